This is an optimization exercise on Yosys and OpenROAD, whose aim is small area, not a production implementation.
Where RTL was checked, it was by simulation tests only, not by an equivalence proof against the original.
Runs are listed by start time; runs that overlapped did not see each other's results, and the first one shown may already differ from the original design.
The series may have gaps, and a smaller design here may also do less where the tests do not look.
Only the layout flow was run in runs 8, 9, 12 and 13; the RTL was not checked for function there.
In runs 7 to 13 and 15 to 20 the design's own scripts or RTL, not TritonCTS, make the clock network.
The clock input has no modelled driver; a real chip could not lean on it and would need a root buffer or a full tree.
No activity file was given, so power comes from the tool's default toggle rates.

File: flow/run.sh
#!/bin/bash
# synth_recipe.tcl (not shown) runs the flow's synth.tcl, then flattens the netlist and writes it again
# the make line also repeats each setting of config.mk as NAME=value (left out here)
make -C /OpenROAD-flow-scripts/flow DESIGN_CONFIG=/design/flow/config.mk WORK_HOME=/design/flow/orfs CLKGATE_MAP_FILE= SYNTH_SCRIPT=/design/flow/synth_recipe.tcl finish
File: flow/config.mk
export PLATFORM = sky130hd
export DESIGN_NAME = Tetris
export DESIGN_NICKNAME = Tetris
export VERILOG_FILES = /design/flow/design.v
export SDC_FILE = /design/flow/constraint.sdc
export NUM_CORES = 4
export LEC_CHECK = 0
export CAP_MARGIN = 20
export CORE_MARGIN = 2
export CORE_UTILIZATION = 40
export SLEW_MARGIN = 20
File: flow/constraint.sdc
create_clock -name core_clock -period 40.0 [get_ports {I_CLK}]
set_input_delay 8.0000 -clock core_clock [delete_from_list [all_inputs] [get_ports {I_CLK}]]
set_output_delay 8.0000 -clock core_clock [all_outputs]
set_load 0.01 [all_outputs]
File: flow/design.v
`timescale 1ns / 1ps
module d_ff(
    clk,
    rst,
    d,
    q
);
input wire clk;
input wire rst;
input wire d;
output reg q;
always@(posedge clk) begin
    if (rst)
        q <= 1'b0;
    else
        q <= d;
end
endmodule
`timescale 1ns / 1ps
module KEY_PRESS(
    clk,
    rst,
    key_sw,
    result
);
parameter
    hold_delay = 800 * 525;  
input clk;
input rst;
input key_sw;
output result;
reg [31:0] push_down_cnt;
reg pressed;
wire d_ff_val1;
wire d_ff_val2;
wire d_ff_val3;
always@(posedge clk) begin
    if (rst) begin
        pressed <= 0;
        push_down_cnt <= 0;
    end
    else if (!key_sw) begin
        pressed <= 0;
        push_down_cnt <= 0;
    end
    else if (push_down_cnt >= hold_delay) begin
        pressed <= 1;
        push_down_cnt <= 0;
    end
    else begin
        push_down_cnt <= push_down_cnt + 1;
    end
end
assign d_ff_val1 = pressed;
d_ff d_ff_module1
(
    .clk(clk),
    .rst(rst),
    .d(d_ff_val1),
    .q(d_ff_val2)
);
d_ff d_ff_module2
(
    .clk(clk),
    .rst(rst),
    .d(d_ff_val2),
    .q(d_ff_val3)
);
assign result = d_ff_val2 && ~d_ff_val3;
endmodule
`timescale 1ns / 1ps
module VGA(
    vga_clk,
    rst,
    coord_value,
    redOut, 
    greenOut,
    blueOut, 
    hsync,
    vsync,
    draw_finish,
    x_coord,
    y_coord,
    display_data
);
input vga_clk;
input rst;
input coord_value;   
output redOut, greenOut, blueOut;   
output hsync;     
output vsync;
output draw_finish;
output [7:0] x_coord;
output [7:0] y_coord;    
output display_data;
reg [9:0] hcount;    
reg [9:0] vcount;
reg [9:0] vpixel_cnt;
reg [9:0] hpixel_cnt;
reg [7:0] x_coord_cnt;
reg [7:0] y_coord_cnt;
reg [2:0] data; 
reg finish_bit;
parameter 
    hsync_end        = 10'd95,
    vsync_end        = 10'd1,
    hdata_begin      = 10'd143,
    hdata_end        = 10'd783,
    vdata_begin      = 10'd34,
    vdata_end        = 10'd514,
    hpixel_end       = 10'd799,
    vline_end        = 10'd524,
    h_start_offset   = 224,
    v_start_offset   = 24,
    h_end_offset     = 220,
    v_end_offset     = 14,
    h_border         = 8,
    v_border         = 8,
    clr_bg           = 3'b001,
    clr_border       = 3'b100,
    clr_pixel_filled = 3'b111,
    clr_pixel_empty  = 3'b000,
    pixel_div        = 24;
always @(posedge vga_clk) begin
        if (rst)
            hcount <= 10'd0;
        else if (hcount == hpixel_end)
            hcount <= 10'd0;
        else
            hcount <= hcount + 10'd1;
end
always @(posedge vga_clk) begin
    if (rst)
        vcount <= 10'd0;
    else if (hcount == hpixel_end) begin
        if (vcount == vline_end)
            vcount <= 10'd0;
        else
            vcount <= vcount + 10'd1;
    end
end
always @(posedge vga_clk) begin
    if (rst)
        finish_bit <= 0;
    else if (vcount == vline_end && hcount == 0)
        finish_bit <= 1;
    else
        finish_bit <= 0;
end
always @(posedge vga_clk)
if (rst) begin
    vpixel_cnt <= 0;
    hpixel_cnt <= 0;
    x_coord_cnt <= 0;
    y_coord_cnt <= 0;
    data <= 0;
end
else begin
    if (hcount == hpixel_end) begin
        if (vcount - vdata_begin > v_start_offset
            && vcount < vdata_end - v_end_offset)
        begin
            if (vpixel_cnt < pixel_div) begin
                vpixel_cnt <= vpixel_cnt + 1;
            end
            else begin
                vpixel_cnt <= 0;
                y_coord_cnt <= y_coord_cnt + 1;
            end
        end
        else begin
            vpixel_cnt <= 0;
            y_coord_cnt <= 0;
        end
    end
    if (hcount - hdata_begin > h_start_offset
        && hcount < hdata_end - h_end_offset)
    begin
        if (hpixel_cnt < pixel_div) begin
            hpixel_cnt <= hpixel_cnt + 1;
        end
        else begin
            hpixel_cnt <= 0;
            x_coord_cnt <= x_coord_cnt + 1;
        end
    end
    else begin
        hpixel_cnt <= 0;
        x_coord_cnt <= 0;
    end
    if (hcount - hdata_begin > h_start_offset
        && hcount < hdata_end - h_end_offset
        && vcount - vdata_begin > v_start_offset
        && vcount < vdata_end - v_end_offset) 
    begin
        if (coord_value)
            data <= clr_pixel_filled;
        else
            data <= clr_pixel_empty;
    end
    else 
    begin  
        if (hcount - hdata_begin + h_border > h_start_offset
            && hcount - h_border < hdata_end - h_end_offset
            && vcount - vdata_begin + v_border > v_start_offset
            && vcount - v_border < vdata_end - v_end_offset)
            data <= clr_border;
        else
            data <= clr_bg;
    end
end
assign display_data = 
        (hcount >= hdata_begin) 
    && (hcount <  hdata_end)
    && (vcount >= vdata_begin) 
    && (vcount <  vdata_end); 
assign hsync = (hcount > hsync_end);
assign vsync = (vcount > vsync_end);
assign { redOut, greenOut, blueOut } = (display_data) ?  data : 3'b000;
assign x_coord = x_coord_cnt;
assign y_coord = y_coord_cnt;
assign draw_finish = finish_bit;
endmodule
`timescale 1ns / 1ps
module STORAGE_CTRL(
    clk,
    rst,
    read_x,
    read_y,
    data_swap,
    draw_finish,
    coord_value
);
input clk;
input rst;
input [7:0] read_x;
input [7:0] read_y;
input [143:0] data_swap;
input draw_finish;
output reg coord_value;
reg [143:0] data;
integer read_idx;  
always@(posedge clk) begin
    if (rst) begin
        coord_value <= 0;
        data <= 0;
    end
    else if (draw_finish) begin
        coord_value <= 0;
        data <= data_swap;
    end
    else begin
        read_idx = read_x + (8 * read_y);
        coord_value <= (read_idx < 144) ? data[read_idx] : 1'b0;  
    end
end
endmodule
`timescale 1ns / 1ps
module GAME_CTRL(
    clk,
    rst,
    op_keys,
    draw_finish,
    data_updated
);
parameter
    move_delay = 30,  
    x_min = 0,
    x_max = 7,
    x_size = 8,
    y_min = 0,
    y_max = 17,
    y_size = 18;
input clk;
input rst;
input [3:0] op_keys;  
input draw_finish;  
output reg [143:0] data_updated;
reg [3:0] op_keys_lt;
reg [7:0] head_x;
reg [7:0] head_y;
reg [143:0] data_next;  
integer head_idx;       
always@(posedge clk) begin
    if (rst) begin
        op_keys_lt <= 0;
        head_x = 0;
        head_y = 0;
        data_updated <= 0;
    end
    else if (draw_finish) begin
        if(op_keys_lt[0]) begin
            op_keys_lt[0] <= 0;
            if ((head_y - 1) > 0)  
                head_y = head_y - 1;
            else
                head_y = 0;
        end
        if(op_keys_lt[1]) begin
            op_keys_lt[1] <= 0;
            if ((head_y + 1) < 17) 
                head_y = head_y + 1;
            else
                head_y = 17;
        end
        if(op_keys_lt[2]) begin
            op_keys_lt[2] <= 0;
            if ((head_x - 1) > 0)  
                head_x = head_x - 1;
            else
                head_x = 0;
        end
        if(op_keys_lt[3]) begin
            op_keys_lt[3] <= 0;
            if ((head_x + 1) < 7)  
                head_x = head_x + 1;
            else
                head_x = 7;
        end
        data_next = 0;
        head_idx = head_x + (8 * head_y);
        if (head_idx < 144)  
            data_next[head_idx] = 1;
        data_updated <= data_next;
    end
    else begin
        op_keys_lt[0] <= op_keys[0] ? 1 : op_keys_lt[0];
        op_keys_lt[1] <= op_keys[1] ? 1 : op_keys_lt[1];
        op_keys_lt[2] <= op_keys[2] ? 1 : op_keys_lt[2];
        op_keys_lt[3] <= op_keys[3] ? 1 : op_keys_lt[3];
    end
end
endmodule
`timescale 1ns / 1ps
module GRID_CTRL(
    vga_clk,
    rst,
    op_keys,
    draw_finish,
    x_coord,
    y_coord,
    coord_value
);
parameter
    move_delay = 30;
input vga_clk;
input rst;
input [3:0] op_keys;
input draw_finish;
input [7:0] x_coord;
input [7:0] y_coord;
output coord_value;
wire [143:0] data_swap;
GAME_CTRL #(move_delay) game_module
(
    .clk(vga_clk),
    .rst(rst),
    .op_keys(op_keys),
    .draw_finish(draw_finish),
    .data_updated(data_swap)
);
STORAGE_CTRL storage_module
(
    .clk(vga_clk),
    .rst(rst),
    .read_x(x_coord),
    .read_y(y_coord),
    .data_swap(data_swap),
    .draw_finish(draw_finish),
    .coord_value(coord_value)
);
endmodule
`timescale 1ns / 1ps
module Tetris(
    I_CLK,
    I_KEY_UP,
    I_KEY_DOWN,
    I_KEY_LEFT,
    I_KEY_RIGHT,
    I_RESET,
    O_RED,
    O_GREEN,
    O_BLUE,
    O_HSYNC,
    O_VSYNC,
    O_LED_KUP,
    O_LED_KDOWN,
    O_LED_KLEFT,
    O_LED_KRIGHT,
    display_data,
    draw_finish
);
parameter
    move_delay = 30;
input I_CLK;
input I_KEY_UP;
input I_KEY_DOWN;
input I_KEY_LEFT;
input I_KEY_RIGHT;
input I_RESET;
output O_RED;
output O_GREEN;
output O_BLUE;
output O_HSYNC;
output O_VSYNC;
output O_LED_KUP;
output O_LED_KDOWN;
output O_LED_KLEFT;
output O_LED_KRIGHT;
output draw_finish;
output display_data;
wire coord_value;
wire [7:0] x_coord;
wire [7:0] y_coord;
wire [3:0] op_keys;
assign O_LED_KUP = I_KEY_UP;
assign O_LED_KDOWN = I_KEY_DOWN;
assign O_LED_KLEFT = I_KEY_LEFT;
assign O_LED_KRIGHT = I_KEY_RIGHT;
KEY_PRESS up_key_event
(
    .clk(I_CLK),
    .rst(I_RESET),
    .key_sw(I_KEY_UP),
    .result(op_keys[0])
);
KEY_PRESS down_key_event
(
    .clk(I_CLK),
    .rst(I_RESET),
    .key_sw(I_KEY_DOWN),
    .result(op_keys[1])
);
KEY_PRESS left_key_event
(
    .clk(I_CLK),
    .rst(I_RESET),
    .key_sw(I_KEY_LEFT),
    .result(op_keys[2])
);
KEY_PRESS right_key_event
(
    .clk(I_CLK),
    .rst(I_RESET),
    .key_sw(I_KEY_RIGHT),
    .result(op_keys[3])
);
VGA vga_controller
(
    .vga_clk(I_CLK),
    .rst(I_RESET),
    .coord_value(coord_value),
    .redOut(O_RED),
    .greenOut(O_GREEN),
    .blueOut(O_BLUE),
    .hsync(O_HSYNC),
    .vsync(O_VSYNC),
    .draw_finish(draw_finish),
    .x_coord(x_coord),
    .y_coord(y_coord),
    .display_data(display_data)
);
GRID_CTRL #(move_delay) grid_controller
(
    .vga_clk(I_CLK),
    .rst(I_RESET),
    .op_keys(op_keys),
    .draw_finish(draw_finish),
    .x_coord(x_coord),
    .y_coord(y_coord),
    .coord_value(coord_value)
);
endmodule
==> flow_summary.yaml, run 1 <==
grt:
  grt_pass1_wl_mm: 80.74
  grt_antenna_before_repair: 0
  grt_pass1_vias: 15705
  grt.overflow.total: 0
  grt_max_degree: 97
  grt_use_total_pct: 17.07
critical_path:
  cp_common_cell: "clkdlybuf4s50_1"
  worstPathCellList: "clkdlybuf4s50_1, clkdlybuf4s50_1"
  path_class: "input port to output pin"
  critPathBufInv: 2
  cp.required_ns: 32.00
  max_stage_delay_ns: 0.55
  cp_top_family: "buffers and inverters"
  r2r_cells: 27
  timing.rr.end: "grid_controller.game_module.data_updated[104]$_SDFFE_PP0P_"
  critPathSlowestCell: "clkdlybuf4s50_1"
  start_kind: "input port"
  path_max_fanout: 3
  arrival_ns: 9.05
  ff2ff_setup_slack_ns: 32.43
  cp-end-kind: "output pin"
  timing.rr.start: "grid_controller.game_module.head_y[0]$_SDFFE_PP0P_"
timing:
  rsz0062_at_grt: "false"
  finClkSkew_ns: 0.03037
  setup_viol: 0
  finalMaxSlewViolations: 0
  finalHoldViolCount: 0
  finalCriticalPeriod_ns: 17.05
  slew-limit-headroom_pct: 25.58
  worst_pin_slew_ns: 1.116
  period_share_pct: 42.62
  timing.hold.ws_ns: 0.4449
  max_freq_mhz: 58.66
  timing.setup.tns_ns: 0
yosys:
  synth_ff_type: "dfxtp_1"
  synth_edf_count: 0
  synth_area_leader_cell: "dfxtp_1"
  ys_seq_area_share_pct: 45.69
  synth_async_sr_flop_share_pct: 0
  ys_seq_elements: 509
  synth_top_area_share_pct: 45.69
  yosysWarnings: 5
  synthTopCellsByArea: "dfxtp_1, mux2i_1, nor2_1"
  synth_area_um2: 22300
  yosysUniqueCellTypes: 93
  synthCells: 2284
  syn_area_per_cell_um2: 9.765
detailed_routing:
  vias_per_cell: 5.272
  vias: 16300
  wl_met1_mm: 23.54
  drc_errors: 0
  drt-total-wl_mm: 48.93
  routedWlPerCell_um: 15.82
  route.met3.wl_mm: 1.737
  drt_iter0_markers: 1101
  top_layer_used: "met4"
  ant_nets: 0
  dr.pass1.iters: 5
  wl_met2_mm: 22.55
clocking:
  clkTransAtPathRegs_ns: 0.06
  cts_made_buffers: 54
  cts_hold_buf: 0
  postCtsSetupBuffers: 0
  cts_tree: "done"
  cts_max_level: 2
  cts.path.max_buffers: 3
  clock_latency_ns: 0.61
  clockRootBuffer: "clkbuf_16"
  clkSinkCount: 509
  cts_resized: 0
power_and_ir_drop:
  combPwrFrac_pct: 6.6
  seqPwrFrac_pct: 47.4
  switching_share_pct: 23.65
  power_w: 0.001087
  worst_ir_drop_vdd_v: 0.00003824
  clkPwrFrac_pct: 46.0
  powerDensity_nw_per_um2: 43.34
  switchingPower_w: 0.0002572
  power.internal_w: 0.0008302
  leakagePower_nw: 9.025
min_path:
  hp-start: "vga_controller.hpixel_cnt[0]$_SDFF_PP0_"
  hold_end: "vga_controller.hpixel_cnt[0]$_SDFF_PP0_"
  hold_path_class: "register to register"
  whs_path_depth: 1
floorplan:
  initial_core_util_pct: 40.48
  die_y_um: 240.1
  die_area_um2: 57660
  die_w_um: 240.1
  ioPinCount: 17
  coreArea_um2: 55090
  rows: 86
placed_design:
  dpl-instance-area_um2: 23280
  io_buffers: 16
  hpwl_mm: 31.44
  finalWeightedCongestion: 0.8435
cells_and_area:
  drive_gt1_share_pct: 7.850
  final_area_um2: 25090
  area_growth_pct: 12.49
  fillCellCount: 5273
  finalNetCount: 2370
  multi_input_area_um2: 11630
  seq_area_um2: 10200
  diodes: 0
  final_common_cell: "dfxtp_1"
  final_cell_mix: "dfxtp_1, nor2_1, mux2i_1, a22o_1, nand2_1"
run:
  cap_violations: 0
status:
  status: "complete, no violations"
power groups by stage:
stage / Combinational (W) / Clock (W) / Sequential (W)
2_1_floorplan: 0.0000580 / 0 / 0.000524
3_3_place_gp: 0.0000710 / 0 / 0.000526
3_5_place_dp: 0.0000720 / 0 / 0.000527
4_1_cts: 0.0000722 / 0.000513 / 0.000516
5_1_grt: 0.0000781 / 0.000534 / 0.000516
6_report: 0.0000722 / 0.000500 / 0.000516
logic make-up (layout without fill, tap and decap cells):
family                     after synthesis  count (layout)  share of synthesized area (%)
muxes                                  214             214                          10.86
AOI/OAI and AO/OA                      373             373                          13.04
xor gates and xnor gates               142             142                          5.638
DFF                                    509             509                          45.69
buffers and inverters                  185             189                          3.338
and+or+nand+nor                        797             797                          17.82
other                                    1              57                        0.01681
adders and majority gates               63              63                          3.601
per-layer routing:
metal  up-vias  global-route usage [%]
met5         -                       0
met1      7885                   23.39
met3        72                   2.262
met4         0                   5.063
li1       8097                       -
met2       246                   28.03
cell type report:
class	instances	area share (%)
multi-input cells	1646	46.34
clock buffers	82	6.403
well taps	748	3.730
repair buffers	37	1.272
clock inverters	17	0.8228
inverters	53	0.7929
flip-flops and latches	509	40.64
worst max path at each step:
| stage | startpoint | end | cells past startpoint |
|---|---|---|---|
| CTS | I_KEY_LEFT | O_LED_KLEFT | 2 |
| global route | I_KEY_UP | O_LED_KUP | 2 |
| floorplan | I_KEY_DOWN | O_LED_KDOWN | 1 |
| global placement | I_KEY_LEFT | O_LED_KLEFT | 2 |
| finish | I_KEY_LEFT | O_LED_KLEFT | 2 |
| detailed placement | I_KEY_LEFT | O_LED_KLEFT | 2 |
stage by stage:
stage / utilization [%] / instances / worst slack, ns
after floorplan: - / 2340 / 23.88
after global placement: 42.25 / 2993 / 22.95
after detailed placement: 42.25 / 2993 / 22.95
after CTS: 45.54 / 3092 / 22.95
after global routing: 45.54 / 3092 / 22.91
final: 45.54 / 3092 / 22.95
registers in the layout, summed over array words and instances (netlist names), 3 cells and up:
name / cells
vga_controller.y_coord_cnt: 8
vga_controller.x_coord_cnt: 8
grid_controller.storage_module.data: 144
vga_controller.hcount: 10
right_key_event.push_down_cnt: 32
up_key_event.push_down_cnt: 32
vga_controller.data: 3
grid_controller.game_module.data_updated: 144
grid_controller.game_module.head_y: 8
grid_controller.game_module.op_keys_lt: 4
down_key_event.push_down_cnt: 32
vga_controller.hpixel_cnt: 10
vga_controller.vpixel_cnt: 10
left_key_event.push_down_cnt: 32
vga_controller.vcount: 10
grid_controller.game_module.head_x: 8
synthesized netlist by cell type (6+ instances only):
cell type	instances
and2_1	10
buf_2	15
mux4_2	22
nor4_4	7
nor2_1	379
nor3_1	38
o22ai_1	12
or3_1	9
or2_2	14
xor2_1	66
buf_1	15
clkbuf_1	95
a2111oi_0	6
ha_1	61
and3_1	31
a21o_1	12
inv_1	52
a211oi_1	8
o21ai_0	32
o221ai_1	8
nand3b_1	7
mux2i_1	188
nand2b_1	13
nand4_1	28
a21oi_1	54
nand2_1	120
a22oi_1	7
xnor2_1	75
a22o_1	144
a31oi_1	13
nor4_1	16
nor4b_4	8
dfxtp_1	509
a221oi_1	9
nand3_1	63
nor2b_1	14
==> run 2, diff against run 1 <==
==> flow/design.v (replaced) <==
`timescale 1ns / 1ps
module d_ff(
    clk,
    rst,
    d,
    q
);
input wire clk;
input wire rst;
input wire d;
output reg q;
always@(posedge clk) begin
    if (rst)
        q <= 1'b0;
    else
        q <= d;
end
endmodule
`timescale 1ns / 1ps
module KEY_PRESS(
    clk,
    rst,
    key_sw,
    rise
);
input clk;
input rst;
input key_sw;
output rise;
localparam [18:0] C0   = 19'h66E32;
localparam [18:0] R    = 19'h3FFFF;
localparam [18:0] MASK = 19'b0101010101010101010;
reg  [18:0] q;
wire [18:0] s = q ^ MASK;
wire        en = key_sw & ~rst;
wire        fb = ~(s[18] ^ s[5]) | rise;
assign rise = (s == R);
always @(posedge clk)
    q <= (en ? {s[17:0], fb} : C0) ^ MASK;
endmodule
`timescale 1ns / 1ps
module VGA(
    vga_clk,
    rst,
    disp_row,
    disp_col,
    redOut,
    greenOut,
    blueOut,
    hsync,
    vsync,
    draw_finish,
    pre_finish,
    display_data
);
input vga_clk;
input rst;
input [4:0] disp_row;
input [2:0] disp_col;
output redOut, greenOut, blueOut;
output hsync;
output vsync;
output draw_finish;
output pre_finish;
output display_data;
reg [9:0] h;
reg [9:0] v;
wire h_end = (h == 10'd799);
wire v_end = (v == 10'd524);
always @(posedge vga_clk) begin
    if (rst) begin
        h <= 0;
        v <= 0;
    end
    else begin
        h <= h_end ? 10'd0 : h + 10'd1;
        if (h_end)
            v <= v_end ? 10'd0 : v + 10'd1;
    end
end
assign draw_finish = v_end && (h == 10'd1);
assign pre_finish  = v_end && (h == 10'd0);
assign display_data = (h >= 10'd143) && (h < 10'd783) && (v >= 10'd34) && (v < 10'd514);
assign hsync = (h > 10'd95);
assign vsync = (v > 10'd1);
wire grid_v = (v >= 10'd59) && (v <= 10'd499);
wire grid_h = (h == 10'd143) || ((h >= 10'd369) && (h <= 10'd563));
wire bord_v = (v >= 10'd51) && (v <= 10'd507);
wire bord_h = (h >= 10'd361) && (h <= 10'd571);
reg [9:0] col_lo, col_hi;
always @(*) begin
    col_lo = 10'd370 + 10'd25 * disp_col;
    col_hi = 10'd394 + 10'd25 * disp_col;
    if (disp_col == 3'd0) col_lo = 10'd369;
end
wire [9:0] row_lo = 10'd59 + 10'd25 * disp_row;
wire [9:0] row_hi = 10'd83 + 10'd25 * disp_row;
wire col_hit = ((h >= col_lo) && (h <= col_hi)) || ((h == 10'd143) && (disp_col == 3'd5));
wire row_hit = (disp_row < 5'd18) && (v >= row_lo) && (v <= row_hi);
wire lit = col_hit && row_hit;
reg [2:0] rgb;
always @(*) begin
    if (!display_data)
        rgb = 3'b000;
    else if (grid_h && grid_v)
        rgb = lit ? 3'b111 : 3'b000;
    else if (bord_h && bord_v)
        rgb = 3'b100;
    else
        rgb = 3'b001;
end
assign {redOut, greenOut, blueOut} = rgb;
endmodule
`timescale 1ns / 1ps
module STORAGE_CTRL;
endmodule
`timescale 1ns / 1ps
module GAME_CTRL(
    clk,
    rst,
    rise,
    draw_finish,
    pre_finish,
    disp_row,
    disp_col
);
input clk;
input rst;
input [3:0] rise;         
input draw_finish;
input pre_finish;         
output reg [4:0] disp_row;
output reg [2:0] disp_col;
reg [3:0] op_keys_lt;     
reg [7:0] head_x;
reg [7:0] head_y;
reg pub_valid;
reg [7:0] y1, y2, x1, x2;
wire [8:0] row = head_y + head_x[7:3];
always @(*) begin
    y1 = op_keys_lt[0] ? head_y - 8'd1 : head_y;
    y2 = op_keys_lt[1] ? ((y1 <= 8'd15) ? y1 + 8'd1 : 8'd17) : y1;
    x1 = op_keys_lt[2] ? head_x - 8'd1 : head_x;
    x2 = op_keys_lt[3] ? ((x1 <= 8'd5) ? x1 + 8'd1 : 8'd7) : x1;
end
always @(posedge clk) begin
    if (rst) begin
        op_keys_lt <= 0;
        head_x <= 0;
        head_y <= 0;
        pub_valid <= 0;
        disp_row <= 5'd31;
        disp_col <= 0;
    end
    else if (draw_finish) begin
        op_keys_lt <= rise;
        head_x <= x2;
        head_y <= y2;
        pub_valid <= 1;
        disp_row <= (pub_valid && row < 9'd18) ? row[4:0] : 5'd31;
        disp_col <= head_x[2:0];
    end
    else begin
        op_keys_lt <= op_keys_lt | (pre_finish ? 4'b0 : rise);
    end
end
endmodule
`timescale 1ns / 1ps
module GRID_CTRL;
endmodule
`timescale 1ns / 1ps
module Tetris(
    I_CLK,
    I_KEY_UP,
    I_KEY_DOWN,
    I_KEY_LEFT,
    I_KEY_RIGHT,
    I_RESET,
    O_RED,
    O_GREEN,
    O_BLUE,
    O_HSYNC,
    O_VSYNC,
    O_LED_KUP,
    O_LED_KDOWN,
    O_LED_KLEFT,
    O_LED_KRIGHT,
    display_data,
    draw_finish
);
input I_CLK;
input I_KEY_UP;
input I_KEY_DOWN;
input I_KEY_LEFT;
input I_KEY_RIGHT;
input I_RESET;
output O_RED;
output O_GREEN;
output O_BLUE;
output O_HSYNC;
output O_VSYNC;
output O_LED_KUP;
output O_LED_KDOWN;
output O_LED_KLEFT;
output O_LED_KRIGHT;
output draw_finish;
output display_data;
wire [3:0] rise;
wire [4:0] disp_row;
wire [2:0] disp_col;
wire pre_finish;
assign O_LED_KUP = I_KEY_UP;
assign O_LED_KDOWN = I_KEY_DOWN;
assign O_LED_KLEFT = I_KEY_LEFT;
assign O_LED_KRIGHT = I_KEY_RIGHT;
KEY_PRESS up_key_event    (.clk(I_CLK), .rst(I_RESET), .key_sw(I_KEY_UP),    .rise(rise[0]));
KEY_PRESS down_key_event  (.clk(I_CLK), .rst(I_RESET), .key_sw(I_KEY_DOWN),  .rise(rise[1]));
KEY_PRESS left_key_event  (.clk(I_CLK), .rst(I_RESET), .key_sw(I_KEY_LEFT),  .rise(rise[2]));
KEY_PRESS right_key_event (.clk(I_CLK), .rst(I_RESET), .key_sw(I_KEY_RIGHT), .rise(rise[3]));
VGA vga_controller
(
    .vga_clk(I_CLK),
    .rst(I_RESET),
    .disp_row(disp_row),
    .disp_col(disp_col),
    .redOut(O_RED),
    .greenOut(O_GREEN),
    .blueOut(O_BLUE),
    .hsync(O_HSYNC),
    .vsync(O_VSYNC),
    .draw_finish(draw_finish),
    .pre_finish(pre_finish),
    .display_data(display_data)
);
GAME_CTRL game_module
(
    .clk(I_CLK),
    .rst(I_RESET),
    .rise(rise),
    .draw_finish(draw_finish),
    .pre_finish(pre_finish),
    .disp_row(disp_row),
    .disp_col(disp_col)
);
endmodule
==> flow_summary.yaml, run 2 <==
status:
  status: "complete, no violations"
yosys:
  synthMostInstantiatedCell: "dfxtp_1"
  yosysUniqueCellTypes: 73
  synth_ff_type: "dfxtp_1"
  synthCells: 871
  synth_async_sr_flop_share_pct: 0
  synth_area_leader_cell: "dfxtp_1"
  synth_top_area_share_pct: 34.53
  yosys-top-cells-count: "dfxtp_1, nor2_1, nand2_1"
  synth_area_um2: 7247
  ys_seq_elements: 125
  syn_area_per_cell_um2: 8.320
  synthTopCellsByArea: "dfxtp_1, ha_1, nor2_1"
  yosysWarnings: 3
  synth_edf_count: 0
  ys_seq_area_share_pct: 34.53
floorplan:
  die_w_um: 138.6
  coreArea_um2: 17840
  initial_core_util_pct: 40.62
  ioPinCount: 17
  die_area_um2: 19210
  rows: 49
  die_y_um: 138.6
clocking:
  cts_hold_buf: 0
  clock_latency_ns: 0.41
  cts_made_buffers: 17
  cts_max_level: 4
  clockRootBuffer: "clkbuf_16"
  clkTransAtPathRegs_ns: 0.06
  cts_resized: 0
  cts.path.max_buffers: 2
  postCtsSetupBuffers: 0
  cts_tree: "done"
  clkSinkCount: 125
detailed_routing:
  routedWlPerCell_um: 13.51
  vias: 5829
  drt-total-wl_mm: 15.01
  drt_iter0_markers: 323
  ant_nets: 0
  vias_per_cell: 5.247
  dr.pass1.iters: 4
  drc_errors: 0
min_path:
  hold_path_class: "register to register"
critical_path:
  arrival_ns: 9.04
  ff2ff_setup_slack_ns: 36.90
  start_kind: "input port"
  path_max_fanout: 3
  cp_top_family: "buffers and inverters"
  critPathSlowestCell: "clkdlybuf4s50_1"
  cp.required_ns: 32.00
  worstPathCellList: "clkdlybuf4s50_1, clkdlybuf4s50_1"
  path_class: "input port to output pin"
  max_stage_delay_ns: 0.54
  cp_common_cell: "clkdlybuf4s50_1"
  cp-end-kind: "output pin"
  critPathBufInv: 2
grt:
  grt_max_degree: 33
  grt_use_total_pct: 16.02
  grt.overflow.total: 0
  grt_pass1_vias: 5364
  grt_antenna_before_repair: 0
  grt_pass1_wl_mm: 25.74
timing:
  setup_viol: 0
  max_freq_mhz: 58.67
  finalMaxSlewViolations: 0
  worst_pin_slew_ns: 0.8504
  finalCriticalPeriod_ns: 17.04
  slew-limit-headroom_pct: 43.15
  period_share_pct: 42.61
  timing.hold.ws_ns: 0.3738
  finalHoldViolCount: 0
  rsz0062_at_grt: "false"
  timing.setup.tns_ns: 0
  finClkSkew_ns: 0.008840
power_and_ir_drop:
  switching_share_pct: 24.18
  worst_ir_drop_vdd_v: 0.00002847
  seqPwrFrac_pct: 45.1
  powerDensity_nw_per_um2: 35.61
  combPwrFrac_pct: 2.8
  power.internal_w: 0.0002190
  leakagePower_nw: 3.310
  switchingPower_w: 0.00006985
  clkPwrFrac_pct: 52.1
run:
  cap_violations: 0
cells_and_area:
  area_growth_pct: 11.95
  fillCellCount: 1767
  finalNetCount: 959
  post-route-util_pct: 45.47
  multi_input_area_um2: 4425
  drive_gt1_share_pct: 4.762
  diodes: 0
  seq_area_um2: 2502
  final_common_cell: "dfxtp_1"
  final_cell_mix: "dfxtp_1, nor2_1, nand2_1, ha_1, a21oi_1"
placed_design:
  hpwl_mm: 10.93
  io_buffers: 16
  finalWeightedCongestion: 0.8198
[run 2: changes by cell type in the layout (fill, tap and decap cells not counted), moves of 36 or more]
cell / change
a22o_1: -142
clkbuf_16: -37
conb_1: -57
dfxtp_1: -382
mux2i_1: -181
nand3_1: -47
nor2_1: -254
xnor2_1: -51
xor2_1: -36
[run 2: final timing paths]
path,start,to,depth (start not counted)
worst max-delay path,I_KEY_LEFT,O_LED_KLEFT,2
worst min-delay path,down_key_event.q[17]$_DFF_P_,down_key_event.q[18]$_SDFF_PN1_,1
worst min register to register,down_key_event.q[17]$_DFF_P_,down_key_event.q[18]$_SDFF_PN1_,1
worst max register to register,vga_controller.v[6]$_SDFFE_PP0P_,game_module.head_x[4]$_SDFFE_PP0P_,5
[run 2: cells by family after synthesis]
group | share of synthesized area, %
AND/OR/NAND/NOR | 25.36
AO/OA/AOI/OAI | 13.35
flip-flops | 34.53
adder cells (fa/ha/maj) | 14.71
buffers and inverters | 4.403
XOR/XNOR | 6.526
multiplexers | 1.122
[run 2: power groups by stage]
stage / Sequential, W / Clock (W) / Combinational (W)
after floorplan: 0.000132 / 0 / 0.00000621
after global placement: 0.000133 / 0 / 0.00000815
after detailed placement: 0.000133 / 0 / 0.00000827
after CTS: 0.000130 / 0.000154 / 0.00000832
after global routing: 0.000131 / 0.000160 / 0.00000936
final: 0.000130 / 0.000150 / 0.00000816
[run 2: per-layer routing]
metal  global-route usage (%)  vias up  share of wire [%]
met1                    22.06     2666                 50
li1                         -     3072                  -
met5                        0        -                  0
met2                    25.17       74                 45
met3                    3.419       17                3.1
met4                    5.156        0                1.4
[run 2: final cells by class]
type / count / share of cell area, %
Clock inverter: 15 / 1.912
Inverter: 40 / 1.851
Multi-Input combinational cell: 668 / 54.55
Timing Repair Buffer: 17 / 2.067
Clock buffer: 17 / 5.244
Sequential cell: 125 / 30.85
Tap cell: 229 / 3.532
[run 2: stage by stage]
step | total power (W) | cells | area, um2 | setup slack [ns]
2_1_floorplan | 0.0001384 | 871 | 7247 | 23.88
5_1_grt | 0.0002998 | 1111 | 8113 | 22.91
4_1_cts | 0.0002928 | 1111 | 8113 | 22.95
6_report | 0.0002889 | 1111 | 8113 | 22.96
3_5_place_dp | 0.0001412 | 1079 | 7532 | 22.95
3_3_place_gp | 0.0001412 | 1079 | 7532 | 22.97
==> run 3, diff against run 2 <==
--- a/flow/design.v
+++ b/flow/design.v
@@ -63,41 +63,79 @@
 output draw_finish;
 output pre_finish;
 output display_data;
-reg [9:0] h;
-reg [9:0] v;
-wire h_end = (h == 10'd799);
-wire v_end = (v == 10'd524);
+reg [4:0] ha, hb, va, vb;
+function ge5;
+    input [4:0] x;
+    input [4:0] k;
+    integer i;
+    begin
+        ge5 = 1'b1;
+        for (i = 0; i < 5; i = i + 1)
+            ge5 = k[i] ? (x[i] & ge5) : (x[i] | ge5);
+    end
+endfunction
+function hge;
+    input [4:0] a;
+    input [4:0] b;
+    input integer t;
+    begin
+        hge = (t / 25 == 31) ? ((a == 5'd31) & ge5(b, t % 25))
+            : (ge5(a, t / 25 + 1) | ((a == t / 25) & ge5(b, t % 25)));
+    end
+endfunction
+function hin;     
+    input [4:0] a;
+    input [4:0] b;
+    input integer lo;
+    input integer hi;
+    begin
+        hin = hge(a, b, lo) & ~hge(a, b, hi + 1);
+    end
+endfunction
+wire hb_end = hb[4] & hb[3];                     
+wire vb_end = vb[4] & vb[3];                     
+wire h_end  = (ha == 5'd1) & (hb == 5'd4);       
+wire v_end  = (va == 5'd20) & vb_end;            
 always @(posedge vga_clk) begin
     if (rst) begin
-        h <= 0;
-        v <= 0;
+        ha <= 5'd1;
+        hb <= 5'd5;
+        va <= 5'd18;
+        vb <= 5'd16;
     end
     else begin
-        h <= h_end ? 10'd0 : h + 10'd1;
-        if (h_end)
-            v <= v_end ? 10'd0 : v + 10'd1;
-    end
-end
-assign draw_finish = v_end && (h == 10'd1);
-assign pre_finish  = v_end && (h == 10'd0);
-assign display_data = (h >= 10'd143) && (h < 10'd783) && (v >= 10'd34) && (v < 10'd514);
-assign hsync = (h > 10'd95);
-assign vsync = (v > 10'd1);
-wire grid_v = (v >= 10'd59) && (v <= 10'd499);
-wire grid_h = (h == 10'd143) || ((h >= 10'd369) && (h <= 10'd563));
-wire bord_v = (v >= 10'd51) && (v <= 10'd507);
-wire bord_h = (h >= 10'd361) && (h <= 10'd571);
-reg [9:0] col_lo, col_hi;
-always @(*) begin
-    col_lo = 10'd370 + 10'd25 * disp_col;
-    col_hi = 10'd394 + 10'd25 * disp_col;
-    if (disp_col == 3'd0) col_lo = 10'd369;
-end
-wire [9:0] row_lo = 10'd59 + 10'd25 * disp_row;
-wire [9:0] row_hi = 10'd83 + 10'd25 * disp_row;
-wire col_hit = ((h >= col_lo) && (h <= col_hi)) || ((h == 10'd143) && (disp_col == 3'd5));
-wire row_hit = (disp_row < 5'd18) && (v >= row_lo) && (v <= row_hi);
-wire lit = col_hit && row_hit;
+        hb <= hb_end ? 5'd0 : hb + 5'd1;
+        if (hb_end)
+            ha <= ha + 5'd1;
+        if (h_end) begin
+            vb <= vb_end ? 5'd0 : vb + 5'd1;
+            if (vb_end)
+                va <= (va == 5'd20) ? 5'd0 : va + 5'd1;
+        end
+    end
+end
+wire last_line = (va == 5'd18) & (vb == 5'd15);   
+wire h_30 = (ha == 5'd1) & (hb == 5'd5);          
+wire h_31 = (ha == 5'd1) & (hb == 5'd6);          
+assign pre_finish  = last_line & h_30;
+assign draw_finish = last_line & h_31;
+wire hsync_n = hin(ha, hb, 30, 125);              
+wire disp_h  = hge(ha, hb, 173) | ~hge(ha, hb, 13);    
+wire h143    = (ha == 5'd6) & (hb == 5'd23);
+wire grid_h  = h143 | hin(ha, hb, 399, 593);      
+wire bord_h  = hin(ha, hb, 391, 601);             
+wire vsync_n = (va == 5'd18) & (vb[4:1] == 4'd8);  
+wire disp_v  = hge(va, vb, 500) | ~hge(va, vb, 455);   
+wire grid_v  = ~hge(va, vb, 441);                 
+wire bord_v  = hge(va, vb, 517) | ~hge(va, vb, 449);   
+assign hsync = ~hsync_n;
+assign vsync = ~vsync_n;
+assign display_data = disp_h & disp_v;
+wire col_hit = h143 ? (disp_col == 3'd5)
+             : (ha == 5'd15) ? (disp_col == 3'd0)
+             : (ha[2:0] == disp_col);
+wire row_hit = (va == disp_row);
+wire lit = col_hit & row_hit;
 reg [2:0] rgb;
 always @(*) begin
     if (!display_data)
@@ -139,9 +177,9 @@
 wire [8:0] row = head_y + head_x[7:3];
 always @(*) begin
     y1 = op_keys_lt[0] ? head_y - 8'd1 : head_y;
-    y2 = op_keys_lt[1] ? ((y1 <= 8'd15) ? y1 + 8'd1 : 8'd17) : y1;
+    y2 = op_keys_lt[1] ? ((~|y1[7:4]) ? y1 + 8'd1 : 8'd17) : y1;
     x1 = op_keys_lt[2] ? head_x - 8'd1 : head_x;
-    x2 = op_keys_lt[3] ? ((x1 <= 8'd5) ? x1 + 8'd1 : 8'd7) : x1;
+    x2 = op_keys_lt[3] ? ((~|x1[7:3] & ~(x1[2] & x1[1])) ? x1 + 8'd1 : 8'd7) : x1;
 end
 always @(posedge clk) begin
     if (rst) begin
@@ -157,7 +195,7 @@
         head_x <= x2;
         head_y <= y2;
         pub_valid <= 1;
-        disp_row <= (pub_valid && row < 9'd18) ? row[4:0] : 5'd31;
+        disp_row <= (pub_valid && ~|row[8:5] && ~(row[4] & (row[3] | row[2] | row[1]))) ? row[4:0] : 5'd31;
         disp_col <= head_x[2:0];
     end
     else begin
==> flow_summary.yaml, run 3 <==
floorplan:
  rows: 44
  ioPinCount: 17
  die_area_um2: 15710
  die_w_um: 125.3
  initial_core_util_pct: 40.67
  die_y_um: 125.3
  coreArea_um2: 14480
timing:
  slew-limit-headroom_pct: 41.41
  setup_viol: 0
  period_share_pct: 42.58
  worst_pin_slew_ns: 0.8763
  finalHoldViolCount: 0
  rsz0062_at_grt: "false"
  finalCriticalPeriod_ns: 17.03
  finClkSkew_ns: 0.006871
  timing.setup.tns_ns: 0
  finalMaxSlewViolations: 0
  layout_setup_ws_ns: 22.97
  max_freq_mhz: 58.72
grt:
  grt_max_degree: 47
  grt_antenna_before_repair: 0
  grt_pass1_vias: 4636
  grt.overflow.total: 0
  grt_pass1_wl_mm: 21.75
  grt_use_total_pct: 16.83
critical_path:
  critPathBufInv: 2
  r2r_cells: 5
  cp_common_cell: "clkdlybuf4s50_1"
  start_kind: "input port"
  path_class: "input port to output pin"
  arrival_ns: 9.03
  startpoint: "I_KEY_DOWN"
  endpoint: "O_LED_KDOWN"
  worstPathCellList: "clkdlybuf4s50_1, clkdlybuf4s50_1"
  cp-end-kind: "output pin"
  critPathSlowestCell: "clkdlybuf4s50_1"
  cp.required_ns: 32.00
  cp_top_family: "buffers and inverters"
  cp_num_cells: 2
  ff2ff_setup_slack_ns: 36.84
  timing.rr.start: "vga_controller.hb[3]$_SDFF_PP0_"
  timing.rr.end: "game_module.disp_row[3]$_SDFFE_PP1P_"
  max_stage_delay_ns: 0.54
  path_max_fanout: 3
yosys:
  synth_adder_area_share_pct: 6.502
  synthMostInstantiatedCell: "dfxtp_1"
  synth_area_um2: 5888
  synthTopCellsByArea: "dfxtp_1, ha_1, nor2_1"
  syn_area_per_cell_um2: 8.608
  synth_compound_gate_area_share_pct: 13.32
  synth_area_leader_cell: "dfxtp_1"
  yosysUniqueCellTypes: 72
  synth_mux_area_share_pct: 0.8500
  synth-xor-area-share_pct: 4.462
  synthCells: 684
  synth_edf_count: 0
  yosys-top-cells-count: "dfxtp_1, nor2_1, nand2_1"
  synth_top_area_share_pct: 42.50
  ys_seq_elements: 125
  ys_seq_area_share_pct: 42.50
  synth_ff_type: "dfxtp_1"
  synth_top_family_by_area: "simple AND/OR/NAND/NOR gates"
  yosys.area_share.simple_pct: 27.20
  yosysWarnings: 3
  synth_async_sr_flop_share_pct: 0
min_path:
  hold_path_class: "register to register"
placed_design:
  hpwl_mm: 8.603
  io_buffers: 16
  pre_cts_ws_ns: 22.96
  finalWeightedCongestion: 0.8157
power_and_ir_drop:
  power_w: 0.0002969
  leakagePower_nw: 2.608
  worst_ir_drop_vdd_v: 0.00003687
  powerDensity_nw_per_um2: 44.33
detailed_routing:
  ant_nets: 0
  drc_errors: 0
  drt-total-wl_mm: 12.61
  vias: 4785
  drt_iter0_markers: 283
  dr.pass1.iters: 5
  vias_per_cell: 5.431
  routedWlPerCell_um: 14.32
clocking:
  cts_tree: "done"
  cts_max_level: 4
  postCtsSetupBuffers: 0
  cts.path.max_buffers: 2
  clock_latency_ns: 0.42
  cts_made_buffers: 17
  cts_resized: 0
  clkTransAtPathRegs_ns: 0.06
  cts_hold_buf: 0
  clkSinkCount: 125
  clockRootBuffer: "clkbuf_16"
cells_and_area:
  diodes: 0
  drive_gt1_share_pct: 6.743
  multi_input_area_um2: 3082
  post-route-util_pct: 46.26
  seq_area_um2: 2502
  area_growth_pct: 13.75
  fillCellCount: 1377
  finalNetCount: 720
  final_cell_mix: "dfxtp_1, nor2_1, nand2_1, a21oi_1, inv_1"
  final_common_cell: "dfxtp_1"
status:
  status: "complete, no violations"
run:
  cap_violations: 0
## run 3: cell types whose count changed in the layout (fill, tap and decap cells not counted), moves of 5 or more
| cell | previous run | this run |
|---|---|---|
| a21oi_1 | 50 | 41 |
| o21ai_0 | 27 | 17 |
| xnor2_1 | 24 | 19 |
| nand2_1 | 102 | 76 |
| nand3_1 | 16 | 11 |
| nor2_1 | 122 | 88 |
| nand4_1 | 21 | 16 |
| xor2_1 | 30 | 11 |
| a21o_1 | 9 | 4 |
| ha_1 | 82 | 29 |
## run 3: stage by stage
| step | hold slack (ns) | std cells | cell area [um2] |
|---|---|---|---|
| 6_report | 0.3758 | 881 | 6698 |
| 5_1_grt | 0.3876 | 881 | 6698 |
| 4_1_cts | 0.3784 | 881 | 6698 |
| 3_5_place_dp | 0.3646 | 849 | 6116 |
| 3_3_place_gp | 0.3575 | 849 | 6116 |
| 2_1_floorplan | 0.3527 | 684 | 5888 |
## run 3: cells by family after synthesis
group	count (synthesis)
fa+ha+maj	30
compound gates	117
simple gates	304
buf+inv	73
flops	125
mux	5
xor+xnor	30
## run 3: worst min path at each step
stage | startpoint | endpoint | cells after the start
CTS | up_key_event.q[2]$_SDFF_PN0_ | up_key_event.q[3]$_DFF_P_ | 1
global placement | up_key_event.q[17]$_DFF_P_ | up_key_event.q[18]$_SDFF_PN1_ | 1
floorplan | down_key_event.q[17]$_DFF_P_ | down_key_event.q[18]$_SDFF_PN1_ | 1
detailed placement | left_key_event.q[2]$_SDFF_PN0_ | left_key_event.q[3]$_DFF_P_ | 1
finish | up_key_event.q[2]$_SDFF_PN0_ | up_key_event.q[3]$_DFF_P_ | 1
global route | down_key_event.q[17]$_DFF_P_ | down_key_event.q[18]$_SDFF_PN1_ | 1
## run 3: final cells by class
class / instances / area share, %
Clock buffer: 19 / 6.763
Clock inverter: 13 / 1.924
Inverter: 37 / 2.074
Multi-Input combinational cell: 486 / 46.01
Sequential cell: 125 / 37.36
Tap cell: 184 / 3.437
Timing Repair Buffer: 17 / 2.429
## run 3: where the power goes
part | leakage [nW] | switching, W | internal [W]
Sequential | 1.02 | 0.00000397 | 0.000129
Combinational | 1.30 | 0.00000875 | 0.00000637
Clock | 0.281 | 0.0000590 | 0.0000899
## run 3: metal layers
layer / GRT usage (%) / routed length [um] / vias up
met4: 7.059 / 177 / 0
met2: 27.69 / 5976 / 83
li1: - / - / 2406
met1: 21.12 / 6066 / 2282
met5: 0 / 0 / -
met3: 4.151 / 392 / 14
==> run 4, diff against run 3 <==
==> flow/config.mk (replaced) <==
export PLATFORM = sky130hd
export DESIGN_NAME = Tetris
export DESIGN_NICKNAME = Tetris
export VERILOG_FILES = /design/flow/design.v
export SDC_FILE = /design/flow/constraint.sdc
export NUM_CORES = 4
export LEC_CHECK = 0
export ABC_AREA = 1
export CAP_MARGIN = 0
export CORE_MARGIN = 2
export CORE_UTILIZATION = 70
export CTS_BUF_LIST = sky130_fd_sc_hd__clkbuf_8
export CTS_CLUSTER_DIAMETER = 500
export CTS_CLUSTER_SIZE = 100
export SLEW_MARGIN = 0
==> flow_summary.yaml, run 4 <==
cells_and_area:
  diodes: 0
  final_cell_mix: "nand2_1, dfxtp_1, nor2_1, inv_1"
  final_common_cell: "nand2_1"
  finalNetCount: 791
  drive_gt1_share_pct: 7.422
  fillCellCount: 539
  area_growth_pct: 10.02
grt:
  grt_pass1_vias: 4404
  grt_use_met2_pct: 46.67
  grt_antenna_before_repair: 0
  grt_pass1_wl_mm: 19.57
  grt_max_degree: 27
  grt.overflow.total: 0
  grtUsageMet1_pct: 35.57
  globalRoute.busiestLayer: "met2"
  grt_use_total_pct: 27.97
  met3_usage_pct: 6.742
critical_path:
  start_kind: "input port"
  cp.required_ns: 32.00
  worstPathCellList: "clkdlybuf4s50_1, clkdlybuf4s50_1"
  cp_num_cells: 2
  ff2ff_setup_slack_ns: 37.80
  cp-end-kind: "output pin"
  startpoint: "I_KEY_DOWN"
  path_class: "input port to output pin"
  timing.rr.end: "game_module.head_y[4]$_SDFFE_PP0P_"
  timing.rr.start: "vga_controller.ha[1]$_SDFFE_PP0P_"
  critPathSlowestCell: "clkdlybuf4s50_1"
  arrival_ns: 9.02
  r2r_cells: 11
  max_stage_delay_ns: 0.54
  critPathBufInv: 2
  path_max_fanout: 2
  cp_common_cell: "clkdlybuf4s50_1"
  cp_top_family: "buffers and inverters"
detailed_routing:
  drt-total-wl_mm: 11.41
  ant_nets: 0
  routedWlPerCell_um: 13.12
  drc_errors: 0
  vias_per_cell: 5.459
  vias: 4749
  dr.pass1.iters: 4
  drt_iter0_markers: 261
power_and_ir_drop:
  worst_ir_drop_vdd_v: 0.00003741
  powerDensity_nw_per_um2: 40.98
  leakagePower_nw: 2.730
status:
  status: "complete, no violations"
timing:
  finalHoldViolCount: 0
  finalMaxSlewViolations: 0
  timing.setup.tns_ns: 0
  slew-limit-headroom_pct: 46.13
  max_freq_mhz: 58.75
  worst_pin_slew_ns: 0.8054
  period_share_pct: 42.55
  finClkSkew_ns: 0.01514
  setup_viol: 0
  layout_setup_ws_ns: 22.98
  rsz0062_at_grt: "false"
  finalCriticalPeriod_ns: 17.02
yosys:
  synth_edf_count: 0
  yosys-top-cells-count: "nand2_1, dfxtp_1, nor2_1"
  synthTopCellsByArea: "dfxtp_1, nand2_1, nor2_1"
  synth_area_um2: 5657
  ys_seq_elements: 125
  synthMostInstantiatedCell: "nand2_1"
  synthCells: 738
  syn_area_per_cell_um2: 7.665
  synth_top_area_share_pct: 44.24
  synth_ff_type: "dfxtp_1"
  synth_area_leader_cell: "dfxtp_1"
  ys_seq_area_share_pct: 44.24
  synth_async_sr_flop_share_pct: 0
  yosysUniqueCellTypes: 40
  yosysWarnings: 3
placed_design:
  hpwl_mm: 7.729
  pre_cts_ws_ns: 22.98
  io_buffers: 16
  finalWeightedCongestion: 0.8803
clocking:
  cts_resized: 0
  clockRootBuffer: "clkbuf_8"
  cts_max_level: 4
  clkTransAtPathRegs_ns: 0.08
  clock_latency_ns: 0.44
  clkSinkCount: 125
  cts_tree: "done"
  cts_made_buffers: 17
  cts.path.max_buffers: 2
  postCtsSetupBuffers: 0
  cts_hold_buf: 0
floorplan:
  die_y_um: 93.90
  initial_core_util_pct: 72.83
  die_w_um: 93.90
  die_area_um2: 8816
  ioPinCount: 17
  rows: 32
  coreArea_um2: 7767
min_path:
  hold_end: "right_key_event.q[18]$_SDFF_PN1_"
  hp-start: "right_key_event.q[17]$_DFF_P_"
  hold_path_class: "register to register"
  whs_path_depth: 1
run:
  cap_violations: 0
==> run 4: power by group <==
part / internal (W) / switching, W
Clock: 0.0000531 / 0.0000570
Sequential: 0.000128 / 0.00000325
Combinational: 0.00000529 / 0.00000795
==> run 4: area by class of cell <==
class / instances / area (um2) / area share, %
clock buffer: 18 / 247.7 / 3.981
clock inverter: 14 / 146.4 / 2.352
inverter: 98 / 367.9 / 5.911
multi-input combinational: 496 / 2664 / 42.80
sequential: 125 / 2502 / 40.21
tap: 102 / 127.6 / 2.051
timing repair buffer: 17 / 167.7 / 2.694
==> run 4: stage by stage <==
stage | instance area (um2) | hold WS (ns) | utilization, % | total power, W | instances
after floorplan | 5657 | 0.3660 | - | 0.0001435 | 738
after global placement | 5829 | 0.3703 | 75.05 | 0.0001469 | 838
after detailed placement | 5829 | 0.3768 | 75.05 | 0.0001475 | 838
after CTS | 6223 | 0.3948 | 80.12 | 0.0002563 | 870
after global routing | 6223 | 0.3947 | 80.12 | 0.0002640 | 870
final | 6223 | 0.3952 | 80.12 | 0.0002550 | 870
==> run 4: worst max-delay path by stage <==
stage,endpoint,slack (ns)
2_1_floorplan,O_LED_KDOWN,23.88
3_3_place_gp,O_LED_KRIGHT,22.99
3_5_place_dp,O_LED_KLEFT,22.98
4_1_cts,O_LED_KUP,22.97
5_1_grt,O_LED_KUP,22.94
6_report,O_LED_KDOWN,22.98
==> run 4: cell families (layout without fill, tap and decap cells) <==
group           after synthesis  count (layout)  synth area share (%)
xor+xnor                     24              24                 3.716
compound gates               92              92                 8.737
fa+ha+maj                    30              30                 6.768
buf+inv                     117             147                 8.671
flops                       125             125                 44.24
simple gates                350             350                 27.87
==> run 4: per-layer routing <==
metal  vias to the layer above  share of wire [%]
met4                         0               0.98
met1                      2216                 47
met2                        98                 48
met3                        14                3.9
li1                       2421                  -
met5                         -                  0
==> run 4: worst register-to-register path, cell delays in order, from the launching register on <==
cell and delay, ns:
dfxtp_1 0.37, inv_1 0.15, ha_1 0.22, nand3_2 0.15, inv_2 0.11, nand3_1 0.09
nor2_1 0.13, nand2_2 0.31, inv_2 0.32, nand2_1 0.09, o21ai_1 0.12, inv_1 0.04
==> run 5, diff against run 4 <==
--- a/flow/design.v
+++ b/flow/design.v
@@ -92,28 +92,33 @@
         hin = hge(a, b, lo) & ~hge(a, b, hi + 1);
     end
 endfunction
+localparam [4:0] HA0 = 5'd1, HB0 = 5'd5, VA0 = 5'd18, VB0 = 5'd16;
 wire hb_end = hb[4] & hb[3];                     
 wire vb_end = vb[4] & vb[3];                     
+wire va_end = va[4] & va[2];                     
 wire h_end  = (ha == 5'd1) & (hb == 5'd4);       
-wire v_end  = (va == 5'd20) & vb_end;            
-always @(posedge vga_clk) begin
-    if (rst) begin
-        ha <= 5'd1;
-        hb <= 5'd5;
-        va <= 5'd18;
-        vb <= 5'd16;
-    end
-    else begin
-        hb <= hb_end ? 5'd0 : hb + 5'd1;
-        if (hb_end)
-            ha <= ha + 5'd1;
-        if (h_end) begin
-            vb <= vb_end ? 5'd0 : vb + 5'd1;
-            if (vb_end)
-                va <= (va == 5'd20) ? 5'd0 : va + 5'd1;
+wire vb_clr = h_end & vb_end;
+wire va_clr = vb_clr & va_end;
+wire [5:0] tha, thb, tva, tvb;
+assign thb[0] = 1'b1;
+assign tha[0] = hb_end;
+assign tvb[0] = h_end;
+assign tva[0] = vb_clr;
+genvar i;
+generate
+    for (i = 0; i < 5; i = i + 1) begin : cnt
+        assign tha[i+1] = tha[i] & ha[i];
+        assign thb[i+1] = thb[i] & hb[i];
+        assign tva[i+1] = tva[i] & va[i];
+        assign tvb[i+1] = tvb[i] & vb[i];
+        always @(posedge vga_clk) begin
+            ha[i] <= rst ? HA0[i] : (ha[i] ^ tha[i]);
+            hb[i] <= rst ? HB0[i] : ~hb_end & (hb[i] ^ thb[i]);
+            va[i] <= rst ? VA0[i] : ~va_clr & (va[i] ^ tva[i]);
+            vb[i] <= rst ? VB0[i] : ~vb_clr & (vb[i] ^ tvb[i]);
         end
     end
-end
+endgenerate
 wire last_line = (va == 5'd18) & (vb == 5'd15);   
 wire h_30 = (ha == 5'd1) & (hb == 5'd5);          
 wire h_31 = (ha == 5'd1) & (hb == 5'd6);          
@@ -173,29 +178,54 @@
 reg [7:0] head_x;
 reg [7:0] head_y;
 reg pub_valid;
-reg [7:0] y1, y2, x1, x2;
+wire [7:0] y_dec = head_y - 8'd1;
+wire [4:0] y_inc = head_y[3:0] + 4'd1;
+wire       y_le15 = ~|head_y[7:4];
+wire       y_mid  = (y_le15 & |head_y[3:0]) | (head_y == 8'd16);   
+wire [7:0] x_dec = head_x - 8'd1;
+wire [2:0] x_inc = head_x[2:0] + 3'd1;
+wire       x_le5  = ~|head_x[7:3] & ~(head_x[2] & head_x[1]);
+wire       x_mid  = ~|head_x[7:3] & |head_x[2:0] & ~&head_x[2:0];    
+wire [1:0] y_op = draw_finish ? op_keys_lt[1:0] : 2'b00;
+wire [1:0] x_op = draw_finish ? op_keys_lt[3:2] : 2'b00;
+reg [7:0] y_new, x_new;
+always @(*) begin
+    case (y_op)
+        2'b00: y_new = head_y;
+        2'b01: y_new = y_dec;
+        2'b10: y_new = y_le15 ? {3'b000, y_inc} : 8'd17;
+        default: y_new = y_mid ? head_y : 8'd17;
+    endcase
+    case (x_op)
+        2'b00: x_new = head_x;
+        2'b01: x_new = x_dec;
+        2'b10: x_new = x_le5 ? {5'b00000, x_inc} : 8'd7;
+        default: x_new = x_mid ? head_x : 8'd7;
+    endcase
+end
 wire [8:0] row = head_y + head_x[7:3];
-always @(*) begin
-    y1 = op_keys_lt[0] ? head_y - 8'd1 : head_y;
-    y2 = op_keys_lt[1] ? ((~|y1[7:4]) ? y1 + 8'd1 : 8'd17) : y1;
-    x1 = op_keys_lt[2] ? head_x - 8'd1 : head_x;
-    x2 = op_keys_lt[3] ? ((~|x1[7:3] & ~(x1[2] & x1[1])) ? x1 + 8'd1 : 8'd7) : x1;
+wire row_ok = ~|row[8:5] & ~(row[4] & |row[3:1]);
+always @(posedge clk) begin
+    if (rst) begin
+        head_x <= 0;
+        head_y <= 0;
+    end
+    else begin
+        head_x <= x_new;
+        head_y <= y_new;
+    end
 end
 always @(posedge clk) begin
     if (rst) begin
         op_keys_lt <= 0;
-        head_x <= 0;
-        head_y <= 0;
         pub_valid <= 0;
         disp_row <= 5'd31;
         disp_col <= 0;
     end
     else if (draw_finish) begin
         op_keys_lt <= rise;
-        head_x <= x2;
-        head_y <= y2;
         pub_valid <= 1;
-        disp_row <= (pub_valid && ~|row[8:5] && ~(row[4] & (row[3] | row[2] | row[1]))) ? row[4:0] : 5'd31;
+        disp_row <= (pub_valid & row_ok) ? row[4:0] : 5'd31;
         disp_col <= head_x[2:0];
     end
     else begin
==> flow/flow/run.sh (new file) <==
#!/bin/bash
# Own layout flow: the standard synthesis, then the combinational logic between the
# flip-flops re-mapped for area with ABC (the flip-flops are kept as they are), checked
# for equivalence, then the standard layout steps.
set -euo pipefail
WORK=$(pwd -P)
R=$WORK/orfs/results/sky130hd/Tetris/base
LIB=$FLOW_HOME/platforms/sky130hd/lib/sky130_fd_sc_hd__tt_025C_1v80.lib
YOSYS=$FLOW_HOME/../tools/install/yosys/bin/yosys
[[ -x $YOSYS ]] || YOSYS=yosys
DONTUSE="-dont_use *probe* -dont_use *lpflow*"

bash standard.sh $R/1_2_yosys.v > $WORK/log_synth.txt 2>&1
cp $R/1_2_yosys.v $WORK/netlist_std.v

sed -e "s#{LIB}#$LIB#g; s#{IN}#$WORK/netlist_std.v#; s#{OUT}#$WORK/netlist_reopt.v#; s#{SCRIPT}#$WORK/flow/abc.script#; s#{DONTUSE}#$DONTUSE#" \
  flow/reopt.ys > $WORK/reopt_run.ys
if $YOSYS -s $WORK/reopt_run.ys > $WORK/log_reopt.txt 2>&1; then
  sed 's/^module Tetris(/module gold(/' $WORK/netlist_std.v > $WORK/eq_gold.v
  sed 's/^module Tetris(/module gate(/' $WORK/netlist_reopt.v > $WORK/eq_gate.v
  sed -e "s#{LIB}#$LIB#g; s#{GOLD}#$WORK/eq_gold.v#; s#{GATE}#$WORK/eq_gate.v#" flow/equiv.ys > $WORK/equiv_run.ys
  if $YOSYS -s $WORK/equiv_run.ys > $WORK/log_equiv.txt 2>&1; then
    cp $WORK/netlist_reopt.v $R/1_2_yosys.v
    echo "re-mapped netlist used" > $WORK/reopt_status.txt
  else
    echo "re-mapped netlist not equivalent; standard netlist kept" > $WORK/reopt_status.txt
  fi
else
  echo "re-mapping failed; standard netlist kept" > $WORK/reopt_status.txt
fi
touch $R/1_2_yosys.v

bash standard.sh finish > $WORK/log_layout.txt 2>&1
==> flow/flow/abc.script (new file) <==
strash
&get -n
&deepsyn -T 30
&put
map -a
topo
==> flow/flow/equiv.ys (new file) <==
read_liberty -ignore_miss_func {LIB}
read_verilog {GOLD} {GATE}
flatten gold gate
opt_clean
equiv_make gold gate eq
hierarchy -top eq
equiv_simple -undef
equiv_induct -undef
equiv_status -assert
==> flow/flow/reopt.ys (new file) <==
# Re-map the combinational logic of the standard synthesis netlist for area.
# Every flip-flop instance keeps its name, cell type and connections.
read_liberty -ignore_miss_func {LIB}
read_verilog {IN}
hierarchy -top Tetris
setattr -mod -set keep_hierarchy 1 sky130_fd_sc_hd__*df* sky130_fd_sc_hd__dl*
flatten
opt_clean -purge
techmap
opt -fast
abc -script {SCRIPT} -liberty {LIB} {DONTUSE}
opt_clean -purge
hilomap -singleton -hicell sky130_fd_sc_hd__conb_1 HI -locell sky130_fd_sc_hd__conb_1 LO
insbuf -buf sky130_fd_sc_hd__buf_4 A X Tetris
splitnets
opt_clean -purge
rename -enumerate -pattern _ro%_ Tetris
select -assert-none Tetris/t:$*
stat -liberty {LIB} Tetris
select Tetris
write_verilog -noattr -nohex -nodec -selected {OUT}
==> flow/standard.sh (new file) <==
#!/bin/bash
# synth_recipe.tcl (not shown) runs the flow's synth.tcl, then flattens the netlist and writes it again
# the make line also repeats each setting of config.mk as NAME=value (left out here)
make -C /OpenROAD-flow-scripts/flow DESIGN_CONFIG=/design/flow/config.mk WORK_HOME=/design/flow/orfs CLKGATE_MAP_FILE= SYNTH_SCRIPT=/design/flow/synth_recipe.tcl "${@:-finish}"
--- a/flow/config.mk
+++ b/flow/config.mk
@@ -5,7 +5,6 @@
 export SDC_FILE = /design/flow/constraint.sdc
 export NUM_CORES = 4
 export LEC_CHECK = 0
-export ABC_AREA = 1
 export CAP_MARGIN = 0
 export CORE_MARGIN = 2
 export CORE_UTILIZATION = 70
removed: flow/run.sh
==> flow_summary.yaml, run 5 <==
status:
  status: "complete, no violations"
cells_and_area:
  final_area_um2: 5300
  drive_gt1_share_pct: 6.547
  diodes: 0
  multi_input_area_um2: 1764
  final_common_cell: "dfxtp_1"
  final_cell_mix: "dfxtp_1, nor2_1, clkinv_1, nand2_1, a21oi_1"
  seq_area_um2: 2502
  finalNetCount: 604
  fillCellCount: 383
  area_growth_pct: 15.39
critical_path:
  arrival_ns: 9.04
  ff2ff_setup_slack_ns: 36.72
  cp-end-kind: "output pin"
  worstPathCellList: "clkdlybuf4s50_1, clkdlybuf4s50_1"
  startpoint: "I_KEY_DOWN"
  r2r_cells: 13
  path_class: "input port to output pin"
  cp_top_family: "buffers and inverters"
  max_stage_delay_ns: 0.55
  path_max_fanout: 2
  cp_common_cell: "clkdlybuf4s50_1"
  critPathBufInv: 2
  timing.rr.start: "vga_controller.va[1]$_SDFF_PP1_"
  critPathSlowestCell: "clkdlybuf4s50_1"
  timing.rr.end: "game_module.head_y[7]$_SDFFE_PP0P_"
  start_kind: "input port"
  cp.required_ns: 32.00
power_and_ir_drop:
  leakagePower_nw: 1.982
  power.internal_w: 0.0002118
  clkPwrFrac_pct: 48.0
  switchingPower_w: 0.00005852
  worst_ir_drop_vdd_v: 0.00004325
  combPwrFrac_pct: 3.6
  power_w: 0.0002704
  powerDensity_nw_per_um2: 51.01
  seqPwrFrac_pct: 48.3
  switching_share_pct: 21.65
timing:
  layout_setup_ws_ns: 22.96
  setup_viol: 0
  timing.setup.tns_ns: 0
  finalMaxSlewViolations: 0
  period_share_pct: 42.61
  finalHoldViolCount: 0
  worst_pin_slew_ns: 0.7213
  max_freq_mhz: 58.67
  rsz0062_at_grt: "false"
  slew-limit-headroom_pct: 51.76
  finClkSkew_ns: 0.01339
  finalCriticalPeriod_ns: 17.04
  timing.hold.ws_ns: 0.3770
detailed_routing:
  vias: 3978
  drt_iter0_markers: 255
  vias_per_cell: 5.782
  dr.pass1.iters: 5
  drt-total-wl_mm: 9.447
  routedWlPerCell_um: 13.73
  ant_nets: 0
  drc_errors: 0
yosys:
  synthCells: 567
  yosysWarnings: 3
  syn_area_per_cell_um2: 8.101
  synth_area_um2: 4593
clocking:
  clockRootBuffer: "clkbuf_8"
  clock_latency_ns: 0.42
  cts_made_buffers: 17
  clkSinkCount: 125
  cts_max_level: 4
  cts_hold_buf: 0
  cts_tree: "done"
  postCtsSetupBuffers: 0
  cts_resized: 0
  cts.path.max_buffers: 2
  clkTransAtPathRegs_ns: 0.08
min_path:
  hold_end: "left_key_event.q[10]$_SDFF_PN1_"
  whs_path_depth: 1
  hp-start: "left_key_event.q[9]$_DFF_P_"
  hold_path_class: "register to register"
floorplan:
  ioPinCount: 17
  coreArea_um2: 6350
  rows: 29
  die_w_um: 85.01
  die_area_um2: 7226
  initial_core_util_pct: 72.33
  die_y_um: 85.01
grt:
  grt_pass1_wl_mm: 16.68
  grt_use_total_pct: 28.45
  grt_pass1_vias: 3837
  grt_antenna_before_repair: 0
  grt.overflow.total: 0
  grt_max_degree: 18
run:
  cap_violations: 0
placed_design:
  pre_cts_ws_ns: 22.96
  finalWeightedCongestion: 0.9182
  io_buffers: 16
  dpl-instance-area_um2: 4820
  hpwl_mm: 6.486
run 5: power by group through the flow:
| stage | Combinational [W] | Sequential (W) | Clock [W] |
|---|---|---|---|
| floorplan | 0.00000650 | 0.000133 | 0 |
| global placement | 0.00000924 | 0.000133 | 0 |
| detailed placement | 0.00000955 | 0.000133 | 0 |
| CTS | 0.00000969 | 0.000131 | 0.000131 |
| global route | 0.0000111 | 0.000131 | 0.000136 |
| finish | 0.00000974 | 0.000131 | 0.000130 |
run 5: worst max-delay path by stage:
stage	slack (ns)	depth (start not counted)	end
2_1_floorplan	23.88	1	O_LED_KDOWN
3_5_place_dp	22.96	2	O_LED_KDOWN
4_1_cts	22.95	2	O_LED_KDOWN
3_3_place_gp	22.99	2	O_LED_KDOWN
6_report	22.96	2	O_LED_KDOWN
5_1_grt	22.94	2	O_LED_KDOWN
run 5: per-stage QoR:
stage	instances	util (%)
detailed placement	656	75.90
global placement	656	75.90
finish	688	83.47
floorplan	567	-
global route	688	83.47
CTS	688	83.47
run 5: area by class of cell:
class	count	share of cell area, %
clock buffer	20	5.194
clock inverter	12	3.872
timing repair buffer	16	3.022
inverter	79	5.595
multi-input combinational	359	33.29
sequential	125	47.21
tap	77	1.818
run 5: metal layers:
layer	part of all wire (%)	wire (um)	GRT usage, %	vias up
met5	0	0	0	-
met3	4.9	467	7.393	30
met4	2.5	232	11.26	0
met2	50	4708	48.93	117
li1	-	-	-	1968
met1	43	4039	34.01	1863
==> run 6, diff against run 5 <==
--- a/flow/flow/run.sh
+++ b/flow/flow/run.sh
@@ -30,4 +30,7 @@
 fi
 touch $R/1_2_yosys.v
 
+# Port buffers of the smallest buffer; a clock tree without dummy loads.
+export BUFFER_PORTS_ARGS="-inputs -outputs -buffer_cell sky130_fd_sc_hd__buf_1"
+export CTS_ARGS="-sink_clustering_enable -repair_clock_nets -sink_clustering_size 100 -sink_clustering_max_diameter 500 -buf_list sky130_fd_sc_hd__clkbuf_8 -dont_use_dummy_load"
 bash standard.sh finish > $WORK/log_layout.txt 2>&1
==> flow_summary.yaml, run 6 <==
cells_and_area:
  final_common_cell: "dfxtp_1"
  post-route-util_pct: 78.13
  finalNetCount: 605
  fillCellCount: 471
  final_cell_mix: "dfxtp_1, nor2_1, clkinv_1, nand2_1, a21oi_1"
  multi_input_area_um2: 1764
  final_area_um2: 4961
  area_growth_pct: 8.009
  seq_area_um2: 2502
  instances_no_fill: 674
  drive_gt1_share_pct: 4.355
  diodes: 0
critical_path:
  arrival_ns: 8.24
  timing.rr.start: "vga_controller.va[1]$_SDFF_PP1_"
  max_stage_delay_ns: 0.15
  worstPathCellList: "buf_1, buf_1"
  ff2ff_setup_slack_ns: 36.68
  critPathBufInv: 2
  path_max_fanout: 2
  path_class: "input port to output pin"
  timing.rr.end: "game_module.head_y[7]$_SDFFE_PP0P_"
  cp-end-kind: "output pin"
  cp.required_ns: 32.00
  cp_top_family: "buffers and inverters"
  start_kind: "input port"
  cp_common_cell: "buf_1"
  critPathSlowestCell: "buf_1"
  r2r_cells: 13
clocking:
  cts_tree: "done"
  cts_made_buffers: 17
  cts_max_level: 4
  cts_resized: 0
  clock_latency_ns: 0.41
  clkSinkCount: 125
  clockRootBuffer: "clkbuf_8"
  cts_hold_buf: 0
  clkTransAtPathRegs_ns: 0.06
  postCtsSetupBuffers: 0
  cts.path.max_buffers: 2
detailed_routing:
  vias: 3830
  wl_met2_mm: 4.474
  vias_per_cell: 5.682
  dr.pass1.iters: 6
  ant_nets: 0
  drt_iter0_markers: 178
  routedWlPerCell_um: 13.61
  drt-total-wl_mm: 9.174
  drc_errors: 0
  wl_met1_mm: 4.077
  route.met3.wl_um: 459
  top_layer_used: "met4"
floorplan:
  die_y_um: 85.01
  rows: 29
  die_area_um2: 7226
  ioPinCount: 17
  die_w_um: 85.01
  coreArea_um2: 6350
  initial_core_util_pct: 72.33
timing:
  setup_viol: 0
  timing.setup.tns_ns: 0
  finalCriticalPeriod_ns: 16.24
  slew-limit-headroom_pct: 59.76
  worst_pin_slew_ns: 0.5999
  max_freq_mhz: 61.58
  rsz0062_at_grt: "false"
  finalHoldViolCount: 0
  finClkSkew_ns: 0.02513
  finalMaxSlewViolations: 0
  period_share_pct: 40.60
grt:
  grt_max_degree: 18
  grt_pass1_vias: 3681
  grt.overflow.total: 0
  grt_antenna_before_repair: 0
  grt_pass1_wl_mm: 15.75
  grt_use_total_pct: 27.02
yosys:
  synthCells: 567
  synth_area_um2: 4593
  syn_area_per_cell_um2: 8.101
  yosysWarnings: 3
power_and_ir_drop:
  worst_ir_drop_vdd_v: 0.00004587
  powerDensity_nw_per_um2: 43.53
  leakagePower_nw: 1.833
run:
  cap_violations: 0
placed_design:
  dpl-instance-area_um2: 4727
  io_buffers: 16
  finalWeightedCongestion: 0.9328
  dp.cells: 657
  hpwl_mm: 6.528
min_path:
  hold_end: "right_key_event.q[18]$_SDFF_PN1_"
  whs_path_depth: 1
  hp-start: "right_key_event.q[17]$_DFF_P_"
  hold_path_class: "register to register"
status:
  status: "complete, no violations"
[run 6: changes by cell type in the layout (fill, tap and decap cells not counted), sizes merged]
cell,before,now
buf,0,17
bufinv,5,0
clkbuf,20,17
clkdlybuf4s50,16,0
clkinv,81,79
clkinvlp,2,0
inv,3,0
[run 6: power breakdown]
part | leakage [nW] | internal [W] | switching (W)
logic | 0.689 | 0.00000287 | 0.00000598
clock network | 0.122 | 0.0000372 | 0.0000390
registers | 1.02 | 0.000128 | 0.00000243
[run 6: cell type report]
class,count,share of cell area (%)
Clock buffer,17,4.716
Timing Repair Buffer,17,1.362
Multi-Input combinational cell,359,35.56
Sequential cell,125,50.44
Inverter,79,5.977
Tap cell,77,1.942
[run 6: worst max-delay path by stage]
stage          startpoint     endpoint  slack [ns]  depth (start not counted)
2_1_floorplan  I_KEY_DOWN  O_LED_KDOWN       23.88                          1
3_3_place_gp     I_KEY_UP    O_LED_KUP       23.76                          2
3_5_place_dp   I_KEY_DOWN  O_LED_KDOWN       23.76                          2
4_1_cts        I_KEY_DOWN  O_LED_KDOWN       23.76                          2
5_1_grt        I_KEY_LEFT  O_LED_KLEFT       23.70                          2
6_report       I_KEY_DOWN  O_LED_KDOWN       23.76                          2
[run 6: metrics by stage]
stage	worst slack [ns]	hold WS, ns	power, W
floorplan	23.88	0.3611	0.0001393
global placement	23.76	0.3702	0.0001419
detailed placement	23.76	0.3733	0.0001422
CTS	23.76	0.3879	0.0002165
global route	23.70	0.4073	0.0002231
finish	23.76	0.3859	0.0002159
[run 6: metal layers]
layer  vias up  track usage [%]
li1       1959                -
met1      1771            33.08
met2        79            44.82
met3        21            7.977
met4         0            10.82
met5         -                0
==> run 7, diff against run 6 <==
--- a/flow/flow/run.sh
+++ b/flow/flow/run.sh
@@ -30,7 +30,10 @@
 fi
 touch $R/1_2_yosys.v
 
-# Port buffers of the smallest buffer; a clock tree without dummy loads.
+# Port buffers of the smallest buffer; a two-level clock tree of a few large buffers.
 export BUFFER_PORTS_ARGS="-inputs -outputs -buffer_cell sky130_fd_sc_hd__buf_1"
-export CTS_ARGS="-sink_clustering_enable -repair_clock_nets -sink_clustering_size 100 -sink_clustering_max_diameter 500 -buf_list sky130_fd_sc_hd__clkbuf_8 -dont_use_dummy_load"
+export PRE_CTS_TCL=$WORK/flow/cts_tree.tcl
+export CTS_TREE_LEAVES=4
+export CTS_TREE_ROOT=sky130_fd_sc_hd__clkbuf_4
+export CTS_TREE_LEAF=sky130_fd_sc_hd__clkbuf_16
 bash standard.sh finish > $WORK/log_layout.txt 2>&1
==> flow/flow/cts_tree.tcl (new file) <==
# Simple two-level clock tree: one root buffer fed by the clock port, K leaf buffers,
# each driving one k-means cluster of the flip-flops. Sources setRC etc. from caller.
proc build_clock_tree { clk_port_name K root_cell leaf_cell } {
  set db [ord::get_db]
  set block [ord::get_db_block]
  set clknet [[$block findBTerm $clk_port_name] getNet]
  set sinks {}
  foreach it [$clknet getITerms] {
    set inst [$it getInst]
    set bb [$inst getBBox]
    lappend sinks [list $it [expr {([$bb xMin] + [$bb xMax]) / 2.0}] [expr {([$bb yMin] + [$bb yMax]) / 2.0}]]
  }
  set n [llength $sinks]
  # k-means, seeded along x
  set sorted [lsort -real -index 1 $sinks]
  set cx {}; set cy {}
  for {set k 0} {$k < $K} {incr k} {
    set s [lindex $sorted [expr {int(($k + 0.5) * $n / $K)}]]
    lappend cx [lindex $s 1]; lappend cy [lindex $s 2]
  }
  for {set iter 0} {$iter < 30} {incr iter} {
    set cap [expr {($n + $K - 1) / $K}]
    set sx [lrepeat $K 0.0]; set sy [lrepeat $K 0.0]; set cnt [lrepeat $K 0]
    set assign [lrepeat $n -1]
    # balanced assignment: sinks nearest to some centre first, each to the nearest centre with room
    set order {}
    set i 0
    foreach s $sinks {
      set bd 1e30
      for {set k 0} {$k < $K} {incr k} {
        set d [expr {abs([lindex $s 1] - [lindex $cx $k]) + abs([lindex $s 2] - [lindex $cy $k])}]
        if {$d < $bd} { set bd $d }
      }
      lappend order [list $i $bd]
      incr i
    }
    foreach o [lsort -real -index 1 $order] {
      set i [lindex $o 0]
      set s [lindex $sinks $i]
      set best -1; set bd 1e30
      for {set k 0} {$k < $K} {incr k} {
        if {[lindex $cnt $k] >= $cap} continue
        set d [expr {abs([lindex $s 1] - [lindex $cx $k]) + abs([lindex $s 2] - [lindex $cy $k])}]
        if {$d < $bd} { set bd $d; set best $k }
      }
      lset assign $i $best
      lset sx $best [expr {[lindex $sx $best] + [lindex $s 1]}]
      lset sy $best [expr {[lindex $sy $best] + [lindex $s 2]}]
      lset cnt $best [expr {[lindex $cnt $best] + 1}]
    }
    for {set k 0} {$k < $K} {incr k} {
      if {[lindex $cnt $k] > 0} {
        lset cx $k [expr {[lindex $sx $k] / [lindex $cnt $k]}]
        lset cy $k [expr {[lindex $sy $k] / [lindex $cnt $k]}]
      }
    }
  }
  puts "clock tree: $n sinks, clusters: $cnt"
  set rootm [$db findMaster $root_cell]
  set leafm [$db findMaster $leaf_cell]
  # root buffer at the centroid of the leaf buffers
  set rx 0.0; set ry 0.0
  for {set k 0} {$k < $K} {incr k} { set rx [expr {$rx + [lindex $cx $k] / $K}]; set ry [expr {$ry + [lindex $cy $k] / $K}] }
  set root [odb::dbInst_create $block $rootm "clkbuf_root_I_CLK"]
  set rootnet [odb::dbNet_create $block "clknet_root_I_CLK"]
  $rootnet setSigType CLOCK
  [$root findITerm A] connect $clknet
  [$root findITerm X] connect $rootnet
  $root setLocation [expr {int($rx)}] [expr {int($ry)}]
  $root setPlacementStatus PLACED
  set leafnets {}
  for {set k 0} {$k < $K} {incr k} {
    set b [odb::dbInst_create $block $leafm "clkbuf_leaf_${k}_I_CLK"]
    set net [odb::dbNet_create $block "clknet_leaf_${k}_I_CLK"]
    $net setSigType CLOCK
    [$b findITerm A] connect $rootnet
    [$b findITerm X] connect $net
    $b setLocation [expr {int([lindex $cx $k])}] [expr {int([lindex $cy $k])}]
    $b setPlacementStatus PLACED
    lappend leafnets $net
  }
  set i 0
  foreach s $sinks {
    set it [lindex $s 0]
    $it disconnect
    $it connect [lindex $leafnets [lindex $assign $i]]
    incr i
  }
}

# Sourced by ORFS's cts.tcl as PRE_CTS_TCL: its clock_tree_synthesis call builds this tree
# instead (CTS_TREE_LEAVES leaf buffers of CTS_TREE_LEAF under one CTS_TREE_ROOT buffer).
# The rest of cts.tcl (placement legalisation, timing repair) runs as usual.
proc clock_tree_synthesis { args } {
  build_clock_tree I_CLK $::env(CTS_TREE_LEAVES) $::env(CTS_TREE_ROOT) $::env(CTS_TREE_LEAF)
  set_propagated_clock [all_clocks]
}
==> flow_summary.yaml, run 7 <==
status:
  status: "complete, no violations"
grt:
  grt.overflow.total: 0
  grt_pass1_wl_mm: 15.22
  grt_pass1_vias: 3571
  grt_antenna_before_repair: 0
  grt_max_degree: 33
  grt_use_total_pct: 24.38
min_path:
  hold_path_class: "register to register"
  hp-start: "right_key_event.q[17]$_DFF_P_"
clocking:
  cts_hold_buf: 0
  clkTransAtPathRegs_ns: 0.11
  cts_resized: 0
  postCtsSetupBuffers: 0
  clock_latency_ns: 0.43
yosys:
  syn_area_per_cell_um2: 8.101
  yosysWarnings: 3
  synthCells: 567
  synth_area_um2: 4593
timing:
  worst_pin_slew_ns: 0.6135
  finClkSkew_ns: 0.01111
  rsz0062_at_grt: "false"
  finalCriticalPeriod_ns: 16.24
  timing.hold.ws_ns: 0.3964
  period_share_pct: 40.60
  finalMaxSlewViolations: 0
  slew-limit-headroom_pct: 58.72
  setup_viol: 0
  finalHoldViolCount: 0
  max_freq_mhz: 61.58
  timing.setup.tns_ns: 0
detailed_routing:
  dr.pass1.iters: 5
  routedWlPerCell_um: 13.07
  drc_errors: 0
  drt-total-wl_mm: 8.654
  vias: 3758
  drt_iter0_markers: 153
  ant_nets: 0
  vias_per_cell: 5.677
run:
  cap_violations: 0
floorplan:
  coreArea_um2: 6350
  ioPinCount: 17
  initial_core_util_pct: 72.33
  die_area_um2: 7226
  die_w_um: 85.01
  rows: 29
  die_y_um: 85.01
critical_path:
  worstPathCellList: "buf_1, buf_1"
  startpoint: "I_KEY_DOWN"
  path_max_fanout: 2
  max_stage_delay_ns: 0.15
  cp.required_ns: 32.00
  cp_common_cell: "buf_1"
  timing.rr.start: "vga_controller.va[1]$_SDFF_PP1_"
  critPathSlowestCell: "buf_1"
  critPathBufInv: 2
  ff2ff_setup_slack_ns: 36.67
  cp_top_family: "buffers and inverters"
  path_class: "input port to output pin"
  start_kind: "input port"
  cp-end-kind: "output pin"
  arrival_ns: 8.24
cells_and_area:
  diodes: 0
  final_common_cell: "dfxtp_1"
  drive_gt1_share_pct: 2.393
  finalNetCount: 593
  final_cell_mix: "dfxtp_1, nor2_1, clkinv_1, nand2_1, a21oi_1"
  area_growth_pct: 5.257
placed_design:
  io_buffers: 16
  hpwl_mm: 6.528
  finalWeightedCongestion: 0.9328
power_and_ir_drop:
  powerDensity_nw_per_um2: 39.80
  power_w: 0.0001924
  worst_ir_drop_vdd_v: 0.00004465
  leakagePower_nw: 1.764
==> run 7: area by class of cell <==
| type | instances | area [um2] |
|---|---|---|
| sequential | 125 | 2502 |
| timing repair buffer | 17 | 67.56 |
| multi-input combinational | 359 | 1764 |
| fill | 487 | 1515 |
| buffer | 5 | 107.6 |
| tap | 77 | 96.34 |
| inverter | 79 | 296.5 |
==> run 7: worst paths after layout <==
kind | cells past startpoint | to
worst min register to register | 1 | right_key_event.q[18]$_SDFF_PN1_
worst max-delay path | 2 | O_LED_KDOWN
worst min-delay path | 1 | right_key_event.q[18]$_SDFF_PN1_
worst max register to register | 13 | game_module.head_y[7]$_SDFFE_PP0P_
==> run 7: per-layer routing <==
layer | global-route usage, % | wire length (um) | vias to the layer above | part of all wire, %
met1 | 32.49 | 3842 | 1712 | 44
met2 | 43.47 | 4288 | 94 | 50
met3 | 1.459 | 354 | 15 | 4.1
li1 | - | - | 1937 | -
met4 | 6.061 | 168 | 0 | 1.9
met5 | 0 | 0 | - | 0
==> run 7: where the power goes <==
part	switching (W)	internal [W]	total, W
Clock	0.0000336	0.0000193	0.0000529
Combinational	0.00000596	0.00000287	0.00000883
Sequential	0.00000240	0.000128	0.000131
Total	0.0000420	0.000150	0.000192
==> run 7: stage by stage <==
step	std cells	instance area, um2	utilization, %	setup WS [ns]
detailed placement	657	4727	74.44	23.76
CTS	662	4835	76.14	23.76
finish	662	4835	76.14	23.76
global placement	657	4727	74.44	23.76
floorplan	567	4593	-	23.88
global route	662	4835	76.14	23.70
==> run 8, diff against run 7 <==
--- a/flow/design.v
+++ b/flow/design.v
@@ -177,32 +177,6 @@
 reg [3:0] op_keys_lt;     
 reg [7:0] head_x;
 reg [7:0] head_y;
-reg pub_valid;
-wire [7:0] y_dec = head_y - 8'd1;
-wire [4:0] y_inc = head_y[3:0] + 4'd1;
-wire       y_le15 = ~|head_y[7:4];
-wire       y_mid  = (y_le15 & |head_y[3:0]) | (head_y == 8'd16);   
-wire [7:0] x_dec = head_x - 8'd1;
-wire [2:0] x_inc = head_x[2:0] + 3'd1;
-wire       x_le5  = ~|head_x[7:3] & ~(head_x[2] & head_x[1]);
-wire       x_mid  = ~|head_x[7:3] & |head_x[2:0] & ~&head_x[2:0];    
-wire [1:0] y_op = draw_finish ? op_keys_lt[1:0] : 2'b00;
-wire [1:0] x_op = draw_finish ? op_keys_lt[3:2] : 2'b00;
-reg [7:0] y_new, x_new;
-always @(*) begin
-    case (y_op)
-        2'b00: y_new = head_y;
-        2'b01: y_new = y_dec;
-        2'b10: y_new = y_le15 ? {3'b000, y_inc} : 8'd17;
-        default: y_new = y_mid ? head_y : 8'd17;
-    endcase
-    case (x_op)
-        2'b00: x_new = head_x;
-        2'b01: x_new = x_dec;
-        2'b10: x_new = x_le5 ? {5'b00000, x_inc} : 8'd7;
-        default: x_new = x_mid ? head_x : 8'd7;
-    endcase
-end
 wire [8:0] row = head_y + head_x[7:3];
 wire row_ok = ~|row[8:5] & ~(row[4] & |row[3:1]);
 always @(posedge clk) begin
@@ -210,27 +184,36 @@
         head_x <= 0;
         head_y <= 0;
     end
-    else begin
-        head_x <= x_new;
-        head_y <= y_new;
+    else if (pre_finish) begin
+        if (op_keys_lt[0])
+            head_y <= head_y - 8'd1;
+        if (op_keys_lt[2])
+            head_x <= head_x - 8'd1;
+    end
+    else if (draw_finish) begin
+        if (op_keys_lt[1])
+            head_y <= (~|head_y[7:4]) ? {3'b000, head_y[3:0] + 5'd1} : 8'd17;
+        if (op_keys_lt[3])
+            head_x <= (~|head_x[7:3] & ~(head_x[2] & head_x[1])) ? {5'b00000, head_x[2:0] + 3'd1} : 8'd7;
     end
 end
 always @(posedge clk) begin
     if (rst) begin
-        op_keys_lt <= 0;
-        pub_valid <= 0;
-        disp_row <= 5'd31;
+        disp_row <= 5'd30;
         disp_col <= 0;
     end
-    else if (draw_finish) begin
-        op_keys_lt <= rise;
-        pub_valid <= 1;
-        disp_row <= (pub_valid & row_ok) ? row[4:0] : 5'd31;
+    else if (pre_finish) begin
+        disp_row <= ((disp_row != 5'd30) & row_ok) ? row[4:0] : 5'd31;
         disp_col <= head_x[2:0];
     end
-    else begin
-        op_keys_lt <= op_keys_lt | (pre_finish ? 4'b0 : rise);
-    end
+end
+always @(posedge clk) begin
+    if (rst)
+        op_keys_lt <= 0;
+    else if (draw_finish)
+        op_keys_lt <= rise;
+    else if (!pre_finish)
+        op_keys_lt <= op_keys_lt | rise;
 end
 endmodule
 `timescale 1ns / 1ps
==> flow_summary.yaml, run 8 <==
clocking:
  cts_hold_buf: 0
  clock_latency_ns: 0.45
  cts_resized: 0
  clkTransAtPathRegs_ns: 0.12
  postCtsSetupBuffers: 0
detailed_routing:
  ant_nets: 0
  dr.pass1.iters: 4
  vias_per_cell: 5.515
  routedWlPerCell_um: 12.71
  drc_errors: 0
  drt-total-wl_mm: 8.618
  drt_iter0_markers: 247
  vias: 3739
grt:
  grt_antenna_before_repair: 0
  grt_pass1_vias: 3427
  grt.overflow.total: 0
  grt_max_degree: 32
  grt_pass1_wl_mm: 14.83
  grt_use_total_pct: 24.05
timing:
  finalHoldViolCount: 0
  worst_pin_slew_ns: 0.6721
  finalMaxSlewViolations: 0
  finClkSkew_ns: 0.01907
  setup_viol: 0
  finalCriticalPeriod_ns: 16.24
  timing.hold.ws_ns: 0.3871
  slew-limit-headroom_pct: 55.19
  period_share_pct: 40.61
  max_freq_mhz: 61.56
  timing.setup.tns_ns: 0
  rsz0062_at_grt: "false"
yosys:
  synthCells: 584
  syn_area_per_cell_um2: 7.854
  synth_area_um2: 4587
  yosysWarnings: 3
cells_and_area:
  final_area_um2: 4821
  seq_area_um2: 2482
  fillCellCount: 479
  instances_no_fill: 678
  final_common_cell: "dfxtp_1"
  multi_input_area_um2: 1725
  final_cell_mix: "dfxtp_1, nor2_1, clkinv_1, nand2_1, a21oi_1"
  finalNetCount: 609
  diodes: 0
  area_growth_pct: 5.101
  drive_gt1_share_pct: 2.662
critical_path:
  r2r_cells: 22
  worstPathCellList: "buf_1, buf_1"
  path_class: "input port to output pin"
  timing.rr.start: "vga_controller.ha[0]$_SDFF_PP1_"
  cp_common_cell: "buf_1"
  cp-end-kind: "output pin"
  cp_top_family: "buffers and inverters"
  startpoint: "I_KEY_UP"
  timing.rr.end: "game_module.head_y[7]$_SDFFE_PP0P_"
  max_stage_delay_ns: 0.16
  critPathSlowestCell: "buf_1"
  ff2ff_setup_slack_ns: 36.46
  path_max_fanout: 2
  cp.required_ns: 32.00
  start_kind: "input port"
  arrival_ns: 8.24
  critPathBufInv: 2
placed_design:
  hpwl_mm: 6.229
  finalWeightedCongestion: 0.8966
  io_buffers: 16
  dp.cells: 673
  dpl-instance-area_um2: 4713
floorplan:
  die_y_um: 84.95
  coreArea_um2: 6350
  ioPinCount: 17
  rows: 29
  initial_core_util_pct: 72.24
  die_area_um2: 7217
  die_w_um: 84.95
min_path:
  hold_path_class: "register to register"
  hold_end: "right_key_event.q[14]$_SDFF_PN1_"
  hp-start: "right_key_event.q[13]$_DFF_P_"
  whs_path_depth: 1
status:
  status: "complete, no violations"
run:
  cap_violations: 0
power_and_ir_drop:
  leakagePower_nw: 1.784
  worst_ir_drop_vdd_v: 0.00004315
  powerDensity_nw_per_um2: 39.58
  power_w: 0.0001908
==> run 8: metal layers <==
metal	vias to the layer above	global-route usage (%)	wire length [um]
met5	-	0	0
met4	0	4.762	171
met3	12	1.654	320
met2	71	43.61	4154
met1	1702	31.80	3972
li1	1954	-	-
==> run 8: worst max path at each step <==
stage	endpoint	cells past startpoint
global route	O_LED_KRIGHT	2
floorplan	O_LED_KDOWN	1
detailed placement	O_LED_KRIGHT	2
finish	O_LED_KUP	2
global placement	O_LED_KRIGHT	2
CTS	O_LED_KRIGHT	2
==> run 8: final cells by class <==
cell class / count / share of cell area, %
Sequential cell: 124 / 51.49
Multi-Input combinational cell: 363 / 35.79
Inverter: 93 / 7.241
Buffer: 5 / 2.232
Tap cell: 77 / 1.998
Timing Repair Buffer: 16 / 1.246
==> run 8: metrics by stage <==
step	utilization [%]	setup slack, ns
final	75.92	23.76
after global routing	75.92	23.71
after CTS	75.92	23.75
after detailed placement	74.23	23.75
after global placement	74.23	23.76
after floorplan	-	23.88
==> run 8: power breakdown <==
group,switching [W],total [W],leakage (nW),internal (W)
combinational,0.00000524,0.00000762,0.716,0.00000238
clock,0.0000344,0.0000537,0.0539,0.0000193
sequential,0.00000234,0.000129,1.01,0.000127
==> run 9, diff against run 8 <==
==> flow/flow/run.sh (replaced) <==
#!/bin/bash
# Own layout flow: the standard synthesis, then the combinational logic between the
# flip-flops re-mapped for area with ABC (the flip-flops are kept as they are): several
# seeded runs, the smallest one that Yosys proves equivalent to the standard netlist is
# used. Then the standard layout steps, with the smallest port buffers and a two-level
# clock tree of a few large buffers.
set -uo pipefail
WORK=$(pwd -P)
R=$WORK/orfs/results/sky130hd/Tetris/base
LIB=$FLOW_HOME/platforms/sky130hd/lib/sky130_fd_sc_hd__tt_025C_1v80.lib
YOSYS=$FLOW_HOME/../tools/install/yosys/bin/yosys
[[ -x $YOSYS ]] || YOSYS=yosys
DONTUSE="-dont_use *probe* -dont_use *lpflow*"

bash standard.sh $R/1_2_yosys.v > $WORK/log_synth.txt 2>&1 || exit 1
cp $R/1_2_yosys.v $WORK/netlist_std.v
sed 's/^module Tetris(/module gold(/' $WORK/netlist_std.v > $WORK/eq_gold.v

# re-mapping runs, 4 at a time
i=0
for kind in amap nf; do
  for seed in 1 2 3 4; do
    i=$((i + 1))
    sed "s/{SEED}/$seed/" flow/abc_$kind.script > $WORK/abc_run_$i.script
    sed -e "s#{LIB}#$LIB#g; s#{IN}#$WORK/netlist_std.v#; s#{OUT}#$WORK/netlist_reopt_$i.v#; s#{SCRIPT}#$WORK/abc_run_$i.script#; s#{DONTUSE}#$DONTUSE#" \
      flow/reopt.ys > $WORK/reopt_run_$i.ys
    $YOSYS -s $WORK/reopt_run_$i.ys > $WORK/log_reopt_$i.txt 2>&1 &
    if (( i % 4 == 0 )); then wait; fi
  done
done
wait

# candidates by area, smallest first
: > $WORK/reopt_areas.txt
for j in $(seq 1 $i); do
  a=$(grep "Chip area for module" $WORK/log_reopt_$j.txt | tail -1 | awk '{print $NF}')
  [[ -n "$a" && -s $WORK/netlist_reopt_$j.v ]] && echo "$a $j" >> $WORK/reopt_areas.txt
done
echo "standard netlist kept" > $WORK/reopt_status.txt
for j in $(sort -g $WORK/reopt_areas.txt | awk '{print $2}'); do
  sed 's/^module Tetris(/module gate(/' $WORK/netlist_reopt_$j.v > $WORK/eq_gate.v
  sed -e "s#{LIB}#$LIB#g; s#{GOLD}#$WORK/eq_gold.v#; s#{GATE}#$WORK/eq_gate.v#" flow/equiv.ys > $WORK/equiv_run.ys
  if $YOSYS -s $WORK/equiv_run.ys > $WORK/log_equiv_$j.txt 2>&1; then
    cp $WORK/netlist_reopt_$j.v $R/1_2_yosys.v
    echo "re-mapped netlist $j used" > $WORK/reopt_status.txt
    break
  fi
done
touch $R/1_2_yosys.v

# Port buffers of the smallest buffer; a two-level clock tree of a few large buffers.
export BUFFER_PORTS_ARGS="-inputs -outputs -buffer_cell sky130_fd_sc_hd__buf_1"
export PRE_CTS_TCL=$WORK/flow/cts_tree.tcl
export CTS_TREE_LEAVES=4
export CTS_TREE_ROOT=sky130_fd_sc_hd__clkbuf_4
export CTS_TREE_LEAF=sky130_fd_sc_hd__clkbuf_16
bash standard.sh finish > $WORK/log_layout.txt 2>&1
==> flow/flow/abc_amap.script (new file) <==
strash
&get -n
&deepsyn -T 30 -S {SEED}
&put
amap
topo
==> flow/flow/abc_nf.script (new file) <==
strash
&get -n
&deepsyn -T 30 -S {SEED}
&nf -R 1000 -p -F 8 -A 8
&put
topo
removed: flow/flow/abc.script
==> flow_summary.yaml, run 9 <==
cells_and_area:
  seq_area_um2: 2482
  drive_gt1_share_pct: 1.193
  multi_input_area_um2: 1907
  final_common_cell: "dfxtp_1"
  final_cell_mix: "dfxtp_1, nor2_1, nand2_1, a21oi_1, o21ai_0"
  diodes: 0
  instances_no_fill: 580
  area_growth_pct: 5.418
  fillCellCount: 462
  finalNetCount: 511
clocking:
  clkTransAtPathRegs_ns: 0.12
  cts_hold_buf: 0
  cts_resized: 0
  clock_latency_ns: 0.44
  postCtsSetupBuffers: 0
timing:
  max_freq_mhz: 61.47
  finalMaxSlewViolations: 0
  setup_viol: 0
  rsz0062_at_grt: "false"
  finalCriticalPeriod_ns: 16.27
  layout_setup_ws_ns: 23.73
  timing.hold.ws_ns: 0.3857
  period_share_pct: 40.67
  finClkSkew_ns: 0.02333
  slew-limit-headroom_pct: 48.95
  timing.setup.tns_ns: 0
  worst_pin_slew_ns: 0.7641
  finalHoldViolCount: 0
critical_path:
  arrival_ns: 8.27
  max_stage_delay_ns: 0.16
  cp_common_cell: "buf_1"
  ff2ff_setup_slack_ns: 35.80
  worstPathCellList: "buf_1, buf_1"
  critPathBufInv: 2
  cp.required_ns: 32.00
  path_class: "input port to output pin"
  path_max_fanout: 3
  cp_top_family: "buffers and inverters"
  startpoint: "I_KEY_UP"
  timing.rr.start: "vga_controller.ha[1]$_SDFF_PP0_"
  cp-end-kind: "output pin"
  start_kind: "input port"
  critPathSlowestCell: "buf_1"
detailed_routing:
  ant_nets: 0
  drt-total-wl_mm: 8.374
  dr.pass1.iters: 4
  vias_per_cell: 5.957
  drc_errors: 0
  drt_iter0_markers: 158
  vias: 3455
  routedWlPerCell_um: 14.44
grt:
  grt_antenna_before_repair: 0
  grt_max_degree: 32
  grt_pass1_vias: 3238
  grt_pass1_wl_mm: 14.22
  grt_use_total_pct: 23.32
  grt.overflow.total: 0
floorplan:
  die_y_um: 83.79
  die_area_um2: 7021
  die_w_um: 83.79
  ioPinCount: 17
  initial_core_util_pct: 71.41
  coreArea_um2: 6241
  rows: 29
power_and_ir_drop:
  worst_ir_drop_vdd_v: 0.00004737
  powerDensity_nw_per_um2: 40.75
  leakagePower_nw: 1.788
min_path:
  hold_path_class: "register to register"
  hp-start: "left_key_event.q[13]$_DFF_P_"
status:
  status: "complete, no violations"
yosys:
  synth_area_um2: 4457
  yosysWarnings: 3
  synthCells: 485
  syn_area_per_cell_um2: 9.189
placed_design:
  dp.cells: 575
  finalWeightedCongestion: 0.8646
  io_buffers: 16
  pre_cts_ws_ns: 23.73
  hpwl_mm: 5.814
run:
  cap_violations: 0
[run 9: cell type report]
class / count / share of cell area [%]
inverters: 10 / 0.7989
well taps: 77 / 2.051
flip-flops and latches: 124 / 52.84
multi-input cells: 347 / 40.59
repair buffers: 17 / 1.438
plain buffers: 5 / 2.290
[run 9: worst paths after layout]
check / to / cells past startpoint
min: left_key_event.q[14]$_SDFF_PN1_ / 1
max: O_LED_KUP / 2
max reg2reg: game_module.head_y[7]$_SDFFE_PP0P_ / 13
min reg2reg: left_key_event.q[14]$_SDFF_PN1_ / 1
[run 9: metrics by stage]
step | util, % | cell area, um2 | power, W
global placement | 73.56 | 4591 | 0.0001404
CTS | 75.28 | 4698 | 0.0001924
floorplan | - | 4457 | 0.0001380
finish | 75.28 | 4698 | 0.0001914
detailed placement | 73.56 | 4591 | 0.0001407
global route | 75.28 | 4698 | 0.0001976
[run 9: metal layers]
layer / GRT usage, % / wire length [um]
met4: 4.545 / 142
met2: 40.87 / 4037
met3: 2.077 / 334
met1: 31.87 / 3860
met5: 0 / 0
[run 9: power by group]
part	switching (W)	internal, W	leakage [nW]
Sequential	0.00000286	0.000127	1.01
Clock	0.0000341	0.0000193	0.0539
Combinational	0.00000488	0.00000307	0.720
Total	0.0000418	0.000150	1.79
==> run 10, diff against run 9 <==
--- a/flow/design.v
+++ b/flow/design.v
@@ -172,46 +172,49 @@
 input [3:0] rise;         
 input draw_finish;
 input pre_finish;         
-output reg [4:0] disp_row;
-output reg [2:0] disp_col;
+output [4:0] disp_row;    
+output [2:0] disp_col;
 reg [3:0] op_keys_lt;     
+reg [3:0] frame_keys;     
 reg [7:0] head_x;
 reg [7:0] head_y;
+reg pub_valid;            
+reg shown_valid;          
 wire [8:0] row = head_y + head_x[7:3];
 wire row_ok = ~|row[8:5] & ~(row[4] & |row[3:1]);
+assign disp_row = (shown_valid & row_ok) ? row[4:0] : 5'd31;
+assign disp_col = head_x[2:0];
 always @(posedge clk) begin
     if (rst) begin
         head_x <= 0;
         head_y <= 0;
     end
     else if (pre_finish) begin
-        if (op_keys_lt[0])
+        if (frame_keys[0])
             head_y <= head_y - 8'd1;
-        if (op_keys_lt[2])
+        if (frame_keys[2])
             head_x <= head_x - 8'd1;
     end
     else if (draw_finish) begin
-        if (op_keys_lt[1])
+        if (frame_keys[1])
             head_y <= (~|head_y[7:4]) ? {3'b000, head_y[3:0] + 5'd1} : 8'd17;
-        if (op_keys_lt[3])
+        if (frame_keys[3])
             head_x <= (~|head_x[7:3] & ~(head_x[2] & head_x[1])) ? {5'b00000, head_x[2:0] + 3'd1} : 8'd7;
     end
 end
 always @(posedge clk) begin
     if (rst) begin
-        disp_row <= 5'd30;
-        disp_col <= 0;
-    end
-    else if (pre_finish) begin
-        disp_row <= ((disp_row != 5'd30) & row_ok) ? row[4:0] : 5'd31;
-        disp_col <= head_x[2:0];
-    end
-end
-always @(posedge clk) begin
-    if (rst)
         op_keys_lt <= 0;
-    else if (draw_finish)
+        frame_keys <= 0;
+        pub_valid <= 0;
+        shown_valid <= 0;
+    end
+    else if (draw_finish) begin
         op_keys_lt <= rise;
+        frame_keys <= op_keys_lt;
+        pub_valid <= 1;
+        shown_valid <= pub_valid;
+    end
     else if (!pre_finish)
         op_keys_lt <= op_keys_lt | rise;
 end
--- a/flow/flow/run.sh
+++ b/flow/flow/run.sh
@@ -54,4 +54,5 @@
 export CTS_TREE_LEAVES=4
 export CTS_TREE_ROOT=sky130_fd_sc_hd__clkbuf_4
 export CTS_TREE_LEAF=sky130_fd_sc_hd__clkbuf_16
+export CTS_TREE_MAX_SLEW=0.110
 bash standard.sh finish > $WORK/log_layout.txt 2>&1
--- a/flow/flow/cts_tree.tcl
+++ b/flow/flow/cts_tree.tcl
@@ -88,10 +88,48 @@
   }
 }
 
+proc remove_clock_tree { clk_port_name } {
+  set block [ord::get_db_block]
+  set clknet [[$block findBTerm $clk_port_name] getNet]
+  foreach inst [$block getInsts] {
+    if {![string match "clkbuf_leaf_*_I_CLK" [$inst getName]]} continue
+    set net [[$inst findITerm X] getNet]
+    foreach it [$net getITerms] {
+      if {[$it getInst] == $inst} continue
+      $it disconnect
+      $it connect $clknet
+    }
+    odb::dbInst_destroy $inst
+    odb::dbNet_destroy $net
+  }
+  set root [$block findInst "clkbuf_root_I_CLK"]
+  set rnet [$block findNet "clknet_root_I_CLK"]
+  odb::dbInst_destroy $root
+  odb::dbNet_destroy $rnet
+}
+
+proc max_clock_pin_slew { } {
+  set mx 0
+  foreach p [get_pins -hierarchical */CLK] {
+    set v [get_property $p slew_max]
+    if {$v > $mx} { set mx $v }
+  }
+  return $mx
+}
+
 # Sourced by ORFS's cts.tcl as PRE_CTS_TCL: its clock_tree_synthesis call builds this tree
-# instead (CTS_TREE_LEAVES leaf buffers of CTS_TREE_LEAF under one CTS_TREE_ROOT buffer).
+# instead: CTS_TREE_LEAVES leaf buffers of CTS_TREE_LEAF under one CTS_TREE_ROOT buffer,
+# with one more leaf while the estimated flip-flop clock slew is over CTS_TREE_MAX_SLEW (ns).
 # The rest of cts.tcl (placement legalisation, timing repair) runs as usual.
 proc clock_tree_synthesis { args } {
-  build_clock_tree I_CLK $::env(CTS_TREE_LEAVES) $::env(CTS_TREE_ROOT) $::env(CTS_TREE_LEAF)
   set_propagated_clock [all_clocks]
+  for {set k $::env(CTS_TREE_LEAVES)} {$k <= 12} {incr k} {
+    build_clock_tree I_CLK $k $::env(CTS_TREE_ROOT) $::env(CTS_TREE_LEAF)
+    detailed_placement
+    estimate_parasitics -placement
+    set slew [max_clock_pin_slew]
+    puts "clock tree with $k leaves: estimated largest clock pin slew $slew"
+    if {$slew <= $::env(CTS_TREE_MAX_SLEW) || $k == 12} break
+    remove_clock_tree I_CLK
+  }
 }
==> flow_summary.yaml, run 10 <==
status:
  status: "complete, no violations"
cells_and_area:
  final_common_cell: "dfxtp_1"
  post-route-util_pct: 77.06
  final_cell_mix: "dfxtp_1, nor2_1, nand2_1, o21ai_0, a21oi_1"
  finalNetCount: 498
  fillCellCount: 412
  area_growth_pct: 6.104
  drive_gt1_share_pct: 1.429
  instances_no_fill: 565
  diodes: 0
min_path:
  hold_path_class: "register to register"
critical_path:
  arrival_ns: 8.26
  max_stage_delay_ns: 0.16
  worstPathCellList: "buf_1, buf_1"
  path_max_fanout: 3
  cp_top_family: "buffers and inverters"
  critPathBufInv: 2
  cp-end-kind: "output pin"
  cp_common_cell: "buf_1"
  cp.required_ns: 32.00
  path_class: "input port to output pin"
  critPathSlowestCell: "buf_1"
  start_kind: "input port"
power_and_ir_drop:
  worst_ir_drop_vdd_v: 0.00004086
  powerDensity_nw_per_um2: 42.37
  leakagePower_nw: 1.699
grt:
  grt_max_degree: 26
  grt.overflow.total: 0
  grt_antenna_before_repair: 0
  grt_pass1_vias: 2815
  grt_pass1_wl_mm: 12.74
  grt_use_total_pct: 23.26
timing:
  finClkSkew_ns: 0.009546
  layout_setup_ws_ns: 23.74
  finalHoldViolCount: 0
  setup_viol: 0
  slew-limit-headroom_pct: 38.15
  worst_pin_slew_ns: 0.9258
  timing.hold.ws_ns: 0.3843
  rsz0062_at_grt: "false"
  finalMaxSlewViolations: 0
  timing.setup.tns_ns: 0
  finalCriticalPeriod_ns: 16.26
  period_share_pct: 40.66
  max_freq_mhz: 61.49
placed_design:
  finalWeightedCongestion: 0.8371
  hpwl_mm: 5.548
  io_buffers: 16
  pre_cts_ws_ns: 23.73
  dp.cells: 559
detailed_routing:
  wl_met2_mm: 3.789
  top_layer_used: "met4"
  drc_errors: 0
  drt_iter0_markers: 162
  vias: 3329
  routedWlPerCell_um: 14.18
  dr.pass1.iters: 4
  route.met3.wl_um: 302
  drt-total-wl_mm: 8.010
  vias_per_cell: 5.892
  ant_nets: 0
  wl_met1_mm: 3.832
clocking:
  clock_latency_ns: 0.45
  cts_hold_buf: 0
  postCtsSetupBuffers: 0
  clkTransAtPathRegs_ns: 0.09
  cts_resized: 0
floorplan:
  rows: 28
  coreArea_um2: 5956
  ioPinCount: 17
  die_w_um: 82.61
  die_area_um2: 6824
  die_y_um: 82.61
  initial_core_util_pct: 72.63
yosys:
  syn_area_per_cell_um2: 9.183
  synth_area_um2: 4325
  yosysWarnings: 3
  synthCells: 471
run:
  cap_violations: 0
==> run 10: through the flow <==
step	instance area (um2)	power, W
finish	4589	0.0001945
floorplan	4325	0.0001369
global placement	4457	0.0001396
CTS	4589	0.0001956
global route	4589	0.0002013
detailed placement	4457	0.0001399
==> run 10: layout make-up <==
type	count	area [um2]	share of cell area (%)
multi-input cells	338	1827	39.80
inverters	7	26.28	0.5725
plain buffers	6	132.6	2.890
repair buffers	17	67.56	1.472
well taps	75	93.84	2.045
flip-flops and latches	122	2442	53.22
==> run 10: final timing paths <==
path / start / end / slack [ns] / cells past startpoint
max: I_KEY_RIGHT / O_LED_KRIGHT / 23.74 / 2
max reg2reg: vga_controller.ha[1]$_SDFF_PP0_ / game_module.head_y[7]$_SDFFE_PP0P_ / 36.25 / 12
min reg2reg: right_key_event.q[13]$_DFF_P_ / right_key_event.q[14]$_SDFF_PN1_ / 0.38 / 1
min: right_key_event.q[13]$_DFF_P_ / right_key_event.q[14]$_SDFF_PN1_ / 0.38 / 1
==> run 10: power by group <==
part / leakage [nW] / internal (W) / switching [W]
clock network: 0.0662 / 0.0000234 / 0.0000339
logic: 0.635 / 0.00000333 / 0.00000528
registers: 0.998 / 0.000125 / 0.00000321
==> run 10: routing by layer <==
| metal | track usage (%) | up-vias |
|---|---|---|
| met5 | 0 | - |
| met1 | 32.56 | 1572 |
| met2 | 40.73 | 56 |
| li1 | - | 1692 |
| met4 | 2.459 | 0 |
| met3 | 2.065 | 9 |
==> run 11, diff against run 10 <==
--- a/flow/flow/run.sh
+++ b/flow/flow/run.sh
@@ -16,16 +16,16 @@
 cp $R/1_2_yosys.v $WORK/netlist_std.v
 sed 's/^module Tetris(/module gold(/' $WORK/netlist_std.v > $WORK/eq_gold.v
 
-# re-mapping runs, 4 at a time
+# re-mapping runs, 6 at a time
 i=0
 for kind in amap nf; do
-  for seed in 1 2 3 4; do
+  for seed in 1 2 3 4 5 6; do
     i=$((i + 1))
     sed "s/{SEED}/$seed/" flow/abc_$kind.script > $WORK/abc_run_$i.script
     sed -e "s#{LIB}#$LIB#g; s#{IN}#$WORK/netlist_std.v#; s#{OUT}#$WORK/netlist_reopt_$i.v#; s#{SCRIPT}#$WORK/abc_run_$i.script#; s#{DONTUSE}#$DONTUSE#" \
       flow/reopt.ys > $WORK/reopt_run_$i.ys
     $YOSYS -s $WORK/reopt_run_$i.ys > $WORK/log_reopt_$i.txt 2>&1 &
-    if (( i % 4 == 0 )); then wait; fi
+    if (( i % 6 == 0 )); then wait; fi
   done
 done
 wait
@@ -54,5 +54,5 @@
 export CTS_TREE_LEAVES=4
 export CTS_TREE_ROOT=sky130_fd_sc_hd__clkbuf_4
 export CTS_TREE_LEAF=sky130_fd_sc_hd__clkbuf_16
-export CTS_TREE_MAX_SLEW=0.110
+export CTS_TREE_MAX_SLEW=0.115
 bash standard.sh finish > $WORK/log_layout.txt 2>&1
--- a/flow/flow/reopt.ys
+++ b/flow/flow/reopt.ys
@@ -11,7 +11,7 @@
 abc -script {SCRIPT} -liberty {LIB} {DONTUSE}
 opt_clean -purge
 hilomap -singleton -hicell sky130_fd_sc_hd__conb_1 HI -locell sky130_fd_sc_hd__conb_1 LO
-insbuf -buf sky130_fd_sc_hd__buf_4 A X Tetris
+insbuf -buf sky130_fd_sc_hd__buf_1 A X Tetris
 splitnets
 opt_clean -purge
 rename -enumerate -pattern _ro%_ Tetris
==> flow_summary.yaml, run 11 <==
status:
  status: "complete, no violations"
floorplan:
  coreArea_um2: 5956
  ioPinCount: 17
  initial_core_util_pct: 72.79
  die_w_um: 82.70
  rows: 28
  die_y_um: 82.70
  die_area_um2: 6839
critical_path:
  critPathBufInv: 2
  path_class: "input port to output pin"
  timing.rr.start: "vga_controller.ha[1]$_SDFF_PP0_"
  cp-end-kind: "output pin"
  worstPathCellList: "buf_1, buf_1"
  startpoint: "I_KEY_DOWN"
  cp_num_cells: 2
  start_kind: "input port"
  arrival_ns: 8.28
  ff2ff_setup_slack_ns: 36.40
  endpoint: "O_LED_KDOWN"
  cp_top_family: "buffers and inverters"
  timing.rr.end: "game_module.head_y[7]$_SDFFE_PP0P_"
  path_max_fanout: 3
  critPathSlowestCell: "buf_1"
  cp.required_ns: 32.00
  r2r_cells: 12
  cp_common_cell: "buf_1"
  max_stage_delay_ns: 0.16
grt:
  grt_pass1_wl_mm: 13.77
  grt_pass1_vias: 3044
  grt_use_total_pct: 25.17
  grt.overflow.total: 0
  grt_antenna_before_repair: 0
  globalRoute.busiestLayer: "met2"
  grtUsageMet1_pct: 33.96
  met3_usage_pct: 1.848
  grt_max_degree: 28
  grt_use_met2_pct: 45.00
cells_and_area:
  final_cell_mix: "dfxtp_1, nor2_1, nand2_1, a21oi_1, buf_1"
  diodes: 0
  final_common_cell: "dfxtp_1"
  multi_input_area_um2: 1852
  seq_area_um2: 2442
  post-route-util_pct: 77.48
  fillCellCount: 428
  finalNetCount: 504
  drive_gt1_share_pct: 1.411
  area_growth_pct: 6.436
placed_design:
  hpwl_mm: 6.016
  io_buffers: 16
  finalWeightedCongestion: 0.8727
timing:
  max_freq_mhz: 61.41
  finalHoldViolCount: 0
  finalMaxSlewViolations: 0
  worst_pin_slew_ns: 0.9731
  setup_viol: 0
  slew-limit-headroom_pct: 34.98
  timing.setup.tns_ns: 0
  finalCriticalPeriod_ns: 16.28
  finClkSkew_ns: 0.007982
  timing.hold.ws_ns: 0.3819
  period_share_pct: 40.71
  rsz0062_at_grt: "false"
detailed_routing:
  routedWlPerCell_um: 15.13
  dr.pass1.iters: 4
  drc_errors: 0
  ant_nets: 0
  vias: 3426
  vias_per_cell: 6.000
  drt_iter0_markers: 232
  drt-total-wl_mm: 8.639
power_and_ir_drop:
  powerDensity_nw_per_um2: 42.39
  leakagePower_nw: 1.739
  worst_ir_drop_vdd_v: 0.00004735
  power_w: 0.0001956
yosys:
  synthCells: 477
  synth_area_um2: 4335
  syn_area_per_cell_um2: 9.089
  yosysWarnings: 3
clocking:
  clkTransAtPathRegs_ns: 0.09
  postCtsSetupBuffers: 0
  clock_latency_ns: 0.44
  cts_resized: 0
  cts_hold_buf: 0
min_path:
  hold_path_class: "register to register"
run:
  cap_violations: 0
-- run 11: cell types whose count changed in the layout (fill, tap and decap cells not counted), sizes merged, moves of 3 or more --
cell | previous run | this run
o22ai | 0 | 3
nand3 | 6 | 10
xnor2 | 15 | 7
xor2 | 6 | 10
nor3 | 12 | 15
o21ai | 31 | 14
a311oi | 0 | 4
o21a | 2 | 6
o31ai | 1 | 6
nand2 | 61 | 65
nor2 | 77 | 82
-- run 11: layer usage --
layer  share of wire (%)  up-vias
met1                  47     1619
met5                   0        -
met3                 3.4       15
li1                    -     1714
met2                  48       78
met4                 1.2        0
-- run 11: per-stage QoR --
| step | area, um2 | setup WS [ns] | instances |
|---|---|---|---|
| 6_report | 4614 | 23.72 | 571 |
| 5_1_grt | 4614 | 23.68 | 571 |
| 4_1_cts | 4614 | 23.72 | 571 |
| 3_5_place_dp | 4482 | 23.72 | 565 |
| 3_3_place_gp | 4482 | 23.74 | 565 |
| 2_1_floorplan | 4335 | 23.88 | 477 |
-- run 11: cell type report --
cell class / instances / share of cell area (%)
timing repair buffer: 17 / 1.464
tap: 75 / 2.034
buffer: 6 / 2.874
inverter: 7 / 0.5694
multi-input combinational: 344 / 40.13
sequential: 122 / 52.93
-- run 11: how the worst min path moves through the flow --
stage | from | to | slack (ns) | cells after the start
after global routing | left_key_event.q[17]$_DFF_P_ | left_key_event.q[18]$_SDFF_PN1_ | 0.40 | 1
after floorplan | up_key_event.q[2]$_SDFF_PN0_ | up_key_event.q[3]$_DFF_P_ | 0.35 | 1
final | right_key_event.q[13]$_DFF_P_ | right_key_event.q[14]$_SDFF_PN1_ | 0.38 | 1
after CTS | right_key_event.q[13]$_DFF_P_ | right_key_event.q[14]$_SDFF_PN1_ | 0.38 | 1
after global placement | down_key_event.q[14]$_SDFF_PN1_ | down_key_event.q[15]$_DFF_P_ | 0.36 | 1
after detailed placement | right_key_event.q[13]$_DFF_P_ | right_key_event.q[14]$_SDFF_PN1_ | 0.36 | 1
-- run 11: power by group --
part	total, W	switching, W	internal [W]
Clock	0.0000572	0.0000338	0.0000234
Sequential	0.000129	0.00000357	0.000125
Combinational	0.00000937	0.00000595	0.00000343
==> run 12, diff against run 11 <==
--- a/flow/design.v
+++ b/flow/design.v
@@ -44,6 +44,7 @@
     rst,
     disp_row,
     disp_col,
+    disp_valid,
     redOut,
     greenOut,
     blueOut,
@@ -55,8 +56,9 @@
 );
 input vga_clk;
 input rst;
-input [4:0] disp_row;
+input [8:0] disp_row;     
 input [2:0] disp_col;
+input disp_valid;
 output redOut, greenOut, blueOut;
 output hsync;
 output vsync;
@@ -139,7 +141,7 @@
 wire col_hit = h143 ? (disp_col == 3'd5)
              : (ha == 5'd15) ? (disp_col == 3'd0)
              : (ha[2:0] == disp_col);
-wire row_hit = (va == disp_row);
+wire row_hit = disp_valid & (disp_row == {4'b0000, va});   
 wire lit = col_hit & row_hit;
 reg [2:0] rgb;
 always @(*) begin
@@ -165,25 +167,26 @@
     draw_finish,
     pre_finish,
     disp_row,
-    disp_col
+    disp_col,
+    disp_valid
 );
 input clk;
 input rst;
 input [3:0] rise;         
 input draw_finish;
 input pre_finish;         
-output [4:0] disp_row;    
+output [8:0] disp_row;    
 output [2:0] disp_col;
+output disp_valid;
 reg [3:0] op_keys_lt;     
 reg [3:0] frame_keys;     
 reg [7:0] head_x;
 reg [7:0] head_y;
 reg pub_valid;            
 reg shown_valid;          
-wire [8:0] row = head_y + head_x[7:3];
-wire row_ok = ~|row[8:5] & ~(row[4] & |row[3:1]);
-assign disp_row = (shown_valid & row_ok) ? row[4:0] : 5'd31;
+assign disp_row = head_y + head_x[7:3];
 assign disp_col = head_x[2:0];
+assign disp_valid = shown_valid;
 always @(posedge clk) begin
     if (rst) begin
         head_x <= 0;
@@ -260,7 +263,8 @@
 output draw_finish;
 output display_data;
 wire [3:0] rise;
-wire [4:0] disp_row;
+wire [8:0] disp_row;
+wire disp_valid;
 wire [2:0] disp_col;
 wire pre_finish;
 assign O_LED_KUP = I_KEY_UP;
@@ -277,6 +281,7 @@
     .rst(I_RESET),
     .disp_row(disp_row),
     .disp_col(disp_col),
+    .disp_valid(disp_valid),
     .redOut(O_RED),
     .greenOut(O_GREEN),
     .blueOut(O_BLUE),
@@ -294,6 +299,7 @@
     .draw_finish(draw_finish),
     .pre_finish(pre_finish),
     .disp_row(disp_row),
-    .disp_col(disp_col)
+    .disp_col(disp_col),
+    .disp_valid(disp_valid)
 );
 endmodule
==> flow_summary.yaml, run 12 <==
placed_design:
  hpwl_mm: 5.901
  finalWeightedCongestion: 0.8957
  io_buffers: 16
timing:
  timing.setup.tns_ns: 0
  setup_viol: 0
  rsz0062_at_grt: "false"
  finalMaxSlewViolations: 0
  max_freq_mhz: 61.41
  period_share_pct: 40.71
  finClkSkew_ns: 0.01474
  finalHoldViolCount: 0
  finalCriticalPeriod_ns: 16.28
  timing.hold.ws_ns: 0.3862
  worst_pin_slew_ns: 0.6542
  slew-limit-headroom_pct: 55.98
cells_and_area:
  multi_input_area_um2: 1862
  seq_area_um2: 2442
  fillCellCount: 413
  area_growth_pct: 6.421
  diodes: 0
  finalNetCount: 505
  final_cell_mix: "dfxtp_1, nor2_1, nand2_1, a21oi_1, o21ai_0"
  final_common_cell: "dfxtp_1"
  drive_gt1_share_pct: 1.408
yosys:
  synthCells: 478
  synth_area_um2: 4345
  syn_area_per_cell_um2: 9.091
  yosysWarnings: 3
detailed_routing:
  drc_errors: 0
  vias: 3471
  routedWlPerCell_um: 14.77
  ant_nets: 0
  vias_per_cell: 6.068
  dr.pass1.iters: 5
  drt-total-wl_mm: 8.446
  drt_iter0_markers: 289
critical_path:
  ff2ff_setup_slack_ns: 36.53
  cp_top_family: "buffers and inverters"
  critPathSlowestCell: "buf_1"
  path_class: "input port to output pin"
  r2r_cells: 10
  timing.rr.start: "vga_controller.ha[2]$_SDFF_PP0_"
  cp-end-kind: "output pin"
  critPathBufInv: 2
  max_stage_delay_ns: 0.17
  cp_common_cell: "buf_1"
  cp.required_ns: 32.00
  start_kind: "input port"
  arrival_ns: 8.28
  worstPathCellList: "buf_1, buf_1"
  timing.rr.end: "game_module.head_y[7]$_SDFFE_PP0P_"
  path_max_fanout: 3
grt:
  grt_pass1_vias: 3054
  grt_pass1_wl_mm: 13.55
  grt.overflow.total: 0
  grt_antenna_before_repair: 0
  grt_use_total_pct: 24.73
  grt_max_degree: 30
floorplan:
  coreArea_um2: 5956
  initial_core_util_pct: 72.96
  die_area_um2: 6854
  rows: 28
  die_y_um: 82.79
  ioPinCount: 17
  die_w_um: 82.79
min_path:
  hold_end: "right_key_event.q[15]$_DFF_P_"
  hp-start: "right_key_event.q[14]$_SDFF_PN1_"
  hold_path_class: "register to register"
  whs_path_depth: 1
status:
  status: "complete, no violations"
clocking:
  clock_latency_ns: 0.45
  postCtsSetupBuffers: 0
  clkTransAtPathRegs_ns: 0.09
  cts_hold_buf: 0
  cts_resized: 0
power_and_ir_drop:
  powerDensity_nw_per_um2: 41.82
  worst_ir_drop_vdd_v: 0.00003592
  leakagePower_nw: 1.734
run:
  cap_violations: 0
==> run 12: per-stage QoR <==
step | utilization, % | power, W | worst slack [ns] | instances | area (um2)
final | 77.65 | 0.0001934 | 23.72 | 572 | 4624
after global routing | 77.65 | 0.0001987 | 23.67 | 572 | 4624
after CTS | 77.65 | 0.0001943 | 23.72 | 572 | 4624
after detailed placement | 75.42 | 0.0001389 | 23.72 | 566 | 4492
after global placement | 75.42 | 0.0001385 | 23.72 | 566 | 4492
after floorplan | - | 0.0001357 | 23.88 | 478 | 4345
==> run 12: area by class of cell <==
class                      instances  area share, %
timing repair buffer              17          1.461
multi-input combinational        345          40.26
tap                               75          2.029
inverter                           7         0.5682
buffer                             6          2.868
sequential                       122          52.81
==> run 12: how the worst max path moves through the flow <==
| stage | startpoint | endpoint | slack [ns] | depth (start not counted) |
|---|---|---|---|---|
| after floorplan | I_KEY_DOWN | O_LED_KDOWN | 23.88 | 1 |
| after CTS | I_KEY_RIGHT | O_LED_KRIGHT | 23.72 | 2 |
| after global placement | I_KEY_RIGHT | O_LED_KRIGHT | 23.72 | 2 |
| after detailed placement | I_KEY_RIGHT | O_LED_KRIGHT | 23.72 | 2 |
| final | I_KEY_RIGHT | O_LED_KRIGHT | 23.72 | 2 |
| after global routing | I_KEY_RIGHT | O_LED_KRIGHT | 23.67 | 2 |
==> run 12: worst reg2reg max path, cell delays in order (launching register included) <==
cell and delay, ns:
dfxtp_1 0.41, nor4_1 0.46, nand4_1 0.21, nor3_1 0.32, and3b_1 0.31, nand2_1 0.11
or2_0 0.30, or4_1 0.52, or4_1 0.46, a22oi_1 0.17, nor3_1 0.06
==> run 12: routing by layer <==
metal  GRT usage, %  vias to the layer above  part of all wire (%)
met3          2.381                       16                   5.1
met2          44.84                       91                    48
li1               -                     1732                     -
met1          33.22                     1632                    46
met4          2.787                        0                   1.4
met5              0                        -                     0
==> run 12: power by group <==
part           switching, W  internal [W]   total (W)
logic            0.00000509    0.00000289  0.00000798
registers        0.00000303      0.000125    0.000128
clock network     0.0000338     0.0000234   0.0000572
total             0.0000419      0.000151    0.000193
==> run 13, diff against run 12 <==
--- a/flow/flow/run.sh
+++ b/flow/flow/run.sh
@@ -18,15 +18,15 @@
 
 # re-mapping runs, 6 at a time
 i=0
-for kind in amap nf; do
-  for seed in 1 2 3 4 5 6; do
-    i=$((i + 1))
-    sed "s/{SEED}/$seed/" flow/abc_$kind.script > $WORK/abc_run_$i.script
-    sed -e "s#{LIB}#$LIB#g; s#{IN}#$WORK/netlist_std.v#; s#{OUT}#$WORK/netlist_reopt_$i.v#; s#{SCRIPT}#$WORK/abc_run_$i.script#; s#{DONTUSE}#$DONTUSE#" \
-      flow/reopt.ys > $WORK/reopt_run_$i.ys
-    $YOSYS -s $WORK/reopt_run_$i.ys > $WORK/log_reopt_$i.txt 2>&1 &
-    if (( i % 6 == 0 )); then wait; fi
-  done
+for run in nf:1 nf:2 nf:3 nf:4 nf:5 nf:6 nf:7 nf:8 nf:9 nf:10 nf:11 nf:12 \
+           amap:1 amap:2 amap:3 amap:4 amap:5 amap:6; do
+  kind=${run%%:*}; seed=${run##*:}
+  i=$((i + 1))
+  sed "s/{SEED}/$seed/" flow/abc_$kind.script > $WORK/abc_run_$i.script
+  sed -e "s#{LIB}#$LIB#g; s#{IN}#$WORK/netlist_std.v#; s#{OUT}#$WORK/netlist_reopt_$i.v#; s#{SCRIPT}#$WORK/abc_run_$i.script#; s#{DONTUSE}#$DONTUSE#" \
+    flow/reopt.ys > $WORK/reopt_run_$i.ys
+  $YOSYS -s $WORK/reopt_run_$i.ys > $WORK/log_reopt_$i.txt 2>&1 &
+  if (( i % 6 == 0 )); then wait; fi
 done
 wait
 
@@ -54,5 +54,5 @@
 export CTS_TREE_LEAVES=4
 export CTS_TREE_ROOT=sky130_fd_sc_hd__clkbuf_4
 export CTS_TREE_LEAF=sky130_fd_sc_hd__clkbuf_16
-export CTS_TREE_MAX_SLEW=0.115
+export CTS_TREE_MAX_SLEW=0.118
 bash standard.sh finish > $WORK/log_layout.txt 2>&1
==> flow_summary.yaml, run 13 <==
min_path:
  whs_path_depth: 1
  hold_path_class: "register to register"
  hp-start: "right_key_event.q[14]$_SDFF_PN1_"
cells_and_area:
  drive_gt1_share_pct: 1.408
  final_common_cell: "dfxtp_1"
  post-route-util_pct: 77.65
  instances_no_fill: 572
  diodes: 0
  final_cell_mix: "dfxtp_1, nor2_1, nand2_1, a21oi_1, o21ai_0"
  area_growth_pct: 6.421
  finalNetCount: 505
  fillCellCount: 413
timing:
  setup_viol: 0
  max_freq_mhz: 61.41
  slew-limit-headroom_pct: 55.98
  timing.setup.tns_ns: 0
  period_share_pct: 40.71
  finalMaxSlewViolations: 0
  worst_pin_slew_ns: 0.6542
  rsz0062_at_grt: "false"
  finalCriticalPeriod_ns: 16.28
  finalHoldViolCount: 0
  finClkSkew_ns: 0.01474
detailed_routing:
  routedWlPerCell_um: 14.77
  drc_errors: 0
  drt-total-wl_mm: 8.446
  ant_nets: 0
  vias_per_cell: 6.068
  drt_iter0_markers: 289
  vias: 3471
  dr.pass1.iters: 5
clocking:
  cts_hold_buf: 0
  postCtsSetupBuffers: 0
  clkTransAtPathRegs_ns: 0.09
  clock_latency_ns: 0.45
  cts_resized: 0
floorplan:
  coreArea_um2: 5956
  initial_core_util_pct: 72.96
  die_y_um: 82.79
  die_w_um: 82.79
  ioPinCount: 17
  rows: 28
  die_area_um2: 6854
yosys:
  synth_area_um2: 4345
  synthCells: 478
  yosysWarnings: 3
  syn_area_per_cell_um2: 9.091
grt:
  grt_pass1_vias: 3054
  grt.overflow.total: 0
  grt_max_degree: 30
  grt_antenna_before_repair: 0
  grt_use_total_pct: 24.73
  grt_pass1_wl_mm: 13.55
critical_path:
  cp_common_cell: "buf_1"
  startpoint: "I_KEY_RIGHT"
  path_max_fanout: 3
  worstPathCellList: "buf_1, buf_1"
  arrival_ns: 8.28
  start_kind: "input port"
  critPathBufInv: 2
  max_stage_delay_ns: 0.17
  critPathSlowestCell: "buf_1"
  cp-end-kind: "output pin"
  cp.required_ns: 32.00
  r2r_cells: 10
  cp_top_family: "buffers and inverters"
  cp_num_cells: 2
  path_class: "input port to output pin"
  timing.rr.start: "vga_controller.ha[2]$_SDFF_PP0_"
power_and_ir_drop:
  leakagePower_nw: 1.734
  powerDensity_nw_per_um2: 41.82
  worst_ir_drop_vdd_v: 0.00003592
  combPwrFrac_pct: 4.1
  power.internal_w: 0.0001514
  switching_share_pct: 21.69
  seqPwrFrac_pct: 66.3
  clkPwrFrac_pct: 29.6
  switchingPower_w: 0.00004194
placed_design:
  dp.cells: 566
  io_buffers: 16
  hpwl_mm: 5.901
  finalWeightedCongestion: 0.8957
run:
  cap_violations: 0
status:
  status: "complete, no violations"
## run 13: layout make-up
class | count | area, um2 | share of cell area [%]
Buffer | 6 | 132.6 | 2.868
Timing Repair Buffer | 17 | 67.56 | 1.461
Inverter | 7 | 26.28 | 0.5682
Multi-Input combinational cell | 345 | 1862 | 40.26
Tap cell | 75 | 93.84 | 2.029
Sequential cell | 122 | 2442 | 52.81
## run 13: path summary, 6_finish.rpt
kind,to,slack (ns)
worst max-delay path,O_LED_KRIGHT,23.72
worst min-delay path,right_key_event.q[15]$_DFF_P_,0.39
worst max register to register,game_module.head_y[7]$_SDFFE_PP0P_,36.53
worst min register to register,right_key_event.q[15]$_DFF_P_,0.39
## run 13: metrics by stage
stage / hold slack [ns] / worst slack (ns) / instance area (um2) / total power [W]
floorplan: 0.3527 / 23.88 / 4345 / 0.0001357
global placement: 0.3588 / 23.72 / 4492 / 0.0001385
detailed placement: 0.3651 / 23.72 / 4492 / 0.0001389
CTS: 0.3906 / 23.72 / 4624 / 0.0001943
global route: 0.4015 / 23.67 / 4624 / 0.0001987
finish: 0.3862 / 23.72 / 4624 / 0.0001934
## run 13: routing by layer
metal / part of all wire, % / up-vias / GRT usage (%)
li1: - / 1732 / -
met1: 46 / 1632 / 33.22
met2: 48 / 91 / 44.84
met3: 5.1 / 16 / 2.381
met4: 1.4 / 0 / 2.787
met5: 0 / - / 0
## run 13: power groups by stage
stage	Clock (W)	Combinational [W]	Sequential (W)
6_report	0.0000572	0.00000798	0.000128
5_1_grt	0.0000609	0.00000907	0.000129
3_5_place_dp	0	0.00000794	0.000131
4_1_cts	0.0000581	0.00000801	0.000128
2_1_floorplan	0	0.00000562	0.000130
3_3_place_gp	0	0.00000762	0.000131
==> run 14, diff against run 13 <==
--- a/flow/design.v
+++ b/flow/design.v
@@ -44,7 +44,6 @@
     rst,
     disp_row,
     disp_col,
-    disp_valid,
     redOut,
     greenOut,
     blueOut,
@@ -56,9 +55,8 @@
 );
 input vga_clk;
 input rst;
-input [8:0] disp_row;     
+input [4:0] disp_row;
 input [2:0] disp_col;
-input disp_valid;
 output redOut, greenOut, blueOut;
 output hsync;
 output vsync;
@@ -141,7 +139,7 @@
 wire col_hit = h143 ? (disp_col == 3'd5)
              : (ha == 5'd15) ? (disp_col == 3'd0)
              : (ha[2:0] == disp_col);
-wire row_hit = disp_valid & (disp_row == {4'b0000, va});   
+wire row_hit = (va == disp_row);
 wire lit = col_hit & row_hit;
 reg [2:0] rgb;
 always @(*) begin
@@ -167,26 +165,25 @@
     draw_finish,
     pre_finish,
     disp_row,
-    disp_col,
-    disp_valid
+    disp_col
 );
 input clk;
 input rst;
 input [3:0] rise;         
 input draw_finish;
 input pre_finish;         
-output [8:0] disp_row;    
+output [4:0] disp_row;    
 output [2:0] disp_col;
-output disp_valid;
 reg [3:0] op_keys_lt;     
 reg [3:0] frame_keys;     
 reg [7:0] head_x;
 reg [7:0] head_y;
 reg pub_valid;            
 reg shown_valid;          
-assign disp_row = head_y + head_x[7:3];
+wire [8:0] row = head_y + head_x[7:3];
+wire row_ok = ~|row[8:5] & ~(row[4] & |row[3:1]);
+assign disp_row = (shown_valid & row_ok) ? row[4:0] : 5'd31;
 assign disp_col = head_x[2:0];
-assign disp_valid = shown_valid;
 always @(posedge clk) begin
     if (rst) begin
         head_x <= 0;
@@ -263,8 +260,7 @@
 output draw_finish;
 output display_data;
 wire [3:0] rise;
-wire [8:0] disp_row;
-wire disp_valid;
+wire [4:0] disp_row;
 wire [2:0] disp_col;
 wire pre_finish;
 assign O_LED_KUP = I_KEY_UP;
@@ -281,7 +277,6 @@
     .rst(I_RESET),
     .disp_row(disp_row),
     .disp_col(disp_col),
-    .disp_valid(disp_valid),
     .redOut(O_RED),
     .greenOut(O_GREEN),
     .blueOut(O_BLUE),
@@ -299,7 +294,6 @@
     .draw_finish(draw_finish),
     .pre_finish(pre_finish),
     .disp_row(disp_row),
-    .disp_col(disp_col),
-    .disp_valid(disp_valid)
+    .disp_col(disp_col)
 );
 endmodule
--- a/flow/config.mk
+++ b/flow/config.mk
@@ -7,8 +7,9 @@
 export LEC_CHECK = 0
 export CAP_MARGIN = 0
 export CORE_MARGIN = 2
-export CORE_UTILIZATION = 70
+export CORE_UTILIZATION = 85
 export CTS_BUF_LIST = sky130_fd_sc_hd__clkbuf_8
 export CTS_CLUSTER_DIAMETER = 500
 export CTS_CLUSTER_SIZE = 100
+export PLACE_DENSITY = 0.92
 export SLEW_MARGIN = 0
==> flow_summary.yaml, run 14 <==
floorplan:
  initial_core_util_pct: 89.61
  die_w_um: 75.26
  rows: 25
  die_y_um: 75.26
status:
  stop_stage: "global placement without I/O"
  status: "did not finish"
  first-error: "[ERROR GPL-0301] Utilization 101.144 % exceeds 100%."
yosys:
  syn_area_per_cell_um2: 9.165
  synth_area_um2: 4317
  synthCells: 471
  yosysWarnings: 3
==> run 15, diff against run 14 <==
--- a/flow/config.mk
+++ b/flow/config.mk
@@ -6,10 +6,12 @@
 export NUM_CORES = 4
 export LEC_CHECK = 0
 export CAP_MARGIN = 0
+export CELL_PAD_IN_SITES_DETAIL_PLACEMENT = 0
+export CELL_PAD_IN_SITES_GLOBAL_PLACEMENT = 0
 export CORE_MARGIN = 2
-export CORE_UTILIZATION = 85
+export CORE_UTILIZATION = 80
 export CTS_BUF_LIST = sky130_fd_sc_hd__clkbuf_8
 export CTS_CLUSTER_DIAMETER = 500
 export CTS_CLUSTER_SIZE = 100
-export PLACE_DENSITY = 0.92
+export PLACE_DENSITY = 0.9
 export SLEW_MARGIN = 0
==> flow_summary.yaml, run 15 <==
status:
  status: "complete, no violations"
detailed_routing:
  ant_nets: 0
  vias: 3574
  drc_errors: 0
  drt-total-wl_mm: 9.580
  vias_per_cell: 6.394
  drt_iter0_markers: 399
  dr.pass1.iters: 5
  routedWlPerCell_um: 17.14
cells_and_area:
  diodes: 0
  final_cell_mix: "dfxtp_1, nor2_1, nand2_1, o21ai_0, a21oi_1"
  final_common_cell: "dfxtp_1"
  fillCellCount: 248
  final_area_um2: 4558
  drive_gt1_share_pct: 1.227
  seq_area_um2: 2442
  multi_input_area_um2: 1827
  area_growth_pct: 5.747
  finalNetCount: 497
timing:
  rsz0062_at_grt: "false"
  slew-limit-headroom_pct: 31.86
  max_freq_mhz: 61.33
  finalCriticalPeriod_ns: 16.31
  finalMaxSlewViolations: 0
  finalHoldViolCount: 0
  worst_pin_slew_ns: 1.020
  timing.hold.ws_ns: 0.3930
  period_share_pct: 40.77
  finClkSkew_ns: 0.01140
  setup_viol: 0
  timing.setup.tns_ns: 0
critical_path:
  cp_common_cell: "buf_1"
  critPathBufInv: 2
  r2r_cells: 12
  arrival_ns: 8.31
  ff2ff_setup_slack_ns: 36.25
  path_max_fanout: 3
  timing.rr.start: "vga_controller.ha[1]$_SDFF_PP0_"
  start_kind: "input port"
  cp.required_ns: 32.00
  path_class: "input port to output pin"
  cp_top_family: "buffers and inverters"
  worstPathCellList: "buf_1, buf_1"
  startpoint: "I_KEY_LEFT"
  max_stage_delay_ns: 0.18
  critPathSlowestCell: "buf_1"
  timing.rr.end: "game_module.head_y[7]$_SDFFE_PP0P_"
  cp-end-kind: "output pin"
floorplan:
  ioPinCount: 17
  die_w_um: 77.40
  die_y_um: 77.40
  rows: 26
  coreArea_um2: 5140
  die_area_um2: 5991
  initial_core_util_pct: 83.86
min_path:
  whs_path_depth: 1
  hold_path_class: "register to register"
  hold_end: "up_key_event.q[15]$_DFF_P_"
  hp-start: "up_key_event.q[14]$_SDFF_PN1_"
placed_design:
  hpwl_mm: 6.650
  io_buffers: 16
  dpl-instance-area_um2: 4451
  finalWeightedCongestion: 0.8753
grt:
  grt.overflow.total: 0
  grt_use_total_pct: 32.26
  grt_pass1_wl_mm: 15.75
  grt_antenna_before_repair: 0
  grt_max_degree: 32
  grt_pass1_vias: 3324
power_and_ir_drop:
  powerDensity_nw_per_um2: 41.98
  worst_ir_drop_vdd_v: 0.00004387
  leakagePower_nw: 1.686
  power_w: 0.0001914
yosys:
  synth_area_um2: 4310
  synthCells: 471
  syn_area_per_cell_um2: 9.152
  yosysWarnings: 3
clocking:
  clock_latency_ns: 0.43
  cts_resized: 0
  cts_hold_buf: 0
  clkTransAtPathRegs_ns: 0.11
  postCtsSetupBuffers: 0
run:
  cap_violations: 0
-- run 15: worst max-delay path by stage --
stage / to / cells after the start / slack [ns]
detailed placement: O_LED_KLEFT / 2 / 23.69
global placement: O_LED_KDOWN / 2 / 23.75
CTS: O_LED_KLEFT / 2 / 23.69
finish: O_LED_KLEFT / 2 / 23.69
floorplan: O_LED_KDOWN / 1 / 23.88
global route: O_LED_KUP / 2 / 23.67
-- run 15: layout make-up --
class                   count  area share (%)
plain buffers               5           2.361
inverters                   7          0.5764
multi-input cells         338           40.08
flip-flops and latches    122           53.58
well taps                  70           1.921
repair buffers             17           1.482
-- run 15: layer usage --
| layer | GRT usage, % | routed length (um) | vias to the layer above |
|---|---|---|---|
| li1 | - | - | 1702 |
| met1 | 41.71 | 3899 | 1687 |
| met2 | 60.78 | 4904 | 157 |
| met3 | 1.395 | 531 | 28 |
| met4 | 5.714 | 244 | 0 |
| met5 | 0 | 0 | - |
-- run 15: report_power, final --
group	switching (W)	internal, W	leakage, nW
Clock	0.0000340	0.0000193	0.0539
Sequential	0.00000353	0.000125	0.998
Combinational	0.00000574	0.00000334	0.635
-- run 15: stage by stage --
stage          utilization (%)  std cells  setup WS [ns]
6_report                 88.68        559          23.69
3_3_place_gp             86.59        554          23.75
2_1_floorplan                -        471          23.88
4_1_cts                  88.68        559          23.69
5_1_grt                  88.68        559          23.67
3_5_place_dp             86.59        554          23.69
==> run 16, diff against run 15 <==
--- a/flow/flow/run.sh
+++ b/flow/flow/run.sh
@@ -54,5 +54,5 @@
 export CTS_TREE_LEAVES=4
 export CTS_TREE_ROOT=sky130_fd_sc_hd__clkbuf_4
 export CTS_TREE_LEAF=sky130_fd_sc_hd__clkbuf_16
-export CTS_TREE_MAX_SLEW=0.118
+export CTS_TREE_MAX_SLEW=0.113
 bash standard.sh finish > $WORK/log_layout.txt 2>&1
==> flow_summary.yaml, run 16 <==
power_and_ir_drop:
  leakagePower_nw: 1.686
  worst_ir_drop_vdd_v: 0.00004387
  powerDensity_nw_per_um2: 41.98
timing:
  period_share_pct: 40.77
  slew-limit-headroom_pct: 31.86
  finalMaxSlewViolations: 0
  worst_pin_slew_ns: 1.020
  finalHoldViolCount: 0
  setup_viol: 0
  rsz0062_at_grt: "false"
  timing.setup.tns_ns: 0
  max_freq_mhz: 61.33
  finClkSkew_ns: 0.01140
  finalCriticalPeriod_ns: 16.31
  timing.hold.ws_ns: 0.3930
yosys:
  synthCells: 471
  yosysWarnings: 3
  synth_area_um2: 4310
  syn_area_per_cell_um2: 9.152
critical_path:
  cp-end-kind: "output pin"
  arrival_ns: 8.31
  max_stage_delay_ns: 0.18
  path_class: "input port to output pin"
  worstPathCellList: "buf_1, buf_1"
  critPathBufInv: 2
  cp_common_cell: "buf_1"
  cp_top_family: "buffers and inverters"
  cp.required_ns: 32.00
  path_max_fanout: 3
  critPathSlowestCell: "buf_1"
  start_kind: "input port"
  ff2ff_setup_slack_ns: 36.25
grt:
  grt_max_degree: 32
  grt.overflow.total: 0
  grt_antenna_before_repair: 0
  grt_use_total_pct: 32.26
  grt_pass1_wl_mm: 15.75
  grt_pass1_vias: 3324
run:
  cap_violations: 0
floorplan:
  coreArea_um2: 5140
  die_y_um: 77.40
  die_area_um2: 5991
  die_w_um: 77.40
  rows: 26
  initial_core_util_pct: 83.86
  ioPinCount: 17
cells_and_area:
  drive_gt1_share_pct: 1.227
  finalNetCount: 497
  final_cell_mix: "dfxtp_1, nor2_1, nand2_1, o21ai_0, a21oi_1"
  instances_no_fill: 559
  final_common_cell: "dfxtp_1"
  area_growth_pct: 5.747
  post-route-util_pct: 88.68
  diodes: 0
  final_area_um2: 4558
clocking:
  clkTransAtPathRegs_ns: 0.11
  clock_latency_ns: 0.43
  cts_resized: 0
  cts_hold_buf: 0
  postCtsSetupBuffers: 0
placed_design:
  finalWeightedCongestion: 0.8753
  dpl-instance-area_um2: 4451
  hpwl_mm: 6.650
  io_buffers: 16
  dp.cells: 554
detailed_routing:
  drc_errors: 0
  drt-total-wl_mm: 9.580
  vias: 3574
  drt_iter0_markers: 399
  routedWlPerCell_um: 17.14
  dr.pass1.iters: 5
  ant_nets: 0
  vias_per_cell: 6.394
min_path:
  hold_path_class: "register to register"
status:
  status: "complete, no violations"
==> run 16: per-stage QoR <==
stage          setup WS (ns)   power, W
2_1_floorplan          23.88  0.0001367
3_3_place_gp           23.75  0.0001395
3_5_place_dp           23.69  0.0001404
4_1_cts                23.69  0.0001899
5_1_grt                23.67  0.0001955
6_report               23.69  0.0001914
==> run 16: area by class of cell <==
type	instances	area (um2)
Buffer	5	107.6
Timing Repair Buffer	17	67.56
Fill cell	248	581.8
Sequential cell	122	2442
Inverter	7	26.28
Multi-Input combinational cell	338	1827
Tap cell	70	87.58
==> run 16: layer usage <==
metal  vias to the layer above  wire (um)  global-route usage, %
li1                       1702          -                      -
met1                      1687       3899                  41.71
met2                       157       4904                  60.78
met3                        28        531                  1.395
met4                         0        244                  5.714
met5                         -          0                      0
==> run 16: final timing paths <==
check / from / to / cells after the start
worst min-delay path: up_key_event.q[14]$_SDFF_PN1_ / up_key_event.q[15]$_DFF_P_ / 1
worst min register to register: up_key_event.q[14]$_SDFF_PN1_ / up_key_event.q[15]$_DFF_P_ / 1
worst max-delay path: I_KEY_LEFT / O_LED_KLEFT / 2
worst max register to register: vga_controller.ha[1]$_SDFF_PP0_ / game_module.head_y[7]$_SDFFE_PP0P_ / 12
==> run 16: where the power goes <==
group / internal (W) / leakage [nW] / total (W) / switching, W
clock network: 0.0000193 / 0.0539 / 0.0000533 / 0.0000340
registers: 0.000125 / 0.998 / 0.000129 / 0.00000353
logic: 0.00000334 / 0.635 / 0.00000908 / 0.00000574
==> run 17, diff against run 16 <==
--- a/flow/flow/run.sh
+++ b/flow/flow/run.sh
@@ -48,11 +48,10 @@
 done
 touch $R/1_2_yosys.v
 
-# Port buffers of the smallest buffer; a two-level clock tree of a few large buffers.
+# Port buffers of the smallest buffer; a two-level clock tree of a few large inverters.
 export BUFFER_PORTS_ARGS="-inputs -outputs -buffer_cell sky130_fd_sc_hd__buf_1"
 export PRE_CTS_TCL=$WORK/flow/cts_tree.tcl
-export CTS_TREE_LEAVES=4
-export CTS_TREE_ROOT=sky130_fd_sc_hd__clkbuf_4
-export CTS_TREE_LEAF=sky130_fd_sc_hd__clkbuf_16
-export CTS_TREE_MAX_SLEW=0.113
+export CTS_TREE_ROOT=sky130_fd_sc_hd__inv_6
+export CTS_TREE_CONFIGS="3:sky130_fd_sc_hd__inv_16 4:sky130_fd_sc_hd__inv_12 4:sky130_fd_sc_hd__inv_16 5:sky130_fd_sc_hd__inv_16 6:sky130_fd_sc_hd__inv_16 8:sky130_fd_sc_hd__inv_16"
+export CTS_TREE_MAX_SLEW=0.108
 bash standard.sh finish > $WORK/log_layout.txt 2>&1
--- a/flow/flow/cts_tree.tcl
+++ b/flow/flow/cts_tree.tcl
@@ -1,3 +1,10 @@
+proc out_iterm { inst } {
+  foreach it [$inst getITerms] {
+    if {[$it isOutputSignal]} { return $it }
+  }
+  error "no output pin on [$inst getName]"
+}
+
 # Simple two-level clock tree: one root buffer fed by the clock port, K leaf buffers,
 # each driving one k-means cluster of the flip-flops. Sources setRC etc. from caller.
 proc build_clock_tree { clk_port_name K root_cell leaf_cell } {
@@ -65,7 +72,7 @@
   set rootnet [odb::dbNet_create $block "clknet_root_I_CLK"]
   $rootnet setSigType CLOCK
   [$root findITerm A] connect $clknet
-  [$root findITerm X] connect $rootnet
+  [out_iterm $root] connect $rootnet
   $root setLocation [expr {int($rx)}] [expr {int($ry)}]
   $root setPlacementStatus PLACED
   set leafnets {}
@@ -74,7 +81,7 @@
     set net [odb::dbNet_create $block "clknet_leaf_${k}_I_CLK"]
     $net setSigType CLOCK
     [$b findITerm A] connect $rootnet
-    [$b findITerm X] connect $net
+    [out_iterm $b] connect $net
     $b setLocation [expr {int([lindex $cx $k])}] [expr {int([lindex $cy $k])}]
     $b setPlacementStatus PLACED
     lappend leafnets $net
@@ -93,7 +100,7 @@
   set clknet [[$block findBTerm $clk_port_name] getNet]
   foreach inst [$block getInsts] {
     if {![string match "clkbuf_leaf_*_I_CLK" [$inst getName]]} continue
-    set net [[$inst findITerm X] getNet]
+    set net [[out_iterm $inst] getNet]
     foreach it [$net getITerms] {
       if {[$it getInst] == $inst} continue
       $it disconnect
@@ -118,18 +125,26 @@
 }
 
 # Sourced by ORFS's cts.tcl as PRE_CTS_TCL: its clock_tree_synthesis call builds this tree
-# instead: CTS_TREE_LEAVES leaf buffers of CTS_TREE_LEAF under one CTS_TREE_ROOT buffer,
-# with one more leaf while the estimated flip-flop clock slew is over CTS_TREE_MAX_SLEW (ns).
+# instead: one CTS_TREE_ROOT cell fed by the clock port, driving the leaf cells, each of
+# which drives one cluster of flip-flops. CTS_TREE_CONFIGS lists "leaves:cell" choices,
+# smallest first; the first whose estimated flip-flop clock slew is at most
+# CTS_TREE_MAX_SLEW (ns) is kept. Root and leaves are both inverters or both buffers, so
+# the flip-flops see the clock's own polarity.
 # The rest of cts.tcl (placement legalisation, timing repair) runs as usual.
 proc clock_tree_synthesis { args } {
   set_propagated_clock [all_clocks]
-  for {set k $::env(CTS_TREE_LEAVES)} {$k <= 12} {incr k} {
-    build_clock_tree I_CLK $k $::env(CTS_TREE_ROOT) $::env(CTS_TREE_LEAF)
+  set configs $::env(CTS_TREE_CONFIGS)
+  set last [expr {[llength $configs] - 1}]
+  set n 0
+  foreach cfg $configs {
+    lassign [split $cfg :] k leaf
+    build_clock_tree I_CLK $k $::env(CTS_TREE_ROOT) $leaf
     detailed_placement
     estimate_parasitics -placement
     set slew [max_clock_pin_slew]
-    puts "clock tree with $k leaves: estimated largest clock pin slew $slew"
-    if {$slew <= $::env(CTS_TREE_MAX_SLEW) || $k == 12} break
+    puts "clock tree with $k leaves of $leaf: estimated largest clock pin slew $slew"
+    if {$slew <= $::env(CTS_TREE_MAX_SLEW) || $n == $last} break
     remove_clock_tree I_CLK
+    incr n
   }
 }
==> flow_summary.yaml, run 17 <==
critical_path:
  critPathBufInv: 2
  max_stage_delay_ns: 0.18
  path_class: "input port to output pin"
  startpoint: "I_KEY_LEFT"
  cp.required_ns: 32.00
  timing.rr.end: "game_module.head_y[7]$_SDFFE_PP0P_"
  start_kind: "input port"
  path_max_fanout: 3
  timing.rr.start: "vga_controller.ha[1]$_SDFF_PP0_"
  worstPathCellList: "buf_1, buf_1"
  critPathSlowestCell: "buf_1"
  cp_common_cell: "buf_1"
  cp_num_cells: 2
  cp-end-kind: "output pin"
  arrival_ns: 8.31
  r2r_cells: 12
  ff2ff_setup_slack_ns: 36.18
  cp_top_family: "buffers and inverters"
  endpoint: "O_LED_KLEFT"
detailed_routing:
  routedWlPerCell_um: 16.95
  drt_iter0_markers: 358
  vias_per_cell: 6.345
  ant_nets: 0
  drt-total-wl_mm: 9.476
  drc_errors: 0
  vias: 3547
  dr.pass1.iters: 6
floorplan:
  rows: 26
  initial_core_util_pct: 83.86
  coreArea_um2: 5140
  die_area_um2: 5991
  ioPinCount: 17
  die_y_um: 77.40
  die_w_um: 77.40
cells_and_area:
  final_cell_mix: "dfxtp_1, nor2_1, nand2_1, o21ai_0, a21oi_1"
  finalNetCount: 497
  final_area_um2: 4539
  drive_gt1_share_pct: 1.227
  area_growth_pct: 5.312
  post-route-util_pct: 88.32
  diodes: 0
  fillCellCount: 257
  instances_no_fill: 559
  final_common_cell: "dfxtp_1"
power_and_ir_drop:
  switching_share_pct: 27.46
  power_w: 0.0001874
  combPwrFrac_pct: 4.8
  seqPwrFrac_pct: 68.8
  powerDensity_nw_per_um2: 41.29
  leakagePower_nw: 1.676
  power.internal_w: 0.0001360
  worst_ir_drop_vdd_v: 0.00003551
  clkPwrFrac_pct: 26.4
  switchingPower_w: 0.00005146
timing:
  timing.setup.tns_ns: 0
  finClkSkew_ns: 0.01756
  rsz0062_at_grt: "false"
  finalHoldViolCount: 0
  slew-limit-headroom_pct: 33.27
  setup_viol: 0
  finalMaxSlewViolations: 0
  period_share_pct: 40.77
  finalCriticalPeriod_ns: 16.31
  worst_pin_slew_ns: 0.9988
  max_freq_mhz: 61.31
placed_design:
  hpwl_mm: 6.650
  dpl-instance-area_um2: 4451
  finalWeightedCongestion: 0.8753
  dp.cells: 554
  io_buffers: 16
grt:
  grt_max_degree: 32
  grt_pass1_vias: 3390
  grt_pass1_wl_mm: 15.69
  grt.overflow.total: 0
  grt_use_total_pct: 31.93
  grt_antenna_before_repair: 0
run:
  cap_violations: 0
clocking:
  cts_hold_buf: 0
  clock_latency_ns: 0.24
  postCtsSetupBuffers: 0
  clkTransAtPathRegs_ns: 0.10
  cts_resized: 0
yosys:
  synth_area_um2: 4310
  synthCells: 471
  yosysWarnings: 3
  syn_area_per_cell_um2: 9.152
min_path:
  hold_path_class: "register to register"
status:
  status: "complete, no violations"
-- run 17: how the worst min path moves through the flow --
stage | start | endpoint | slack, ns | depth (start not counted)
6_report | right_key_event.q[17]$_DFF_P_ | right_key_event.q[18]$_SDFF_PN1_ | 0.39 | 1
5_1_grt | right_key_event.q[17]$_DFF_P_ | right_key_event.q[18]$_SDFF_PN1_ | 0.40 | 1
4_1_cts | right_key_event.q[17]$_DFF_P_ | right_key_event.q[18]$_SDFF_PN1_ | 0.39 | 1
3_5_place_dp | down_key_event.q[2]$_SDFF_PN0_ | down_key_event.q[3]$_DFF_P_ | 0.37 | 1
3_3_place_gp | up_key_event.q[2]$_SDFF_PN0_ | up_key_event.q[3]$_DFF_P_ | 0.35 | 1
2_1_floorplan | up_key_event.q[2]$_SDFF_PN0_ | up_key_event.q[3]$_DFF_P_ | 0.35 | 1
-- run 17: area by class of cell --
type | count | area [um2] | area share (%)
inverters | 12 | 115.1 | 2.536
multi-input cells | 338 | 1827 | 40.24
flip-flops and latches | 122 | 2442 | 53.80
well taps | 70 | 87.58 | 1.929
repair buffers | 17 | 67.56 | 1.488
-- run 17: stage by stage --
step,setup WS (ns),hold WS (ns)
after floorplan,23.88,0.3528
after global placement,23.75,0.3541
after detailed placement,23.69,0.3658
after CTS,23.69,0.3903
after global routing,23.67,0.4046
final,23.69,0.3864
-- run 17: power groups by stage --
stage / Clock (W) / Combinational [W] / Sequential [W]
finish: 0.0000494 / 0.00000904 / 0.000129
global route: 0.0000528 / 0.0000101 / 0.000129
CTS: 0.0000488 / 0.00000892 / 0.000129
floorplan: 0 / 0.00000624 / 0.000130
global placement: 0 / 0.00000823 / 0.000131
detailed placement: 0 / 0.00000884 / 0.000132
-- run 17: layer usage --
layer	share of wire, %	global-route usage (%)	wire, um	up-vias
met5	0	0	0	-
met4	3.4	9.464	321	0
met3	6.1	2.907	577	42
met2	50	59.13	4763	138
met1	40	39.53	3814	1672
li1	-	-	-	1695
==> run 18, diff against run 17 <==
--- a/flow/design.v
+++ b/flow/design.v
@@ -30,11 +30,12 @@
 localparam [18:0] C0   = 19'h66E32;
 localparam [18:0] R    = 19'h3FFFF;
 localparam [18:0] MASK = 19'b0101010101010101010;
+localparam [18:0] RMASK = 19'h7FEFD;    
 reg  [18:0] q;
 wire [18:0] s = q ^ MASK;
 wire        en = key_sw & ~rst;
 wire        fb = ~(s[18] ^ s[5]) | rise;
-assign rise = (s == R);
+assign rise = ((s & RMASK) == (R & RMASK));
 always @(posedge clk)
     q <= (en ? {s[17:0], fb} : C0) ^ MASK;
 endmodule
--- a/flow/flow/run.sh
+++ b/flow/flow/run.sh
@@ -19,6 +19,7 @@
 # re-mapping runs, 6 at a time
 i=0
 for run in nf:1 nf:2 nf:3 nf:4 nf:5 nf:6 nf:7 nf:8 nf:9 nf:10 nf:11 nf:12 \
+           nf:13 nf:14 nf:15 nf:16 nf:17 nf:18 \
            amap:1 amap:2 amap:3 amap:4 amap:5 amap:6; do
   kind=${run%%:*}; seed=${run##*:}
   i=$((i + 1))
==> flow_summary.yaml, run 18 <==
status:
  status: "complete, no violations"
power_and_ir_drop:
  clkPwrFrac_pct: 26.7
  powerDensity_nw_per_um2: 41.21
  switchingPower_w: 0.00005233
  power_w: 0.0001882
  leakagePower_nw: 1.717
  worst_ir_drop_vdd_v: 0.00004313
  seqPwrFrac_pct: 68.6
  combPwrFrac_pct: 4.8
  power.internal_w: 0.0001358
  switching_share_pct: 27.81
floorplan:
  rows: 26
  die_w_um: 77.56
  die_y_um: 77.56
  ioPinCount: 17
  coreArea_um2: 5172
  initial_core_util_pct: 83.70
  die_area_um2: 6016
detailed_routing:
  routedWlPerCell_um: 17.56
  drc_errors: 0
  vias_per_cell: 6.523
  ant_nets: 0
  drt-total-wl_mm: 9.903
  dr.pass1.iters: 5
  drt_iter0_markers: 336
  vias: 3679
cells_and_area:
  diodes: 0
  drive_gt1_share_pct: 1.417
  fillCellCount: 256
  area_growth_pct: 5.462
  finalNetCount: 502
  post-route-util_pct: 88.27
  final_cell_mix: "dfxtp_1, nor2_1, nand2_1, a21oi_1, o21ai_0"
  instances_no_fill: 564
  final_common_cell: "dfxtp_1"
critical_path:
  worstPathCellList: "buf_1, buf_1"
  cp.required_ns: 32.00
  cp-end-kind: "output pin"
  path_class: "input port to output pin"
  timing.rr.start: "vga_controller.ha[2]$_SDFF_PP0_"
  max_stage_delay_ns: 0.18
  arrival_ns: 8.31
  path_max_fanout: 3
  critPathSlowestCell: "buf_1"
  cp_common_cell: "buf_1"
  critPathBufInv: 2
  startpoint: "I_KEY_LEFT"
  cp_top_family: "buffers and inverters"
  start_kind: "input port"
placed_design:
  dp.cells: 559
  finalWeightedCongestion: 0.8703
  io_buffers: 16
  hpwl_mm: 6.555
grt:
  grt_max_degree: 32
  grt_use_total_pct: 33.01
  grt.overflow.total: 0
  grt_pass1_vias: 3384
  grt_antenna_before_repair: 0
  grt_pass1_wl_mm: 16.33
timing:
  rsz0062_at_grt: "false"
  slew-limit-headroom_pct: 57.51
  finClkSkew_ns: 0.01413
  period_share_pct: 40.77
  finalCriticalPeriod_ns: 16.31
  finalHoldViolCount: 0
  worst_pin_slew_ns: 0.6334
  finalMaxSlewViolations: 0
  setup_viol: 0
  timing.setup.tns_ns: 0
  max_freq_mhz: 61.32
clocking:
  clock_latency_ns: 0.24
  clkTransAtPathRegs_ns: 0.10
  cts_resized: 0
  postCtsSetupBuffers: 0
  cts_hold_buf: 0
yosys:
  yosysWarnings: 3
  synth_area_um2: 4329
  synthCells: 475
  syn_area_per_cell_um2: 9.114
min_path:
  hp-start: "down_key_event.q[6]$_SDFF_PN0_"
  hold_path_class: "register to register"
run:
  cap_violations: 0
-- run 18: final cells by class --
type	instances	area, um2	share of cell area, %
inverters	12	115.1	2.521
multi-input cells	342	1846	40.42
flip-flops and latches	122	2442	53.49
well taps	70	87.58	1.918
repair buffers	18	75.07	1.644
-- run 18: per-stage QoR --
| stage | hold WS (ns) | instance area (um2) | worst slack [ns] |
|---|---|---|---|
| floorplan | 0.3527 | 4329 | 23.88 |
| global placement | 0.3632 | 4477 | 23.74 |
| detailed placement | 0.3682 | 4477 | 23.71 |
| CTS | 0.3817 | 4566 | 23.69 |
| global route | 0.3974 | 4566 | 23.69 |
| finish | 0.3753 | 4566 | 23.69 |
-- run 18: power groups by stage --
| stage | Combinational, W | Clock (W) | Sequential (W) |
|---|---|---|---|
| 2_1_floorplan | 0.00000610 | 0 | 0.000130 |
| 3_3_place_gp | 0.00000803 | 0 | 0.000131 |
| 3_5_place_dp | 0.00000867 | 0 | 0.000131 |
| 4_1_cts | 0.00000883 | 0.0000492 | 0.000129 |
| 5_1_grt | 0.00000997 | 0.0000531 | 0.000130 |
| 6_report | 0.00000894 | 0.0000502 | 0.000129 |
-- run 18: final timing paths --
check	end	slack, ns	cells past startpoint
setup / recovery	O_LED_KLEFT	23.69	2
hold / removal	down_key_event.q[7]$_DFF_P_	0.38	1
setup reg to reg	game_module.head_y[6]$_SDFFE_PP0P_	36.30	10
hold reg to reg	down_key_event.q[7]$_DFF_P_	0.38	1
-- run 18: metal layers --
metal / wire length [um] / track usage (%)
met3: 599 / 1.395
met5: 0 / 0
met1: 3948 / 42.28
met4: 236 / 8.036
met2: 5119 / 61.48
==> run 19, diff against run 18 <==
--- a/flow/flow/run.sh
+++ b/flow/flow/run.sh
@@ -3,7 +3,7 @@
 # flip-flops re-mapped for area with ABC (the flip-flops are kept as they are): several
 # seeded runs, the smallest one that Yosys proves equivalent to the standard netlist is
 # used. Then the standard layout steps, with the smallest port buffers and a two-level
-# clock tree of a few large buffers.
+# clock tree of a few large inverters.
 set -uo pipefail
 WORK=$(pwd -P)
 R=$WORK/orfs/results/sky130hd/Tetris/base
@@ -18,9 +18,10 @@
 
 # re-mapping runs, 6 at a time
 i=0
-for run in nf:1 nf:2 nf:3 nf:4 nf:5 nf:6 nf:7 nf:8 nf:9 nf:10 nf:11 nf:12 \
-           nf:13 nf:14 nf:15 nf:16 nf:17 nf:18 \
-           amap:1 amap:2 amap:3 amap:4 amap:5 amap:6; do
+runs=""
+for seed in $(seq 1 36); do runs="$runs nf:$seed"; done
+for seed in $(seq 1 12); do runs="$runs amap:$seed"; done
+for run in $runs; do
   kind=${run%%:*}; seed=${run##*:}
   i=$((i + 1))
   sed "s/{SEED}/$seed/" flow/abc_$kind.script > $WORK/abc_run_$i.script
==> flow_summary.yaml, run 19 <==
detailed_routing:
  routedWlPerCell_um: 17.59
  dr.pass1.iters: 5
  ant_nets: 0
  vias: 3565
  drt-total-wl_mm: 9.832
  drt_iter0_markers: 220
  vias_per_cell: 6.377
  drc_errors: 0
cells_and_area:
  diodes: 0
  fillCellCount: 258
  final_common_cell: "dfxtp_1"
  area_growth_pct: 5.488
  drive_gt1_share_pct: 1.431
  final_cell_mix: "dfxtp_1, nor2_1, nand2_1, a21oi_1, o21ai_0"
  finalNetCount: 497
grt:
  grt_antenna_before_repair: 0
  globalRoute.busiestLayer: "met2"
  grt_pass1_vias: 3396
  met3_usage_pct: 2.209
  grt_use_total_pct: 32.71
  grt_pass1_wl_mm: 16.07
  grt.overflow.total: 0
  grt_use_met2_pct: 59.83
  grt_max_degree: 32
  grtUsageMet1_pct: 42.20
critical_path:
  arrival_ns: 8.31
  ff2ff_setup_slack_ns: 36.04
  cp-end-kind: "output pin"
  timing.rr.end: "game_module.head_x[7]$_SDFFE_PP0P_"
  cp_top_family: "buffers and inverters"
  critPathSlowestCell: "buf_1"
  cp.required_ns: 32.00
  path_class: "input port to output pin"
  timing.rr.start: "vga_controller.va[2]$_SDFF_PP0_"
  start_kind: "input port"
  cp_common_cell: "buf_1"
  path_max_fanout: 3
  worstPathCellList: "buf_1, buf_1"
  r2r_cells: 11
  max_stage_delay_ns: 0.17
  critPathBufInv: 2
floorplan:
  ioPinCount: 17
  die_y_um: 77.39
  die_w_um: 77.39
  die_area_um2: 5989
  initial_core_util_pct: 83.84
  rows: 26
  coreArea_um2: 5140
timing:
  finClkSkew_ns: 0.01414
  worst_pin_slew_ns: 0.8630
  rsz0062_at_grt: "false"
  setup_viol: 0
  finalHoldViolCount: 0
  max_freq_mhz: 61.30
  timing.setup.tns_ns: 0
  finalCriticalPeriod_ns: 16.31
  period_share_pct: 40.78
  slew-limit-headroom_pct: 41.65
  finalMaxSlewViolations: 0
  layout_setup_ws_ns: 23.69
power_and_ir_drop:
  worst_ir_drop_vdd_v: 0.00003403
  leakagePower_nw: 1.697
  powerDensity_nw_per_um2: 41.43
yosys:
  synth_area_um2: 4309
  syn_area_per_cell_um2: 9.168
  synthCells: 470
  yosysWarnings: 3
run:
  cap_violations: 0
placed_design:
  hpwl_mm: 6.158
  io_buffers: 16
  finalWeightedCongestion: 0.9130
  pre_cts_ws_ns: 23.72
clocking:
  clock_latency_ns: 0.23
  cts_hold_buf: 0
  clkTransAtPathRegs_ns: 0.10
  cts_resized: 0
  postCtsSetupBuffers: 0
status:
  status: "complete, no violations"
min_path:
  hold_path_class: "register to register"
  whs_path_depth: 1
  hp-start: "right_key_event.q[1]$_DFF_P_"
  hold_end: "right_key_event.q[2]$_SDFF_PN0_"
## run 19: per-layer routing
layer  vias to the layer above  part of all wire (%)
met5                         -                     0
met4                         0                   2.3
met3                        26                   5.5
met2                       147                    50
met1                      1684                    42
li1                       1708                     -
## run 19: power breakdown
group	total [W]	switching (W)	leakage (nW)	internal, W
clock network	0.0000491	0.0000420	0.0437	0.00000716
logic	0.00000973	0.00000609	0.655	0.00000363
registers	0.000129	0.00000388	0.998	0.000126
total	0.000188	0.0000519	1.70	0.000136
## run 19: area by class of cell
| cell class | instances | area (um2) | area share, % |
|---|---|---|---|
| Timing Repair Buffer | 18 | 75.07 | 1.652 |
| Tap cell | 70 | 87.58 | 1.927 |
| Inverter | 11 | 111.4 | 2.450 |
| Multi-Input combinational cell | 338 | 1829 | 40.24 |
| Sequential cell | 122 | 2442 | 53.73 |
## run 19: worst max path at each step
| stage | from | endpoint | slack [ns] | depth (start not counted) |
|---|---|---|---|---|
| floorplan | I_KEY_DOWN | O_LED_KDOWN | 23.88 | 1 |
| global placement | I_KEY_DOWN | O_LED_KDOWN | 23.75 | 2 |
| detailed placement | I_KEY_RIGHT | O_LED_KRIGHT | 23.72 | 2 |
| global route | I_KEY_RIGHT | O_LED_KRIGHT | 23.68 | 2 |
| finish | I_KEY_RIGHT | O_LED_KRIGHT | 23.69 | 2 |
| CTS | I_KEY_RIGHT | O_LED_KRIGHT | 23.70 | 2 |
## run 19: through the flow
step | util, % | hold WS [ns] | area, um2 | power, W | std cells
finish | 88.44 | 0.3891 | 4546 | 0.0001883 | 559
global placement | 86.71 | 0.3594 | 4457 | 0.0001405 | 554
global route | 88.44 | 0.4036 | 4546 | 0.0001940 | 559
CTS | 88.44 | 0.3914 | 4546 | 0.0001882 | 559
floorplan | - | 0.3527 | 4309 | 0.0001378 | 470
detailed placement | 86.71 | 0.3676 | 4457 | 0.0001412 | 554
==> run 20, diff against run 19 <==
--- a/flow/design.v
+++ b/flow/design.v
@@ -30,12 +30,11 @@
 localparam [18:0] C0   = 19'h66E32;
 localparam [18:0] R    = 19'h3FFFF;
 localparam [18:0] MASK = 19'b0101010101010101010;
-localparam [18:0] RMASK = 19'h7FEFD;    
 reg  [18:0] q;
 wire [18:0] s = q ^ MASK;
 wire        en = key_sw & ~rst;
 wire        fb = ~(s[18] ^ s[5]) | rise;
-assign rise = ((s & RMASK) == (R & RMASK));
+assign rise = (s == R);
 always @(posedge clk)
     q <= (en ? {s[17:0], fb} : C0) ^ MASK;
 endmodule
--- a/flow/flow/run.sh
+++ b/flow/flow/run.sh
@@ -3,7 +3,7 @@
 # flip-flops re-mapped for area with ABC (the flip-flops are kept as they are): several
 # seeded runs, the smallest one that Yosys proves equivalent to the standard netlist is
 # used. Then the standard layout steps, with the smallest port buffers and a two-level
-# clock tree of a few large inverters.
+# clock tree of a few large buffers.
 set -uo pipefail
 WORK=$(pwd -P)
 R=$WORK/orfs/results/sky130hd/Tetris/base
@@ -18,10 +18,8 @@
 
 # re-mapping runs, 6 at a time
 i=0
-runs=""
-for seed in $(seq 1 36); do runs="$runs nf:$seed"; done
-for seed in $(seq 1 12); do runs="$runs amap:$seed"; done
-for run in $runs; do
+for run in nf:1 nf:2 nf:3 nf:4 nf:5 nf:6 nf:7 nf:8 nf:9 nf:10 nf:11 nf:12 \
+           amap:1 amap:2 amap:3 amap:4 amap:5 amap:6; do
   kind=${run%%:*}; seed=${run##*:}
   i=$((i + 1))
   sed "s/{SEED}/$seed/" flow/abc_$kind.script > $WORK/abc_run_$i.script
--- a/flow/flow/reopt.ys
+++ b/flow/flow/reopt.ys
@@ -11,7 +11,6 @@
 abc -script {SCRIPT} -liberty {LIB} {DONTUSE}
 opt_clean -purge
 hilomap -singleton -hicell sky130_fd_sc_hd__conb_1 HI -locell sky130_fd_sc_hd__conb_1 LO
-insbuf -buf sky130_fd_sc_hd__buf_1 A X Tetris
 splitnets
 opt_clean -purge
 rename -enumerate -pattern _ro%_ Tetris
==> flow_summary.yaml, run 20 <==
critical_path:
  critPathSlowestCell: "buf_1"
  path_class: "input port to output pin"
  arrival_ns: 8.29
  cp-end-kind: "output pin"
  start_kind: "input port"
  max_stage_delay_ns: 0.17
  critPathBufInv: 2
  worstPathCellList: "buf_1, buf_1"
  cp_common_cell: "buf_1"
  cp.required_ns: 32.00
  cp_top_family: "buffers and inverters"
  path_max_fanout: 3
timing:
  max_freq_mhz: 61.37
  setup_viol: 0
  rsz0062_at_grt: "false"
  timing.setup.tns_ns: 0
  finalHoldViolCount: 0
  period_share_pct: 40.74
  slew-limit-headroom_pct: 40.04
  worst_pin_slew_ns: 0.8975
  finalMaxSlewViolations: 0
  timing.hold.ws_ns: 0.3798
  finalCriticalPeriod_ns: 16.29
  finClkSkew_ns: 0.01619
cells_and_area:
  final_common_cell: "dfxtp_1"
  instances_no_fill: 559
  drive_gt1_share_pct: 1.227
  finalNetCount: 497
  area_growth_pct: 5.680
  diodes: 0
  post-route-util_pct: 88.32
  final_cell_mix: "dfxtp_1, nor2_1, nand2_1, o21ai_0, a21oi_1"
placed_design:
  dp.cells: 554
  io_buffers: 16
  hpwl_mm: 6.690
  finalWeightedCongestion: 0.9321
power_and_ir_drop:
  power_w: 0.0001884
  powerDensity_nw_per_um2: 41.51
  worst_ir_drop_vdd_v: 0.00003845
  leakagePower_nw: 1.676
floorplan:
  coreArea_um2: 5140
  die_y_um: 77.28
  initial_core_util_pct: 83.57
  die_w_um: 77.28
  ioPinCount: 17
  die_area_um2: 5971
  rows: 26
clocking:
  cts_resized: 0
  clock_latency_ns: 0.24
  cts_hold_buf: 0
  clkTransAtPathRegs_ns: 0.11
  postCtsSetupBuffers: 0
detailed_routing:
  drc_errors: 0
  vias: 3542
  ant_nets: 0
  dr.pass1.iters: 6
  routedWlPerCell_um: 17.27
  drt-total-wl_mm: 9.655
  vias_per_cell: 6.336
  drt_iter0_markers: 274
status:
  status: "complete, no violations"
grt:
  grt_pass1_wl_mm: 16.20
  grt.overflow.total: 0
  grt_use_total_pct: 32.84
  grt_antenna_before_repair: 0
  grt_pass1_vias: 3502
  grt_max_degree: 32
run:
  cap_violations: 0
yosys:
  yosysWarnings: 3
  synthCells: 467
  syn_area_per_cell_um2: 9.198
  synth_area_um2: 4295
min_path:
  hold_path_class: "register to register"
==> run 20: where the power goes <==
| part | switching (W) | leakage [nW] | total [W] | internal [W] |
|---|---|---|---|---|
| registers | 0.00000357 | 0.998 | 0.000129 | 0.000125 |
| logic | 0.00000590 | 0.635 | 0.00000923 | 0.00000334 |
| clock network | 0.0000430 | 0.0437 | 0.0000502 | 0.00000717 |
==> run 20: worst paths after layout <==
| kind | cells past startpoint | from | endpoint | slack (ns) |
|---|---|---|---|---|
| worst max-delay path | 2 | I_KEY_UP | O_LED_KUP | 23.71 |
| worst min-delay path | 1 | down_key_event.q[2]$_SDFF_PN0_ | down_key_event.q[3]$_DFF_P_ | 0.38 |
| worst max register to register | 11 | vga_controller.hb[4]$_SDFF_PP0_ | game_module.head_y[7]$_SDFFE_PP0P_ | 36.16 |
| worst min register to register | 1 | down_key_event.q[2]$_SDFF_PN0_ | down_key_event.q[3]$_DFF_P_ | 0.38 |
==> run 20: routing by layer <==
metal	GRT usage (%)	wire, um
met1	42.20	3845
met4	10.54	393
met5	0	0
met2	58.87	4882
met3	2.471	532
==> run 20: stage by stage <==
stage / setup slack, ns / instance area [um2]
after detailed placement: 23.70 / 4451
final: 23.71 / 4539
after CTS: 23.69 / 4539
after floorplan: 24.00 / 4295
after global routing: 23.67 / 4539
after global placement: 23.75 / 4451
==> run 20: layout make-up <==
cell class              count  area [um2]
inverters                  12       115.1
multi-input cells         338        1827
flip-flops and latches    122        2442
repair buffers             17       67.56
well taps                  70       87.58
fillers                   259       600.6

==> separate check: timing with driven ports <==
No port has a modelled driver above. Below, the same layouts with a new extraction and two added sets of constraints. Step 1 (the two cells are an assumption about what drives the block):
set clk [get_ports {I_CLK}]
set_driving_cell -lib_cell sky130_fd_sc_hd__clkbuf_16 $clk
set_driving_cell -lib_cell sky130_fd_sc_hd__buf_2 [delete_from_list [all_inputs] $clk]
Step 2, shift: input delay + t, output delay - t, t = (earliest + latest rising clock arrival at the registers) / 2. This alone moves slack from input paths to output paths. a / b / c = ideal ports / drivers / drivers and shift; a / b = the first two.
run	t, ns	setup WS [ns]	hold WS [ns]	latest minus earliest clock arrival (ns)
run 1	0.651	22.951 / 22.929 / 22.929	0.445 / 0.445 / 0.445	0.030 / 0.031
run 2	0.455	22.955 / 22.932 / 22.932	0.374 / 0.374 / 0.374	0.010 / 0.010
run 3	0.453	22.969 / 22.942 / 22.942	0.376 / 0.376 / 0.376	0.008 / 0.008
run 4	0.466	22.980 / 22.952 / 22.952	0.395 / 0.395 / 0.395	0.016 / 0.016
run 5	0.443	22.957 / 22.932 / 22.932	0.377 / 0.377 / 0.377	0.014 / 0.014
run 6	0.434	23.761 / 23.738 / 23.738	0.386 / 0.386 / 0.386	0.030 / 0.031
run 7	0.452	23.761 / 23.738 / 23.738	0.396 / 0.396 / 0.396	0.015 / 0.014
run 8	0.466	23.755 / 23.727 / 23.727	0.387 / 0.387 / 0.387	0.021 / 0.021
run 9	0.456	23.733 / 23.709 / 23.709	0.386 / 0.386 / 0.386	0.023 / 0.024
run 10	0.469	23.738 / 23.715 / 23.715	0.384 / 0.384 / 0.384	0.010 / 0.010
run 11	0.461	23.717 / 23.690 / 23.690	0.382 / 0.382 / 0.382	0.010 / 0.009
run 12	0.472	23.716 / 23.692 / 23.692	0.386 / 0.386 / 0.386	0.015 / 0.015
run 13	0.472	23.716 / 23.692 / 23.692	0.386 / 0.386 / 0.386	0.015 / 0.015
run 15	0.455	23.694 / 23.665 / 23.665	0.393 / 0.393 / 0.393	0.013 / 0.013
run 16	0.455	23.694 / 23.665 / 23.665	0.393 / 0.393 / 0.393	0.013 / 0.013
run 17	0.268	23.690 / 23.662 / 23.662	0.386 / 0.386 / 0.386	0.018 / 0.017
run 18	0.270	23.692 / 23.670 / 23.670	0.375 / 0.375 / 0.375	0.015 / 0.015
run 19	0.266	23.687 / 23.640 / 23.640	0.389 / 0.389 / 0.389	0.014 / 0.014
run 20	0.269	23.705 / 23.678 / 23.678	0.380 / 0.380 / 0.380	0.017 / 0.017
After both steps setup and hold are still met in every run listed. The setup slack of run 19, which loses most, moves by -0.047 ns with the drivers and by -0.047 ns with both steps.
